This design comes from an exercise in tuning for small area, a short achievable clock period and few clock cycles on the open sky130 flow, not from production work.
RTL that was checked went through simulation tests only; none was proved equivalent to the original.
Runs are listed by start time; runs that overlapped did not see each other's results, and the first one shown may already differ from the original design.
The series may have gaps, and a smaller design here may also do less where the tests do not look.
No functional check of the RTL was part of runs 2 to 5, 7, 8, 12, 13 and 15.
Power and IR drop assume default switching activity.

## flow/constraint.sdc

```tcl
create_clock -name core_clock -period 10.0 [get_ports {clk}]
set_input_delay 2.0000 -clock core_clock [delete_from_list [all_inputs] [get_ports {clk}]]
set_output_delay 2.0000 -clock core_clock [all_outputs]
set_load 0.01 [all_outputs]
```

## flow/run.sh

```bash
#!/bin/bash
# synth_recipe.tcl (not shown) runs the flow's synth.tcl, then flattens the netlist and writes it again
# the make line also repeats each setting of config.mk as NAME=value (left out here)
make -C /OpenROAD-flow-scripts/flow DESIGN_CONFIG=/design/flow/config.mk WORK_HOME=/design/flow/orfs CLKGATE_MAP_FILE= SYNTH_SCRIPT=/design/flow/synth_recipe.tcl finish
```

## flow/design.v

```verilog
module ALU(
  input  [32-1:0] in_0,
  input  [32-1:0] in_1,
  input  [2:0]         func,    
  input                sub,     
  output reg [32-1:0] out,
  output               eq,
  output               lt_s,
  output               lt_u
);
  wire [32-1:0] x = in_0 ^ in_1;
  wire [32:0] sum = {1'b0, in_0} + {1'b0, in_1 ^ {32{sub}}} + {32'b0, sub};
  assign eq   = ~|x;
  assign lt_u = ~sum[32];
  assign lt_s = (in_0[31] ^ in_1[31]) ? in_0[31] : sum[31];
  wire left = func[0];
  reg [31:0] rin, rsh, rout;
  integer i;
  always @(*) begin
    for (i = 0; i < 32; i = i + 1) rin[i] = left ? in_0[31-i] : in_0[i];
    rsh = rin >> in_1[4:0];
    for (i = 0; i < 32; i = i + 1) rout[i] = left ? rsh[31-i] : rsh[i];
  end
  always @(*) begin
    case (func)
      3'd0: out = in_0 & in_1;
      3'd1: out = in_0 | in_1;
      3'd2: out = x;
      3'd3, 3'd4, 3'd5: out = sum[31:0];
      default: out = rout;
    endcase
  end
endmodule
module GPregistor(
    input clk,
    input rst,
    input  [4:0]  rd_addr,
    output [31:0] rd_data,
    input         we,
    input  [4:0]  wr_addr,
    input  [31:0] wr_data
   );
   reg [31:0] gpr [0:31];
   reg [31:0] gval;
   assign rd_data = gval[rd_addr] ? gpr[rd_addr] : 32'b0;
   always @(posedge clk) begin
     if (we) gpr[wr_addr] <= wr_data;
   end
   always @(posedge clk or negedge rst) begin
     if (~rst) gval <= 32'b0;
     else if (we) gval[wr_addr] <= 1'b1;
   end
endmodule
module CPU_top (
  input  wire                     clk,
  input  wire                     reset,            
  input  wire [32-1:0]       if_bus_rd_data,
  input  wire                     if_bus_rdy,
  input  wire                     if_bus_grnt,
  output wire                     if_bus_req,
  output wire [30-1:0]  if_bus_addr,
  output wire                     if_bus_as,
  input  wire [32-1:0]       mem_bus_rd_data,
  input  wire                     mem_bus_rdy,
  input  wire                     mem_bus_grnt,
  output wire                     mem_bus_req,
  output wire [30-1:0]  mem_bus_addr,
  output wire                     mem_bus_as,
  output wire                     mem_bus_rw,
  output wire [32-1:0]       mem_bus_wr_data
);
  localparam PH_IDLE = 2'd0, PH_A = 2'd1, PH_B = 2'd2, PH_C = 2'd3;
  reg  [1:0]  ph;
  reg         if_req_r;    
  reg         fok;         
  reg         issued;      
  reg         nxt_v;       
  reg  [29:0] fpc;         
  reg  [31:0] ir;
  reg  [4:0]  raddr;
  reg  [31:0] opA, opB;
  reg  [29:0] maddr;       
  reg  [4:0]  dst_q;
  reg         rw_q;
  reg         mreq, mpend, mok;
  wire [5:0]  op     = ir[31:26];
  wire [15:0] imm    = ir[15:0];
  wire [31:0] imm_s  = {{16{imm[15]}}, imm};
  wire [31:0] imm_u  = {16'b0, imm};
  wire is_alu  = (op[5:4] == 2'b00);
  wire is_br   = (op[5:2] == 4'b0100);
  wire is_call = (op == 6'h15);
  wire is_ctl  = (op[5:3] == 3'b010) & ~op[2] | (op[5:1] == 5'b01010);   
  wire is_st   = (op == 6'h17);
  wire is_mem  = (op[5:1] == 5'b01011);
  wire rtype   = is_alu & (~op[0] | (op[3:0] == 4'hb));
  wire imm_sx  = is_alu & (op[3:1] == 3'b011 || op[3:1] == 3'b100);   
  wire [2:0] func = op[3:1];
  wire [31:0] rf_rd;
  wire        ld_wb  = mem_bus_rdy & ~rw_q;                
  wire        c_act  = (ph == PH_C) & ~nxt_v;               
  wire        we_c   = c_act & (is_alu | is_call) & (~is_ctl | issued);
  wire [31:0] alu_out;
  wire [31:0] wres   = is_call ? {fpc, 2'b00} : alu_out;
  wire        rf_we  = we_c | ld_wb;
  wire [31:0] rf_wd  = c_act ? wres : mem_bus_rd_data;
  GPregistor gpr (
    .clk     (clk),
    .rst     (reset),
    .rd_addr (raddr),
    .rd_data (rf_rd),
    .we      (rf_we),
    .wr_addr (dst_q),
    .wr_data (rf_wd)
  );
  wire [31:0] rd_a = (ld_wb && dst_q == raddr) ? mem_bus_rd_data : rf_rd;
  wire eq, lt_s, lt_u;
  ALU alu (
    .in_0 (opA),
    .in_1 (opB),
    .func (func),
    .sub  (is_br | (is_alu & func == 3'd5)),
    .out  (alu_out),
    .eq   (eq),
    .lt_s (lt_s),
    .lt_u (lt_u)
  );
  reg cond;
  always @(*) begin
    case (op[1:0])
      2'd0: cond = eq;
      2'd1: cond = ~eq;
      2'd2: cond = lt_s;
      default: cond = lt_u;
    endcase
  end
  wire taken = is_br ? cond : 1'b1;
  wire [31:0] ax  = is_br ? {fpc, 2'b00} : rd_a;
  wire [31:0] ay  = is_br ? {imm_s[29:0], 2'b00} : (is_mem ? imm_s : 32'b0);
  wire [31:0] asum = ax + ay;
  wire if_as   = if_bus_grnt & fok;
  wire m_as    = mem_bus_grnt & mok;
  wire a_done  = ~mreq | mem_bus_rdy;
  wire c_done  = (mreq & ~mpend) ? m_as : (~is_ctl | issued | nxt_v);
  wire have    = nxt_v | if_bus_rdy;
  wire [31:0] nir = if_bus_rdy ? if_bus_rd_data : ir;
  wire fin     = (ph == PH_IDLE) | (ph == PH_C & c_done);
  wire enter_a = fin & have;
  wire redirect = c_act & is_ctl & issued & taken;
  reg [1:0] ph_n;
  always @(*) begin
    ph_n = ph;
    case (ph)
      PH_A: if (a_done) ph_n = PH_B;
      PH_B: ph_n = PH_C;
      default: if (fin) ph_n = have ? PH_A : PH_IDLE;
    endcase
  end
  wire issued_n = enter_a ? 1'b0 : (issued | if_as);
  wire nxt_v_n  = enter_a ? 1'b0 : (nxt_v | if_bus_rdy);
  wire fok_n    = (ph_n != PH_A) & ~issued_n & ~nxt_v_n;
  wire mreq_n   = (ph == PH_A & a_done & is_mem) | (mreq & ~mem_bus_rdy);
  wire mpend_n  = m_as | (mpend & ~mem_bus_rdy);
  always @(posedge clk or negedge reset) begin
    if (~reset) begin
      ph       <= PH_IDLE;
      if_req_r <= 1'b0;
      fok      <= 1'b0;
      issued   <= 1'b0;
      nxt_v    <= 1'b0;
      fpc      <= 30'b0;
      mreq     <= 1'b0;
      mpend    <= 1'b0;
      mok      <= 1'b0;
    end else begin
      ph       <= ph_n;
      if_req_r <= 1'b1;
      fok      <= fok_n;
      issued   <= issued_n;
      nxt_v    <= nxt_v_n;
      if (redirect)   fpc <= maddr;
      else if (if_as) fpc <= fpc + 30'd1;
      mreq     <= mreq_n;
      mpend    <= mpend_n;
      mok      <= mreq_n & ~mpend_n;
    end
  end
  always @(posedge clk) begin
    if (if_bus_rdy) ir <= if_bus_rd_data;
    if (enter_a) raddr <= nir[25:21];
    else if (ph == PH_A && a_done) raddr <= ir[20:16];
    if (ph == PH_A) begin
      opA   <= rd_a;
      maddr <= asum[31:2];
    end
    if (ph == PH_B) begin
      opB   <= (rtype | is_br | is_st) ? rf_rd : (imm_sx ? imm_s : imm_u);
      dst_q <= rtype ? ir[15:11] : (is_call ? 5'd31 : ir[20:16]);
      rw_q  <= is_st;
    end
  end
  assign if_bus_req      = if_req_r;
  assign if_bus_addr     = fpc;
  assign if_bus_as       = if_as;
  assign mem_bus_req     = mreq;
  assign mem_bus_addr    = maddr;
  assign mem_bus_as      = m_as;
  assign mem_bus_rw      = rw_q;
  assign mem_bus_wr_data = opB;
endmodule
```

## flow/config.mk

```make
export PLATFORM = sky130hd
export DESIGN_NAME = CPU_top
export DESIGN_NICKNAME = CPU_top
export VERILOG_FILES = /design/flow/design.v
export SDC_FILE = /design/flow/constraint.sdc
export NUM_CORES = 4
export LEC_CHECK = 0
export CAP_MARGIN = 20
export CORE_MARGIN = 2
export CORE_UTILIZATION = 40
export PLACE_DENSITY = 0.6
export SLEW_MARGIN = 20
```

==> results.txt, run 1 <==
Top FF cell, synth=edfxtp_1; worst rel slew slack=between 20% and 30%; clk buf depth=3; CTS tree=done; TritonCTS Buffers=120; CP max-delay cell=o311ai_0; Post-Route Skew=36.7 ps; cell mode on critical path=a21oi_1; Core Area=between 0.1 and 0.15 mm^2; register bit total from synthesis=1237; final wirelength=172 mm; via/cell ratio=between 5 and 6; clock transition at the registers of the reported paths=roughly 60 ps; worst setup margin=2860 ps; pwr dens=roughly 310 mW/mm^2; I/O Pins=167; Slew Limit Fails=0; status=complete, no violations; share of cells above drive strength 1=a little under a quarter; register area share after synthesis=about two thirds; post-cts sizing count=0; delay-heaviest family, CP=compound AO/OA/AOI/OAI gates; TNS Setup=0 ps; worst path arrival time=roughly 7600 ps; DP Worst Slack=approximately 1900 ps; Worst Tran Pin Value=between 1000 and 1500 ps; RSZ-0062 raised after global routing=no; drc violations=0; Clock Latency Late Sink=roughly 740 ps; f_max=140 MHz; vias in the first global route=32600; fill count=12100; Starting Density=40.1%; die area=0.145 mm^2; Synth Area per Inst=16.5 um^2; P&R area growth vs syn=15.3%; root buf cell=clkbuf_16; Bufs and invs on worst path=1; Power Total=20.3 mW; largest net degree at the start of global routing=127; fin crit period=approximately 7100 ps; Netlist cell types=81; Tcrit/Tclk final=71.4%; WP data required=10460 ps; Post-Syn Instances=roughly 3400; routed via count=33100; GRT overflow=0; Lkg Pwr=around 22 nW; Die H=380 um; Chip Width=380 um; DR WL/cell=between 30 and 40 um; Hold Buf Count CTS=0; worst hold slack=455 ps; Placer Congestion=0.991; post-layout util=46.3%; FP Rows=138; startpoint types=input pin; # setup viols final=0; commonest non-fill, non-tap cells in the layout=edfxtp_1 (1156), mux4_2 (343), nand2_1 (185), o21ai_0 (164), clkdlybuf4s50_1 (164); worst vdd ir=0.179 mV; classification of the worst setup path=input pin to flop; number of synthesized flops with an enable pin=1156; Clock Sinks=1237; crit path max fanout=66; Syn. warnings=3; first-pass GRT wire length=243 mm; Detail Placement HPWL=108 mm; Post-synth ARST share=under 10%; CP endpoint kind=flop; # H-tree levels=3; initial antenna violation count=1; Hold WC Path Type=flop to flop; buffers inserted by post-CTS timing repair=0; Storage cell area=0.0367 mm^2; Max Cap Viol=0; most common cell after layout, fill and taps aside=edfxtp_1; Cell Area, Synth=between 0.05 and 0.06 mm^2; PortBufs=166; Antenna Violating Nets Remaining=0; nets=about 3800; number of iterations in the first detailed-routing pass=6; multi-input logic area=0.0193 mm^2; First DRT Iteration DRCs=3600; count of final hold-check violations=0; crit-path cells=clkdlybuf4s50_1, nand2b_1, nor2_1, and2_4, o21ai_0, mux2_2, ha_1, a21oi_1, o211ai_1, a21oi_1, o22ai_1, o311ai_0, a21oi_1, a211o_1, a21oi_1, xnor2_1; gr usage total=approximately a quarter; Post-Syn Nets=3628; Crit path largest cell delay=~900 ps
cell type report:
type                            count  share of cell area, %
Antenna cell                        2                0.00766
Timing Repair Buffer              279                   3.96
Inverter                          100                  0.575
Multi-Input combinational cell   1901                   29.5
Clock inverter                     79                   1.18
Sequential cell                  1237                   56.2
Clock buffer                      149                   4.90
Tap cell                         1890                   3.62
synth_stat cells, types with 71 or more instances:
master	n	area, um^2
a21oi_1	101	505
clkbuf_1	122	458
dfrtp_1	71	1780
edfxtp_1	1156	34700
ha_1	134	1680
inv_1	100	375
mux2_2	88	991
mux2i_1	76	761
mux4_2	343	7720
nand2_1	185	694
nor2_1	171	642
o21ai_0	182	911
xnor2_1	94	823
kinds of logic (layout without fill, tap and decap cells):
family                     after synthesis  in the layout  synth area share, %
DFF                                   1237           1237                 64.8
xor gates and xnor gates               120            120                 1.86
and+or+nand+nor                        551            551                 4.44
adders and majority gates              135            135                 3.00
muxes                                  536            536                 17.5
buffers and inverters                  285            607                 2.05
other                                    1              3              0.00662
AOI/OAI and AO/OA                      558            558                 6.36
sequential cells by signal, indices dropped and copies added (netlist names), 2 cells and up, named ones only:
signal and cells:
dst_q 5, fpc 30, gpr.gpr 1024, gpr.gval 32
ir 32, maddr 30, opA 32, opB 32
ph 2, raddr 5
layer usage:
metal | up-vias | part of all wire [%] | GRT usage (%)
li1 | 14100 | - | -
met1 | 17400 | 41 | 31.5
met2 | 1300 | 47 | 37.5
met3 | 293 | 6.9 | 3.82
met4 | 2 | 5.0 | 11.2
met5 | - | 0.0064 | 0
path summary, 6_finish.rpt:
check,from,endpoint,slack (ps),depth (start not counted)
worst min-delay path,gpr.gval[21],gpr.gval[21],460,1
max in group asynchronous,reset,fpc[25],7680,2
worst max register to register,flop,maddr[24],3220,17
worst min register to register,gpr.gval[21],gpr.gval[21],460,1
worst max-delay path,mem_bus_rdy,maddr[24],2860,16
min in group asynchronous,reset,gpr.gval[29],1140,1
through the flow:
step           cells  area, um^2
4_1_cts         5634       65200
6_report        5637       65300
3_5_place_dp    5406       61300
3_3_place_gp    5405       61200
5_1_grt         5635       65300
2_1_floorplan   3423       56600
where the power goes:
| part | switching [mW] | internal (mW) |
|---|---|---|
| clock network | 1.97 | 2.61 |
| registers | 0.855 | 6.72 |
| logic | 4.58 | 3.52 |
| total | 7.40 | 12.8 |
Testbench counts, summed over its fixed seeds: cycles 50,315.
==> run 2: changes to the inputs <==
--- a/flow/design.v
+++ b/flow/design.v
@@ -5,4 +5,5 @@
   input                sub,     
   output reg [32-1:0] out,
+  output [32-1:0] sum,
   output               eq,
   output               lt_s,
@@ -10,16 +11,18 @@
 );
   wire [32-1:0] x = in_0 ^ in_1;
-  wire [32:0] sum = {1'b0, in_0} + {1'b0, in_1 ^ {32{sub}}} + {32'b0, sub};
+  wire [32:0] s33 = {1'b0, in_0} + {1'b0, in_1 ^ {32{sub}}} + {32'b0, sub};
+  assign sum  = s33[31:0];
   assign eq   = ~|x;
-  assign lt_u = ~sum[32];
-  assign lt_s = (in_0[31] ^ in_1[31]) ? in_0[31] : sum[31];
+  assign lt_u = ~s33[32];
+  assign lt_s = (in_0[31] ^ in_1[31]) ? in_0[31] : s33[31];
   wire left = func[0];
-  reg [31:0] rin, rsh, rout;
-  integer i;
-  always @(*) begin
-    for (i = 0; i < 32; i = i + 1) rin[i] = left ? in_0[31-i] : in_0[i];
-    rsh = rin >> in_1[4:0];
-    for (i = 0; i < 32; i = i + 1) rout[i] = left ? rsh[31-i] : rsh[i];
-  end
+  wire [4:0] amt = left ? (5'd0 - in_1[4:0]) : in_1[4:0];
+  wire [31:0] r1 = amt[4] ? {in_0[15:0], in_0[31:16]} : in_0;
+  wire [31:0] r2 = amt[3] ? {r1[7:0], r1[31:8]} : r1;
+  wire [31:0] r3 = amt[2] ? {r2[3:0], r2[31:4]} : r2;
+  wire [31:0] r4 = amt[1] ? {r3[1:0], r3[31:2]} : r3;
+  wire [31:0] r5 = amt[0] ? {r4[0], r4[31:1]} : r4;
+  wire [31:0] mask = left ? (32'hffffffff << in_1[4:0]) : (32'hffffffff >> in_1[4:0]);
+  wire [31:0] rout = r5 & mask;
   always @(*) begin
     case (func)
@@ -27,8 +30,11 @@
       3'd1: out = in_0 | in_1;
       3'd2: out = x;
-      3'd3, 3'd4, 3'd5: out = sum[31:0];
+      3'd3, 3'd4, 3'd5: out = sum;
       default: out = rout;
     endcase
   end
+endmodule
+module rf_rdbit(input [31:0] d, input [31:0] sel, output o);
+  assign o = |(d & sel);
 endmodule
 module GPregistor(
@@ -43,5 +49,18 @@
    reg [31:0] gpr [0:31];
    reg [31:0] gval;
-   assign rd_data = gval[rd_addr] ? gpr[rd_addr] : 32'b0;
+   wire [31:0] sel;
+   genvar k, b;
+   generate
+     for (k = 0; k < 32; k = k + 1) begin : g_sel
+       assign sel[k] = gval[k] & (rd_addr == k);
+     end
+     for (b = 0; b < 32; b = b + 1) begin : g_rd
+       wire [31:0] col;
+       for (k = 0; k < 32; k = k + 1) begin : g_col
+         assign col[k] = gpr[k][b];
+       end
+       rf_rdbit u (.d(col), .sel(sel), .o(rd_data[b]));
+     end
+   endgenerate
    always @(posedge clk) begin
      if (we) gpr[wr_addr] <= wr_data;
@@ -91,10 +110,14 @@
   wire is_br   = (op[5:2] == 4'b0100);
   wire is_call = (op == 6'h15);
-  wire is_ctl  = (op[5:3] == 3'b010) & ~op[2] | (op[5:1] == 5'b01010);   
+  wire is_jc   = (op[5:1] == 5'b01010);                  
+  wire is_ctl  = is_br | is_jc;
   wire is_st   = (op == 6'h17);
   wire is_mem  = (op[5:1] == 5'b01011);
   wire rtype   = is_alu & (~op[0] | (op[3:0] == 4'hb));
-  wire imm_sx  = is_alu & (op[3:1] == 3'b011 || op[3:1] == 3'b100);   
+  wire imm_sx  = is_mem | is_alu & (op[3:1] == 3'b011 || op[3:1] == 3'b100);   
   wire [2:0] func = op[3:1];
+  wire [31:0] imm_ext = is_br ? {imm_s[29:0], 2'b00} :
+                        is_jc ? 32'b0 :
+                        imm_sx ? imm_s : imm_u;
   wire [31:0] rf_rd;
   wire        ld_wb  = mem_bus_rdy & ~rw_q;                
@@ -102,7 +125,6 @@
   wire        we_c   = c_act & (is_alu | is_call) & (~is_ctl | issued);
   wire [31:0] alu_out;
-  wire [31:0] wres   = is_call ? {fpc, 2'b00} : alu_out;
   wire        rf_we  = we_c | ld_wb;
-  wire [31:0] rf_wd  = c_act ? wres : mem_bus_rd_data;
+  wire [31:0] rf_wd  = c_act ? alu_out : mem_bus_rd_data;
   GPregistor gpr (
     .clk     (clk),
@@ -115,11 +137,15 @@
   );
   wire [31:0] rd_a = (ld_wb && dst_q == raddr) ? mem_bus_rd_data : rf_rd;
+  wire use_pc = (ph == PH_B) ? is_br : is_call;            
+  wire [31:0] alu_in0 = use_pc ? {fpc, 2'b00} : opA;
+  wire [31:0] alu_sum;
   wire eq, lt_s, lt_u;
   ALU alu (
-    .in_0 (opA),
+    .in_0 (alu_in0),
     .in_1 (opB),
     .func (func),
-    .sub  (is_br | (is_alu & func == 3'd5)),
+    .sub  ((ph != PH_B) & (is_br | (is_alu & func == 3'd5))),
     .out  (alu_out),
+    .sum  (alu_sum),
     .eq   (eq),
     .lt_s (lt_s),
@@ -136,7 +162,4 @@
   end
   wire taken = is_br ? cond : 1'b1;
-  wire [31:0] ax  = is_br ? {fpc, 2'b00} : rd_a;
-  wire [31:0] ay  = is_br ? {imm_s[29:0], 2'b00} : (is_mem ? imm_s : 32'b0);
-  wire [31:0] asum = ax + ay;
   wire if_as   = if_bus_grnt & fok;
   wire m_as    = mem_bus_grnt & mok;
@@ -144,5 +167,4 @@
   wire c_done  = (mreq & ~mpend) ? m_as : (~is_ctl | issued | nxt_v);
   wire have    = nxt_v | if_bus_rdy;
-  wire [31:0] nir = if_bus_rdy ? if_bus_rd_data : ir;
   wire fin     = (ph == PH_IDLE) | (ph == PH_C & c_done);
   wire enter_a = fin & have;
@@ -188,12 +210,13 @@
   always @(posedge clk) begin
     if (if_bus_rdy) ir <= if_bus_rd_data;
-    if (enter_a) raddr <= nir[25:21];
+    if (if_bus_rdy) raddr <= if_bus_rd_data[25:21];
     else if (ph == PH_A && a_done) raddr <= ir[20:16];
     if (ph == PH_A) begin
-      opA   <= rd_a;
-      maddr <= asum[31:2];
+      opA <= rd_a;
+      opB <= imm_ext;
     end
     if (ph == PH_B) begin
-      opB   <= (rtype | is_br | is_st) ? rf_rd : (imm_sx ? imm_s : imm_u);
+      maddr <= alu_sum[31:2];
+      if (rtype | is_br | is_st) opB <= rf_rd;
       dst_q <= rtype ? ir[15:11] : (is_call ? 5'd31 : ir[20:16]);
       rw_q  <= is_st;
--- a/flow/config.mk
+++ b/flow/config.mk
@@ -10,3 +10,4 @@
 export CORE_UTILIZATION = 40
 export PLACE_DENSITY = 0.6
+export SETUP_SLACK_MARGIN = 5
 export SLEW_MARGIN = 20
==> results.txt, run 2 <==
First DRT Iteration DRCs=around 5500; mux contribution to synthesized area=4.31%; CP max-delay cell=clkdlybuf4s50_1; Compound-Gate Fraction of Synth Area=a little over an eighth; reg2reg setup slack=5050 ps; combinational power share=37.8%; most common cell after layout, fill and taps aside=edfxtp_1; Hold WC Path Type=flop to flop; Synth area leaders=edfxtp_1 (64%), a22oi_1 (4.8%), dfrtp_1 (3.4%), ha_1 (2.6%), a221oi_1 (2.1%); Tcrit/Tclk final=49.7%; Starting Density=roughly two fifths; Worst setup startpoint=mem_bus_grnt; top post-synthesis cells by count=edfxtp_1 (1124), a22oi_1 (336), clkbuf_1 (192); clock transition at the registers of the reported paths=60 ps; f_max=201 MHz; die area=0.134 mm^2; Slew Limit Fails=0; register area share after synthesis=between 60% and 70%; Die H=approximately 370 um; share of the synthesized area in the top cell type=64.3%; Top FF cell, synth=edfxtp_1; gr usage total=29.9%; worst path arrival time=approximately 3000 ps; Levels on crit path=4; register bit total from synthesis=1227; Biggest register=gpr.gpr; Post-Route Skew=about 34 ps; FF-to-FF path depth=14; CTS tree=done; share of cells above drive strength 1=17.6%; worst vdd ir=0.158 mV; Core Area=0.130 mm^2; fin cells=5714; Post-synth ARST share=~5.8%; Synth Area in Adders=around 2.6%; NetSw=between 7 and 8 mW; nets=4047; vias in the first global route=roughly 35000; Netlist cell types=just over 80; Synth area leader=edfxtp_1; Detail Placement HPWL=116 mm; clk buf depth=3; GRT overflow=0; # H-tree levels=3; fin crit period=4970 ps; number of synthesized flops with an enable pin=1124; via/cell ratio=around 6.5; Post-Syn Instances=3593; crit-path cells=clkdlybuf4s50_1, nand2_1, inv_1, dlygate4sd2_1; classification of the worst setup path=input pin to primary output; Bufs and invs on worst path=3; pwr dens=303 mW/mm^2; placed cells=5389; DR WL/cell=36.2 um; startpoint types=input pin; drc violations=0; fill count=11200; Syn. warnings=3; largest net degree at the start of global routing=72; Crit path largest cell delay=490 ps; Cell Area, Synth=0.0525 mm^2; max reg flops=1024; Reg power frac=38.2%; Clk pwr share=approximately a quarter; final wirelength=207 mm; initial antenna violation count=5; Chip Width=366 um; CP endpoint kind=primary output; delay-heaviest family, CP=buffers and inverters; I/O Pins=167; P&R area growth vs syn=19.5%; number of iterations in the first detailed-routing pass=6; root buf cell=clkbuf_16; Post-Syn Nets=3772; status=complete, no violations; count of final hold-check violations=0; worst rel slew slack=28.5%; Synth Area per Inst=14.6 um^2; routed via count=37000; Worst Tran Pin Value=~1100 ps; PortBufs=166; Placer Congestion=0.998; R2R Path End=gpr.gpr[1][22]; R2R Path Start=opB[0]; commonest non-fill, non-tap cells in the layout=edfxtp_1 (1124), a22oi_1 (336), buf_4 (181), nand2_1 (165), clkdlybuf4s50_1 (162); largest family of logic cells by synthesized area=compound AO/OA/AOI/OAI gates; switching part of the total power=37.0%; internal cell power=12.0 mW; simple-gate share of the synthesized area=under 10%; FP Rows=132; Storage cell area=0.0362 mm^2; XOR/XNOR share of the synthesized area=under 10%; crit path to=mem_bus_as; TritonCTS Buffers=121; Clock Sinks=1227; Max Cap Viol=0; WP data required=8000 ps; crit path max fanout=2; # setup viols final=0; Antenna Violating Nets Remaining=0; RSZ-0062 raised after global routing=yes; most common cell in the synthesized netlist=edfxtp_1; TNS Setup=0 ps; first-pass GRT wire length=~280 mm; Lkg Pwr=around 22 nW; post-layout util=48.3%; multi-input logic area=about 0.016 mm^2; Clock Latency Late Sink=760 ps
==> run 2: changes by cell type in the layout (fill, tap and decap cells not counted), sizes merged, moves of 32 or more <==
cell | previous run | this run
mux4 | 343 | 24
a22o | 17 | 96
nand4 | 17 | 95
edfxtp | 1156 | 1124
a21oi | 101 | 143
o21ai | 188 | 61
a22oi | 22 | 336
a221oi | 5 | 124
mux2 | 117 | 70
and3 | 16 | 48
buf | 115 | 209
==> run 2: how the worst min path moves through the flow <==
stage,start,depth (start not counted),to,slack [ps]
after floorplan,gpr.gval[10],1,gpr.gval[10],420
after global placement,gpr.gval[27],1,gpr.gval[27],430
after detailed placement,gpr.gval[22],1,gpr.gval[22],430
after CTS,gpr.gval[22],1,gpr.gval[22],450
after global routing,gpr.gval[13],1,gpr.gval[13],460
final,gpr.gval[21],1,gpr.gval[21],450
==> run 2: area by class of cell <==
type	instances	share of cell area, %
diodes	2	0.00798
clock buffers	147	5.05
clock inverters	78	1.20
inverters	92	0.556
multi-input cells	2050	26.2
flip-flops and latches	1227	57.7
well taps	1742	3.47
repair buffers	376	5.80
==> run 2: logic make-up (layout without fill, tap and decap cells) <==
family | after synthesis | in the layout
AND/OR/NAND/NOR | 690 | 690
adder cells (fa/ha/maj) | 109 | 109
AO/OA/AOI/OAI | 964 | 974
buffers and inverters | 326 | 693
multiplexers | 176 | 176
other | 1 | 3
XOR/XNOR | 100 | 100
flip-flops | 1227 | 1227
==> run 2: stage by stage <==
stage	worst slack, ps	hold slack, ps	instance area [um^2]	power, mW
6_report	5030	447	62700	19.0
3_5_place_dp	2840	435	56800	13.6
2_1_floorplan	5000	420	52600	10.9
3_3_place_gp	2880	429	56800	13.6
4_1_cts	5020	449	62000	18.6
5_1_grt	4940	456	62700	19.6
==> run 2: power groups by stage <==
stage | logic, mW | clock network, mW | registers, mW
after floorplan | 3.72 | 0 | 7.20
after global placement | 6.23 | 0 | 7.33
after detailed placement | 6.28 | 0 | 7.32
after CTS | 6.71 | 4.59 | 7.25
after global routing | 7.54 | 4.78 | 7.30
final | 7.18 | 4.56 | 7.27
==> run 2: per-layer routing <==
layer	vias to the layer above	global-route usage (%)	part of all wire [%]
li1	14900	-	-
met1	19000	40.1	38
met2	2561	46.7	45
met3	505	6.64	11
met4	2	13.2	4.9
met5	-	0	0.0068
==> run 2: timing repair <==
item,4_1_cts,5_1_grt
setup buffers,38,43
pin swaps,20,26
cloned,14,2
gates resized for setup,120,43
setup endpoints to repair,1076,507
hold buffers,0,0
hold endpoints to repair,0,0
==> run 3: changes to the inputs <==
--- a/flow/config.mk
+++ b/flow/config.mk
@@ -6,8 +6,9 @@
 export NUM_CORES = 4
 export LEC_CHECK = 0
+export ABC_CLOCK_PERIOD_IN_PS = 4500
 export CAP_MARGIN = 20
 export CORE_MARGIN = 2
-export CORE_UTILIZATION = 40
-export PLACE_DENSITY = 0.6
+export CORE_UTILIZATION = 60
+export PLACE_DENSITY = 0.7
 export SETUP_SLACK_MARGIN = 5
 export SLEW_MARGIN = 20
==> results.txt, run 3 <==
status=finished with violations; Layout Check Failures=max-capacitance violations, max-slew violations; largest family of logic cells by synthesized area=compound AO/OA/AOI/OAI gates; WP data required=8000 ps; met2 WL=87.4 mm; TritonCTS Buffers=~120; fill count=5617; Hold WC Path Type=flop to flop; PortBufs=166; max reg flops=1024; Compound-Gate Fraction of Synth Area=13.6%; Hold Buf Count CTS=0; top post-synthesis cells by count=edfxtp_1 (1124), a22oi_1 (336), clkbuf_1 (192); P&R area growth vs syn=18.0%; post-layout util=between 70% and 80%; Hold Path Sink=gpr.gval[10]; GRT overflow=0; fin crit period=4920 ps; Placer Congestion=~1; Cell Area, Synth=0.0525 mm^2; First DRT Iteration DRCs=6798; routed via count=37800; die area=0.0899 mm^2; Antenna Violating Nets Remaining=0; Core Area=0.0868 mm^2; Syn. warnings=3; worst rel slew slack=-0.427%; share of the synthesized area in the top cell type=64.3%; number of synthesized flops with an enable pin=roughly 1100; reg2reg setup slack=5100 ps; simple-gate share of the synthesized area=6.49%; worst setup margin=5080 ps; drc violations=0; most common cell after layout, fill and taps aside=edfxtp_1; DR WL/cell=38.8 um; TNS Setup=0 ps; Worst setup startpoint=mem_bus_grnt; Synth Area per Inst=14.6 um^2; DP Worst Slack=2920 ps; Synth area leaders=edfxtp_1 (64%), a22oi_1 (4.8%), dfrtp_1 (3.4%), ha_1 (2.6%), a221oi_1 (2.1%); startpoint types=input pin; Lkg Pwr=21.5 nW; XOR/XNOR share of the synthesized area=1.67%; worst vdd ir=0.261 mV; HP Start=gpr.gval[10]; Slew Limit Fails=3; nets=4040; FP Rows=108; RSZ-0062 raised after global routing=no; R2R Path Start=ph[1]; Synth area leader=edfxtp_1; Worst Tran Pin Value=1500 ps; register area share after synthesis=~69%; Netlist cell types=83; classification of the worst setup path=input pin to primary output; met3 WL=between 30 and 40 mm; I/O Pins=167; Chip Width=300 um; f_max=203 MHz; Clock Sinks=between 1000 and 1500; Clock Latency Late Sink=760 ps; Post-Route Skew=~88 ps; Max Used Layer=met5; Starting Density=between 60% and 70%; Biggest register=gpr.gpr; CTS tree=done; Synth Area in Adders=2.61%; Tcrit/Tclk final=about half; hold path cells=1; placed cells=4792; share of cells above drive strength 1=between 10% and 20%; Die H=300 um; number of iterations in the first detailed-routing pass=8; gr usage total=43.6%; initial antenna violation count=7; fin area=0.0619 mm^2; clock transition at the registers of the reported paths=60 ps; largest net degree at the start of global routing=between 70 and 80; Post-Syn Instances=3593; Top FF cell, synth=edfxtp_1; # H-tree levels=3; Post-Syn Nets=3772; met1 wire length=67.1 mm; CP endpoint kind=primary output; register bit total from synthesis=around 1200; commonest non-fill, non-tap cells in the layout=edfxtp_1 (1124), a22oi_1 (336), buf_4 (173), nand2_1 (165), clkdlybuf4s50_1 (162); fin cells=5122; via/cell ratio=7.39; count of final hold-check violations=0; crit path max fanout=2; Max Cap Viol=1; vias in the first global route=between 30000 and 40000; most common cell in the synthesized netlist=edfxtp_1; clk buf depth=3; Area after DPL=0.0560 mm^2; worst path arrival time=2920 ps; root buf cell=clkbuf_16; final wirelength=just under 200 mm; pwr dens=302 mW/mm^2; Post-synth ARST share=5.79%; first-pass GRT wire length=271 mm; R2R Path End=gpr.gpr[9][24]; FF-to-FF path depth=19; Detail Placement HPWL=between 100 and 150 mm; # setup viols final=0; mux contribution to synthesized area=4.31%
run 3: cell counts after synthesis:
Identical to the previous run, type by type.
run 3: through the flow:
step	hold WS (ps)	total power, mW
floorplan	420	10.9
global placement	429	13.3
detailed placement	436	13.4
CTS	451	18.2
global route	466	19.3
finish	450	18.7
run 3: cell type report:
class	instances	area, um^2	share of cell area (%)
Inverter	92	352	0.568
Sequential cell	1227	36200	58.4
Antenna cell	5	12.5	0.0202
Multi-Input combinational cell	2052	16500	26.7
Clock inverter	83	772	1.25
Timing Repair Buffer	372	3650	5.90
Tap cell	1155	1450	2.33
Clock buffer	136	2990	4.83
run 3: worst max path at each step:
stage | end | slack [ps] | cells after the start
final | mem_bus_as | 5080 | 4
after global routing | gpr.gpr[21][20] | 4980 | 18
after CTS | fpc[16] | 4980 | 20
after detailed placement | gpr.gpr[18][30] | 2920 | 17
after global placement | gpr.gpr[11][27] | 2780 | 16
after floorplan | gpr.gpr[0][30] | 5000 | 19
run 3: what timing repair did:
action | 4_1_cts | 5_1_grt
buffers inserted | 52 | 34
pin swaps | 28 | 19
gates cloned | 13 | 6
resized for setup | 124 | 44
hold endpoints to repair | 0 | 0
endpoints found under the setup margin | 1077 | 655
run 3: critical path: stages:
cell	delay [ps]
clkdlybuf4s50_1	460
nand2_1	70
inv_1	80
dlygate4sd2_1	300
run 3: cell families after synthesis:
| group | Yosys count |
|---|---|
| other cells | 1 |
| mux | 176 |
| flops | 1227 |
| compound gates | 964 |
| buf+inv | 326 |
| xor+xnor | 100 |
| fa+ha+maj | 109 |
| simple gates | 690 |
run 3: power breakdown:
group	switching, mW	leakage [nW]	total [mW]	internal (mW)
Clock	1.95	1.82	4.36	2.40
Combinational	4.46	8.34	7.06	2.60
Sequential	0.513	11.4	7.30	6.79
run 3: routing by layer:
| layer | up-vias | GRT usage, % |
|---|---|---|
| met5 | - | 0 |
| met4 | 4 | 23.8 |
| met3 | 744 | 12.4 |
| met2 | 3466 | 65.4 |
| met1 | 18700 | 58.0 |
| li1 | 14900 | - |
==> run 4: changes to the inputs <==
--- a/flow/design.v
+++ b/flow/design.v
@@ -35,39 +35,78 @@
   end
 endmodule
-module rf_rdbit(input [31:0] d, input [31:0] sel, output o);
-  assign o = |(d & sel);
-endmodule
 module GPregistor(
     input clk,
     input rst,
-    input  [4:0]  rd_addr,
-    output [31:0] rd_data,
+    input         ra_ld,       
+    input  [4:0]  ra_nxt,      
+    output [31:0] rd_data,     
     input         we,
     input  [4:0]  wr_addr,
-    input  [31:0] wr_data
+    input  [31:0] wr_data,
+    input         ld,          
+    input  [31:0] ld_data
    );
-   reg [31:0] gpr [0:31];
-   reg [31:0] gval;
+   reg [31:0] s0 [0:15];
+   reg [31:0] s1 [0:15];
+   reg [15:0] v0, v1;
+   reg        t;
+   reg [4:0]  raddr;           
+   reg        rslot;           
+   reg        pv;              
+   reg [4:0]  pa;
+   reg [31:0] pd;
+   wire        wnow  = we & (wr_addr[0] ^ t);              
+   wire        do_w  = pv | wnow;
+   wire [4:0]  wa    = pv ? pa : wr_addr;
+   wire [31:0] wd    = pv ? pd : wr_data;
+   integer j;
+   always @(posedge clk) begin
+     for (j = 0; j < 16; j = j + 1) begin
+       s1[j] <= s0[j];
+       s0[j] <= (do_w && wa[4:1] == j) ? wd : s1[j];
+     end
+     pa <= wr_addr;
+     pd <= wr_data;
+     if (ra_ld) raddr <= ra_nxt;
+   end
+   always @(posedge clk or negedge rst) begin
+     if (~rst) begin
+       v0 <= 16'b0;
+       v1 <= 16'b0;
+       t  <= 1'b0;
+       pv <= 1'b0;
+       rslot <= 1'b0;
+     end else begin
+       for (j = 0; j < 16; j = j + 1) begin
+         v1[j] <= v0[j];
+         v0[j] <= (do_w && wa[4:1] == j) | v1[j];
+       end
+       t  <= ~t;
+       pv <= we & ~wnow;
+       rslot <= ra_ld ? ~(ra_nxt[0] ^ t) : ~rslot;
+     end
+   end
    wire [31:0] sel;
    genvar k, b;
    generate
-     for (k = 0; k < 32; k = k + 1) begin : g_sel
-       assign sel[k] = gval[k] & (rd_addr == k);
+     for (k = 0; k < 16; k = k + 1) begin : g_sel
+       assign sel[2*k]   = v0[k] & ~rslot & (raddr[4:1] == k);
+       assign sel[2*k+1] = v1[k] &  rslot & (raddr[4:1] == k);
      end
      for (b = 0; b < 32; b = b + 1) begin : g_rd
        wire [31:0] col;
-       for (k = 0; k < 32; k = k + 1) begin : g_col
-         assign col[k] = gpr[k][b];
+       for (k = 0; k < 16; k = k + 1) begin : g_col
+         assign col[2*k]   = s0[k][b];
+         assign col[2*k+1] = s1[k][b];
        end
-       rf_rdbit u (.d(col), .sel(sel), .o(rd_data[b]));
+       rf_rdbit u (.d(col), .sel(sel), .o(rf_rd[b]));
      end
    endgenerate
-   always @(posedge clk) begin
-     if (we) gpr[wr_addr] <= wr_data;
-   end
-   always @(posedge clk or negedge rst) begin
-     if (~rst) gval <= 32'b0;
-     else if (we) gval[wr_addr] <= 1'b1;
-   end
+   wire [31:0] rf_rd;
+   assign rd_data = (ld & (wr_addr == raddr)) ? ld_data :
+                    (pv & (pa == raddr))      ? pd : rf_rd;
+endmodule
+module rf_rdbit(input [31:0] d, input [31:0] sel, output o);
+  assign o = |(d & sel);
 endmodule
 module CPU_top (
@@ -97,5 +136,4 @@
   reg  [29:0] fpc;         
   reg  [31:0] ir;
-  reg  [4:0]  raddr;
   reg  [31:0] opA, opB;
   reg  [29:0] maddr;       
@@ -103,4 +141,7 @@
   reg         rw_q;
   reg         mreq, mpend, mok;
+  reg         use_pc;      
+  reg         sub;         
+  reg         rd_q;        
   wire [5:0]  op     = ir[31:26];
   wire [15:0] imm    = ir[15:0];
@@ -127,15 +168,19 @@
   wire        rf_we  = we_c | ld_wb;
   wire [31:0] rf_wd  = c_act ? alu_out : mem_bus_rd_data;
+  wire        ra_ld  = if_bus_rdy | (ph == PH_A && a_done);
+  wire [4:0]  ra_nxt = if_bus_rdy ? if_bus_rd_data[25:21] : ir[20:16];
   GPregistor gpr (
     .clk     (clk),
     .rst     (reset),
-    .rd_addr (raddr),
+    .ra_ld   (ra_ld),
+    .ra_nxt  (ra_nxt),
     .rd_data (rf_rd),
     .we      (rf_we),
     .wr_addr (dst_q),
-    .wr_data (rf_wd)
+    .wr_data (rf_wd),
+    .ld      (ld_wb),
+    .ld_data (mem_bus_rd_data)
   );
-  wire [31:0] rd_a = (ld_wb && dst_q == raddr) ? mem_bus_rd_data : rf_rd;
-  wire use_pc = (ph == PH_B) ? is_br : is_call;            
+  wire [31:0] rd_a = rf_rd;    
   wire [31:0] alu_in0 = use_pc ? {fpc, 2'b00} : opA;
   wire [31:0] alu_sum;
@@ -145,5 +190,5 @@
     .in_1 (opB),
     .func (func),
-    .sub  ((ph != PH_B) & (is_br | (is_alu & func == 3'd5))),
+    .sub  (sub),
     .out  (alu_out),
     .sum  (alu_sum),
@@ -195,4 +240,5 @@
       mpend    <= 1'b0;
       mok      <= 1'b0;
+      rd_q     <= 1'b0;
     end else begin
       ph       <= ph_n;
@@ -201,5 +247,6 @@
       issued   <= issued_n;
       nxt_v    <= nxt_v_n;
-      if (redirect)   fpc <= maddr;
+      rd_q     <= redirect;
+      if (rd_q)       fpc <= maddr;
       else if (if_as) fpc <= fpc + 30'd1;
       mreq     <= mreq_n;
@@ -210,6 +257,11 @@
   always @(posedge clk) begin
     if (if_bus_rdy) ir <= if_bus_rd_data;
-    if (if_bus_rdy) raddr <= if_bus_rd_data[25:21];
-    else if (ph == PH_A && a_done) raddr <= ir[20:16];
+    if (ph == PH_A) begin
+      use_pc <= is_br;
+      sub <= 1'b0;
+    end else if (ph == PH_B) begin
+      use_pc <= is_call;                                  
+      sub <= is_br | (is_alu & func == 3'd5);
+    end
     if (ph == PH_A) begin
       opA <= rd_a;
--- a/flow/config.mk
+++ b/flow/config.mk
@@ -6,9 +6,9 @@
 export NUM_CORES = 4
 export LEC_CHECK = 0
-export ABC_CLOCK_PERIOD_IN_PS = 4500
 export CAP_MARGIN = 20
 export CORE_MARGIN = 2
-export CORE_UTILIZATION = 60
-export PLACE_DENSITY = 0.7
+export CORE_UTILIZATION = 40
+export CTS_BUF_LIST = sky130_fd_sc_hd__clkbuf_4 sky130_fd_sc_hd__clkbuf_8
+export PLACE_DENSITY = 0.6
 export SETUP_SLACK_MARGIN = 5
 export SLEW_MARGIN = 20
==> results.txt, run 4 <==
Reg power frac=a little under two fifths; Die H=360 um; Synth area leaders=dfxtp_1 (43%), a22oi_1 (7.2%), edfxtp_1 (6.0%), mux2_2 (5.8%), dfrtp_1 (3.7%); Detail Placement HPWL=145 mm; internal cell power=14.0 mW; via/cell ratio=6.25; delay-heaviest family, CP=simple AND/OR/NAND/NOR gates; TritonCTS Buffers=197; RSZ-0062 raised after global routing=yes; count of final hold-check violations=0; fin area=0.0593 mm^2; number of synthesized flops with an enable pin=101; GRT overflow=0; P&R area growth vs syn=16.9%; PortBufs=166; status=complete, no violations; register area share after synthesis=a little over half; vias in the first global route=41800; routed via count=43100; most common cell in the synthesized netlist=dfxtp_1; TNS Setup=0 ps; first-pass GRT wire length=roughly 310 mm; DP Worst Slack=4110 ps; CTS tree=done; worst setup margin=5030 ps; startpoint types=flop; Area after DPL=0.0544 mm^2; Regs by FF count=gpr.s0: 512 flops, gpr.s1: 512 flops; drc violations=0; Hold WC Path Type=flop to flop; Clock Latency Late Sink=~940 ps; worst path arrival time=5810 ps; share of the synthesized area in the top cell type=43.1%; Cell Area, Synth=0.0508 mm^2; Power Total=between 20 and 25 mW; Clk pwr share=20.7%; Chip Width=360 um; post-layout util=a little under half; Post-Syn Nets=5151; Antenna Violating Nets Remaining=0; worst vdd ir=0.398 mV; First DRT Iteration DRCs=5387; HP Start=gpr.s0[6][12]; Starting Density=roughly two fifths; pwr dens=412 mW/mm^2; largest net degree at the start of global routing=70; nets=5257; WP data required=10850 ps; die area=0.130 mm^2; Synth Area per Inst=10.2 um^2; most common cell after layout, fill and taps aside=dfxtp_1; classification of the worst setup path=flop to flop; NetSw=10.5 mW; final wirelength=~220 mm; f_max=201 MHz; # setup viols final=0; reg2reg setup slack=5030 ps; Lkg Pwr=22.8 nW; Bufs and invs on worst path=3; Syn. warnings=5; initial antenna violation count=6; switching part of the total power=42.9%; clock transition at the registers of the reported paths=80 ps; fill count=11800; worst rel slew slack=14.6%; Slew Limit Fails=0; Tcrit/Tclk final=between 40% and 50%; number of iterations in the first detailed-routing pass=6; I/O Pins=between 150 and 200; Placer Congestion=1.07; Core Area=0.126 mm^2; FP Rows=between 100 and 150; crit-path cells=clkbuf_8, mux2i_1, inv_1, ha_1, a21oi_1, o21ai_0, nor4_1, a21oi_1, and2_1, xor2_1, and2_1, o31ai_4, buf_12, o21ai_0; Max Cap Viol=0; DR WL/cell=32.3 um; register bit total from synthesis=1270; Synth area leader=dfxtp_1; fin crit period=4970 ps; Post-Syn Instances=4977; Netlist cell types=91; CP endpoint kind=flop; Top FF cell, synth=dfxtp_1; Worst setup startpoint=use_pc; combinational power share=41.8%; top post-synthesis cells by count=dfxtp_1 (1094), a22oi_1 (488), nand2_1 (386); root buf cell=clkbuf_8; Post-synth ARST share=approximately 5.9%; R2R Path Start=use_pc; CP max-delay cell=mux2i_1; # H-tree levels=4; share of cells above drive strength 1=18.6%; Crit path largest cell delay=between 600 and 700 ps; clk buf depth=3; commonest non-fill, non-tap cells in the layout=dfxtp_1 (1093), a22oi_1 (480), nand2_1 (381), nor2_1 (324), o21ai_0 (297); Clock Sinks=1270; crit path max fanout=33; Post-Route Skew=66.3 ps; Worst Tran Pin Value=1270 ps; gr usage total=approximately a third
-- run 4: cell types whose count changed after synthesis, sizes merged, moves of 102 or more --
| cell | change |
|---|---|
| a22oi | +152 |
| edfxtp | -1023 |
| nor2 | +144 |
| o21ai | +256 |
| clkbuf | +147 |
| dfxtp | +1062 |
| nand2 | +217 |
| mux2 | +203 |
| a21oi | +102 |
-- run 4: kinds of logic (layout without fill, tap and decap cells) --
kind of cell,after synthesis,count (layout),share of synthesized area (%)
flip-flops,1270,1270,52.8
buffers and inverters,494,772,3.87
AO/OA/AOI/OAI,1487,1487,19.8
adder cells (fa/ha/maj),104,104,2.58
AND/OR/NAND/NOR,1140,1140,10.4
multiplexers,383,383,8.87
other,1,3,0.00738
XOR/XNOR,98,98,1.69
-- run 4: cell type report --
cell class,instances,area (um^2),area share (%)
flip-flops and latches,1270,26800,45.2
multi-input cells,3213,22600,38.2
clock buffers,313,3900,6.57
repair buffers,313,2840,4.78
well taps,1650,2060,3.48
clock inverters,58,753,1.27
inverters,88,330,0.557
diodes,2,5.00,0.00843
-- run 4: what timing repair did --
| item | 4_1_cts | 5_1_grt |
|---|---|---|
| hold buffers | 0 | 0 |
| cloned | 0 | 0 |
| endpoints found under the setup margin | 360 | 330 |
| resized for setup | 39 | 17 |
| pin swaps | 1 | 1 |
| buffers inserted | 3 | 2 |
-- run 4: power by group through the flow --
| stage | Combinational (mW) | Sequential, mW | Clock (mW) |
|---|---|---|---|
| floorplan | 5.71 | 8.66 | 0 |
| global placement | 9.66 | 9.14 | 0 |
| detailed placement | 9.63 | 9.19 | 0 |
| CTS | 9.77 | 9.12 | 5.10 |
| global route | 10.6 | 9.38 | 5.33 |
| finish | 10.2 | 9.17 | 5.06 |
-- run 4: per-stage QoR --
step / hold WS (ps) / instances
finish: 325 / 6907
global route: 333 / 6906
CTS: 316 / 6903
detailed placement: 336 / 6529
global placement: 333 / 6529
floorplan: 331 / 4977
-- run 4: path summary, 6_finish.rpt --
kind	to	cells past startpoint
worst max-delay path	gpr.s0[9][21]	14
worst max register to register	gpr.s0[9][21]	14
worst min-delay path	gpr.s1[6][12]	0
max in group asynchronous	gpr.pv	2
worst min register to register	gpr.s1[6][12]	0
min in group asynchronous	fpc[3]	1
-- run 4: routing by layer --
metal,share of wire [%],up-vias,global-route usage [%]
li1,-,18600,-
met1,40,21400,43.0
met2,43,2504,50.5
met3,9.1,633,6.43
met4,7.8,4,23.2
met5,0.012,-,0
==> run 5: changes to the inputs <==
==> flow/flow/run.sh (new file) <==
#!/bin/bash
# The standard layout (standard.sh), with a tighter setup repair target and
# small buffers on the ports.  Each step's full output is in orfs/logs; make's output
# goes to flow.log here.
set -euo pipefail
bash standard.sh SETUP_SLACK_MARGIN=5.6 \
  "BUFFER_PORTS_ARGS=-buffer_cell sky130_fd_sc_hd__buf_2" finish > flow.log 2>&1
==> flow/standard.sh (new file) <==
#!/bin/bash
# synth_recipe.tcl (not shown) runs the flow's synth.tcl, then flattens the netlist and writes it again
# the make line also repeats each setting of config.mk as NAME=value (left out here)
make -C /OpenROAD-flow-scripts/flow DESIGN_CONFIG=/design/flow/config.mk WORK_HOME=/design/flow/orfs CLKGATE_MAP_FILE= SYNTH_SCRIPT=/design/flow/synth_recipe.tcl "${@:-finish}"
removed: flow/run.sh
==> results.txt, run 5 <==
status=complete, no violations; I/O Pins=167; # setup viols final=0; Hold Buf Count CTS=0; register bit total from synthesis=roughly 1300; Cell Area, Synth=0.0508 mm^2; Core Area=0.126 mm^2; Post-Syn Instances=4977; Synth area leaders=dfxtp_1 (43%), a22oi_1 (7.2%), edfxtp_1 (6.0%), mux2_2 (5.8%), dfrtp_1 (3.7%); P&R area growth vs syn=17.7%; clock transition at the registers of the reported paths=70 ps; Detail Placement HPWL=146 mm; Hold WC Path Type=flop to flop; Post-synth ARST share=under 10%; initial antenna violation count=13; most common cell after layout, fill and taps aside=dfxtp_1; Post-Syn Nets=around 5200; Syn. warnings=5; root buf cell=clkbuf_8; final wirelength=224 mm; FP Rows=130; routed via count=43500; Netlist cell types=between 90 and 100; top post-synthesis cells by count=dfxtp_1 (1094), a22oi_1 (488), nand2_1 (386); worst hold slack=about 320 ps; number of iterations in the first detailed-routing pass=7; Clk pwr share=19.4%; Clock Sinks=1270; crit path max fanout=29; via/cell ratio=6.25; internal cell power=14.2 mW; Synth area leader=dfxtp_1; count of final hold-check violations=0; classification of the worst setup path=flop to flop; Tcrit/Tclk final=45.3%; NetSw=10.8 mW; fin crit period=4530 ps; Reg power frac=36.9%; Chip Width=360 um; die area=0.130 mm^2; worst rel slew slack=a little over a tenth; TritonCTS Buffers=196; switching part of the total power=43.2%; Top FF cell, synth=dfxtp_1; worst vdd ir=between 0.2 and 0.3 mV; nets=5303; startpoint types=flop; Slew Limit Fails=0; Antenna Violating Nets Remaining=0; worst path arrival time=5350 ps; vias in the first global route=41800; Area after DPL=0.0536 mm^2; clk buf depth=3; GRT overflow=0; Post-Route Skew=64.3 ps; Starting Density=40.4%; Clock Latency Late Sink=950 ps; CP endpoint kind=flop; fin area=0.0598 mm^2; # H-tree levels=4; WP data required=about 11000 ps; worst setup margin=5470 ps; RSZ-0062 raised after global routing=yes; combinational power share=43.7%; Lkg Pwr=23.1 nW; DP Worst Slack=about 4000 ps; f_max=about 220 MHz; TNS Setup=0 ps; largest net degree at the start of global routing=70; share of the synthesized area in the top cell type=about 43%; register area share after synthesis=52.8%; Placer Congestion=1.03; Synth Area per Inst=10.2 um^2; gr usage total=33.4%; most common cell in the synthesized netlist=dfxtp_1; Worst Tran Pin Value=1330 ps; Regs by FF count=gpr.s0: 512 flops, gpr.s1: 512 flops; CTS tree=done; pwr dens=418 mW/mm^2; Die H=360 um; drc violations=0; first-pass GRT wire length=313 mm; DR WL/cell=32.3 um; First DRT Iteration DRCs=between 4000 and 5000; PortBufs=approximately 170; share of cells above drive strength 1=roughly a quarter; number of synthesized flops with an enable pin=101; commonest non-fill, non-tap cells in the layout=dfxtp_1 (1091), a22oi_1 (480), nand2_1 (383), nor2_1 (323), o21ai_0 (289); Max Cap Viol=0
-- run 5: cell type report --
cell class | count | area (um^2)
Clock buffer | 316 | 3960
Clock inverter | 43 | 478
Tap cell | 1650 | 2060
Sequential cell | 1270 | 26800
Antenna cell | 7 | 17.5
Timing Repair Buffer | 359 | 2650
Inverter | 88 | 342
Fill cell | 11800 | 66000
Multi-Input combinational cell | 3214 | 23400
-- run 5: final timing paths --
path	startpoint	depth (start not counted)	to	slack [ps]
max	opB[2]	12	gpr.s0[14][1]	5470
min	gpr.s0[4][16]	0	gpr.s1[4][16]	320
max reg2reg	opB[2]	12	gpr.s0[14][1]	5470
min reg2reg	gpr.s0[4][16]	0	gpr.s1[4][16]	320
max in group asynchronous	reset	2	gpr.pv	7800
min in group asynchronous	reset	1	fpc[27]	1000
-- run 5: kinds of logic after synthesis --
kind of cell               after synthesis  synth area share [%]
AOI/OAI and AO/OA                     1487                  19.8
and+or+nand+nor                       1140                  10.4
xor gates and xnor gates                98                  1.69
buffers and inverters                  494                  3.87
adders and majority gates              104                  2.58
DFF                                   1270                  52.8
other                                    1               0.00738
muxes                                  383                  8.87
-- run 5: repair_timing --
| action | in CTS | in global routing |
|---|---|---|
| pin swaps | 13 | 11 |
| cloned | 3 | 3 |
| resized for setup | 150 | 76 |
| buffers inserted | 25 | 20 |
| setup endpoints to repair | 559 | 465 |
-- run 5: worst max-delay path, stage by stage (launching register included) --
cell and delay (ps):
dfxtp_1 510, buf_6 330, inv_1 310, ha_1 450, mux2_2 170, buf_4 390, mux4_2 390, mux2i_2 450
mux2i_1 150, a211o_1 330, a31oi_2 390, mux2i_4 300, a21oi_1 200
-- run 5: stage by stage --
stage | power, mW | std cells | utilization, %
floorplan | 14.4 | 4977 | -
global placement | 18.6 | 6528 | 42.6
detailed placement | 18.6 | 6528 | 42.6
CTS | 24.1 | 6915 | 47.0
global route | 25.8 | 6942 | 47.5
finish | 25.0 | 6947 | 47.5
-- run 5: layer usage --
| layer | global-route usage [%] | up-vias | wire length, um |
|---|---|---|---|
| li1 | - | 18700 | - |
| met1 | 42.9 | 21500 | 88800 |
| met2 | 51.8 | 2548 | 98500 |
| met3 | 6.05 | 653 | 20400 |
| met4 | 21.5 | 6 | 16600 |
| met5 | 0 | - | 38 |
-- run 5: power groups by stage --
stage	Combinational, mW	Clock (mW)	Sequential (mW)
2_1_floorplan	5.72	0	8.66
3_3_place_gp	9.46	0	9.13
3_5_place_dp	9.42	0	9.18
6_report	10.9	4.84	9.21
4_1_cts	10.1	4.86	9.14
5_1_grt	11.3	5.09	9.42
==> run 6: changes to the inputs <==
--- a/flow/design.v
+++ b/flow/design.v
@@ -10,10 +10,33 @@
   output               lt_u
 );
-  wire [32-1:0] x = in_0 ^ in_1;
-  wire [32:0] s33 = {1'b0, in_0} + {1'b0, in_1 ^ {32{sub}}} + {32'b0, sub};
-  assign sum  = s33[31:0];
-  assign eq   = ~|x;
-  assign lt_u = ~s33[32];
-  assign lt_s = (in_0[31] ^ in_1[31]) ? in_0[31] : s33[31];
+  wire [31:0] bb = in_1 ^ {32{sub}};
+  wire [31:0] g0 = in_0 & bb;
+  wire [31:0] p0 = in_0 ^ bb;
+  reg [31:0] G, P;
+  reg [32:0] cc;
+  integer i, l;
+  always @(*) begin
+    G = g0;
+    P = p0;
+    G[0] = g0[0] | (p0[0] & sub);
+    for (l = 1; l <= 5; l = l + 1)
+      for (i = 0; i < 32; i = i + 1)
+        if ((i % (1 << l)) == (1 << l) - 1) begin
+          G[i] = G[i] | (P[i] & G[i - (1 << (l-1))]);
+          P[i] = P[i] & P[i - (1 << (l-1))];
+        end
+    for (l = 4; l >= 1; l = l - 1)
+      for (i = 0; i < 32; i = i + 1)
+        if ((i % (1 << l)) == (1 << (l-1)) - 1 && i >= (1 << l)) begin
+          G[i] = G[i] | (P[i] & G[i - (1 << (l-1))]);
+          P[i] = P[i] & P[i - (1 << (l-1))];
+        end
+    cc[0] = sub;
+    for (i = 0; i < 32; i = i + 1) cc[i+1] = G[i];
+  end
+  assign sum  = p0 ^ cc[31:0];
+  assign eq   = &p0;                        
+  assign lt_u = ~cc[32];
+  assign lt_s = (in_0[31] ^ in_1[31]) ? in_0[31] : sum[31];
   wire left = func[0];
   wire [4:0] amt = left ? (5'd0 - in_1[4:0]) : in_1[4:0];
@@ -27,7 +50,7 @@
   always @(*) begin
     case (func)
-      3'd0: out = in_0 & in_1;
-      3'd1: out = in_0 | in_1;
-      3'd2: out = x;
+      3'd0: out = g0;
+      3'd1: out = g0 | p0;
+      3'd2: out = p0;
       3'd3, 3'd4, 3'd5: out = sum;
       default: out = rout;
==> results.txt, run 6 <==
Starting Density=roughly two fifths; WP data required=10770 ps; clk buf depth=3; Core Area=0.122 mm^2; Post-synth ARST share=5.91%; Regs by FF count=gpr.s0: 512 flops, gpr.s1: 512 flops; worst rel slew slack=16.4%; share of the synthesized area in the top cell type=44.3%; XOR/XNOR share of the synthesized area=1.61%; I/O Pins=167; internal cell power=14.0 mW; Detail Placement HPWL=129 mm; share of cells above drive strength 1=22.8%; number of iterations in the first detailed-routing pass=9; register bit total from synthesis=1270; Synth area leader=dfxtp_1; largest family of logic cells by synthesized area=compound AO/OA/AOI/OAI gates; Tcrit/Tclk final=48.7%; Cell Area, Synth=0.0494 mm^2; GRT overflow=0; Max Cap Viol=0; CTS tree=done; crit-path cells=buf_6, buf_12, buf_4, buf_12, mux2i_4, inv_2, ha_1, a21oi_2, nor2_1, a211oi_2, o31a_1, buf_6, nor2_4, o41ai_4, fa_2, xnor2_4, a221oi_2, nand2_2, o31ai_4, buf_6, buf_8, o21ai_2; routed via count=43200; switching part of the total power=40.5%; f_max=205 MHz; Syn. warnings=5; TritonCTS Buffers=194; Reg power frac=a little under two fifths; Clock Sinks=1270; fill count=roughly 11000; Worst Tran Pin Value=~1300 ps; initial antenna violation count=11; Crit path largest cell delay=410 ps; Top FF cell, synth=dfxtp_1; DP Worst Slack=4040 ps; register area share after synthesis=a little over half; Clock Latency Late Sink=960 ps; status=complete, no violations; largest net degree at the start of global routing=65; Bufs and invs on worst path=8; # H-tree levels=4; combinational power share=41.6%; nets=5374; PortBufs=166; drc violations=0; Synth Area per Inst=9.84 um^2; clock transition at the registers of the reported paths=about 70 ps; Compound-Gate Fraction of Synth Area=22.4%; P&R area growth vs syn=20.4%; First DRT Iteration DRCs=5469; die area=0.126 mm^2; vias in the first global route=41500; FP Rows=128; count of final hold-check violations=0; CP max-delay cell=edfxtp_1; most common cell in the synthesized netlist=dfxtp_1; most common cell after layout, fill and taps aside=dfxtp_1; Post-Route Skew=50.5 ps; mux contribution to synthesized area=3.37%; gr usage total=32.0%; fin crit period=4870 ps; delay-heaviest family, CP=compound AO/OA/AOI/OAI gates; DR WL/cell=around 30 um; crit path max fanout=8; pwr dens=395 mW/mm^2; Power Total=about 24 mW; final wirelength=209 mm; Synth Area in Adders=under 10%; via/cell ratio=6.16; Lkg Pwr=23.3 nW; Hold WC Path Type=flop to flop; TNS Setup=0 ps; number of synthesized flops with an enable pin=101; reg2reg setup slack=5130 ps; worst hold slack=328 ps; commonest non-fill, non-tap cells in the layout=dfxtp_1 (1090), nand2_1 (633), a22oi_1 (534), o21ai_1 (272), clkbuf_8 (246); first-pass GRT wire length=~300 mm; Antenna Violating Nets Remaining=0; worst path arrival time=5640 ps; # setup viols final=0; NetSw=9.52 mW; startpoint types=flop; worst vdd ir=0.193 mV; Chip Width=355 um; Die H=355 um; root buf cell=clkbuf_8; simple-gate share of the synthesized area=11.5%; Placer Congestion=1.02; classification of the worst setup path=flop to flop; CP endpoint kind=flop; Slew Limit Fails=0; Synth area leaders=dfxtp_1 (44%), a22oi_1 (8.1%), edfxtp_1 (6.1%), nand2_1 (5.0%), dfrtp_1 (3.8%); top post-synthesis cells by count=dfxtp_1 (1094), nand2_1 (657), a22oi_1 (535); Clk pwr share=20.6%; cell mode on critical path=buf_6; RSZ-0062 raised after global routing=yes; worst setup margin=5130 ps; Post-Syn Nets=5179; Netlist cell types=99; Post-Syn Instances=approximately 5000
[run 6: timing repair]
action                     in CTS  in global routing
setup buffers                  87                 35
setup endpoints to repair     542                491
pin swaps                      93                104
hold buffers                    0                  0
gates cloned                    7                  8
gates resized for setup       236                245
[run 6: power by group through the flow]
stage          registers, mW  logic [mW]  clock network, mW
3_5_place_dp            8.86        7.40                  0
4_1_cts                 8.82        8.55               4.89
6_report                8.87        9.78               4.85
2_1_floorplan           8.47        4.78                  0
5_1_grt                 9.08        10.2               5.13
3_3_place_gp            8.81        7.39                  0
[run 6: through the flow]
| step | utilization, % | std cells | instance area (um^2) |
|---|---|---|---|
| 2_1_floorplan | - | 5020 | 49500 |
| 3_3_place_gp | 42.4 | 6507 | 51800 |
| 3_5_place_dp | 42.4 | 6507 | 51800 |
| 4_1_cts | 47.6 | 6960 | 58100 |
| 5_1_grt | 48.7 | 7007 | 59500 |
| 6_report | 48.7 | 7009 | 59500 |
[run 6: layout make-up]
class | instances | area (um^2) | area share (%)
Antenna cell | 6 | 15.0 | 0.0253
Clock buffer | 302 | 3810 | 6.40
Clock inverter | 57 | 621 | 1.04
Inverter | 101 | 382 | 0.642
Multi-Input combinational cell | 3229 | 22500 | 37.8
Sequential cell | 1270 | 26800 | 45.1
Tap cell | 1625 | 2030 | 3.42
Timing Repair Buffer | 419 | 3320 | 5.58
[run 6: kinds of logic after synthesis]
group / count (synthesis)
other cells: 1
simple gates: 1248
mux: 144
buf+inv: 522
flops: 1270
fa+ha+maj: 89
xor+xnor: 90
compound gates: 1656
[run 6: layer usage]
layer	up-vias	track usage, %	part of all wire (%)
li1	18900	-	-
met1	21100	42.6	40
met2	2532	47.5	43
met3	636	8.30	11
met4	6	17.1	6.1
met5	-	0	0.017
[run 6: worst reg2reg max path: cells and delay by family (launching register included)]
family | cells | cell delay [ps]
xor+xnor | 1 | 90
flops | 1 | 410
simple gates | 3 | 320
fa+ha+maj | 2 | 710
compound gates | 7 | 1740
mux | 1 | 270
buf+inv | 8 | 1150
[run 6: final timing paths]
kind / startpoint / cells past startpoint / to
worst max register to register: use_pc / 22 / gpr.s0[7][31]
worst max-delay path: use_pc / 22 / gpr.s0[7][31]
min in group asynchronous: reset / 1 / fpc[15]
worst min register to register: gpr.s0[8][16] / 0 / gpr.s1[8][16]
worst min-delay path: gpr.s0[8][16] / 0 / gpr.s1[8][16]
max in group asynchronous: reset / 2 / gpr.pv
Testbench counts for the RTL of run 6, summed over its fixed seeds: cycles 50,315.
==> run 7: changes to the inputs <==
--- a/flow/design.v
+++ b/flow/design.v
@@ -4,4 +4,5 @@
   input  [2:0]         func,    
   input                sub,     
+  input                arith,   
   output reg [32-1:0] out,
   output [32-1:0] sum,
@@ -13,23 +14,23 @@
   wire [31:0] g0 = in_0 & bb;
   wire [31:0] p0 = in_0 ^ bb;
-  reg [31:0] G, P;
+  reg [31:0] G, P, Gn, Pn;
   reg [32:0] cc;
-  integer i, l;
+  integer i, l, k;
   always @(*) begin
     G = g0;
     P = p0;
     G[0] = g0[0] | (p0[0] & sub);
-    for (l = 1; l <= 5; l = l + 1)
+    for (l = 0; l < 5; l = l + 1) begin
+      Gn = G;
+      Pn = P;
       for (i = 0; i < 32; i = i + 1)
-        if ((i % (1 << l)) == (1 << l) - 1) begin
-          G[i] = G[i] | (P[i] & G[i - (1 << (l-1))]);
-          P[i] = P[i] & P[i - (1 << (l-1))];
-        end
-    for (l = 4; l >= 1; l = l - 1)
-      for (i = 0; i < 32; i = i + 1)
-        if ((i % (1 << l)) == (1 << (l-1)) - 1 && i >= (1 << l)) begin
-          G[i] = G[i] | (P[i] & G[i - (1 << (l-1))]);
-          P[i] = P[i] & P[i - (1 << (l-1))];
+        if (i[l]) begin
+          k = ((i >> l) << l) - 1;
+          Gn[i] = G[i] | (P[i] & G[k]);
+          Pn[i] = P[i] & P[k];
         end
+      G = Gn;
+      P = Pn;
+    end
     cc[0] = sub;
     for (i = 0; i < 32; i = i + 1) cc[i+1] = G[i];
@@ -40,5 +41,5 @@
   assign lt_s = (in_0[31] ^ in_1[31]) ? in_0[31] : sum[31];
   wire left = func[0];
-  wire [4:0] amt = left ? (5'd0 - in_1[4:0]) : in_1[4:0];
+  wire [4:0] amt = in_1[4:0];
   wire [31:0] r1 = amt[4] ? {in_0[15:0], in_0[31:16]} : in_0;
   wire [31:0] r2 = amt[3] ? {r1[7:0], r1[31:8]} : r1;
@@ -46,14 +47,16 @@
   wire [31:0] r4 = amt[1] ? {r3[1:0], r3[31:2]} : r3;
   wire [31:0] r5 = amt[0] ? {r4[0], r4[31:1]} : r4;
-  wire [31:0] mask = left ? (32'hffffffff << in_1[4:0]) : (32'hffffffff >> in_1[4:0]);
+  wire [31:0] rmask = 32'hffffffff >> amt;
+  wire [31:0] mask = ~left ? rmask : (amt == 5'd0) ? 32'hffffffff : ~rmask;
   wire [31:0] rout = r5 & mask;
+  reg [31:0] other;
   always @(*) begin
     case (func)
-      3'd0: out = g0;
-      3'd1: out = g0 | p0;
-      3'd2: out = p0;
-      3'd3, 3'd4, 3'd5: out = sum;
-      default: out = rout;
+      3'd0: other = g0;
+      3'd1: other = g0 | p0;
+      3'd6, 3'd7: other = rout;
+      default: other = p0;
     endcase
+    out = arith ? sum : other;
   end
 endmodule
@@ -64,7 +67,7 @@
     input  [4:0]  ra_nxt,      
     output [31:0] rd_data,     
-    input         we,
     input  [4:0]  wr_addr,
-    input  [31:0] wr_data,
+    input         we_alu,      
+    input  [31:0] alu_data,
     input         ld,          
     input  [31:0] ld_data
@@ -77,10 +80,10 @@
    reg        rslot;           
    reg        pv;              
-   reg [4:0]  pa;
    reg [31:0] pd;
+   wire        we    = we_alu | ld;
    wire        wnow  = we & (wr_addr[0] ^ t);              
    wire        do_w  = pv | wnow;
-   wire [4:0]  wa    = pv ? pa : wr_addr;
-   wire [31:0] wd    = pv ? pd : wr_data;
+   wire [4:0]  wa    = wr_addr;     
+   wire [31:0] wd    = we_alu ? alu_data : (pv ? pd : ld_data);
    integer j;
    always @(posedge clk) begin
@@ -89,6 +92,5 @@
        s0[j] <= (do_w && wa[4:1] == j) ? wd : s1[j];
      end
-     pa <= wr_addr;
-     pd <= wr_data;
+     pd <= we_alu ? alu_data : ld_data;
      if (ra_ld) raddr <= ra_nxt;
    end
@@ -127,6 +129,7 @@
    endgenerate
    wire [31:0] rf_rd;
-   assign rd_data = (ld & (wr_addr == raddr)) ? ld_data :
-                    (pv & (pa == raddr))      ? pd : rf_rd;
+   wire hit = wr_addr == raddr;
+   assign rd_data = (ld & hit) ? ld_data :
+                    (pv & hit) ? pd : rf_rd;
 endmodule
 module rf_rdbit(input [31:0] d, input [31:0] sel, output o);
@@ -166,4 +169,5 @@
   reg         use_pc;      
   reg         sub;         
+  reg         arith;       
   reg         rd_q;        
   wire [5:0]  op     = ir[31:26];
@@ -181,4 +185,5 @@
   wire imm_sx  = is_mem | is_alu & (op[3:1] == 3'b011 || op[3:1] == 3'b100);   
   wire [2:0] func = op[3:1];
+  wire is_shl  = is_alu & (func == 3'd7);
   wire [31:0] imm_ext = is_br ? {imm_s[29:0], 2'b00} :
                         is_jc ? 32'b0 :
@@ -189,6 +194,4 @@
   wire        we_c   = c_act & (is_alu | is_call) & (~is_ctl | issued);
   wire [31:0] alu_out;
-  wire        rf_we  = we_c | ld_wb;
-  wire [31:0] rf_wd  = c_act ? alu_out : mem_bus_rd_data;
   wire        ra_ld  = if_bus_rdy | (ph == PH_A && a_done);
   wire [4:0]  ra_nxt = if_bus_rdy ? if_bus_rd_data[25:21] : ir[20:16];
@@ -199,7 +202,7 @@
     .ra_nxt  (ra_nxt),
     .rd_data (rf_rd),
-    .we      (rf_we),
     .wr_addr (dst_q),
-    .wr_data (rf_wd),
+    .we_alu  (we_c),
+    .alu_data(alu_out),
     .ld      (ld_wb),
     .ld_data (mem_bus_rd_data)
@@ -214,4 +217,5 @@
     .func (func),
     .sub  (sub),
+    .arith(arith),
     .out  (alu_out),
     .sum  (alu_sum),
@@ -286,12 +290,13 @@
       use_pc <= is_call;                                  
       sub <= is_br | (is_alu & func == 3'd5);
+      arith <= is_alu & (func == 3'd3 || func == 3'd4 || func == 3'd5);
     end
     if (ph == PH_A) begin
       opA <= rd_a;
-      opB <= imm_ext;
+      opB <= {imm_ext[31:5], is_shl ? 5'd0 - imm_ext[4:0] : imm_ext[4:0]};
     end
     if (ph == PH_B) begin
       maddr <= alu_sum[31:2];
-      if (rtype | is_br | is_st) opB <= rf_rd;
+      if (rtype | is_br | is_st) opB <= {rf_rd[31:5], is_shl ? 5'd0 - rf_rd[4:0] : rf_rd[4:0]};
       dst_q <= rtype ? ir[15:11] : (is_call ? 5'd31 : ir[20:16]);
       rw_q  <= is_st;
--- a/flow/config.mk
+++ b/flow/config.mk
@@ -9,6 +9,10 @@
 export CORE_MARGIN = 2
 export CORE_UTILIZATION = 40
-export CTS_BUF_LIST = sky130_fd_sc_hd__clkbuf_4 sky130_fd_sc_hd__clkbuf_8
+export CTS_BUF_LIST = sky130_fd_sc_hd__clkbuf_16
+export CTS_CLUSTER_DIAMETER = 100
+export CTS_CLUSTER_SIZE = 30
 export PLACE_DENSITY = 0.6
 export SETUP_SLACK_MARGIN = 5
 export SLEW_MARGIN = 20
+export SYNTH_HIERARCHICAL = 1
+export SYNTH_MINIMUM_KEEP_SIZE = 0
==> results.txt, run 7 <==
status=complete, no violations; share of cells above drive strength 1=24.7%; Placer Congestion=1.00; fin cells=6172; GRT overflow=0; f_max=226 MHz; classification of the worst setup path=input pin to primary output; Antenna Violating Nets Remaining=0; CP endpoint kind=primary output; TNS Setup=0 ps; Regs by FF count=gpr.s0: 512 flops, gpr.s1: 512 flops; Storage cell area=approximately 0.027 mm^2; Tcrit/Tclk final=between 40% and 50%; die area=between 0.1 and 0.15 mm^2; CP max-delay cell=and2_4; delay-heaviest family, CP=buffers and inverters; vias in the first global route=~36000; number of iterations in the first detailed-routing pass=8; # setup viols final=0; fin area=0.0553 mm^2; startpoint types=input pin; via/cell ratio=6.07; Lkg Pwr=21.4 nW; routed via count=approximately 37000; WP data required=8000 ps; most common cell after layout, fill and taps aside=dfxtp_1; P&R area growth vs syn=9.43%; drc violations=0; post-layout util=between 40% and 50%; worst path arrival time=2420 ps; first-pass GRT wire length=255 mm; root buf cell=clkbuf_16; Die H=360 um; initial antenna violation count=9; Area after DPL=0.0533 mm^2; Hold WC Path Type=flop to flop; FP Rows=130; DP Worst Slack=between 4000 and 5000 ps; worst vdd ir=0.173 mV; nets=4647; Cell Area, Synth=0.0506 mm^2; crit-path cells=buf_8, and2_4, buf_6; worst setup margin=5580 ps; TritonCTS Buffers=50; Bufs and invs on worst path=2; crit path max fanout=2; Post-Route Skew=46.6 ps; gr usage total=26.5%; clock transition at the registers of the reported paths=about 110 ps; Slew Limit Fails=0; Crit path largest cell delay=180 ps; clk buf depth=3; DR WL/cell=28.7 um; CTS tree=done; fin crit period=4420 ps; Starting Density=between 40 and 50%; Synth Area per Inst=~11 um^2; count of final hold-check violations=0; Post-Syn Instances=4399; Max Cap Viol=0; Core Area=roughly 0.13 mm^2; # H-tree levels=2; placed cells=6082; commonest non-fill, non-tap cells in the layout=dfxtp_1 (1086), mux2_2 (560), a22oi_1 (483), nand2_1 (180), inv_1 (168); multi-input logic area=approximately 0.023 mm^2; Chip Width=~360 um; First DRT Iteration DRCs=3879; pwr dens=between 300 and 400 mW/mm^2; Clock Sinks=between 1000 and 1500; worst rel slew slack=between 20% and 30%; PortBufs=166; Detail Placement HPWL=112 mm; RSZ-0062 raised after global routing=yes; largest net degree at the start of global routing=98; Post-Syn Nets=roughly 4500; final wirelength=between 150 and 200 mm; Syn. warnings=11; Clock Latency Late Sink=710 ps; I/O Pins=167; fill count=11900; Hold Buf Count CTS=0; Worst Tran Pin Value=approximately 1200 ps
run 7: path summary, 6_finish.rpt:
kind,start,end,slack (ps),cells after the start
worst min register to register,gpr.s0[7][22],gpr.s1[7][22],330,0
min in group asynchronous,reset,fpc[14],1230,1
worst min-delay path,gpr.s0[7][22],gpr.s1[7][22],330,0
worst max register to register,gpr.raddr[3],opB[4],5720,15
worst max-delay path,if_bus_grnt,if_bus_as,5580,3
max in group asynchronous,reset,gpr.pv,7720,2
run 7: repair_timing:
action | in CTS | in global routing
gates resized for setup | 46 | 54
setup endpoints to repair | 532 | 496
cloned | 2 | 1
pin swaps | 5 | 4
buffers inserted | 10 | 4
run 7: cell type report:
cell class,instances,area share [%]
timing repair buffer,289,3.44
clock inverter,16,0.335
inverter,162,1.10
tap,1650,3.73
sequential,1266,48.4
antenna,6,0.0271
multi-input combinational,2732,40.7
clock buffer,51,2.31
run 7: metrics by stage:
stage	hold slack (ps)	total power, mW
finish	325	19.3
global route	334	20.3
CTS	326	19.0
detailed placement	335	16.4
global placement	333	16.2
floorplan	332	13.7
run 7: routing by layer:
| metal | global-route usage (%) | routed length [um] | part of all wire, % |
|---|---|---|---|
| met1 | 36.3 | 74700 | 42 |
| met2 | 41.9 | 79200 | 45 |
| met3 | 3.86 | 15600 | 8.8 |
| met4 | 10.8 | 7900 | 4.5 |
| met5 | 0 | 13 | 0.0073 |
run 7: report_power, final:
group          switching, mW  internal (mW)  total, mW
Sequential              1.44           7.65       9.09
Clock                   1.63          0.970       2.60
Combinational           4.49           3.13       7.62
Total                   7.55           11.8       19.3
==> run 8: changes to the inputs <==
--- a/flow/flow/run.sh
+++ b/flow/flow/run.sh
@@ -4,4 +4,4 @@
 # goes to flow.log here.
 set -euo pipefail
-bash standard.sh SETUP_SLACK_MARGIN=5.6 \
+bash standard.sh SETUP_SLACK_MARGIN=5.9 \
   "BUFFER_PORTS_ARGS=-buffer_cell sky130_fd_sc_hd__buf_2" finish > flow.log 2>&1
==> results.txt, run 8 <==
status=complete, no violations; CTS tree=done; WP data required=8000 ps; Cell Area, Synth=0.0506 mm^2; FP Rows=130; Reg power frac=45.2%; P&R area growth vs syn=12.4%; Hold WC Path Type=flop to flop; Clock Sinks=1266; routed via count=about 38000; fin area=0.0568 mm^2; worst path arrival time=about 2400 ps; classification of the worst setup path=input pin to primary output; die area=between 0.1 and 0.15 mm^2; Starting Density=40.3%; post-layout util=45.2%; nets=4703; Slew Limit Fails=0; most common cell after layout, fill and taps aside=dfxtp_1; fin cells=slightly above 6000; commonest non-fill, non-tap cells in the layout=dfxtp_1 (1086), mux2_2 (543), a22oi_1 (483), nand2_1 (169), inv_1 (167); Post-Syn Instances=~4400; Worst Tran Pin Value=1160 ps; NetSw=~8.0 mW; Area after DPL=roughly 0.053 mm^2; initial antenna violation count=6; Max Cap Viol=0; Core Area=0.126 mm^2; switching part of the total power=39.6%; I/O Pins=167; crit path max fanout=2; Antenna Violating Nets Remaining=0; f_max=230 MHz; fin crit period=around 4400 ps; R2R Path Start=use_pc; worst vdd ir=0.196 mV; first-pass GRT wire length=263 mm; via/cell ratio=6.14; Syn. warnings=11; PortBufs=166; largest net degree at the start of global routing=81; startpoint types=input pin; Chip Width=360 um; R2R Path End=gpr.s0[13][11]; placed cells=6071; count of final hold-check violations=0; Post-Route Skew=46.2 ps; Clock Latency Late Sink=730 ps; Die H=360 um; Synth Area per Inst=11.5 um^2; TNS Setup=0 ps; Worst setup startpoint=if_bus_grnt; Hold Buf Count CTS=0; TritonCTS Buffers=just over 50; share of cells above drive strength 1=27.3%; vias in the first global route=36600; GRT overflow=0; pwr dens=355 mW/mm^2; HP Start=gpr.s0[2][0]; # H-tree levels=2; Lkg Pwr=22.0 nW; DR WL/cell=30.0 um; combinational power share=41.6%; number of iterations in the first detailed-routing pass=5; worst rel slew slack=22.5%; root buf cell=clkbuf_16; Detail Placement HPWL=112 mm; FF-to-FF path depth=17; final wirelength=187 mm; Placer Congestion=0.989; crit path to=if_bus_as; RSZ-0062 raised after global routing=yes; reg2reg setup slack=5920 ps; gr usage total=27.6%; Post-Syn Nets=4545; First DRT Iteration DRCs=4398; Clk pwr share=about an eighth; drc violations=0; clock transition at the registers of the reported paths=between 100 and 150 ps; CP endpoint kind=primary output; Regs by FF count=gpr.s0: 512 flops, gpr.s1: 512 flops; # setup viols final=0; internal cell power=roughly 12 mW; clk buf depth=3; Tcrit/Tclk final=43.5%
[run 8: cell types whose count changed in the layout (fill, tap and decap cells not counted), moves of 11 or more]
cell     before  now
o21ai_4       2   17
mux2_2      560  543
mux2_4        1   18
buf_6        11   48
ha_1         69   53
nand2_1     180  169
[run 8: critical path: stages]
cell and delay (ps):
buf_6 90, and2_4 140, buf_6 120
[run 8: layer usage]
| metal | global-route usage, % | share of wire [%] | vias up |
|---|---|---|---|
| met2 | 43.4 | 44 | 1941 |
| li1 | - | - | 16800 |
| met1 | 37.2 | 41 | 19100 |
| met5 | 0 | 0 | - |
| met3 | 4.25 | 9.4 | 442 |
| met4 | 13.3 | 5.6 | 0 |
[run 8: power groups by stage]
stage | clock network (mW) | registers, mW | logic, mW
after global routing | 2.85 | 9.36 | 8.89
final | 2.65 | 9.11 | 8.39
after floorplan | 0 | 8.71 | 5.01
after detailed placement | 0 | 9.18 | 7.17
after CTS | 2.68 | 9.08 | 7.70
after global placement | 0 | 9.13 | 7.11
[run 8: how the worst min path moves through the flow]
stage                     to  depth (start not counted)
2_1_floorplan  gpr.s1[11][0]                          0
3_3_place_gp    gpr.s1[5][6]                          0
3_5_place_dp   gpr.s1[4][18]                          0
4_1_cts        gpr.s1[9][20]                          0
5_1_grt        gpr.s1[9][20]                          0
6_report        gpr.s1[2][0]                          0
[run 8: final cells by class]
| type | count | area, um^2 |
|---|---|---|
| diodes | 5 | 12.5 |
| inverters | 162 | 608 |
| clock buffers | 52 | 1300 |
| flip-flops and latches | 1266 | 26800 |
| clock inverters | 20 | 246 |
| fillers | 11700 | 68800 |
| repair buffers | 333 | 2460 |
| well taps | 1650 | 2060 |
| multi-input cells | 2743 | 23400 |
[run 8: stage by stage]
stage	setup WS, ps	total power [mW]	hold slack (ps)
final	5650	20.1	331
after global routing	5640	21.1	326
after CTS	5650	19.5	324
after detailed placement	4800	16.3	336
after global placement	4850	16.2	333
after floorplan	5730	13.7	332
[run 8: timing repair]
action                                  CTS  global route
endpoints found under the setup margin  524           515
gates cloned                             13             7
pin swaps                                29            31
setup buffers                            28            35
gates resized for setup                 140           138
==> run 9: changes to the inputs <==
--- a/flow/design.v
+++ b/flow/design.v
@@ -75,5 +75,5 @@
    reg [31:0] s0 [0:15];
    reg [31:0] s1 [0:15];
-   reg [15:0] v0, v1;
+   reg        clr, clr0;      
    reg        t;
    reg [4:0]  raddr;           
@@ -85,10 +85,10 @@
    wire        do_w  = pv | wnow;
    wire [4:0]  wa    = wr_addr;     
-   wire [31:0] wd    = we_alu ? alu_data : (pv ? pd : ld_data);
+   wire [31:0] wd    = clr ? 32'b0 : we_alu ? alu_data : (pv ? pd : ld_data);
    integer j;
    always @(posedge clk) begin
      for (j = 0; j < 16; j = j + 1) begin
        s1[j] <= s0[j];
-       s0[j] <= (do_w && wa[4:1] == j) ? wd : s1[j];
+       s0[j] <= (clr || (do_w && wa[4:1] == j)) ? wd : s1[j];
      end
      pd <= we_alu ? alu_data : ld_data;
@@ -97,14 +97,12 @@
    always @(posedge clk or negedge rst) begin
      if (~rst) begin
-       v0 <= 16'b0;
-       v1 <= 16'b0;
+       clr0 <= 1'b1;
+       clr  <= 1'b1;
        t  <= 1'b0;
        pv <= 1'b0;
        rslot <= 1'b0;
      end else begin
-       for (j = 0; j < 16; j = j + 1) begin
-         v1[j] <= v0[j];
-         v0[j] <= (do_w && wa[4:1] == j) | v1[j];
-       end
+       clr0 <= 1'b0;
+       clr  <= clr0;
        t  <= ~t;
        pv <= we & ~wnow;
@@ -116,6 +114,6 @@
    generate
      for (k = 0; k < 16; k = k + 1) begin : g_sel
-       assign sel[2*k]   = v0[k] & ~rslot & (raddr[4:1] == k);
-       assign sel[2*k+1] = v1[k] &  rslot & (raddr[4:1] == k);
+       assign sel[2*k]   = ~rslot & (raddr[4:1] == k);
+       assign sel[2*k+1] =  rslot & (raddr[4:1] == k);
      end
      for (b = 0; b < 32; b = b + 1) begin : g_rd
--- a/flow/flow/run.sh
+++ b/flow/flow/run.sh
@@ -4,4 +4,4 @@
 # goes to flow.log here.
 set -euo pipefail
-bash standard.sh SETUP_SLACK_MARGIN=5.9 \
+bash standard.sh SETUP_SLACK_MARGIN=5.6 \
   "BUFFER_PORTS_ARGS=-buffer_cell sky130_fd_sc_hd__buf_2" finish > flow.log 2>&1
--- a/flow/config.mk
+++ b/flow/config.mk
@@ -11,5 +11,5 @@
 export CTS_BUF_LIST = sky130_fd_sc_hd__clkbuf_16
 export CTS_CLUSTER_DIAMETER = 100
-export CTS_CLUSTER_SIZE = 30
+export CTS_CLUSTER_SIZE = 24
 export PLACE_DENSITY = 0.6
 export SETUP_SLACK_MARGIN = 5
==> results.txt, run 9 <==
worst rel slew slack=13.4%; Clock Sinks=1236; Worst Tran Pin Value=1300 ps; combinational power share=42.8%; TNS Setup=0 ps; FF-to-FF path depth=15; R2R Path End=opB[4]; Bufs and invs on worst path=2; die area=0.126 mm^2; Starting Density=40.2%; HP Start=gpr.s0[4][23]; crit path max fanout=3; R2R Path Start=gpr.raddr[1]; Post-Syn Nets=4676; routed via count=40500; classification of the worst setup path=input pin to primary output; # setup viols final=0; Syn. warnings=11; fin crit period=between 4000 and 5000 ps; Power Total=15.4 mW; DP Worst Slack=4620 ps; CP endpoint kind=primary output; P&R area growth vs syn=10.0%; Placer Congestion=0.970; FP Rows=~130; Synth Area per Inst=10.9 um^2; Slew Limit Fails=0; number of iterations in the first detailed-routing pass=8; delay-heaviest family, CP=buffers and inverters; RSZ-0062 raised after global routing=yes; Detail Placement HPWL=122 mm; Hold Buf Count CTS=0; share of cells above drive strength 1=between 10% and 20%; f_max=228 MHz; count of final hold-check violations=0; Tcrit/Tclk final=a little over two fifths; Core Area=around 0.12 mm^2; I/O Pins=167; Crit path largest cell delay=between 150 and 200 ps; root buf cell=clkbuf_16; initial antenna violation count=3; WP data required=about 8000 ps; switching part of the total power=41.5%; worst path arrival time=2380 ps; worst setup margin=5620 ps; crit-path cells=buf_2, and2_4, buf_6; final wirelength=194 mm; PortBufs=166; vias in the first global route=38500; via/cell ratio=6.47; DR WL/cell=30.9 um; post-layout util=between 40 and 50%; most common cell after layout, fill and taps aside=dfxtp_1; hold path cells=0; Die H=roughly 360 um; largest net degree at the start of global routing=between 100 and 150; status=complete, no violations; CTS tree=done; clk buf depth=3; commonest non-fill, non-tap cells in the layout=dfxtp_1 (1084), a22oi_1 (483), a22o_1 (375), nor2_1 (219), inv_1 (171); First DRT Iteration DRCs=roughly 5200; internal cell power=9.01 mW; startpoint types=input pin; drc violations=0; fin cells=6269; Chip Width=roughly 360 um; nets=roughly 4800; GRT overflow=0; pwr dens=283 mW/mm^2; NetSw=6.39 mW; CP max-delay cell=and2_4; worst vdd ir=about 0.18 mV; Regs by FF count=gpr.s0: 512 flops, gpr.s1: 512 flops; TritonCTS Buffers=59; Clk pwr share=approximately 18%; # H-tree levels=2; first-pass GRT wire length=276 mm; Reg power frac=39.5%; Clock Latency Late Sink=720 ps; gr usage total=slightly below 30%; Post-Route Skew=38.8 ps; Lkg Pwr=~20 nW; Max Cap Viol=0; Hold Path Sink=gpr.s1[4][23]; Cell Area, Synth=0.0495 mm^2; Antenna Violating Nets Remaining=0; Post-Syn Instances=4530; clock transition at the registers of the reported paths=100 ps; reg2reg setup slack=approximately 5700 ps; Hold WC Path Type=flop to flop; placed cells=6147
[run 9: cell type report]
cell class	count	area [um^2]
fill	11500	68700
sequential	1236	26000
multi-input combinational	2846	22100
tap	1637	2050
timing repair buffer	304	1960
clock buffer	59	1480
inverter	165	619
clock inverter	16	139
antenna	6	15.0
[run 9: worst max-delay path by stage]
| stage | from | slack, ps | cells past startpoint | endpoint |
|---|---|---|---|---|
| 2_1_floorplan | if_bus_grnt | 5670 | 2 | if_bus_as |
| 3_3_place_gp | mem_bus_rdy | 4660 | 8 | gpr.s0[11][4] |
| 3_5_place_dp | mem_bus_rdy | 4620 | 8 | gpr.s0[7][6] |
| 4_1_cts | if_bus_grnt | 5610 | 3 | if_bus_as |
| 5_1_grt | use_pc | 5500 | 19 | gpr.s0[6][17] |
| 6_report | if_bus_grnt | 5620 | 3 | if_bus_as |
[run 9: through the flow]
step	hold slack [ps]	area [um^2]
5_1_grt	344	54400
3_3_place_gp	333	52200
3_5_place_dp	337	52200
6_report	343	54400
2_1_floorplan	332	49500
4_1_cts	344	54100
[run 9: repair_timing]
| item | CTS | global route |
|---|---|---|
| setup endpoints to repair | 411 | 357 |
| cloned | 1 | 1 |
| setup buffers | 25 | 14 |
| pin swaps | 20 | 11 |
| gates resized for setup | 34 | 52 |
[run 9: metal layers]
layer	vias to the layer above	GRT usage (%)	wire length, um
met5	-	0	0
met4	0	14.8	11500
met3	559	5.58	19300
met2	2509	46.5	85900
met1	20000	39.0	77200
li1	17400	-	-
[run 9: power by group through the flow]
stage / registers, mW / clock network, mW / logic (mW)
finish: 6.08 / 2.72 / 6.59
global route: 6.13 / 2.90 / 6.99
CTS: 6.07 / 2.73 / 6.36
detailed placement: 6.17 / 0 / 6.24
global placement: 6.17 / 0 / 6.19
floorplan: 6.03 / 0 / 4.19
Testbench counts for the RTL of run 9, summed over its fixed seeds: cycles 50,315.
==> run 10: changes to the inputs <==
--- a/flow/design.v
+++ b/flow/design.v
@@ -165,4 +165,5 @@
   reg         rw_q;
   reg         mreq, mpend, mok;
+  reg         fok_nb, mok_nb;  
   reg         use_pc;      
   reg         sub;         
@@ -265,4 +266,6 @@
       mpend    <= 1'b0;
       mok      <= 1'b0;
+      fok_nb   <= 1'b1;
+      mok_nb   <= 1'b1;
       rd_q     <= 1'b0;
     end else begin
@@ -278,4 +281,6 @@
       mpend    <= mpend_n;
       mok      <= mreq_n & ~mpend_n;
+      fok_nb   <= ~fok_n;
+      mok_nb   <= ~(mreq_n & ~mpend_n);
     end
   end
@@ -303,8 +308,8 @@
   assign if_bus_req      = if_req_r;
   assign if_bus_addr     = fpc;
-  assign if_bus_as       = if_as;
+  assign if_bus_as       = if_bus_grnt & ~fok_nb;    
   assign mem_bus_req     = mreq;
   assign mem_bus_addr    = maddr;
-  assign mem_bus_as      = m_as;
+  assign mem_bus_as      = mem_bus_grnt & ~mok_nb;   
   assign mem_bus_rw      = rw_q;
   assign mem_bus_wr_data = opB;
==> flow/flow/run.sh (replaced) <==
#!/bin/bash
# The standard layout (standard.sh), with a tighter setup repair target and
# small buffers on the ports.  Each step's full output is in orfs/logs; make's output
# goes to flow.log here.
set -euo pipefail
bash standard.sh SETUP_SLACK_MARGIN=5.7 \
  "BUFFER_PORTS_ARGS=-buffer_cell sky130_fd_sc_hd__buf_1" finish > flow.log 2>&1
--- a/flow/config.mk
+++ b/flow/config.mk
@@ -6,4 +6,5 @@
 export NUM_CORES = 4
 export LEC_CHECK = 0
+export ABC_CLOCK_PERIOD_IN_PS = 4400
 export CAP_MARGIN = 20
 export CORE_MARGIN = 2
==> results.txt, run 10 <==
Clock Latency Late Sink=770 ps; CP max-delay cell=nor2b_2; vias in the first global route=approximately 39000; Clk pwr share=18.0%; die area=0.125 mm^2; share of cells above drive strength 1=13.2%; routed via count=40600; fin crit period=4350 ps; Post-Syn Instances=4473; worst path arrival time=2350 ps; classification of the worst setup path=input pin to primary output; status=complete, no violations; worst setup margin=5650 ps; First DRT Iteration DRCs=5836; startpoint types=input pin; Worst Tran Pin Value=1090 ps; Crit path largest cell delay=140 ps; Regs by FF count=gpr.s0: 512 flops, gpr.s1: 512 flops; # H-tree levels=2; Cell Area, Synth=approximately 0.049 mm^2; Hold WC Path Type=flop to flop; pwr dens=286 mW/mm^2; Clock Sinks=1238; Post-Route Skew=around 80 ps; Detail Placement HPWL=118 mm; commonest non-fill, non-tap cells in the layout=dfxtp_1 (1085), a22oi_1 (484), a22o_1 (372), nor2_1 (182), inv_1 (169); first-pass GRT wire length=about 280 mm; Max Cap Viol=0; WP data required=8000 ps; DP Worst Slack=4150 ps; root buf cell=clkbuf_16; P&R area growth vs syn=11.7%; GRT overflow=0; FF-to-FF path depth=15; Placer Congestion=0.960; NetSw=roughly 6.5 mW; most common cell after layout, fill and taps aside=dfxtp_1; clock transition at the registers of the reported paths=roughly 90 ps; Chip Width=354 um; switching part of the total power=41.5%; multi-input logic area=approximately 0.022 mm^2; initial antenna violation count=5; Slew Limit Fails=0; via/cell ratio=~6.5; largest net degree at the start of global routing=97; CP endpoint kind=primary output; hold path cells=0; worst rel slew slack=between 20% and 30%; Storage cell area=0.0261 mm^2; Antenna Violating Nets Remaining=0; I/O Pins=167; nets=4717; combinational power share=between 40% and 50%; # setup viols final=0; f_max=230 MHz; count of final hold-check violations=0; Power Total=15.6 mW; Syn. warnings=11; number of iterations in the first detailed-routing pass=7; clk buf depth=3; drc violations=0; gr usage total=30.2%; worst hold slack=299 ps; internal cell power=9.12 mW; CTS tree=done; final wirelength=197 mm; Starting Density=40.2%; Synth Area per Inst=10.9 um^2; PortBufs=166; DR WL/cell=between 30 and 40 um; Lkg Pwr=19.6 nW; worst vdd ir=0.211 mV; fill count=11300; TNS Setup=0 ps; FP Rows=128; Post-Syn Nets=4619; crit-path cells=buf_1, nor2b_2, buf_2; RSZ-0062 raised after global routing=yes; Die H=354 um; crit path max fanout=2; Hold Buf Count CTS=0; Tcrit/Tclk final=43.5%; Core Area=0.122 mm^2; Reg power frac=38.8%; TritonCTS Buffers=60
==> run 10: changes by cell type in the layout (fill, tap and decap cells not counted), moves of 15 or more <==
cell and change:
a21oi_1 -17, buf_1 +161, buf_2 -164, buf_4 -17, mux2i_1 +19, nor2_1 -37
o21ai_1 -15, o2bb2ai_1 -16
==> run 10: final cells by class <==
class                   count  area share (%)
flip-flops and latches   1238            47.7
multi-input cells        2800            40.7
well taps                1625            3.72
repair buffers            308            3.60
clock buffers              60            2.75
inverters                 163            1.12
clock inverters            19           0.405
diodes                      5          0.0229
==> run 10: timing repair <==
action                     CTS  global route
buffers inserted            32            14
cloned                       5             0
pin swaps                   24            22
setup endpoints to repair  415           392
resized for setup          143            98
==> run 10: routing by layer <==
| metal | global-route usage, % | share of wire (%) |
|---|---|---|
| met1 | 39.6 | 40 |
| met2 | 46.6 | 43 |
| met3 | 6.75 | 11 |
| met4 | 15.3 | 6.1 |
| met5 | 0 | 0.014 |
==> run 10: per-stage QoR <==
step | std cells | instance area [um^2] | utilization [%]
6_report | 6218 | 54600 | 44.9
5_1_grt | 6213 | 54600 | 44.9
4_1_cts | 6198 | 54100 | 44.5
3_5_place_dp | 6082 | 51400 | 42.3
3_3_place_gp | 6082 | 51400 | 42.3
2_1_floorplan | 4473 | 48900 | -
==> run 10: path summary, 6_finish.rpt <==
path / start / to / slack, ps
min in group asynchronous: reset / fpc[6] / 1400
worst max-delay path: mem_bus_grnt / mem_bus_as / 5650
max in group asynchronous: reset / gpr.pv / 8090
worst max register to register: gpr.raddr[3] / opB[4] / 5750
worst min-delay path: gpr.s0[13][15] / gpr.s1[13][15] / 300
worst min register to register: gpr.s0[13][15] / gpr.s1[13][15] / 300
==> run 10: power groups by stage <==
stage	clock, mW	sequential [mW]	combinational [mW]
6_report	2.81	6.05	6.74
5_1_grt	3.00	6.09	7.07
4_1_cts	2.83	6.04	6.32
3_5_place_dp	0	6.14	5.93
3_3_place_gp	0	6.14	5.88
2_1_floorplan	0	6.01	3.93
==> run 10: worst max-delay path, delay by kind of cell <==
kind,cells,cell delay (ps)
buf+inv,2,210
simple gates,1,140
Testbench counts for the RTL of run 10, summed over its fixed seeds: cycles 50,315.
==> run 11: changes to the inputs <==
--- a/flow/config.mk
+++ b/flow/config.mk
@@ -6,5 +6,4 @@
 export NUM_CORES = 4
 export LEC_CHECK = 0
-export ABC_CLOCK_PERIOD_IN_PS = 4400
 export CAP_MARGIN = 20
 export CORE_MARGIN = 2
==> results.txt, run 11 <==
count of final hold-check violations=0; Post-Syn Instances=about 4500; WP data required=8000 ps; Post-Syn Nets=4619; fin crit period=4350 ps; Slew Limit Fails=0; first-pass GRT wire length=278 mm; Clock Latency Late Sink=approximately 770 ps; Post-Route Skew=80.6 ps; HP Start=gpr.s0[13][15]; DR WL/cell=31.6 um; Core Area=0.122 mm^2; number of iterations in the first detailed-routing pass=7; Bufs and invs on worst path=2; Tcrit/Tclk final=43.5%; Clock Sinks=approximately 1200; delay-heaviest family, CP=buffers and inverters; FF-to-FF path depth=15; reg2reg setup slack=between 5000 and 6000 ps; largest net degree at the start of global routing=97; Lkg Pwr=19.6 nW; FP Rows=128; clock transition at the registers of the reported paths=90 ps; nets=4717; die area=about 0.13 mm^2; GRT overflow=0; fin area=roughly 0.055 mm^2; Starting Density=about two fifths; I/O Pins=~170; commonest non-fill, non-tap cells in the layout=dfxtp_1 (1085), a22oi_1 (484), a22o_1 (372), nor2_1 (182), inv_1 (169); root buf cell=clkbuf_16; Crit path largest cell delay=140 ps; Placer Congestion=0.960; # setup viols final=0; worst vdd ir=0.211 mV; crit path max fanout=2; gr usage total=30.2%; via/cell ratio=about 6.5; R2R Path End=opB[4]; Worst Tran Pin Value=1090 ps; TritonCTS Buffers=60; Hold WC Path Type=flop to flop; PortBufs=166; final wirelength=just under 200 mm; # H-tree levels=2; Die H=354 um; drc violations=0; status=complete, no violations; Synth Area per Inst=10.9 um^2; vias in the first global route=38600; pwr dens=286 mW/mm^2; R2R Path Start=gpr.raddr[3]; initial antenna violation count=5; most common cell after layout, fill and taps aside=dfxtp_1; Cell Area, Synth=0.0489 mm^2; RSZ-0062 raised after global routing=yes; classification of the worst setup path=input pin to primary output; Area after DPL=0.0514 mm^2; Detail Placement HPWL=between 100 and 150 mm; CP endpoint kind=primary output; First DRT Iteration DRCs=5836; clk buf depth=3; worst rel slew slack=27.4%; Antenna Violating Nets Remaining=0; Hold Path Sink=gpr.s1[13][15]; worst path arrival time=roughly 2400 ps; startpoint types=input pin; hold path cells=0; post-layout util=about 45%; Max Cap Viol=0; P&R area growth vs syn=11.7%; crit-path cells=buf_1, nor2b_2, buf_2; f_max=between 200 and 250 MHz; Syn. warnings=11; CP max-delay cell=nor2b_2; Chip Width=354 um; routed via count=40600; CTS tree=done; share of cells above drive strength 1=13.2%; TNS Setup=0 ps; Regs by FF count=gpr.s0: 512 flops, gpr.s1: 512 flops
## run 11: where the power goes
| part | total [mW] | switching, mW | internal [mW] |
|---|---|---|---|
| registers | 6.05 | 0.464 | 5.58 |
| clock network | 2.81 | 1.70 | 1.11 |
| logic | 6.74 | 4.31 | 2.42 |
## run 11: area by class of cell
type                            count  area (um^2)
Timing Repair Buffer              308         1960
Clock buffer                       60         1500
Multi-Input combinational cell   2800        22200
Antenna cell                        5         12.5
Clock inverter                     19          221
Inverter                          163          612
Fill cell                       11300        66900
Tap cell                         1625         2030
Sequential cell                  1238        26100
## run 11: routing by layer
| metal | track usage [%] | up-vias | wire length, um |
|---|---|---|---|
| li1 | - | 17200 | - |
| met1 | 39.6 | 20100 | 78200 |
| met2 | 46.6 | 2523 | 85500 |
| met3 | 6.75 | 694 | 20800 |
| met4 | 15.3 | 4 | 12000 |
| met5 | 0 | - | 27 |
## run 11: worst reg2reg max path: stages, from the launching register on
cell and delay, ps:
edfxtp_1 680, nand2b_4 410, nor2_4 140, buf_6 300
a22oi_1 260, nand4_1 110, or4_1 760, o22ai_1 300
a221oi_2 120, inv_1 90, ha_1 160, inv_1 40
o311ai_0 340, xor2_1 180, mux2i_1 70, and3_1 200
## run 11: timing repair
action | CTS | global route
buffers inserted | 32 | 14
endpoints found under the setup margin | 415 | 392
hold buffers | 0 | 0
pin swaps | 24 | 22
gates cloned | 5 | 0
gates resized for setup | 143 | 98
## run 11: worst max-delay path by stage
| stage | end | slack (ps) | startpoint | depth (start not counted) |
|---|---|---|---|---|
| floorplan | gpr.s0[1][17] | 5770 | opB[4] | 20 |
| global placement | gpr.s0[3][23] | 4210 | mem_bus_rdy | 7 |
| detailed placement | gpr.s0[11][25] | 4150 | mem_bus_rdy | 7 |
| CTS | gpr.s0[11][31] | 5570 | use_pc | 18 |
| global route | opB[4] | 5580 | gpr.raddr[4] | 13 |
| finish | mem_bus_as | 5650 | mem_bus_grnt | 3 |
## run 11: per-stage QoR
stage	hold slack [ps]	cells	worst slack (ps)	total power [mW]
after floorplan	332	4473	5770	9.94
after global placement	333	6082	4210	12.0
after global routing	303	6213	5580	16.2
after detailed placement	336	6082	4150	12.1
final	299	6218	5650	15.6
after CTS	308	6198	5570	15.2
==> run 12: changes to the inputs <==
--- a/flow/design.v
+++ b/flow/design.v
@@ -71,5 +71,7 @@
     input  [31:0] alu_data,
     input         ld,          
-    input  [31:0] ld_data
+    input  [31:0] ld_data,
+    output        ld_hold,     
+    input  [31:0] held_ld      
    );
    reg [31:0] s0 [0:15];
@@ -79,11 +81,13 @@
    reg [4:0]  raddr;           
    reg        rslot;           
-   reg        pv;              
-   reg [31:0] pd;
+   reg        pv_alu;          
+   reg        pv_ld;           
    wire        we    = we_alu | ld;
    wire        wnow  = we & (wr_addr[0] ^ t);              
+   wire        pv    = pv_alu | pv_ld;
    wire        do_w  = pv | wnow;
    wire [4:0]  wa    = wr_addr;     
-   wire [31:0] wd    = clr ? 32'b0 : we_alu ? alu_data : (pv ? pd : ld_data);
+   wire [31:0] wd    = clr ? 32'b0 : (we_alu | pv_alu) ? alu_data : (pv_ld ? held_ld : ld_data);
+   assign ld_hold = ld & ~wnow;
    integer j;
    always @(posedge clk) begin
@@ -92,5 +96,4 @@
        s0[j] <= (clr || (do_w && wa[4:1] == j)) ? wd : s1[j];
      end
-     pd <= we_alu ? alu_data : ld_data;
      if (ra_ld) raddr <= ra_nxt;
    end
@@ -100,5 +103,6 @@
        clr  <= 1'b1;
        t  <= 1'b0;
-       pv <= 1'b0;
+       pv_alu <= 1'b0;
+       pv_ld  <= 1'b0;
        rslot <= 1'b0;
      end else begin
@@ -106,30 +110,38 @@
        clr  <= clr0;
        t  <= ~t;
-       pv <= we & ~wnow;
+       pv_alu <= we_alu & ~wnow;
+       pv_ld  <= ld & ~wnow;
        rslot <= ra_ld ? ~(ra_nxt[0] ^ t) : ~rslot;
      end
    end
-   wire [31:0] sel;
+   wire hit = wr_addr == raddr;
+   wire bl  = ld & hit;
+   wire ba  = pv_alu & hit;
+   wire bh  = pv_ld & hit;
+   wire byp = bl | ba | bh;
+   wire [34:0] sel;
    genvar k, b;
    generate
      for (k = 0; k < 16; k = k + 1) begin : g_sel
-       assign sel[2*k]   = ~rslot & (raddr[4:1] == k);
-       assign sel[2*k+1] =  rslot & (raddr[4:1] == k);
+       assign sel[2*k]   = ~byp & ~rslot & (raddr[4:1] == k);
+       assign sel[2*k+1] = ~byp &  rslot & (raddr[4:1] == k);
      end
+     assign sel[32] = bl;
+     assign sel[33] = ba;
+     assign sel[34] = bh;
      for (b = 0; b < 32; b = b + 1) begin : g_rd
-       wire [31:0] col;
+       wire [34:0] col;
        for (k = 0; k < 16; k = k + 1) begin : g_col
          assign col[2*k]   = s0[k][b];
          assign col[2*k+1] = s1[k][b];
        end
-       rf_rdbit u (.d(col), .sel(sel), .o(rf_rd[b]));
+       assign col[32] = ld_data[b];
+       assign col[33] = alu_data[b];
+       assign col[34] = held_ld[b];
+       rf_rdbit u (.d(col), .sel(sel), .o(rd_data[b]));
      end
    endgenerate
-   wire [31:0] rf_rd;
-   wire hit = wr_addr == raddr;
-   assign rd_data = (ld & hit) ? ld_data :
-                    (pv & hit) ? pd : rf_rd;
 endmodule
-module rf_rdbit(input [31:0] d, input [31:0] sel, output o);
+module rf_rdbit(input [34:0] d, input [34:0] sel, output o);
   assign o = |(d & sel);
 endmodule
@@ -161,5 +173,6 @@
   reg  [31:0] ir;
   reg  [31:0] opA, opB;
-  reg  [29:0] maddr;       
+  reg  [31:0] maddr;       
+  reg  [2:0]  func_q;      
   reg  [4:0]  dst_q;
   reg         rw_q;
@@ -189,4 +202,5 @@
                         imm_sx ? imm_s : imm_u;
   wire [31:0] rf_rd;
+  wire        ld_hold;
   wire        ld_wb  = mem_bus_rdy & ~rw_q;                
   wire        c_act  = (ph == PH_C) & ~nxt_v;               
@@ -205,5 +219,7 @@
     .alu_data(alu_out),
     .ld      (ld_wb),
-    .ld_data (mem_bus_rd_data)
+    .ld_data (mem_bus_rd_data),
+    .ld_hold (ld_hold),
+    .held_ld (maddr)
   );
   wire [31:0] rd_a = rf_rd;    
@@ -214,5 +230,5 @@
     .in_0 (alu_in0),
     .in_1 (opB),
-    .func (func),
+    .func (func_q),
     .sub  (sub),
     .arith(arith),
@@ -276,5 +292,5 @@
       nxt_v    <= nxt_v_n;
       rd_q     <= redirect;
-      if (rd_q)       fpc <= maddr;
+      if (rd_q)       fpc <= maddr[31:2];
       else if (if_as) fpc <= fpc + 30'd1;
       mreq     <= mreq_n;
@@ -287,4 +303,5 @@
   always @(posedge clk) begin
     if (if_bus_rdy) ir <= if_bus_rd_data;
+    if (ld_hold) maddr <= mem_bus_rd_data;
     if (ph == PH_A) begin
       use_pc <= is_br;
@@ -300,5 +317,6 @@
     end
     if (ph == PH_B) begin
-      maddr <= alu_sum[31:2];
+      maddr <= alu_sum;
+      func_q <= func;
       if (rtype | is_br | is_st) opB <= {rf_rd[31:5], is_shl ? 5'd0 - rf_rd[4:0] : rf_rd[4:0]};
       dst_q <= rtype ? ir[15:11] : (is_call ? 5'd31 : ir[20:16]);
@@ -310,5 +328,5 @@
   assign if_bus_as       = if_bus_grnt & ~fok_nb;    
   assign mem_bus_req     = mreq;
-  assign mem_bus_addr    = maddr;
+  assign mem_bus_addr    = maddr[31:2];
   assign mem_bus_as      = mem_bus_grnt & ~mok_nb;   
   assign mem_bus_rw      = rw_q;
==> results.txt, run 12 <==
fin area=0.0549 mm^2; DR WL/cell=around 35 um; Antenna Violating Nets Remaining=0; Synth Area per Inst=roughly 11 um^2; worst path arrival time=5170 ps; HP Start=gpr.s0[11][29]; fin crit period=about 4500 ps; worst hold slack=around 340 ps; RSZ-0062 raised after global routing=yes; pwr dens=303 mW/mm^2; die area=about 0.12 mm^2; Post-Route Skew=34.0 ps; I/O Pins=between 150 and 200; Lkg Pwr=20.3 nW; Netlist cell types=92; Detail Placement HPWL=127 mm; classification of the worst setup path=input pin to flop; Starting Density=40.3%; FF-to-FF path depth=18; share of cells above drive strength 1=17.1%; Post-Syn Instances=4264; Cell Area, Synth=0.0484 mm^2; register area share after synthesis=52.9%; CP max-delay cell=or3_4; Placer Congestion=around 0.94; Chip Width=352 um; Regs by FF count=gpr.s0: 512 flops, gpr.s1: 512 flops; nets=4536; PortBufs=166; via/cell ratio=6.78; number of iterations in the first detailed-routing pass=8; Hold WC Path Type=flop to flop; initial antenna violation count=6; Synth Area in Adders=2.06%; status=complete, no violations; worst rel slew slack=24.9%; worst setup margin=5470 ps; reg2reg setup slack=about 5500 ps; Top FF cell, synth=dfxtp_1; top post-synthesis cells by count=dfxtp_1 (1057), a22o_1 (675), nor2_1 (256); worst vdd ir=about 0.22 mV; R2R Path End=opB[29]; number of synthesized flops with an enable pin=about 110; Syn. warnings=11; register bit total from synthesis=1212; Compound-Gate Fraction of Synth Area=24.6%; root buf cell=clkbuf_16; WP data required=10640 ps; First DRT Iteration DRCs=6234; Bufs and invs on worst path=5; delay-heaviest family, CP=simple AND/OR/NAND/NOR gates; clk buf depth=3; Clock Latency Late Sink=around 740 ps; share of the synthesized area in the top cell type=43.7%; TNS Setup=0 ps; vias in the first global route=38200; Die H=352 um; final wirelength=213 mm; f_max=221 MHz; Max Cap Viol=0; largest net degree at the start of global routing=77; crit-path cells=buf_1, nor2b_4, nor3_4, nor3_4, buf_12, buf_8, nor4b_4, buf_12, a22o_1, a221oi_1, nand4_1, or3_4, inv_2, ha_4, a21oi_2, xnor2_1, a22oi_1; first-pass GRT wire length=292 mm; simple-gate share of the synthesized area=7.79%; Crit path largest cell delay=around 460 ps; XOR/XNOR share of the synthesized area=about 1.8%; routed via count=40900; Core Area=0.120 mm^2; CP endpoint kind=flop; P&R area growth vs syn=13.5%; R2R Path Start=use_pc; Post-Syn Nets=4410; mux contribution to synthesized area=7.02%; Post-synth ARST share=3.96%; Synth area leader=dfxtp_1; Tcrit/Tclk final=45.3%; gr usage total=33.1%; most common cell after layout, fill and taps aside=dfxtp_1; startpoint types=input pin; DP Worst Slack=~3700 ps; Worst Tran Pin Value=1120 ps; crit path max fanout=32; Clock Sinks=1212; hold path cells=0; Hold Path Sink=gpr.s1[11][29]; drc violations=0; CTS tree=done; largest family of logic cells by synthesized area=compound AO/OA/AOI/OAI gates; GRT overflow=0; TritonCTS Buffers=58; most common cell in the synthesized netlist=dfxtp_1; clock transition at the registers of the reported paths=100 ps; placed cells=5862; Synth area leaders=dfxtp_1 (44%), a22o_1 (12%), edfxtp_1 (6.6%), mux2_2 (3.3%), a22oi_1 (3.1%); commonest non-fill, non-tap cells in the layout=dfxtp_1 (1052), a22o_1 (673), nor2_1 (245), a22oi_1 (199), buf_1 (161); fin cells=6034; Area after DPL=slightly above 0.05 mm^2; # H-tree levels=2; # setup viols final=0; count of final hold-check violations=0; Slew Limit Fails=0; FP Rows=127
[run 12: cell count changes in the layout (fill, tap and decap cells not counted), moves of 50 or more]
| cell | previous run | this run |
|---|---|---|
| a221oi_1 | 44 | 130 |
| mux2i_1 | 111 | 61 |
| inv_1 | 169 | 103 |
| a22o_1 | 372 | 673 |
| nor2_1 | 182 | 245 |
| o2bb2ai_1 | 126 | 0 |
| a22oi_1 | 484 | 199 |
[run 12: routing by layer]
metal	wire, um	share of wire [%]	track usage [%]	vias to the layer above
li1	-	-	-	16700
met5	29	0.014	0	-
met3	26600	13	7.96	826
met1	82400	39	44.3	20200
met4	17200	8.1	21.7	4
met2	86600	41	47.3	3143
[run 12: worst reg2reg max path: cells and delay by family, from the launching register on]
kind	cells	cell delay [ps]
simple gates	4	830
flops	1	440
mux	1	290
compound gates	8	1960
fa+ha+maj	1	290
buf+inv	4	620
[run 12: layout make-up]
cell class	count	area, um^2
clock buffer	58	1450
antenna	3	7.51
fill	11100	65100
tap	1612	2020
timing repair buffer	344	2350
sequential	1212	25600
multi-input combinational	2677	22900
inverter	97	367
clock inverter	31	214
[run 12: worst max-delay path by stage]
| stage | end | slack [ps] | start | cells after the start |
|---|---|---|---|---|
| 2_1_floorplan | opB[4] | 4950 | mem_bus_rdy | 13 |
| 3_3_place_gp | opB[3] | 3730 | mem_bus_rdy | 14 |
| 3_5_place_dp | opB[3] | 3670 | mem_bus_rdy | 14 |
| 4_1_cts | opB[17] | 5520 | use_pc | 19 |
| 5_1_grt | opB[4] | 5360 | use_pc | 20 |
| 6_report | opB[4] | 5470 | mem_bus_rdy | 17 |
[run 12: Yosys stat by module (local to each module, per instance)]
module      times used  cell area (um^2)  cells
ALU                  1              6660    906
rf_rdbit            32               174     21
CPU_top              1              8220    690
GPregistor           1             28000   1996
[run 12: logic make-up after synthesis]
family / after synthesis
buffers and inverters: 380
flip-flops: 1212
other: 2
AO/OA/AOI/OAI: 1469
adder cells (fa/ha/maj): 77
multiplexers: 269
XOR/XNOR: 99
AND/OR/NAND/NOR: 756
[run 12: power by group]
group	internal, mW	switching, mW
Sequential	5.38	0.633
Clock	1.07	1.66
Combinational	2.95	4.93
Total	9.41	7.22
[run 12: stage by stage]
step / util (%) / total power, mW
final: 45.8 / 16.6
after floorplan: - / 9.95
after global routing: 45.8 / 17.1
after CTS: 44.7 / 15.5
after detailed placement: 42.6 / 12.5
after global placement: 42.6 / 12.4
[run 12: repair_timing]
item,4_1_cts,5_1_grt
setup buffers,24,46
hold endpoints to repair,0,0
pin swaps,27,60
endpoints found under the setup margin,586,488
hold buffers,0,0
resized for setup,149,178
cloned,7,3
==> run 13: changes to the inputs <==
--- a/flow/config.mk
+++ b/flow/config.mk
@@ -8,9 +8,9 @@
 export CAP_MARGIN = 20
 export CORE_MARGIN = 2
-export CORE_UTILIZATION = 40
+export CORE_UTILIZATION = 50
 export CTS_BUF_LIST = sky130_fd_sc_hd__clkbuf_16
 export CTS_CLUSTER_DIAMETER = 100
 export CTS_CLUSTER_SIZE = 24
-export PLACE_DENSITY = 0.6
+export PLACE_DENSITY = 0.65
 export SETUP_SLACK_MARGIN = 5
 export SLEW_MARGIN = 20
==> results.txt, run 13 <==
gr usage total=38.8%; worst hold slack=~330 ps; Post-Syn Nets=4410; I/O Pins=167; CP max-delay cell=mux4_2; HP Start=gpr.s0[11][19]; Post-Syn Instances=4264; Synth area leader=dfxtp_1; Antenna Violating Nets Remaining=0; final wirelength=199 mm; crit path max fanout=16; Netlist cell types=92; status=complete, no violations; via/cell ratio=around 7; largest net degree at the start of global routing=75; clk buf depth=3; commonest non-fill, non-tap cells in the layout=dfxtp_1 (1052), a22o_1 (673), nor2_1 (244), a22oi_1 (198), buf_1 (161); Cell Area, Synth=0.0484 mm^2; nets=4502; startpoint types=flop; Area after DPL=around 0.051 mm^2; RSZ-0062 raised after global routing=yes; PortBufs=166; fill count=8294; Slew Limit Fails=0; Worst Tran Pin Value=1200 ps; most common cell after layout, fill and taps aside=dfxtp_1; Bufs and invs on worst path=4; fin area=0.0541 mm^2; TNS Setup=0 ps; worst rel slew slack=18.7%; Syn. warnings=11; drc violations=0; vias in the first global route=37900; f_max=about 220 MHz; Core Area=0.0963 mm^2; # H-tree levels=2; Worst setup startpoint=use_pc; CP endpoint kind=flop; Synth Area per Inst=11.4 um^2; top post-synthesis cells by count=dfxtp_1 (1057), a22o_1 (675), nor2_1 (256); share of cells above drive strength 1=16.5%; classification of the worst setup path=flop to flop; delay-heaviest family, CP=multiplexers; Regs by FF count=gpr.s0: 512 flops, gpr.s1: 512 flops; worst path arrival time=5230 ps; Post-synth ARST share=under 10%; Starting Density=50.3%; first-pass GRT wire length=277 mm; Detail Placement HPWL=119 mm; Crit path largest cell delay=520 ps; Post-Route Skew=approximately 48 ps; share of the synthesized area in the top cell type=43.7%; crit-path cells=buf_4, buf_12, mux2_4, buf_12, mux2_4, mux4_2, mux4_2, a41o_1, nand2_2, o311ai_4, buf_6, a22o_1, a221oi_2, nand4_1, or3_4, o22a_1; fin crit period=around 4600 ps; First DRT Iteration DRCs=6219; CTS tree=done; pwr dens=303 mW/mm^2; Clock Latency Late Sink=720 ps; Lkg Pwr=around 20 nW; register bit total from synthesis=roughly 1200; Max Cap Viol=0; Die H=315 um; die area=0.0993 mm^2; most common cell in the synthesized netlist=dfxtp_1; Synth area leaders=dfxtp_1 (44%), a22o_1 (12%), edfxtp_1 (6.6%), mux2_2 (3.3%), a22oi_1 (3.1%); clock transition at the registers of the reported paths=roughly 110 ps; # setup viols final=0; TritonCTS Buffers=58; root buf cell=clkbuf_16; Placer Congestion=0.961; Chip Width=315 um; WP data required=between 10000 and 15000 ps; Power Total=16.4 mW; Tcrit/Tclk final=a little under half; DR WL/cell=35.2 um; worst vdd ir=about 0.20 mV; FP Rows=114; Hold WC Path Type=flop to flop; number of iterations in the first detailed-routing pass=8; number of synthesized flops with an enable pin=roughly 110; count of final hold-check violations=0; initial antenna violation count=3; R2R Path Start=use_pc; routed via count=40100; GRT overflow=0; P&R area growth vs syn=11.8%; Clock Sinks=1212; Top FF cell, synth=dfxtp_1; register area share after synthesis=about 53%
-- run 13: cell counts after synthesis --
No cell type changed its count.
-- run 13: worst paths after layout --
kind                                  end  slack [ps]  cells after the start
max in group asynchronous       gpr.rslot        7970                      2
setup reg to reg                  opB[21]        5380                     16
hold reg to reg            gpr.s1[11][19]         330                      0
hold / removal             gpr.s1[11][19]         330                      0
min in group asynchronous           ph[1]        1440                      2
setup / recovery                  opB[21]        5380                     16
-- run 13: per-stage QoR --
step	utilization [%]	setup WS (ps)	instances
floorplan	-	4950	4264
global placement	52.6	4220	5513
detailed placement	52.6	4200	5513
CTS	55.2	5370	5620
global route	56.2	5340	5655
finish	56.2	5380	5658
-- run 13: metal layers --
| layer | vias up | part of all wire, % | global-route usage (%) |
|---|---|---|---|
| met4 | 4 | 8.3 | 25.8 |
| li1 | 16700 | - | - |
| met2 | 2943 | 40 | 54.6 |
| met3 | 778 | 13 | 10.7 |
| met5 | - | 0.071 | 1.06 |
| met1 | 19700 | 38 | 51.7 |
-- run 13: kinds of logic (layout without fill, tap and decap cells) --
family / after synthesis / count (layout) / synth area share (%)
xor+xnor: 99 / 99 / 1.79
simple gates: 756 / 760 / 7.79
flops: 1212 / 1212 / 52.9
mux: 269 / 269 / 7.02
other cells: 2 / 5 / 0.0155
fa+ha+maj: 77 / 77 / 2.06
compound gates: 1469 / 1469 / 24.6
buf+inv: 380 / 491 / 3.84
-- run 13: layout make-up --
type                    instances  area (um^2)  area share [%]
diodes                          3         7.51          0.0139
inverters                      97          369           0.682
well taps                    1276         1600            2.95
clock buffers                  58         1450            2.68
repair buffers                311         2140            3.95
clock inverters                25          176           0.326
flip-flops and latches       1212        25600            47.3
multi-input cells            2676        22800            42.1
-- run 13: power by group --
part | internal [mW] | switching [mW] | leakage [nW]
Sequential | 5.38 | 0.627 | 10.1
Clock | 1.07 | 1.61 | 0.858
Combinational | 2.86 | 4.83 | 9.15
Total | 9.31 | 7.07 | 20.1
-- run 13: modules after synthesis (local to each module, per instance) --
module | flops+latches | cell area (um^2)
ALU | 0 | 6660
CPU_top | 177 | 8220
GPregistor | 1035 | 28000
rf_rdbit | 0 | 174
-- run 13: worst reg2reg max path: stages, from the launching register on --
cell      delay, ps
edfxtp_1        430
buf_4           160
buf_12          170
mux2_4          390
buf_12          150
mux2_4          300
mux4_2          520
mux4_2          490
a41o_1          240
nand2_2         100
o311ai_4        160
buf_6           210
a22o_1          220
a221oi_2        170
nand4_1         130
or3_4           460
o22a_1          220
-- run 13: what timing repair did --
| action | CTS | global route |
|---|---|---|
| endpoints found under the setup margin | 582 | 450 |
| buffers inserted | 18 | 33 |
| pin swaps | 16 | 80 |
| endpoints found under the hold margin | 0 | 0 |
| gates resized for setup | 165 | 152 |
| cloned | 6 | 2 |
| hold buffers | 0 | 0 |
==> run 14: changes to the inputs <==
==> flow/design.v: back to that of run 10 <==
--- a/flow/config.mk
+++ b/flow/config.mk
@@ -8,9 +8,9 @@
 export CAP_MARGIN = 20
 export CORE_MARGIN = 2
-export CORE_UTILIZATION = 50
+export CORE_UTILIZATION = 40
 export CTS_BUF_LIST = sky130_fd_sc_hd__clkbuf_16
-export CTS_CLUSTER_DIAMETER = 100
-export CTS_CLUSTER_SIZE = 24
-export PLACE_DENSITY = 0.65
+export CTS_CLUSTER_DIAMETER = 70
+export CTS_CLUSTER_SIZE = 28
+export PLACE_DENSITY = 0.6
 export SETUP_SLACK_MARGIN = 5
 export SLEW_MARGIN = 20
==> results.txt, run 14 <==
root buf cell=clkbuf_16; initial antenna violation count=6; worst rel slew slack=between 20% and 30%; Placer Congestion=0.960; Synth Area per Inst=10.9 um^2; Post-Syn Instances=around 4500; Hold WC Path Type=flop to flop; largest net degree at the start of global routing=97; worst path arrival time=2350 ps; fin cells=6270; CP endpoint kind=primary output; GRT overflow=0; commonest non-fill, non-tap cells in the layout=dfxtp_1 (1085), a22oi_1 (484), a22o_1 (372), nor2_1 (188), inv_1 (163); Lkg Pwr=20.1 nW; share of cells above drive strength 1=13.7%; Worst Tran Pin Value=1070 ps; Storage cell area=0.0261 mm^2; R2R Path Start=use_pc; gr usage total=a little under a third; status=complete, no violations; Regs by FF count=gpr.s0: 512 flops, gpr.s1: 512 flops; Chip Width=between 300 and 400 um; TNS Setup=0 ps; FF-to-FF path depth=20; Die H=between 300 and 400 um; Post-Syn Nets=between 4000 and 5000; most common cell after layout, fill and taps aside=dfxtp_1; PortBufs=166; Starting Density=between 40% and 50%; f_max=~230 MHz; vias in the first global route=approximately 39000; Slew Limit Fails=0; Antenna Violating Nets Remaining=0; nets=roughly 4700; drc violations=0; fill count=11300; P&R area growth vs syn=13.5%; Hold Buf Count CTS=0; placed cells=6082; classification of the worst setup path=input pin to primary output; DR WL/cell=31.3 um; final wirelength=approximately 200 mm; crit path max fanout=2; fin crit period=4350 ps; startpoint types=input pin; Tcrit/Tclk final=43.5%; Clock Latency Late Sink=about 710 ps; CTS tree=done; via/cell ratio=6.48; count of final hold-check violations=0; pwr dens=295 mW/mm^2; # H-tree levels=3; RSZ-0062 raised after global routing=yes; Worst setup startpoint=mem_bus_grnt; I/O Pins=roughly 170; Clock Sinks=~1200; Detail Placement HPWL=roughly 120 mm; die area=around 0.13 mm^2; WP data required=8000 ps; Cell Area, Synth=about 0.049 mm^2; clk buf depth=3; Max Cap Viol=0; number of iterations in the first detailed-routing pass=6; reg2reg setup slack=5750 ps; post-layout util=45.6%; clock transition at the registers of the reported paths=110 ps; # setup viols final=0; multi-input logic area=0.0220 mm^2; Post-Route Skew=47.9 ps; R2R Path End=gpr.s0[12][17]; First DRT Iteration DRCs=5632; TritonCTS Buffers=77; Area after DPL=approximately 0.051 mm^2; fin area=0.0555 mm^2; first-pass GRT wire length=278 mm; Core Area=0.122 mm^2; FP Rows=128; Syn. warnings=11; worst vdd ir=about 0.2 mV; routed via count=40600; crit path to=mem_bus_as
==> run 14: cell types whose count changed in the layout (fill, tap and decap cells not counted), moves of 37 or more <==
cell | previous run | this run
a22o_1 | 673 | 372
a22oi_1 | 198 | 484
o2bb2ai_1 | 0 | 133
a221oi_1 | 131 | 43
inv_1 | 104 | 163
nor2_1 | 244 | 188
mux2i_1 | 58 | 111
mux2_2 | 116 | 74
nor2_4 | 1 | 38
==> run 14: worst min path at each step <==
stage	cells past startpoint	from	to
finish	0	gpr.s0[10][28]	gpr.s1[10][28]
global route	0	gpr.s0[6][6]	gpr.s1[6][6]
CTS	0	gpr.s0[5][10]	gpr.s1[5][10]
detailed placement	0	gpr.s0[0][15]	gpr.s1[0][15]
global placement	0	gpr.s0[6][5]	gpr.s1[6][5]
floorplan	0	gpr.s0[11][0]	gpr.s1[11][0]
==> run 14: metrics by stage <==
| stage | setup WS (ps) | hold slack, ps | power (mW) |
|---|---|---|---|
| after floorplan | 5770 | 332 | 9.94 |
| after global placement | 4210 | 333 | 12.0 |
| after detailed placement | 4150 | 336 | 12.1 |
| after CTS | 5620 | 332 | 15.9 |
| after global routing | 5610 | 331 | 16.9 |
| final | 5650 | 328 | 16.3 |
==> run 14: layout make-up <==
cell class / instances / area share [%]
clock inverters: 56 / 1.58
multi-input cells: 2800 / 39.6
flip-flops and latches: 1238 / 47.0
repair buffers: 308 / 3.52
diodes: 1 / 0.00451
clock buffers: 79 / 3.56
inverters: 163 / 1.10
well taps: 1625 / 3.66
==> run 14: critical path: stages <==
cell,delay (ps)
buf_1,80
nor2b_2,140
buf_2,130
==> run 14: layer usage <==
| layer | routed length [um] | part of all wire (%) | track usage, % | vias up |
|---|---|---|---|---|
| met5 | 23 | 0.012 | 0 | - |
| li1 | - | - | - | 17300 |
| met3 | 20900 | 11 | 6.73 | 658 |
| met4 | 11600 | 5.9 | 15.7 | 4 |
| met2 | 85600 | 44 | 46.4 | 2546 |
| met1 | 78200 | 40 | 39.6 | 20100 |
==> run 14: timing repair <==
item	in CTS	in global routing
resized for setup	85	109
buffers inserted	26	20
setup endpoints to repair	447	398
pin swaps	14	16
endpoints found under the hold margin	0	0
cloned	4	1
==> run 14: where the power goes <==
group | switching [mW] | internal [mW] | leakage [nW]
Sequential | 0.460 | 5.58 | 10.3
Combinational | 4.25 | 2.32 | 8.40
Clock | 2.11 | 1.62 | 1.37
Testbench counts for the RTL of run 14, summed over its fixed seeds: cycles 50,315.
==> run 15: changes to the inputs <==
--- a/flow/design.v
+++ b/flow/design.v
@@ -110,26 +110,30 @@
      end
    end
-   wire [31:0] sel;
+   wire hit = wr_addr == raddr;
+   wire bl  = ld & hit;
+   wire bp  = pv & hit;
+   wire byp = bl | bp;
+   wire [33:0] sel;
    genvar k, b;
    generate
      for (k = 0; k < 16; k = k + 1) begin : g_sel
-       assign sel[2*k]   = ~rslot & (raddr[4:1] == k);
-       assign sel[2*k+1] =  rslot & (raddr[4:1] == k);
+       assign sel[2*k]   = ~byp & ~rslot & (raddr[4:1] == k);
+       assign sel[2*k+1] = ~byp &  rslot & (raddr[4:1] == k);
      end
+     assign sel[32] = bl;
+     assign sel[33] = bp;
      for (b = 0; b < 32; b = b + 1) begin : g_rd
-       wire [31:0] col;
+       wire [33:0] col;
        for (k = 0; k < 16; k = k + 1) begin : g_col
          assign col[2*k]   = s0[k][b];
          assign col[2*k+1] = s1[k][b];
        end
-       rf_rdbit u (.d(col), .sel(sel), .o(rf_rd[b]));
+       assign col[32] = ld_data[b];
+       assign col[33] = pd[b];
+       rf_rdbit u (.d(col), .sel(sel), .o(rd_data[b]));
      end
    endgenerate
-   wire [31:0] rf_rd;
-   wire hit = wr_addr == raddr;
-   assign rd_data = (ld & hit) ? ld_data :
-                    (pv & hit) ? pd : rf_rd;
 endmodule
-module rf_rdbit(input [31:0] d, input [31:0] sel, output o);
+module rf_rdbit(input [33:0] d, input [33:0] sel, output o);
   assign o = |(d & sel);
 endmodule
--- a/flow/config.mk
+++ b/flow/config.mk
@@ -10,6 +10,6 @@
 export CORE_UTILIZATION = 40
 export CTS_BUF_LIST = sky130_fd_sc_hd__clkbuf_16
-export CTS_CLUSTER_DIAMETER = 70
-export CTS_CLUSTER_SIZE = 28
+export CTS_CLUSTER_DIAMETER = 100
+export CTS_CLUSTER_SIZE = 24
 export PLACE_DENSITY = 0.6
 export SETUP_SLACK_MARGIN = 5
==> results.txt, run 15 <==
status=complete, no violations; gr usage total=31.0%; worst vdd ir=between 0.2 and 0.3 mV; Die H=355 um; Clock Sinks=1238; CTS tree=done; crit path max fanout=2; RSZ-0062 raised after global routing=yes; TritonCTS Buffers=just under 60; fin crit period=between 4000 and 5000 ps; Worst Tran Pin Value=~1200 ps; Placer Congestion=approximately 0.96; Levels on crit path=4; WP data required=around 8000 ps; cell mode on critical path=buf_6; Post-Syn Nets=4547; GRT overflow=0; Regs by FF count=gpr.s0: 512 flops, gpr.s1: 512 flops; largest net degree at the start of global routing=around 130; routed via count=40800; worst rel slew slack=18.1%; Chip Width=355 um; commonest non-fill, non-tap cells in the layout=dfxtp_1 (1086), a22oi_1 (505), a22o_1 (497), buf_4 (183), buf_1 (159); FF-to-FF path depth=15; TNS Setup=0 ps; delay-heaviest family, CP=buffers and inverters; I/O Pins=roughly 170; nets=4771; crit path to=if_bus_as; Synth Area per Inst=11.2 um^2; DR WL/cell=32.4 um; number of iterations in the first detailed-routing pass=8; Post-Syn Instances=around 4400; CP max-delay cell=nor2b_4; Slew Limit Fails=0; first-pass GRT wire length=roughly 280 mm; Cell Area, Synth=0.0492 mm^2; First DRT Iteration DRCs=5587; Hold WC Path Type=flop to flop; startpoint types=input pin; via/cell ratio=roughly 6.5; initial antenna violation count=2; Bufs and invs on worst path=3; Tcrit/Tclk final=44.4%; die area=~0.13 mm^2; root buf cell=clkbuf_16; count of final hold-check violations=0; crit-path cells=buf_6, buf_6, nor2b_4, buf_6; final wirelength=roughly 200 mm; # setup viols final=0; Power Total=around 16 mW; R2R Path End=gpr.s0[9][27]; most common cell after layout, fill and taps aside=dfxtp_1; FP Rows=between 100 and 150; drc violations=0; Lkg Pwr=20.6 nW; P&R area growth vs syn=14.6%; worst path arrival time=2440 ps; Area after DPL=0.0520 mm^2; fill count=11200; Max Cap Viol=0; Core Area=0.122 mm^2; Clock Latency Late Sink=roughly 750 ps; hold path cells=0; Worst setup startpoint=if_bus_grnt; vias in the first global route=39000; fin area=0.0564 mm^2; Detail Placement HPWL=124 mm; share of cells above drive strength 1=18.2%; PortBufs=166; Syn. warnings=11; f_max=225 MHz; Crit path largest cell delay=120 ps; pwr dens=283 mW/mm^2; Post-Route Skew=between 60 and 70 ps; clk buf depth=3; clock transition at the registers of the reported paths=roughly 100 ps; Antenna Violating Nets Remaining=0; CP endpoint kind=primary output; R2R Path Start=use_pc; Starting Density=40.4%; reg2reg setup slack=5720 ps; # H-tree levels=2; classification of the worst setup path=input pin to primary output
## run 15: report_power, final
group	leakage (nW)	switching (mW)	internal [mW]
clock	0.838	1.65	1.10
sequential	10.3	0.493	5.58
combinational	9.47	4.65	2.49
total	20.6	6.79	9.18
## run 15: repair_timing
item | CTS | global route
cloned | 9 | 1
pin swaps | 36 | 49
endpoints found under the setup margin | 566 | 419
setup buffers | 86 | 43
resized for setup | 182 | 113
hold buffers | 0 | 0
## run 15: per-stage QoR
| step | instances | utilization, % | hold WS (ps) | setup WS (ps) |
|---|---|---|---|---|
| after floorplan | 4401 | - | 331 | 5210 |
| after global placement | 6048 | 42.6 | 334 | 3950 |
| after detailed placement | 6050 | 42.7 | 335 | 3950 |
| after CTS | 6222 | 45.5 | 317 | 5490 |
| after global routing | 6266 | 46.3 | 328 | 5540 |
| final | 6267 | 46.3 | 325 | 5560 |
## run 15: worst min-delay path by stage
stage / startpoint / endpoint / slack, ps
after floorplan: gpr.s0[12][0] / gpr.s1[12][0] / 330
after detailed placement: gpr.s0[15][0] / gpr.s1[15][0] / 340
after CTS: gpr.s0[15][3] / gpr.s1[15][3] / 320
after global routing: gpr.s0[15][3] / gpr.s1[15][3] / 330
after global placement: gpr.s0[13][23] / gpr.s1[13][23] / 330
final: gpr.s0[15][3] / gpr.s1[15][3] / 330
## run 15: metal layers
| layer | part of all wire (%) | vias up | global-route usage [%] |
|---|---|---|---|
| met5 | 0.0064 | - | 0 |
| met1 | 39 | 20200 | 40.1 |
| met4 | 6.1 | 2 | 15.8 |
| met3 | 11 | 602 | 8.03 |
| met2 | 44 | 2663 | 47.6 |
| li1 | - | 17400 | - |
## run 15: layout make-up
class | instances | area, um^2 | share of cell area [%]
Antenna cell | 1 | 2.50 | 0.00444
Timing Repair Buffer | 417 | 3300 | 5.85
Inverter | 103 | 392 | 0.695
Clock inverter | 17 | 170 | 0.302
Sequential cell | 1238 | 26100 | 46.2
Clock buffer | 60 | 1500 | 2.66
Multi-Input combinational cell | 2806 | 22900 | 40.7
Tap cell | 1625 | 2030 | 3.61
==> run 16: changes to the inputs <==
--- a/flow/design.v
+++ b/flow/design.v
@@ -110,30 +110,26 @@
      end
    end
-   wire hit = wr_addr == raddr;
-   wire bl  = ld & hit;
-   wire bp  = pv & hit;
-   wire byp = bl | bp;
-   wire [33:0] sel;
+   wire [31:0] sel;
    genvar k, b;
    generate
      for (k = 0; k < 16; k = k + 1) begin : g_sel
-       assign sel[2*k]   = ~byp & ~rslot & (raddr[4:1] == k);
-       assign sel[2*k+1] = ~byp &  rslot & (raddr[4:1] == k);
+       assign sel[2*k]   = ~rslot & (raddr[4:1] == k);
+       assign sel[2*k+1] =  rslot & (raddr[4:1] == k);
      end
-     assign sel[32] = bl;
-     assign sel[33] = bp;
      for (b = 0; b < 32; b = b + 1) begin : g_rd
-       wire [33:0] col;
+       wire [31:0] col;
        for (k = 0; k < 16; k = k + 1) begin : g_col
          assign col[2*k]   = s0[k][b];
          assign col[2*k+1] = s1[k][b];
        end
-       assign col[32] = ld_data[b];
-       assign col[33] = pd[b];
-       rf_rdbit u (.d(col), .sel(sel), .o(rd_data[b]));
+       rf_rdbit u (.d(col), .sel(sel), .o(rf_rd[b]));
      end
    endgenerate
+   wire [31:0] rf_rd;
+   wire hit = wr_addr == raddr;
+   assign rd_data = (ld & hit) ? ld_data :
+                    (pv & hit) ? pd : rf_rd;
 endmodule
-module rf_rdbit(input [33:0] d, input [33:0] sel, output o);
+module rf_rdbit(input [31:0] d, input [31:0] sel, output o);
   assign o = |(d & sel);
 endmodule
--- a/flow/config.mk
+++ b/flow/config.mk
@@ -12,5 +12,5 @@
 export CTS_CLUSTER_DIAMETER = 100
 export CTS_CLUSTER_SIZE = 24
-export PLACE_DENSITY = 0.6
+export PLACE_DENSITY = 0.5
 export SETUP_SLACK_MARGIN = 5
 export SLEW_MARGIN = 20
==> results.txt, run 16 <==
# setup viols final=0; die area=0.125 mm^2; Worst Tran Pin Value=about 1200 ps; count of final hold-check violations=0; Die H=between 300 and 400 um; Area after DPL=0.0516 mm^2; fin crit period=approximately 4300 ps; most common cell after layout, fill and taps aside=dfxtp_1; GRT overflow=0; Power Total=about 16 mW; Bufs and invs on worst path=2; CP max-delay cell=nor2b_4; first-pass GRT wire length=290 mm; Synth Area per Inst=10.9 um^2; Lkg Pwr=roughly 20 nW; vias in the first global route=38400; Core Area=between 0.1 and 0.15 mm^2; gr usage total=32.0%; Post-Syn Instances=4473; P&R area growth vs syn=11.7%; status=complete, no violations; combinational power share=43.1%; RSZ-0062 raised after global routing=yes; WP data required=8000 ps; via/cell ratio=6.43; initial antenna violation count=4; commonest non-fill, non-tap cells in the layout=dfxtp_1 (1085), a22oi_1 (484), a22o_1 (372), nor2_1 (188), inv_1 (167); fill count=about 11000; CTS tree=done; DR WL/cell=about 34 um; TNS Setup=0 ps; Hold WC Path Type=flop to flop; Cell Area, Synth=between 0.04 and 0.05 mm^2; PortBufs=166; fin area=0.0546 mm^2; internal cell power=9.05 mW; worst vdd ir=0.236 mV; FP Rows=128; largest net degree at the start of global routing=86; pwr dens=285 mW/mm^2; Detail Placement HPWL=between 100 and 150 mm; worst path arrival time=2320 ps; startpoint types=input pin; Chip Width=354 um; routed via count=about 40000; crit path max fanout=2; Post-Syn Nets=4619; Clk pwr share=18.1%; Clock Latency Late Sink=760 ps; classification of the worst setup path=input pin to primary output; f_max=around 230 MHz; CP endpoint kind=primary output; Placer Congestion=0.954; final wirelength=around 210 mm; Reg power frac=38.8%; delay-heaviest family, CP=buffers and inverters; nets=4730; clk buf depth=3; number of iterations in the first detailed-routing pass=6; drc violations=0; Starting Density=roughly two fifths; Regs by FF count=gpr.s0: 512 flops, gpr.s1: 512 flops; # H-tree levels=2; worst rel slew slack=21.2%; worst hold slack=314 ps; share of cells above drive strength 1=between 10% and 20%; Post-Route Skew=70.9 ps; root buf cell=clkbuf_16; Max Cap Viol=0; First DRT Iteration DRCs=approximately 4600; Syn. warnings=11; crit-path cells=buf_12, nor2b_4, buf_6; I/O Pins=167; placed cells=6101; Clock Sinks=1238; switching part of the total power=41.8%; fin cells=6229; Crit path largest cell delay=between 100 and 150 ps; NetSw=6.50 mW; Slew Limit Fails=0; Antenna Violating Nets Remaining=0; TritonCTS Buffers=60; clock transition at the registers of the reported paths=around 100 ps; Tcrit/Tclk final=43.2%
-- run 16: worst paths after layout --
| kind | from | end | slack, ps | cells past startpoint |
|---|---|---|---|---|
| setup / recovery | if_bus_grnt | if_bus_as | 5680 | 3 |
| hold / removal | gpr.s0[12][5] | gpr.s1[12][5] | 310 | 0 |
| setup reg to reg | use_pc | gpr.s0[15][19] | 5700 | 18 |
| hold reg to reg | gpr.s0[12][5] | gpr.s1[12][5] | 310 | 0 |
| max in group asynchronous | reset | fpc[16] | 7880 | 2 |
| min in group asynchronous | reset | mreq | 1220 | 1 |
-- run 16: worst reg2reg max path, cell delays in order, from the launching register on --
cell and delay (ps):
edfxtp_1 400, buf_4 160, buf_12 160, mux2_2 380
inv_1 70, ha_1 380, and4_1 270, a2111oi_4 350
buf_6 200, buf_4 160, o21ai_2 80, a21o_1 220
o31a_1 290, xor2_2 190, o21a_1 200, nand2_1 100
o21a_4 210, nand2b_2 220, o2bb2ai_1 210
-- run 16: power groups by stage --
stage | Sequential (mW) | Clock (mW) | Combinational [mW]
after floorplan | 6.01 | 0 | 3.93
after global placement | 6.13 | 0 | 6.04
after detailed placement | 6.13 | 0 | 6.05
after CTS | 6.03 | 2.85 | 6.23
after global routing | 6.08 | 3.01 | 7.09
final | 6.03 | 2.81 | 6.71
-- run 16: repair_timing --
action	4_1_cts	5_1_grt
gates resized for setup	74	147
buffers inserted	21	18
endpoints found under the setup margin	428	415
hold buffers	0	0
cloned	3	3
pin swaps	10	23
-- run 16: cell type report --
| type | instances | area [um^2] | area share [%] |
|---|---|---|---|
| Clock inverter | 17 | 191 | 0.350 |
| Tap cell | 1625 | 2030 | 3.72 |
| Timing Repair Buffer | 320 | 2000 | 3.67 |
| Antenna cell | 5 | 12.5 | 0.0229 |
| Multi-Input combinational cell | 2801 | 22200 | 40.7 |
| Inverter | 163 | 612 | 1.12 |
| Clock buffer | 60 | 1500 | 2.75 |
| Sequential cell | 1238 | 26100 | 47.7 |
-- run 16: metrics by stage --
stage          util (%)  setup slack (ps)
2_1_floorplan         -              5770
3_3_place_gp       42.4              4370
3_5_place_dp       42.5              4290
4_1_cts            44.2              5560
5_1_grt            44.9              5600
6_report           44.9              5680
-- run 16: routing by layer --
metal / share of wire, % / wire [um] / global-route usage [%]
met5: 0 / 0 / 0
met4: 5.9 / 12400 / 15.0
met3: 7.9 / 16500 / 5.55
met2: 46 / 96200 / 52.4
met1: 40 / 83900 / 41.1
Testbench counts for the RTL of run 16, summed over its fixed seeds: cycles 50,315.
==> run 17: changes to the inputs <==
--- a/flow/config.mk
+++ b/flow/config.mk
@@ -8,9 +8,9 @@
 export CAP_MARGIN = 20
 export CORE_MARGIN = 2
-export CORE_UTILIZATION = 40
+export CORE_UTILIZATION = 45
 export CTS_BUF_LIST = sky130_fd_sc_hd__clkbuf_16
 export CTS_CLUSTER_DIAMETER = 100
 export CTS_CLUSTER_SIZE = 24
-export PLACE_DENSITY = 0.5
+export PLACE_DENSITY = 0.65
 export SETUP_SLACK_MARGIN = 5
 export SLEW_MARGIN = 20
==> results.txt, run 17 <==
Syn. warnings=11; FP Rows=120; number of iterations in the first detailed-routing pass=9; RSZ-0062 raised after global routing=yes; f_max=approximately 230 MHz; nets=4713; Core Area=~0.11 mm^2; # setup viols final=0; drc violations=0; Clock Sinks=about 1200; first-pass GRT wire length=270 mm; hold path cells=0; Max Cap Viol=0; classification of the worst setup path=input pin to primary output; Slew Limit Fails=0; Levels on crit path=3; fill count=9602; Lkg Pwr=19.5 nW; Placer Congestion=between 0.9 and 1; Post-Syn Nets=approximately 4600; fin crit period=4330 ps; crit path max fanout=2; DR WL/cell=31.7 um; CP endpoint kind=primary output; PortBufs=166; Hold WC Path Type=flop to flop; clk buf depth=3; commonest non-fill, non-tap cells in the layout=dfxtp_1 (1085), a22oi_1 (484), a22o_1 (372), nor2_1 (188), inv_1 (171); reg2reg setup slack=~5800 ps; Die H=between 300 and 400 um; startpoint types=input pin; I/O Pins=about 170; largest net degree at the start of global routing=97; most common cell after layout, fill and taps aside=dfxtp_1; Chip Width=334 um; worst vdd ir=0.172 mV; routed via count=40500; R2R Path End=gpr.s0[4][29]; delay-heaviest family, CP=buffers and inverters; status=complete, no violations; Detail Placement HPWL=roughly 120 mm; Crit path largest cell delay=130 ps; initial antenna violation count=3; First DRT Iteration DRCs=5358; Cell Area, Synth=0.0489 mm^2; Post-Route Skew=between 30 and 40 ps; Storage cell area=0.0261 mm^2; Tcrit/Tclk final=43.3%; worst hold slack=approximately 340 ps; share of cells above drive strength 1=12.6%; CTS tree=done; Post-Syn Instances=about 4500; worst path arrival time=about 2300 ps; Hold Path Sink=gpr.s1[10][14]; WP data required=approximately 8000 ps; TritonCTS Buffers=59; Clock Latency Late Sink=740 ps; Worst Tran Pin Value=1210 ps; R2R Path Start=use_pc; final wirelength=190 mm; CP max-delay cell=buf_2; HP Start=gpr.s0[10][14]; gr usage total=32.9%; die area=0.111 mm^2; FF-to-FF path depth=18; clock transition at the registers of the reported paths=90 ps; Synth Area per Inst=between 10 and 15 um^2; root buf cell=clkbuf_16; pwr dens=284 mW/mm^2; Antenna Violating Nets Remaining=0; via/cell ratio=6.77; vias in the first global route=between 30000 and 40000; Starting Density=45.5%; GRT overflow=0; P&R area growth vs syn=10.4%; worst rel slew slack=19.5%; crit-path cells=buf_12, nor2b_1, buf_2; # H-tree levels=2; Bufs and invs on worst path=2; Regs by FF count=gpr.s0: 512 flops, gpr.s1: 512 flops; Hold Buf Count CTS=0; multi-input logic area=roughly 0.022 mm^2; TNS Setup=0 ps; count of final hold-check violations=0
run 17: changes by cell type in the layout (fill, tap and decap cells not counted), moves of 3 or more:
cell       delta
buf_6         -8
buf_4         -7
nor2_2        +5
inv_1         +4
nor2_4        -4
o2bb2ai_1     +4
o2bb2ai_2     -4
xor2_1        +4
xor2_2        -4
clkinv_2      -3
diode_2       -3
nand2b_4      -3
o21a_1        +3
o21a_4        -3
run 17: worst max path at each step:
stage | from | endpoint
after floorplan | opB[4] | gpr.s0[1][17]
after global placement | mem_bus_rdy | gpr.s0[3][27]
after detailed placement | mem_bus_rdy | gpr.s0[11][21]
after CTS | mem_bus_grnt | mem_bus_as
after global routing | use_pc | gpr.s0[6][23]
final | if_bus_grnt | if_bus_as
run 17: worst register-to-register path, cell delays in order, from the launching register on:
cell	delay [ps]
edfxtp_1	340
buf_4	170
clkbuf_16	220
mux2_2	460
ha_1	280
a211oi_2	270
nor2_1	110
a2111oi_4	290
buf_6	200
buf_4	150
o211a_1	230
o21ai_2	90
a21oi_2	200
a21oi_1	90
o221a_1	280
nand2_1	100
o21a_4	220
nor2_1	120
a22o_1	300
run 17: cell type report:
type,instances,area share (%)
timing repair buffer,304,3.37
multi-input combinational,2801,40.8
clock buffer,61,2.83
sequential,1238,48.3
inverter,163,1.13
clock inverter,16,0.278
tap,1403,3.25
antenna,2,0.00927
run 17: per-stage QoR:
step / area, um^2 / instances / setup slack (ps) / total power [mW] / utilization [%]
final: 54000 / 5988 / 5670 / 15.3 / 50.3
after global routing: 54000 / 5986 / 5600 / 15.9 / 50.3
after CTS: 53300 / 5967 / 5660 / 14.8 / 49.6
after detailed placement: 51200 / 5860 / 4580 / 12.0 / 47.7
after global placement: 51100 / 5860 / 4630 / 12.0 / 47.6
after floorplan: 48900 / 4473 / 5770 / 9.94 / -
run 17: layer usage:
| metal | vias to the layer above | share of wire [%] | wire length (um) | GRT usage [%] |
|---|---|---|---|---|
| met1 | 19900 | 38 | 72600 | 42.5 |
| met3 | 691 | 11 | 21700 | 7.36 |
| met5 | - | 0.016 | 31 | 0 |
| met4 | 4 | 6.4 | 12200 | 17.1 |
| met2 | 2690 | 44 | 83400 | 51.5 |
| li1 | 17200 | - | - | - |
run 17: repair_timing:
action                                  in CTS  in global routing
setup buffers                               26                 17
pin swaps                                   16                 16
gates cloned                                 4                  1
endpoints found under the setup margin     376                386
endpoints found under the hold margin        0                  0
gates resized for setup                     58                121
run 17: report_power, final:
part	switching, mW	internal [mW]	leakage [nW]	total (mW)
sequential	0.444	5.58	10.3	6.03
combinational	4.21	2.32	8.36	6.54
clock	1.63	1.13	0.855	2.77
total	6.29	9.04	19.5	15.3
==> run 18: changes to the inputs <==
--- a/flow/config.mk
+++ b/flow/config.mk
@@ -8,9 +8,9 @@
 export CAP_MARGIN = 20
 export CORE_MARGIN = 2
-export CORE_UTILIZATION = 45
+export CORE_UTILIZATION = 50
 export CTS_BUF_LIST = sky130_fd_sc_hd__clkbuf_16
 export CTS_CLUSTER_DIAMETER = 100
 export CTS_CLUSTER_SIZE = 24
-export PLACE_DENSITY = 0.65
+export PLACE_DENSITY = 0.7
 export SETUP_SLACK_MARGIN = 5
 export SLEW_MARGIN = 20
==> results.txt, run 18 <==
status=complete, no violations; Antenna Violating Nets Remaining=0; worst path arrival time=2320 ps; via/cell ratio=6.94; commonest non-fill, non-tap cells in the layout=dfxtp_1 (1085), a22oi_1 (484), a22o_1 (372), nor2_1 (189), inv_1 (169); worst setup margin=5680 ps; die area=0.100 mm^2; PortBufs=166; WP data required=8000 ps; Detail Placement HPWL=109 mm; largest net degree at the start of global routing=about 100; Cell Area, Synth=0.0489 mm^2; R2R Path Start=use_pc; Synth Area per Inst=roughly 11 um^2; Max Cap Viol=0; hold path cells=0; pwr dens=284 mW/mm^2; TritonCTS Buffers=59; root buf cell=clkbuf_16; crit path max fanout=2; NetSw=6.29 mW; Worst Tran Pin Value=1200 ps; first-pass GRT wire length=between 200 and 300 mm; share of cells above drive strength 1=between 10 and 15%; drc violations=0; P&R area growth vs syn=10.2%; CTS tree=done; Post-Route Skew=55.0 ps; R2R Path End=gpr.s0[1][19]; Syn. warnings=11; Hold Path Sink=gpr.s1[9][12]; count of final hold-check violations=0; number of iterations in the first detailed-routing pass=8; combinational power share=43.0%; initial antenna violation count=2; Clock Latency Late Sink=720 ps; FF-to-FF path depth=19; TNS Setup=0 ps; most common cell after layout, fill and taps aside=dfxtp_1; clock transition at the registers of the reported paths=100 ps; Reg power frac=39.3%; routed via count=40600; Core Area=0.0969 mm^2; CP endpoint kind=primary output; Chip Width=317 um; final wirelength=187 mm; Clk pwr share=17.7%; internal cell power=9.03 mW; Die H=317 um; fin cells=5852; fin area=0.0539 mm^2; gr usage total=a little over a third; startpoint types=input pin; vias in the first global route=38700; Slew Limit Fails=0; First DRT Iteration DRCs=5476; worst rel slew slack=about 20%; I/O Pins=167; Post-Syn Instances=4473; nets=about 4700; placed cells=5732; # H-tree levels=2; Regs by FF count=gpr.s0: 512 flops, gpr.s1: 512 flops; classification of the worst setup path=input pin to primary output; reg2reg setup slack=5700 ps; Area after DPL=between 0.05 and 0.06 mm^2; post-layout util=between 50% and 60%; HP Start=gpr.s0[9][12]; DP Worst Slack=4130 ps; Placer Congestion=between 0.9 and 1; FP Rows=114; Clock Sinks=approximately 1200; worst vdd ir=between 0.15 and 0.2 mV; switching part of the total power=roughly 40%; RSZ-0062 raised after global routing=yes; Starting Density=50.5%; clk buf depth=3; Post-Syn Nets=4619; GRT overflow=0; Hold WC Path Type=flop to flop; f_max=232 MHz; Lkg Pwr=19.5 nW; DR WL/cell=~32 um; # setup viols final=0; worst hold slack=328 ps; Power Total=approximately 15 mW; fin crit period=4320 ps; Tcrit/Tclk final=between 40% and 50%; fill count=8354
## run 18: timing repair
action                                 CTS  global route
gates cloned                             4             1
endpoints found under the hold margin    0             0
gates resized for setup                 89           130
hold buffers                             0             0
pin swaps                                6            15
setup endpoints to repair              512           452
setup buffers                           15            24
## run 18: worst max-delay path by stage
stage	from	to	slack, ps	cells past startpoint
after detailed placement	mem_bus_rdy	gpr.s0[3][23]	4130	7
after CTS	mem_bus_grnt	mem_bus_as	5660	3
after global routing	use_pc	gpr.s0[12][19]	5620	19
after global placement	mem_bus_rdy	gpr.s0[7][18]	4130	7
final	if_bus_grnt	if_bus_as	5680	3
after floorplan	opB[4]	gpr.s0[1][17]	5770	20
## run 18: metal layers
| metal | track usage, % | wire [um] | up-vias |
|---|---|---|---|
| met4 | 23.1 | 14200 | 2 |
| met3 | 9.85 | 24100 | 795 |
| met2 | 54.6 | 80200 | 2958 |
| met1 | 45.6 | 68500 | 19700 |
| met5 | 0 | 13 | - |
| li1 | - | - | 17200 |
## run 18: worst max-delay path: stages
cell and delay [ps]:
buf_12 100, nor2b_4 110, buf_6 110
## run 18: power groups by stage
| stage | combinational, mW | sequential [mW] | clock (mW) |
|---|---|---|---|
| 2_1_floorplan | 3.93 | 6.01 | 0 |
| 3_3_place_gp | 5.75 | 6.11 | 0 |
| 3_5_place_dp | 5.81 | 6.12 | 0 |
| 4_1_cts | 5.99 | 6.02 | 2.71 |
| 5_1_grt | 6.92 | 6.06 | 2.88 |
| 6_report | 6.58 | 6.02 | 2.71 |
## run 18: area by class of cell
class | instances | area, um^2 | share of cell area (%)
diodes | 2 | 5.00 | 0.00929
clock buffers | 59 | 1480 | 2.74
clock inverters | 14 | 149 | 0.276
inverters | 163 | 612 | 1.14
multi-input cells | 2800 | 22100 | 41.0
flip-flops and latches | 1238 | 26100 | 48.4
well taps | 1276 | 1600 | 2.96
repair buffers | 300 | 1910 | 3.54

-- separate check: timing with driven ports --
Ports are ideal in the flow. The routed layouts listed here were re-timed in OpenROAD.
Step 1, drivers: a clkbuf_16 drives clk and a buf_2 each remaining input, both assumed.
Step 2, shift: input delay + t, output delay - t, t = (earliest + latest rising clock arrival at the registers) / 2. This alone moves slack from input paths to output paths.
Slacks: ideal ports / drivers / drivers and shift; pairs: ideal ports / drivers.
run | t, ns | slack for setup (ns) | worst setup path after step 2
run 1 | 0.794 | 2.858 / 2.907 / 2.114 | input to register
run 2 | 0.826 | 5.030 / 4.994 / 4.299 | input to register
run 3 | 0.791 | 5.077 / 5.030 / 4.316 | input to register
run 4 | 0.974 | 5.034 / 5.034 / 4.785 | input to register
run 5 | 0.990 | 5.472 / 5.444 / 5.231 | input to register
run 6 | 1.002 | 5.130 / 5.130 / 4.788 | input to register
run 7 | 0.766 | 5.584 / 5.543 / 5.158 | input to register
run 8 | 0.773 | 5.646 / 5.609 / 5.510 | input to register
run 9 | 0.776 | 5.620 / 5.595 / 5.140 | input to register
run 10 | 0.805 | 5.653 / 5.627 / 5.203 | input to register
run 11 | 0.805 | 5.653 / 5.627 / 5.203 | input to register
run 12 | 0.793 | 5.470 / 5.485 / 4.713 | input to register
run 13 | 0.766 | 5.380 / 5.380 / 4.767 | input to register
run 14 | 0.765 | 5.653 / 5.627 / 5.200 | input to register
run 15 | 0.800 | 5.564 / 5.532 / 4.816 | input to register
run 16 | 0.806 | 5.681 / 5.632 / 5.067 | input to register
run 17 | 0.794 | 5.667 / 5.619 / 5.028 | input to register
run 18 | 0.768 | 5.681 / 5.633 / 5.264 | input to register
For run 3, which loses most, drivers alone change the setup slack by -0.047 ns; drivers and shift together by -0.761 ns.
